This is an optimization exercise on Yosys and OpenROAD, whose aim is small area, not a production implementation.
Where RTL was checked, it was by simulation tests only, not by an equivalence proof against the original.
Order is by start time. A run may have started before the one above it ended, and the first run may already hold edits.
Some runs may be left out. An edit can pass the tests and still lose a function that they never use.
The RTL of runs 2, 3, 7 and 8 was laid out without a check of its function.
The clock port is modelled as an ideal driver; clocking choices that lean on that would not hold on a real chip.
No activity file was given, so power comes from the tool's default toggle rates.

<file path="design.v">
module core#(
    parameter ADR_MSB = 15,
    parameter DAT_MSB = 15
)(
    input       wire            clk,
    input       wire            rst,
    input       wire            m_wait,
    input       wire[7:0]       m_idata,
    output      wire[7:0]       m_odata,
    output      wire[ADR_MSB:0] m_addr,
    output      wire            m_cs,
    output      wire            m_we
);
localparam CS_HOLD      = 3'b000;
localparam CS_PRE_FETCH = 3'b001;
localparam CS_FETCH     = 3'b010;
localparam CS_DECODE    = 3'b011;
localparam CS_LD_BYTE_L = 3'b100;
localparam CS_LD_BYTE_H = 3'b101;
localparam CS_ST_BYTE_L = 3'b110;
localparam CS_ST_BYTE_H = 3'b111;
localparam OP_LDI = 3'b000;  
localparam OP_LDM = 3'b001;  
localparam OP_STM = 3'b010;  
localparam OP_STL = 3'b011;  
localparam OP_ALU = 3'b100;  
localparam OP_MVX = 3'b101;  
localparam OP_JMP = 3'b110;  
localparam OP_JPC = 3'b111;  
reg [DAT_MSB:0] dr;          
reg [DAT_MSB:0] ac;          
reg [ADR_MSB:0] ix;          
reg [ADR_MSB:0] lr;          
reg [ADR_MSB:0] pc;          
reg [5:0]       ir;          
reg [7:0]       db;          
reg             ac_isz;      
reg             ac_carry;    
reg [2:0]       status;      
reg             ar_sel;      
reg             ar_set_bit;  
reg             mem_req;     
reg             mem_wr;      
assign m_addr = ar_sel ? pc[ADR_MSB:0] : { ix[ADR_MSB:1], ix[0] | ar_set_bit };
assign m_odata = db;
assign m_cs = mem_req;
assign m_we = mem_wr;
reg is_fetch;
reg is_decode;
reg is_ld_byte;
reg is_ld_byte_l;
wire is_ldi = ~ir[5] & ~ir[4] & ~ir[3];
wire is_ldm = ~ir[5] & ~ir[4] & ir[3];
wire is_stm = ~ir[5] & ir[4] & ~ir[3];
wire is_stl = ~ir[5] & ir[4] & ir[3];
wire is_alu = ir[5] & ~ir[4] & ~ir[3];
wire is_mvx = ir[5] & ~ir[4] & ir[3];
wire is_jmp = ir[5] & ir[4] & ~ir[3];
wire is_jpc = ir[5] & ir[4] & ir[3];
wire is_mem_op = ~ir[5];
wire is_full_word = ir[2];
wire[2:0] next_mem_status  = { 1'b1, ir[4], 1'b0 };     
always @(posedge clk) begin
    if (is_ld_byte_l) begin      
        dr[7:0] <= m_idata;
    end
    if (is_ld_byte) begin        
        dr[DAT_MSB:8] <= m_idata & { status[0], status[0], status[0], status[0], status[0], status[0], status[0], status[0] };
    end
end
wire use_alu_sel = is_decode & is_alu;
wire[2:0] alu_sel = ir[2:0] & { use_alu_sel, use_alu_sel, use_alu_sel };
reg[DAT_MSB:0] alu_rs;
reg carry;
always @(*) begin
    case(alu_sel)
        3'b000: { carry, alu_rs } = { ac_carry, ac };
        3'b001: { carry, alu_rs } = { 1'b0, dr };
        3'b010: { carry, alu_rs } = ac + dr;
        3'b011: { carry, alu_rs } = ac + ~dr + 1'b1;
        3'b100: { carry, alu_rs } = { 1'b0, ac & dr };
        3'b101: { carry, alu_rs } = { 1'b0, ac | dr };
        3'b110: { carry, alu_rs } = { 1'b0, ac ^ dr };
        3'b111: { carry, alu_rs } = { ac[0], ac_carry, ac[DAT_MSB:1] };
    endcase
end
always @(posedge clk) begin
    if (is_fetch) begin          
        ir <= m_idata[7:2];
    end
end
reg[2:0] next_status;
wire hold_status = rst | mem_req & m_wait;
wire[2:0] masked_status = status & { ~hold_status, ~hold_status, ~hold_status };
always @(*) begin
    case (masked_status)
        CS_HOLD      : next_status = rst ? CS_PRE_FETCH : status;
        CS_PRE_FETCH : next_status = CS_FETCH;
        CS_FETCH     : next_status = CS_DECODE;
        CS_DECODE    : next_status = is_mem_op ? next_mem_status : CS_PRE_FETCH;
        CS_LD_BYTE_L : next_status = is_full_word ? CS_LD_BYTE_H : CS_PRE_FETCH;
        CS_LD_BYTE_H : next_status = CS_PRE_FETCH;
        CS_ST_BYTE_L : next_status = is_full_word ? CS_ST_BYTE_H : CS_PRE_FETCH;
        CS_ST_BYTE_H : next_status = CS_PRE_FETCH;
        default      : next_status = CS_PRE_FETCH;
    endcase
end
wire will_write_mem = (next_status[2] & next_status[1]);
always @(posedge clk) begin
    mem_wr <= will_write_mem;
    mem_req <= next_status[2] | (next_status == CS_FETCH);
    ar_set_bit <= next_status[2] & next_status[0];    
    ar_sel <= ( ~next_status[2] & ( ~next_status[1] ^ ~next_status[2] ) ) | (next_status[2] & is_ldi) | rst;
    case({ir[3], next_status[0]})
    2'b00: db <= ac[7:0];
    2'b01: db <= ac[DAT_MSB:8];
    2'b10: db <= lr[7:0];
    2'b11: db <= lr[ADR_MSB:8];
    endcase
    status <= next_status;
    is_fetch <= next_status == CS_FETCH;
    is_decode <= next_status == CS_DECODE;
    is_ld_byte <= next_status[2] & ~next_status[1];
    is_ld_byte_l <= next_status == CS_LD_BYTE_L;
end
always @(posedge clk) begin
    if (is_decode & is_mvx) begin
        ix <= dr;
    end
end
always @(posedge clk) begin
    if (is_decode & is_jmp & ir[0]) begin
        lr <= pc;
    end
end
always @(posedge clk) begin
    ac <= alu_rs;
    ac_isz <= (ac == 16'b0);
	ac_carry <= carry;
end
wire do_jpc = ac_isz & ~ir[2] | ac_carry & ir[2];
wire ld_pc = (is_decode & (is_jmp | is_jpc & do_jpc)) | rst;
wire inc_pc = (is_fetch | is_ld_byte) & ar_sel & ~m_wait;
always @(posedge clk) begin
	if (ld_pc) begin
        pc <= rst ? 16'b0 : dr;
    end else begin
        pc <= pc + inc_pc;
    end
end
endmodule
</file>
<file path="run.sh">
#!/bin/bash
# synth_recipe.tcl (not shown) runs the flow's synth.tcl, then flattens the netlist and writes it again
# the make line also repeats each setting of config.mk as NAME=value (left out here)
make -C /OpenROAD-flow-scripts/flow DESIGN_CONFIG=/design/flow/config.mk WORK_HOME=/design/flow/orfs CLKGATE_MAP_FILE= SYNTH_SCRIPT=/design/flow/synth_recipe.tcl finish
</file>
<file path="config.mk">
export PLATFORM = sky130hd
export DESIGN_NAME = core
export DESIGN_NICKNAME = core
export VERILOG_FILES = /design/flow/design.v
export SDC_FILE = /design/flow/constraint.sdc
export NUM_CORES = 4
export LEC_CHECK = 0
export CAP_MARGIN = 20
export CORE_MARGIN = 2
export CORE_UTILIZATION = 40
export SLEW_MARGIN = 20
</file>
<file path="constraint.sdc">
create_clock -name core_clock -period 5.0 [get_ports {clk}]
set_input_delay 1.0000 -clock core_clock [delete_from_list [all_inputs] [get_ports {clk}]]
set_output_delay 1.0000 -clock core_clock [all_outputs]
set_load 0.01 [all_outputs]
</file>
==> results of run 1 <==
## through the flow
stage,cell area (um^2),instances,worst slack [ps]
after global placement,7243,900,1555
after CTS,7542,916,1785
final,7542,916,1761
after detailed placement,7243,900,1440
after global routing,7542,916,1609
after floorplan,6753,673,2339
## cell families (layout without fill, tap and decap cells)
family | count (synthesis) | in the layout | share of synthesized area (%)
AOI/OAI and AO/OA | 183 | 183 | 19.01
DFF | 107 | 107 | 42.25
xor gates and xnor gates | 18 | 18 | 2.335
buffers and inverters | 83 | 106 | 5.373
adders and majority gates | 52 | 52 | 9.857
muxes | 27 | 27 | 5.892
and+or+nand+nor | 203 | 203 | 15.29
## cell usage in the layout (no fill, tap or decap), types with 4 or more instances in the layout
cell	netlist	final
and3_1	5	5
xnor2_1	9	9
a211o_1	7	7
mux2_2	16	16
o21ai_1	9	9
xor2_1	9	9
dfxtp_1	36	36
o31ai_1	4	4
o211ai_1	8	8
buf_4	3	4
or3_1	6	6
o21ai_0	28	28
clkbuf_16	0	9
a21oi_1	45	45
inv_1	48	48
and2_1	11	11
clkdlybuf4s50_1	0	36
nand3_1	15	15
nor2_1	63	63
nand2_1	40	40
ha_1	50	50
a221oi_1	4	4
a311oi_1	4	4
mux4_2	6	6
edfxtp_1	71	71
nor2b_1	4	4
o221ai_1	4	4
a22oi_1	7	7
a211oi_1	20	20
nor3_1	14	14
nor4_1	8	8
nand2b_1	13	13
## critical path: stages
cell and delay (ps):
clkdlybuf4s50_1 470, nor3b_1 340, ha_1 240, ha_1 180, nand3_1 110, nor2_1 200
nand3_1 180, nor2b_1 220, nand4_1 140, xor2_1 170, a211oi_1 240
## routing by layer
layer  track usage [%]  share of wire [%]
met1             32.05                 44
met2             36.21                 46
met3             3.855                6.1
met4             9.043                3.1
met5                 0                  0
## area by class of cell
type | instances | area [um^2]
Clock buffer | 10 | 239.0
Clock inverter | 6 | 60.06
Fill cell | 1575 | 8982
Inverter | 50 | 187.7
Multi-Input combinational cell | 483 | 3537
Sequential cell | 107 | 2853
Tap cell | 220 | 275.3
Timing Repair Buffer | 40 | 390.4
## path summary, 6_finish.rpt
kind | to | slack (ps) | depth (start not counted)
setup reg to reg | ac[12]$_DFFE_PP_ | 1890 | 6
hold / removal | lr[0]$_DFFE_PP_ | 530 | 0
setup / recovery | pc[14]$_DFF_P_ | 1760 | 11
hold reg to reg | lr[0]$_DFFE_PP_ | 530 | 0
## power by group through the flow
stage	sequential (mW)	combinational (mW)	clock, mW
global placement	1.28	0.784	0
finish	1.27	0.808	0.721
CTS	1.27	0.801	0.730
floorplan	1.18	0.586	0
global route	1.28	0.889	0.758
detailed placement	1.29	0.795	0
## sequential cells by signal (all words and copies together) (netlist names), 3 cells and up
name    cells
db          8
lr         16
ac         16
ix         16
ir          6
pc         16
status      3
dr         16
==> results.sh, run 1 <==
export IMPL_setup_viol=0
export IMPL_synth_edf_count=71
export IMPL_synthCells=673
export IMPL_syn_avg_cell_area_um2=10.03
export IMPL_ys_flop_type="edfxtp_1"
export IMPL_gp_congestion=0.9394
export IMPL_final_nets=754
export IMPL_antenna_found_initial=0
export IMPL_cts_root_buf="clkbuf_16"
export IMPL_grt_max_degree=33
export IMPL_cts_tree="done"
export IMPL_total_power_mw=2.795
export IMPL_vias_per_cell=5.922
export IMPL_slew_violations=0
export IMPL_synth_top_cell_area_share_pct=31.57
export IMPL_internal_power_mw=1.821
export IMPL_drv_cap=0
export IMPL_cp_max_fo=4
export IMPL_synthToLayoutAreaGrowth_pct=11.69
export IMPL_swShare_pct=34.83
export IMPL_routed_wl_mm=20.01
export IMPL_synth_fp_nets=736
export IMPL_grt_pass1_vias=5266
export IMPL_cp_start_kind="input pin"
export IMPL_hpwlAfterDp_mm=14.49
export IMPL_post_cts_resized=0
export IMPL_core_area_mm2=0.01652
export IMPL_htree_levels=3
export IMPL_drc_errors=0
export IMPL_slew_headroom_pct=30.96
export IMPL_cts_made_buffers=9
export IMPL_yosysWarnings=1
export IMPL_p_comb_share_pct=28.9
export IMPL_powerDensity_mw_per_mm2=370.5
export IMPL_r2r_start="ir[3]$_DFFE_PP_"
export IMPL_die_h_um=133.9
export IMPL_fmax_ghz=0.3087
export IMPL_diodes=0
export IMPL_status="finished clean"
export IMPL_clk_pin_slew_ps=70
export IMPL_peakVddDrop_v=0.0002475
export IMPL_min_period_ps=3239
export IMPL_hp_start="pc[0]$_DFF_P_"
export IMPL_die_area_mm2=0.01794
export IMPL_cp_arrival_ps=3490
export IMPL_yosys_register_bits=107
export IMPL_grtUsageTotal_pct=23.10
export IMPL_synth_common_cells="edfxtp_1, nor2_1, ha_1, inv_1, a21oi_1"
export IMPL_grt_overflow=0
export IMPL_hold_worst_slack_ps=530.3
export IMPL_fin_crit_sh_pct=64.79
export IMPL_pin_count=37
export IMPL_die_w_um=133.9
export IMPL_p_sw_mw=0.9734
export IMPL_power_share_clock_pct=25.8
export IMPL_hold_violations=0
export IMPL_start_util_pct=40.86
export IMPL_setup_tns_ps=0
export IMPL_pwr_share_seq_pct=45.3
export IMPL_cts_max_path_buffers=2
export IMPL_critPathKind="input pin to flip-flop"
export IMPL_dr_total_vias=5425
export IMPL_cts_hold_buffers_added=0
export IMPL_synth_top_area_cell="edfxtp_1"
export IMPL_wl_per_cell_um=21.84
export IMPL_grt_pass1_wl_mm=31.33
export IMPL_row_count=47
export IMPL_synth_most_common_cell="edfxtp_1"
export IMPL_synth_seq_area_share_pct=42.25
export IMPL_drive_gt1_share_pct=9.052
export IMPL_drtAntennaViolNets=0
export IMPL_syn_area_mm2=0.006753
export IMPL_startpoint="m_wait"
export IMPL_async_flop_share_pct=0
export IMPL_p_leak_nw=2.816
export IMPL_clock_skew_ps=13.86
export IMPL_crit_required_ps=5250
export IMPL_cts_setup_buffers=0
export IMPL_clock_sink_count=107
export IMPL_crit_path_end_kind="flip-flop"
export IMPL_drtIter0Drc=612
export IMPL_synth_area_top_cells="edfxtp_1, dfxtp_1, ha_1"
export IMPL_rsz0062_at_grt="false"
export IMPL_insertion_delay_ps=360
export IMPL_io_buffers=36
export IMPL_post_route_util_pct=45.64
export IMPL_tightestPinTransition_ps=1033
export IMPL_hold_class="flip-flop to flip-flop"
export IMPL_synth_cell_types=86
export IMPL_firstDrtPassIters=5
==> run 2: changes to the inputs <==
==> design.v (replaced) <==
module core#(
    parameter ADR_MSB = 15,
    parameter DAT_MSB = 15
)(
    input       wire            clk,
    input       wire            rst,
    input       wire            m_wait,
    input       wire[7:0]       m_idata,
    output      wire[7:0]       m_odata,
    output      wire[ADR_MSB:0] m_addr,
    output      wire            m_cs,
    output      wire            m_we
);
reg [15:0] dr;       
reg [15:0] ac;       
reg [15:0] ix;       
reg [15:0] lr;       
reg [15:0] pc;       
reg [5:0]  ir;       
reg        cf;       
reg st_m;            
reg st_a;            
reg st_b;            
wire s_fetch  = st_b;
wire s_decode = ~st_m & st_a;
wire s_mem    = st_m;
wire s_hi     = st_a;
wire is_ldi  = ~ir[4] & ~ir[3];      
wire is_st   = ir[4];                
wire w       = ir[2];
wire sel_pc  = st_b | is_ldi;
assign m_cs   = st_m | st_b;
assign m_we   = st_m & is_st;
assign m_addr = sel_pc ? pc : { ix[15:1], ix[0] | s_hi };
wire [15:0] st_src = ir[3] ? lr : ac;
assign m_odata = s_hi ? st_src[15:8] : st_src[7:0];
always @(posedge clk) begin
    st_b <= ~rst & ~st_m & ~st_a & (~st_b | m_wait);
    st_a <= ~rst & ((st_b & ~m_wait) | (st_m & (st_a ? m_wait : (~m_wait & w))));
    st_m <= ~rst & ((s_decode & ~ir[5]) | (st_m & (m_wait | (~st_a & w))));
end
always @(posedge clk) begin
    if (s_fetch)
        ir <= m_idata[7:2];
end
wire ld_mem = s_mem & ~is_st;
always @(posedge clk) begin
    if (ld_mem & ~s_hi)
        dr[7:0] <= m_idata;
    if (ld_mem)
        dr[15:8] <= s_hi ? m_idata : 8'h00;
end
wire op_alu = ir[5] & ~ir[4] & ~ir[3];
wire op_mvx = ir[5] & ~ir[4] &  ir[3];
wire op_jmp = ir[5] &  ir[4] & ~ir[3];
wire op_jpc = ir[5] &  ir[4] &  ir[3];
always @(posedge clk) begin
    if (s_decode & op_mvx)
        ix <= dr;
    if (s_decode & op_jmp & ir[0])
        lr <= pc;
end
wire zf = ~|ac;
wire take = op_jmp | (op_jpc & (ir[2] ? cf : zf));
wire ld_pc = s_decode & take;
wire inc = m_cs & sel_pc & ~m_wait;
wire [16:0] pcc;
wire [15:0] pci;
assign pcc[0] = inc;
genvar i;
generate
    for (i = 0; i < 16; i = i + 1) begin : g_pc
        assign pci[i] = pc[i] ^ pcc[i];
        assign pcc[i+1] = pc[i] & pcc[i];
    end
endgenerate
always @(posedge clk) begin
    if (rst)
        pc <= 16'h0000;
    else if (ld_pc)
        pc <= dr;
    else
        pc <= pci;
end
wire [2:0] s = ir[2:0];
wire sub = s[0];                     
wire [15:0] bo = dr ^ {16{sub}};
wire [16:0] c;
wire [15:0] sum;
assign c[0] = sub;
generate
    for (i = 0; i < 16; i = i + 1) begin : g_add
        assign sum[i] = ac[i] ^ bo[i] ^ c[i];
        assign c[i+1] = (ac[i] & bo[i]) | (c[i] & (ac[i] ^ bo[i]));
    end
endgenerate
reg [15:0] res;
reg        cres;
always @(*) begin
    case (s)
        3'd0: begin res = ac;            cres = cf;           end
        3'd1: begin res = dr;            cres = 1'b0;         end
        3'd2: begin res = sum;           cres = c[16];        end
        3'd3: begin res = sum;           cres = ~c[16];       end
        3'd4: begin res = ac & dr;       cres = 1'b0;         end
        3'd5: begin res = ac | dr;       cres = 1'b0;         end
        3'd6: begin res = ac ^ dr;       cres = 1'b0;         end
        3'd7: begin res = {cf, ac[15:1]}; cres = ac[0];       end
    endcase
end
always @(posedge clk) begin
    if (s_decode & op_alu) begin
        ac <= res;
        cf <= cres;
    end
end
endmodule
--- a/config.mk
+++ b/config.mk
@@ -6,6 +6,8 @@
 export NUM_CORES = 4
 export LEC_CHECK = 0
+export ABC_AREA = 1
 export CAP_MARGIN = 20
 export CORE_MARGIN = 2
-export CORE_UTILIZATION = 40
+export CORE_UTILIZATION = 70
+export CTS_BUF_LIST = sky130_fd_sc_hd__clkbuf_4 sky130_fd_sc_hd__clkbuf_8
 export SLEW_MARGIN = 20
==> results.sh, run 2 <==
export IMPL_layout_cells_non_filler=713
export IMPL_total_power_mw=1.532
export IMPL_clock_sink_count=90
export IMPL_crit_required_ps=5200
export IMPL_r2r_setup_slack_ps=-980
export IMPL_cts_max_path_buffers=2
export IMPL_clock_skew_ps=10.27
export IMPL_syn_area_mm2=0.005444
export IMPL_row_count=32
export IMPL_fmax_ghz=0.1672
export IMPL_ys_flop_type="edfxtp_1"
export IMPL_cp_max_fo=2
export IMPL_routed_wl_mm=14.22
export IMPL_synth_area_top_cells="edfxtp_1, ha_1, dfxtp_1"
export IMPL_antenna_found_initial=0
export IMPL_p_leak_nw=2.576
export IMPL_setup_viol=4
export IMPL_htree_levels=3
export IMPL_synth_compound_area_share_pct=11.68
export IMPL_slew_headroom_pct=44.06
export IMPL_hold_class="flip-flop to flip-flop"
export IMPL_drv_cap=0
export IMPL_insertion_delay_ps=360
export IMPL_critPathKind="flip-flop to flip-flop"
export IMPL_rsz0062_at_grt="true"
export IMPL_synth_top_family_by_area="adder cells"
export IMPL_dr_total_vias=4343
export IMPL_drive_gt1_share_pct=13.91
export IMPL_gp_congestion=0.9592
export IMPL_critPathMaxStageDelay_ps=440
export IMPL_r2r_start="dr[1]$_DFFE_PP_"
export IMPL_post_route_util_pct=80.87
export IMPL_grt_pass1_wl_mm=22.85
export IMPL_layout_common_cells="nand2_1, inv_1, edfxtp_1"
export IMPL_wl_per_cell_um=19.95
export IMPL_drtAntennaViolNets=0
export IMPL_cts_tree="done"
export IMPL_synth_common_cells="nand2_1, inv_1, edfxtp_1, nor2_1, ha_1"
export IMPL_hold_depth=0
export IMPL_holdPathEnd="lr[11]$_DFFE_PP_"
export IMPL_setup_tns_ps=-2912
export IMPL_final_nets=679
export IMPL_min_period_ps=5980
export IMPL_syn_avg_cell_area_um2=9.670
export IMPL_synth_edf_count=71
export IMPL_n_fill_cell=510
export IMPL_placedInstanceArea_mm2=0.005978
export IMPL_cts_setup_buffers=0
export IMPL_diodes=0
export IMPL_synth_xor_area_share_pct=2.574
export IMPL_crit_path_end_kind="flip-flop"
export IMPL_grt_max_degree=32
export IMPL_grtUsageTotal_pct=35.51
export IMPL_async_flop_share_pct=0
export IMPL_path_common_cell="fa_2"
export IMPL_fin_area_mm2=0.006185
export IMPL_dp_cells=697
export IMPL_die_h_um=92.19
export IMPL_clk_pin_slew_ps=100
export IMPL_drtIter0Drc=447
export IMPL_synth_top_cell_area_share_pct=39.16
export IMPL_synth_top_area_cell="edfxtp_1"
export IMPL_checkFailReasons="negative setup slack"
export IMPL_grt_overflow=0
export IMPL_r2r_end="ac[15]$_DFFE_PP_"
export IMPL_synth_fp_nets=636
export IMPL_synth_seq_area_share_pct=46.15
export IMPL_setup_ws_ps=-979.7
export IMPL_peakVddDrop_v=0.0002114
export IMPL_hpwlAfterDp_mm=10.35
export IMPL_hp_start="pc[11]$_SDFF_PP0_"
export IMPL_core_area_mm2=0.007647
export IMPL_crit_chain="xor2_2 -> fa_2 -> fa_2 -> fa_2 -> fa_2 -> fa_2 -> inv_2 -> fa_2 -> fa_2 -> inv_2 -> fa_2 -> inv_2 -> fa_2 -> fa_2 -> inv_2 -> fa_2 -> inv_2 -> fa_2 -> inv_2 -> fa_2 -> fa_2 -> inv_2 -> fa_1 -> o221ai_1"
export IMPL_yosysWarnings=1
export IMPL_grt_pass1_vias=4482
export IMPL_cp_arrival_ps=6180
export IMPL_die_w_um=92.19
export IMPL_cts_root_buf="clkbuf_8"
export IMPL_status="finished with violations"
export IMPL_synth_fa_ha_area_share_pct=16.32
export IMPL_pin_count=37
export IMPL_worst_path_max_delay_cell="edfxtp_1"
export IMPL_hold_worst_slack_ps=476.7
export IMPL_slew_violations=0
export IMPL_yosys_register_bits=90
export IMPL_start_util_pct=71.19
export IMPL_io_buffers=36
export IMPL_synth_most_common_cell="nand2_1"
export IMPL_drc_errors=0
export IMPL_fin_crit_sh_pct=119.6
export IMPL_synthCells=563
export IMPL_synth_cell_types=35
export IMPL_synth_simple_area_share_pct=14.59
export IMPL_powerDensity_mw_per_mm2=247.7
export IMPL_vias_per_cell=6.091
export IMPL_hold_violations=0
export IMPL_dp_slack_ps=-925.4
export IMPL_cp_start_kind="flip-flop"
export IMPL_final_common_cell="nand2_1"
export IMPL_synthToLayoutAreaGrowth_pct=13.61
export IMPL_cts_made_buffers=9
export IMPL_tightestPinTransition_ps=836.0
export IMPL_die_area_mm2=0.008498
export IMPL_firstDrtPassIters=5
export IMPL_synth_mux_area_share_pct=0
export IMPL_reg2regPathDepth=24
## run 2: cell count changes after synthesis, sizes merged, moves of 14 or more
cell / change
a211oi: -22
inv: +33
nor3: -14
dfxtp: -17
nand2: +51
nand2b: -14
mux2: -16
## run 2: worst max-delay path by stage
| stage | from | to | slack (ps) |
|---|---|---|---|
| after CTS | dr[1]$_DFFE_PP_ | ac[15]$_DFFE_PP_ | -970 |
| final | dr[1]$_DFFE_PP_ | ac[15]$_DFFE_PP_ | -980 |
| after global placement | dr[1]$_DFFE_PP_ | ac[15]$_DFFE_PP_ | -870 |
| after global routing | ac[0]$_DFFE_PP_ | cf$_DFFE_PP_ | -1250 |
| after detailed placement | ac[0]$_DFFE_PP_ | ac[15]$_DFFE_PP_ | -930 |
| after floorplan | ir[0]$_DFFE_PP_ | ac[15]$_DFFE_PP_ | -950 |
## run 2: kinds of logic after synthesis
group | after synthesis
AO/OA/AOI/OAI | 104
flip-flops | 90
adder cells (fa/ha/maj) | 62
XOR/XNOR | 16
buffers and inverters | 107
AND/OR/NAND/NOR | 184
## run 2: area by class of cell
| type | count | area, um^2 | area share (%) |
|---|---|---|---|
| tap | 102 | 127.6 | 2.064 |
| clock buffer | 10 | 131.4 | 2.124 |
| clock inverter | 6 | 47.55 | 0.7688 |
| sequential | 90 | 2512 | 40.62 |
| timing repair buffer | 55 | 503.0 | 8.133 |
| multi-input combinational | 366 | 2547 | 41.19 |
| inverter | 84 | 315.3 | 5.098 |
## run 2: power by group
group / switching, mW / internal, mW / total [mW] / leakage, nW
sequential: 0.0156 / 0.819 / 0.835 / 0.786
combinational: 0.137 / 0.0936 / 0.231 / 1.69
clock: 0.274 / 0.192 / 0.467 / 0.0955
## run 2: repair_timing
| item | CTS | global route |
|---|---|---|
| setup endpoints to repair | 4 | 5 |
| resized for setup | 2 | 5 |
| pin swaps | 1 | 1 |
| hold buffers | 0 | 0 |
| cloned | 0 | 0 |
## run 2: critical path: cells and delay by family, from the launching register on
family                     cells  cell delay [ps]
adders and majority gates     15             4610
DFF                            1              440
xor gates and xnor gates       1              210
AOI/OAI and AO/OA              1              150
buffers and inverters          7              390
## run 2: layer usage
layer / vias up / track usage [%] / share of wire [%]
met5: - / 0 / 0
met4: 0 / 16.42 / 5.0
met3: 58 / 5.588 / 7.8
met2: 245 / 61.46 / 49
met1: 2062 / 43.82 / 38
li1: 1978 / - / -
==> run 3: changes to the inputs <==
==> config.mk (replaced) <==
export PLATFORM = sky130hd
export DESIGN_NAME = core
export DESIGN_NICKNAME = core
export VERILOG_FILES = /design/flow/design.v
export SDC_FILE = /design/flow/constraint.sdc
export NUM_CORES = 4
export LEC_CHECK = 0
export CAP_MARGIN = 20
export CORE_MARGIN = 2
export CORE_UTILIZATION = 40
export SLEW_MARGIN = 20
==> results.sh, run 3 <==
export IMPL_hold_class="flip-flop to flip-flop"
export IMPL_insertion_delay_ps=340
export IMPL_grt_pass1_vias=3460
export IMPL_fin_area_mm2=0.006536
export IMPL_reg2regPathDepth=26
export IMPL_die_w_um=121.5
export IMPL_peakVddDrop_v=0.0001644
export IMPL_row_count=42
export IMPL_clock_skew_ps=8.948
export IMPL_drtIter0Drc=271
export IMPL_synth_common_cells="edfxtp_1, inv_1, ha_1, nand2b_1, mux2_2"
export IMPL_synth_cell_types=36
export IMPL_cts_made_buffers=9
export IMPL_placedInstanceArea_mm2=0.006223
export IMPL_post_cts_resized=0
export IMPL_core_area_mm2=0.01335
export IMPL_cts_tree="done"
export IMPL_cp_start_kind="flip-flop"
export IMPL_status="finished with violations"
export IMPL_slew_violations=0
export IMPL_cts_root_buf="clkbuf_16"
export IMPL_grt_overflow=0
export IMPL_synth_mux_area_share_pct=17.87
export IMPL_synth_edf_count=71
export IMPL_gp_congestion=0.8304
export IMPL_setup_viol=5
export IMPL_drv_cap=0
export IMPL_r2r_setup_slack_ps=-920
export IMPL_cts_hold_buffers_added=0
export IMPL_p_leak_nw=2.619
export IMPL_setup_ws_ps=-920.0
export IMPL_grt_pass1_wl_mm=20.22
export IMPL_async_flop_share_pct=0
export IMPL_fin_crit_sh_pct=118.4
export IMPL_htree_levels=3
export IMPL_synth_area_top_cells="edfxtp_1, ha_1, mux4_2"
export IMPL_synth_most_common_cell="edfxtp_1"
export IMPL_syn_area_mm2=0.005525
export IMPL_diodes=0
export IMPL_path_common_cell="fa_2"
export IMPL_drc_errors=0
export IMPL_clk_pin_slew_ps=70
export IMPL_synth_top_area_cell="edfxtp_1"
export IMPL_min_period_ps=5920
export IMPL_cp_max_fo=3
export IMPL_synth_compound_area_share_pct=3.306
export IMPL_hp_start="pc[0]$_SDFF_PP0_"
export IMPL_worst_path_max_delay_cell="edfxtp_1"
export IMPL_synth_xor_area_share_pct=2.695
export IMPL_final_nets=555
export IMPL_setup_tns_ps=-3084
export IMPL_critPathTopFamily="adder cells"
export IMPL_rsz0062_at_grt="true"
export IMPL_synthCells=430
export IMPL_pin_count=37
export IMPL_synth_fa_ha_area_share_pct=16.08
export IMPL_holdPathEnd="lr[0]$_DFFE_PP_"
export IMPL_crit_required_ps=5200
export IMPL_synth_seq_area_share_pct=45.47
export IMPL_vias_per_cell=5.166
export IMPL_synth_simple_area_share_pct=8.945
export IMPL_hpwlAfterDp_mm=9.518
export IMPL_final_common_cell="edfxtp_1"
export IMPL_grtUsageTotal_pct=18.57
export IMPL_dr_total_vias=3425
export IMPL_cp_arrival_ps=6120
export IMPL_cts_max_path_buffers=2
export IMPL_tightestPinTransition_ps=808.4
export IMPL_io_buffers=36
export IMPL_r2r_end="ac[15]$_DFFE_PP_"
export IMPL_critPathKind="flip-flop to flip-flop"
export IMPL_synth_top_family_by_area="multiplexers"
export IMPL_layout_common_cells="edfxtp_1, ha_1, inv_1"
export IMPL_yosysWarnings=1
export IMPL_hold_violations=0
export IMPL_grt_max_degree=36
export IMPL_start_util_pct=41.39
export IMPL_routed_wl_mm=12.86
export IMPL_synth_top_cell_area_share_pct=38.59
export IMPL_critPathMaxStageDelay_ps=430
export IMPL_syn_avg_cell_area_um2=12.85
export IMPL_antenna_found_initial=0
export IMPL_wl_per_cell_um=19.39
export IMPL_powerDensity_mw_per_mm2=269.8
export IMPL_r2r_start="ir[0]$_DFFE_PP_"
export IMPL_drive_gt1_share_pct=23.41
export IMPL_crit_path_end_kind="flip-flop"
export IMPL_die_area_mm2=0.01477
export IMPL_yosys_register_bits=90
export IMPL_firstDrtPassIters=4
export IMPL_ys_flop_type="edfxtp_1"
export IMPL_path_buf_inv=7
export IMPL_drtAntennaViolNets=0
export IMPL_checkFailReasons="negative setup slack"
export IMPL_fmax_ghz=0.1689
export IMPL_slew_headroom_pct=45.90
export IMPL_synthToLayoutAreaGrowth_pct=18.30
export IMPL_die_h_um=121.5
export IMPL_clock_sink_count=90
export IMPL_hold_depth=0
export IMPL_synth_fp_nets=503
## run 3: changes by cell type after synthesis, moves of 16 or more
cell / previous run / this run
nand3_1: 21 / 3
nor2_1: 57 / 11
a21oi_1: 33 / 9
nand2_1: 88 / 20
o22ai_1: 16 / 0
mux2_2: 0 / 23
nand2b_1: 0 / 31
inv_1: 79 / 51
mux4_2: 0 / 22
mux2i_1: 0 / 18
## run 3: final cells by class
class / instances / area [um^2]
clock buffer: 11 / 242.7
inverter: 51 / 191.4
sequential: 90 / 2512
clock inverter: 5 / 60.06
tap: 176 / 220.2
timing repair buffer: 63 / 558.0
fill: 1222 / 6812
multi-input combinational: 267 / 2751
## run 3: worst reg2reg max path, delay by kind of cell (launching register included)
| family | cells | cell delay, ps |
|---|---|---|
| compound gates | 2 | 190 |
| fa+ha+maj | 15 | 4410 |
| flops | 1 | 430 |
| mux | 1 | 300 |
| simple gates | 1 | 60 |
| buf+inv | 7 | 390 |
## run 3: worst max path at each step
stage                                from               end  cells past startpoint
final                     ir[0]$_DFFE_PP_  ac[15]$_DFFE_PP_                     26
after CTS                 ir[0]$_DFFE_PP_  ac[15]$_DFFE_PP_                     26
after global routing      ir[0]$_DFFE_PP_  ac[15]$_DFFE_PP_                     26
after floorplan           ir[0]$_DFFE_PP_  ac[15]$_DFFE_PP_                     29
after detailed placement  ir[0]$_DFFE_PP_  ac[15]$_DFFE_PP_                     26
after global placement    ir[0]$_DFFE_PP_  ac[15]$_DFFE_PP_                     26
## run 3: stage by stage
step	instances	utilization [%]	total power [mW]	hold slack (ps)	setup slack [ps]
2_1_floorplan	430	-	1.002	431.1	-1198
6_report	663	48.97	1.764	465.8	-920.0
3_3_place_gp	645	46.63	1.073	444.0	-911.6
4_1_cts	663	49.01	1.776	466.8	-947.1
5_1_grt	663	48.97	1.826	479.2	-1175
3_5_place_dp	645	46.63	1.080	452.2	-976.6
## run 3: per-layer routing
layer	global-route usage [%]	vias to the layer above	wire length [um]
li1	-	1612	-
met1	25.62	1736	5864
met2	30.55	62	6315
met3	3.137	15	464
met4	4.957	0	213
met5	0	-	0
## run 3: repair_timing
| action | 4_1_cts | 5_1_grt |
|---|---|---|
| hold endpoints to repair | 0 | 0 |
| gates cloned | 0 | 0 |
| setup buffers | 2 | 0 |
| pin swaps | 3 | 0 |
| setup endpoints to repair | 6 | 6 |
## run 3: cell families after synthesis
| logic type | after synthesis |
|---|---|
| muxes | 65 |
| xor gates and xnor gates | 17 |
| buffers and inverters | 73 |
| and+or+nand+nor | 91 |
| AOI/OAI and AO/OA | 32 |
| DFF | 90 |
| adders and majority gates | 62 |
## run 3: power by group
group / leakage, nW / switching (mW) / internal, mW
registers: 0.823 / 0.0148 / 0.819
clock network: 0.147 / 0.297 / 0.404
logic: 1.65 / 0.109 / 0.120
total: 2.62 / 0.420 / 1.34
==> run 4: changes to the inputs <==
==> design.v (replaced) <==
module core#(
    parameter ADR_MSB = 15,
    parameter DAT_MSB = 15
)(
    input       wire            clk,
    input       wire            rst,
    input       wire            m_wait,
    input       wire[7:0]       m_idata,
    output      wire[7:0]       m_odata,
    output      wire[ADR_MSB:0] m_addr,
    output      wire            m_cs,
    output      wire            m_we
);
reg [15:0] dr;       
reg [15:0] ac;       
reg [15:0] ix;       
reg [15:0] lr;       
reg [15:0] pc;       
reg [5:0]  ir;       
reg        cf;       
reg        t;        
reg st_m, st_a, st_b;
wire s_fetch  = st_b & ~st_m;
wire s_decode = st_a & ~st_b;
wire s_post   = st_m & ~st_b;
wire s_mem    = st_m & st_b;
wire s_hi     = st_a;
wire is_ldi  = ~ir[4] & ~ir[3];      
wire is_st   = ir[4];                
wire w       = ir[2];
wire sel_pc  = ~st_m | is_ldi;
assign m_cs   = st_b;
assign m_we   = st_m & is_st;
assign m_addr = sel_pc ? pc : { ix[15:1], ix[0] | s_hi };
wire [15:0] st_src = ir[3] ? lr : ac;
assign m_odata = s_hi ? st_src[15:8] : st_src[7:0];
wire mem_op = ~ir[5];
always @(posedge clk) begin
    if (rst) begin
        st_m <= s_decode;
        st_a <= 1'b0;
        st_b <= 1'b0;
    end else if (s_mem) begin
        st_m <= m_wait | (~st_a & w);
        st_a <= st_a ? m_wait : (~m_wait & w);
        st_b <= m_wait | (~st_a & w);
    end else if (s_fetch) begin
        st_m <= 1'b0;
        st_a <= ~m_wait;
        st_b <= m_wait;
    end else if (s_decode) begin
        st_m <= 1'b1;
        st_a <= 1'b0;
        st_b <= mem_op;
    end else begin                   
        st_m <= 1'b0;
        st_a <= 1'b0;
        st_b <= 1'b1;
    end
end
always @(posedge clk) begin
    if (s_fetch)
        ir <= m_idata[7:2];
end
wire ld_mem = s_mem & ~is_st;
always @(posedge clk) begin
    if (ld_mem & ~s_hi)
        dr[7:0] <= m_idata;
    if (ld_mem)
        dr[15:8] <= s_hi ? m_idata : 8'h00;
end
wire op_alu = ir[5] & ~ir[4] & ~ir[3];
wire op_mvx = ir[5] & ~ir[4] &  ir[3];
wire op_jmp = ir[5] &  ir[4] & ~ir[3];
wire op_jpc = ir[5] &  ir[4] &  ir[3];
always @(posedge clk) begin
    if (s_decode & op_mvx)
        ix <= dr;
    if (s_decode & op_jmp & ir[0])
        lr <= pc;
end
wire zf = ~|ac;
wire take = op_jmp | (op_jpc & (ir[2] ? cf : zf));
wire ld_pc = s_decode & take;
wire inc = st_b & sel_pc & ~m_wait;
wire [16:0] pcc;
wire [15:0] pci;
assign pcc[0] = inc;
genvar i;
generate
    for (i = 0; i < 16; i = i + 1) begin : g_pc
        assign pci[i] = pc[i] ^ pcc[i];
        assign pcc[i+1] = pc[i] & pcc[i];
    end
endgenerate
always @(posedge clk) begin
    if (rst)
        pc <= 16'h0000;
    else if (ld_pc)
        pc <= dr;
    else
        pc <= pci;
end
wire [2:0] s = ir[2:0];
reg  [3:0] k;
always @(*) begin
    case (s)
        3'd0: k = 4'b1100;           
        3'd1: k = 4'b1010;           
        3'd2: k = 4'b0110;           
        3'd3: k = 4'b1001;           
        3'd4: k = 4'b1000;           
        3'd5: k = 4'b1110;           
        3'd6: k = 4'b0110;           
        3'd7: k = 4'b0000;           
    endcase
end
wire arith = ~s[2] & s[1];
wire sub   = arith & s[0];
wire ror   = &s;
wire ph1 = s_decode & op_alu;
wire ph2 = s_post & op_alu;
wire [7:0] a = ac[7:0];
wire [7:0] d = ph2 ? dr[15:8] : dr[7:0];
wire [8:0] nb = { 1'b0, ph2 ? cf : ac[8], a[7:1] };
wire [8:0] c;
wire [7:0] f, res;
assign c[0] = ph2 ? (arith & t) : sub;
generate
    for (i = 0; i < 8; i = i + 1) begin : g_alu
        assign f[i] = k[{a[i], d[i]}];
        assign c[i+1] = f[i] ? c[i] : (a[i] & arith);
        assign res[i] = f[i] ^ (c[i] | (ror & nb[i]));
    end
endgenerate
always @(posedge clk) begin
    t <= ror ? a[0] : c[8];
    if (ph1 | ph2) begin
        ac[7:0]  <= ac[15:8];
        ac[15:8] <= res;
    end
    if (ph2) begin
        case (s)
            3'd0:    cf <= cf;
            3'd2:    cf <= c[8];
            3'd3:    cf <= ~c[8];
            3'd7:    cf <= t;
            default: cf <= 1'b0;
        endcase
    end
end
endmodule
--- a/config.mk
+++ b/config.mk
@@ -6,6 +6,8 @@
 export NUM_CORES = 4
 export LEC_CHECK = 0
+export ABC_AREA = 1
 export CAP_MARGIN = 20
 export CORE_MARGIN = 2
-export CORE_UTILIZATION = 40
+export CORE_UTILIZATION = 70
+export CTS_BUF_LIST = sky130_fd_sc_hd__clkbuf_4 sky130_fd_sc_hd__clkbuf_8
 export SLEW_MARGIN = 20
==> results.sh, run 4 <==
export IMPL_status="finished clean"
export IMPL_grtUsageTotal_pct=31.14
export IMPL_hold_class="flip-flop to flip-flop"
export IMPL_r2r_setup_slack_ps=620
export IMPL_row_count=29
export IMPL_tightestPinTransition_ps=985.4
export IMPL_cp_max_fo=4
export IMPL_yosysWarnings=1
export IMPL_synthCells=485
export IMPL_cp_arrival_ps=4690
export IMPL_layout_cells_non_filler=601
export IMPL_synth_area_top_cells="edfxtp_1, dfxtp_1, nand2_1"
export IMPL_wl_per_cell_um=17.61
export IMPL_grt_max_degree=27
export IMPL_synth_top_family_by_area="simple AND/OR/NAND/NOR gates"
export IMPL_die_w_um=85.14
export IMPL_holdPathEnd="ix[11]$_DFFE_PP_"
export IMPL_synth_mux_area_share_pct=0
export IMPL_die_area_mm2=0.007248
export IMPL_clock_sink_count=95
export IMPL_grt_pass1_vias=3478
export IMPL_final_common_cell="nand2_1"
export IMPL_critPathKind="input pin to flip-flop"
export IMPL_cts_max_path_buffers=2
export IMPL_io_buffers=36
export IMPL_path_common_cell="ha_1"
export IMPL_cts_root_buf="clkbuf_8"
export IMPL_pin_count=37
export IMPL_synth_xor_area_share_pct=1.711
export IMPL_synth_fp_nets=512
export IMPL_hold_depth=0
export IMPL_synth_fa_ha_area_share_pct=4.344
export IMPL_synth_edf_count=71
export IMPL_firstDrtPassIters=5
export IMPL_drive_gt1_share_pct=7.634
export IMPL_async_flop_share_pct=0
export IMPL_fin_crit_sh_pct=88.87
export IMPL_worst_path_max_delay_cell="clkdlybuf4s50_1"
export IMPL_fmax_ghz=0.2251
export IMPL_critPathMaxStageDelay_ps=520
export IMPL_core_area_mm2=0.006350
export IMPL_p_leak_nw=2.247
export IMPL_drv_cap=0
export IMPL_drtAntennaViolNets=0
export IMPL_hold_violations=0
export IMPL_gp_congestion=0.9050
export IMPL_syn_avg_cell_area_um2=9.501
export IMPL_layout_common_cells="nand2_1, edfxtp_1, inv_1"
export IMPL_crit_path_end_kind="flip-flop"
export IMPL_setup_tns_ps=0
export IMPL_grt_overflow=0
export IMPL_clock_skew_ps=11.66
export IMPL_synth_simple_area_share_pct=18.57
export IMPL_r2r_end="pc[15]$_SDFF_PP0_"
export IMPL_cts_tree="done"
export IMPL_start_util_pct=72.57
export IMPL_slew_headroom_pct=33.80
export IMPL_setup_viol=0
export IMPL_clk_pin_slew_ps=100
export IMPL_die_h_um=85.14
export IMPL_dr_total_vias=3619
export IMPL_slew_violations=0
export IMPL_cts_made_buffers=9
export IMPL_syn_area_mm2=0.004608
export IMPL_cp_start_kind="input pin"
export IMPL_drtIter0Drc=351
export IMPL_n_fill_cell=377
export IMPL_vias_per_cell=6.022
export IMPL_synth_top_area_cell="edfxtp_1"
export IMPL_crit_chain="clkdlybuf4s50_1 -> nor3_1 -> ha_1 -> ha_1 -> ha_1 -> ha_1 -> ha_1 -> ha_1 -> ha_1 -> ha_1 -> ha_1 -> ha_1 -> ha_1 -> ha_1 -> ha_1 -> ha_1 -> ha_1 -> xor2_1 -> o21ai_0 -> a21oi_1"
export IMPL_cts_hold_buffers_added=0
export IMPL_rsz0062_at_grt="false"
export IMPL_synth_top_cell_area_share_pct=46.27
export IMPL_diodes=0
export IMPL_dp_cells=585
export IMPL_hp_start="dr[11]$_SDFFCE_PN0P_"
export IMPL_insertion_delay_ps=370
export IMPL_peakVddDrop_v=0.0003502
export IMPL_reg2regPathDepth=21
export IMPL_antenna_found_initial=0
export IMPL_synthToLayoutAreaGrowth_pct=13.03
export IMPL_hpwlAfterDp_mm=7.947
export IMPL_synth_compound_area_share_pct=11.87
export IMPL_synth_cell_types=31
export IMPL_ys_flop_type="edfxtp_1"
export IMPL_total_power_mw=1.557
export IMPL_crit_required_ps=5250
export IMPL_final_nets=546
export IMPL_r2r_start="ir[3]$_DFFE_PP_"
export IMPL_synth_most_common_cell="nand2_1"
export IMPL_routed_wl_mm=10.58
export IMPL_min_period_ps=4443
export IMPL_post_cts_resized=0
export IMPL_yosys_register_bits=95
export IMPL_htree_levels=3
export IMPL_drc_errors=0
export IMPL_grt_pass1_wl_mm=17.06
export IMPL_cts_setup_buffers=0
export IMPL_powerDensity_mw_per_mm2=299.0
export IMPL_synth_common_cells="nand2_1, edfxtp_1, inv_1, o21ai_0, nor2_1"
export IMPL_synth_seq_area_share_pct=56.69
==> run 4: cell count changes after synthesis, moves of 15 or more <==
| cell | before | now |
|---|---|---|
| mux2_2 | 23 | 0 |
| nand2b_1 | 31 | 0 |
| nand2_1 | 20 | 103 |
| fa_1 | 15 | 0 |
| nor2_1 | 11 | 36 |
| o211ai_1 | 0 | 15 |
| ha_1 | 47 | 16 |
| mux2i_1 | 18 | 0 |
| nand3_1 | 3 | 22 |
| o21ai_0 | 19 | 49 |
| mux4_2 | 22 | 0 |
==> run 4: worst max path at each step <==
| stage | startpoint | end | slack [ps] | depth (start not counted) |
|---|---|---|---|---|
| 6_report | m_wait | pc[15]$_SDFF_PP0_ | 560 | 20 |
| 5_1_grt | m_wait | pc[15]$_SDFF_PP0_ | 410 | 20 |
| 4_1_cts | m_wait | pc[15]$_SDFF_PP0_ | 550 | 20 |
| 3_5_place_dp | m_wait | pc[15]$_SDFF_PP0_ | 160 | 20 |
| 3_3_place_gp | m_wait | pc[15]$_SDFF_PP0_ | 260 | 20 |
| 2_1_floorplan | ir[4]$_DFFE_PP_ | pc[15]$_SDFF_PP0_ | 750 | 22 |
==> run 4: metal layers <==
metal | routed length (um) | vias up | share of wire [%] | GRT usage [%]
li1 | - | 1729 | - | -
met1 | 4341 | 1687 | 41 | 43.16
met2 | 5120 | 169 | 48 | 50.78
met3 | 852 | 34 | 8.0 | 6.128
met4 | 269 | 0 | 2.5 | 8.514
met5 | 0 | - | 0 | 0
==> run 4: layout make-up <==
type,instances,area [um^2],share of cell area [%]
flip-flops and latches,95,2613,50.16
multi-input cells,313,1699,32.62
repair buffers,38,375.4,7.206
inverters,62,232.7,4.468
clock buffers,10,137.6,2.642
well taps,77,96.34,1.850
clock inverters,6,55.05,1.057
==> run 4: logic make-up after synthesis <==
group	count (synthesis)
xor+xnor	9
simple gates	192
compound gates	96
flops	95
fa+ha+maj	16
buf+inv	77
==> run 4: stage by stage <==
stage,instance area [um^2],hold WS (ps),setup slack [ps],util [%]
after floorplan,4608,426.4,747.7,-
after global placement,5010,434.9,264.7,78.90
after detailed placement,5016,441.4,156.5,79.00
after CTS,5209,465.0,550.1,82.03
after global routing,5209,473.2,411.7,82.03
final,5209,464.4,556.6,82.03
==> run 4: where the power goes <==
part           leakage (nW)  switching, mW  internal (mW)  total (mW)
Combinational          1.27          0.100         0.0679       0.168
Clock                 0.102          0.293          0.207       0.500
Sequential            0.875         0.0271          0.862       0.889
==> run 4: worst max-delay path, delay by kind of cell <==
kind / cells / cell delay, ps
compound gates: 2 / 210
xor+xnor: 1 / 170
fa+ha+maj: 15 / 2720
buf+inv: 1 / 520
simple gates: 1 / 80
==> run 5: changes to the inputs <==
==> flow/run.sh (new file) <==
#!/bin/bash
# Own layout flow: the standard ORFS flow, with
#  - an area-oriented ABC script for the combinational logic (registers are
#    mapped exactly as in the standard synthesis; abc does not touch them),
#  - minimum-size buffers on the ports.
set -euo pipefail
HERE=$(pwd)
cat > "$HERE/flow/own_synth.tcl" <<EOT
proc abc {args} {
  set i [lsearch \$args -script]
  set args [lreplace \$args [expr {\$i+1}] [expr {\$i+1}] $HERE/flow/area.abc]
  yosys abc {*}\$args
}
source $HERE/synth_recipe.tcl
EOT
bash standard.sh SYNTH_SCRIPT="$HERE/flow/own_synth.tcl" \
  BUFFER_PORTS_ARGS="-buffer_cell sky130_fd_sc_hd__buf_1" finish > "$HERE/flow_make.log" 2>&1
==> flow/area.abc (new file) <==
strash
dch
amap
topo
==> flow/own_synth.tcl (new file) <==
proc abc {args} {
  set i [lsearch $args -script]
  set args [lreplace $args [expr {$i+1}] [expr {$i+1}] /design/flow/flow/area.abc]
  yosys abc {*}$args
}
source /design/flow/synth_recipe.tcl
==> standard.sh (new file) <==
#!/bin/bash
# synth_recipe.tcl (not shown) runs the flow's synth.tcl, then flattens the netlist and writes it again
# the make line also repeats each setting of config.mk as NAME=value (left out here)
make -C /OpenROAD-flow-scripts/flow DESIGN_CONFIG=/design/flow/config.mk WORK_HOME=/design/flow/orfs CLKGATE_MAP_FILE= SYNTH_SCRIPT=/design/flow/synth_recipe.tcl "${@:-finish}"
removed: run.sh
==> results.sh, run 5 <==
export IMPL_status="finished clean"
export IMPL_cts_setup_buffers=0
export IMPL_synth_top_area_cell="edfxtp_1"
export IMPL_path_buf_inv=5
export IMPL_fmax_ghz=0.2230
export IMPL_crit_path_end_kind="flip-flop"
export IMPL_setup_tns_ps=0
export IMPL_start_util_pct=71.60
export IMPL_fin_crit_sh_pct=89.68
export IMPL_synth_top_cell_area_share_pct=50.90
export IMPL_layout_cells_non_filler=472
export IMPL_yosysWarnings=1
export IMPL_cts_hold_buffers_added=0
export IMPL_antenna_found_initial=0
export IMPL_drive_gt1_share_pct=7.305
export IMPL_drc_errors=0
export IMPL_hold_violations=0
export IMPL_setup_ws_ps=515.9
export IMPL_layout_common_cells="edfxtp_1, clkinv_1, buf_1"
export IMPL_syn_avg_cell_area_um2=12.47
export IMPL_clock_sink_count=95
export IMPL_grt_overflow=0
export IMPL_cp_start_kind="flip-flop"
export IMPL_total_power_mw=1.492
export IMPL_dp_cells=456
export IMPL_routed_wl_mm=10.23
export IMPL_cts_made_buffers=9
export IMPL_syn_area_mm2=0.004189
export IMPL_drtAntennaViolNets=0
export IMPL_htree_levels=3
export IMPL_grt_max_degree=22
export IMPL_crit_chain="buf_4 -> clkinv_1 -> nand3_1 -> nor3_1 -> buf_4 -> clkinv_1 -> o22ai_1 -> clkinv_1 -> a22oi_1 -> o22ai_1 -> nor2_1 -> a31oi_1 -> o22a_1 -> nor2_1 -> a21oi_1 -> nor2_1 -> a31oi_1 -> a21oi_1 -> a32oi_1 -> o32ai_1 -> a22oi_1 -> a22oi_1 -> o41ai_1"
export IMPL_diodes=0
export IMPL_hold_class="flip-flop to flip-flop"
export IMPL_dr_total_vias=3219
export IMPL_holdPathEnd="lr[15]$_DFFE_PP_"
export IMPL_cp_depth=23
export IMPL_cp_max_fo=20
export IMPL_row_count=28
export IMPL_crit_required_ps=5120
export IMPL_setup_viol=0
export IMPL_cts_root_buf="clkbuf_8"
export IMPL_synth_area_top_cells="edfxtp_1, dfxtp_1, ha_1"
export IMPL_slew_violations=0
export IMPL_ys_flop_type="edfxtp_1"
export IMPL_synth_edf_count=71
export IMPL_r2r_end="cf$_DFFE_PP_"
export IMPL_core_area_mm2=0.005851
export IMPL_r2r_start="ir[3]$_DFFE_PP_"
export IMPL_pin_count=37
export IMPL_async_flop_share_pct=0
export IMPL_final_nets=419
export IMPL_worst_path_max_delay_cell="edfxtp_1"
export IMPL_synthCells=336
export IMPL_rsz0062_at_grt="false"
export IMPL_synth_most_common_cell="edfxtp_1"
export IMPL_vias_per_cell=6.820
export IMPL_synth_fp_nets=363
export IMPL_die_h_um=81.36
export IMPL_post_cts_resized=0
export IMPL_hpwlAfterDp_mm=7.497
export IMPL_critPathMaxStageDelay_ps=380
export IMPL_powerDensity_mw_per_mm2=317.8
export IMPL_cts_max_path_buffers=2
export IMPL_cts_tree="done"
export IMPL_io_buffers=36
export IMPL_min_period_ps=4484
export IMPL_firstDrtPassIters=5
export IMPL_synthToLayoutAreaGrowth_pct=12.04
export IMPL_yosys_register_bits=95
export IMPL_dp_slack_ps=531.4
export IMPL_peakVddDrop_v=0.0002858
export IMPL_critPathKind="flip-flop to flip-flop"
export IMPL_clock_skew_ps=10.59
export IMPL_gp_congestion=0.9485
export IMPL_post_route_util_pct=80.22
export IMPL_die_w_um=81.36
export IMPL_grtUsageTotal_pct=33.82
export IMPL_drv_cap=0
export IMPL_clk_pin_slew_ps=90
export IMPL_hold_depth=0
export IMPL_slew_headroom_pct=49.56
export IMPL_n_fill_cell=347
export IMPL_reg2regPathDepth=23
export IMPL_hp_start="pc[15]$_SDFF_PP0_"
export IMPL_p_leak_nw=1.578
export IMPL_grt_pass1_vias=3013
export IMPL_critPathTopFamily="compound AO/OA/AOI/OAI gates"
export IMPL_insertion_delay_ps=370
export IMPL_grt_pass1_wl_mm=15.95
export IMPL_synth_seq_area_share_pct=62.37
export IMPL_wl_per_cell_um=21.68
export IMPL_final_common_cell="edfxtp_1"
export IMPL_synth_cell_types=32
export IMPL_die_area_mm2=0.006619
export IMPL_cp_arrival_ps=4600
export IMPL_drtIter0Drc=474
export IMPL_r2r_setup_slack_ps=520
export IMPL_tightestPinTransition_ps=753.8
export IMPL_synth_common_cells="edfxtp_1, clkinv_1, dfxtp_1, nor2_1, o22ai_1"
## run 5: worst max path at each step
stage                               start           endpoint  slack, ps
after floorplan           ir[3]$_DFFE_PP_  pc[14]$_SDFF_PP0_        100
after global placement             m_wait  pc[15]$_SDFF_PP0_        740
after detailed placement           m_wait  pc[15]$_SDFF_PP0_        530
after CTS                 ir[3]$_DFFE_PP_       cf$_DFFE_PP_        630
after global routing      ir[3]$_DFFE_PP_       cf$_DFFE_PP_        240
final                     ir[3]$_DFFE_PP_       cf$_DFFE_PP_        520
## run 5: layout make-up
class	instances	area, um^2	area share (%)
Clock buffer	10	137.6	2.933
Clock inverter	6	43.79	0.9331
Inverter	41	153.9	3.279
Multi-Input combinational cell	200	1449	30.87
Sequential cell	95	2613	55.67
Tap cell	75	93.84	1.999
Timing Repair Buffer	45	202.7	4.319
## run 5: cells by family (layout without fill, tap and decap cells)
| kind of cell | Yosys count | count (layout) | share of synthesized area [%] |
|---|---|---|---|
| buffers and inverters | 41 | 102 | 3.674 |
| AOI/OAI and AO/OA | 130 | 130 | 23.24 |
| DFF | 95 | 95 | 62.37 |
| adders and majority gates | 16 | 16 | 4.779 |
| and+or+nand+nor | 54 | 54 | 5.944 |
## run 5: worst reg2reg max path, stage by stage (launching register included)
cell and delay (ps):
edfxtp_1 380, buf_4 230, clkinv_1 90, nand3_1 120, nor3_1 160, buf_4 230, clkinv_1 200, o22ai_1 350
clkinv_1 160, a22oi_1 210, o22ai_1 150, nor2_1 130, a31oi_1 70, o22a_1 250, nor2_1 90, a21oi_1 60
nor2_1 130, a31oi_1 70, a21oi_1 230, a32oi_1 100, o32ai_1 260, a22oi_1 230, a22oi_1 240, o41ai_1 110
## run 5: metrics by stage
step | cell area (um^2) | hold slack (ps)
after floorplan | 4189 | 416.1
after global placement | 4501 | 422.4
after detailed placement | 4501 | 426.2
after CTS | 4682 | 448.8
after global routing | 4693 | 482.1
final | 4693 | 452.0
## run 5: metal layers
layer | vias up | GRT usage (%) | share of wire (%)
li1 | 1464 | - | -
met1 | 1532 | 47.05 | 41
met2 | 193 | 53.28 | 48
met3 | 30 | 5.000 | 7.9
met4 | 0 | 14.75 | 2.8
met5 | - | 0 | 0
## run 5: power by group
group | internal, mW | leakage (nW) | switching [mW]
registers | 0.861 | 0.818 | 0.0273
logic | 0.0510 | 0.667 | 0.0868
clock network | 0.196 | 0.0926 | 0.270
total | 1.11 | 1.58 | 0.384
==> run 6: changes to the inputs <==
--- a/config.mk
+++ b/config.mk
@@ -9,5 +9,6 @@
 export CAP_MARGIN = 20
 export CORE_MARGIN = 2
-export CORE_UTILIZATION = 70
-export CTS_BUF_LIST = sky130_fd_sc_hd__clkbuf_4 sky130_fd_sc_hd__clkbuf_8
+export CORE_UTILIZATION = 85
+export CTS_BUF_LIST = sky130_fd_sc_hd__clkbuf_1 sky130_fd_sc_hd__clkbuf_2
+export CTS_CLUSTER_SIZE = 25
 export SLEW_MARGIN = 20
==> results.sh, run 6 <==
export IMPL_clock_sink_count=95
export IMPL_dp_slack_ps=62.01
export IMPL_async_flop_share_pct=0
export IMPL_cts_max_path_buffers=2
export IMPL_synth_most_common_cell="edfxtp_1"
export IMPL_synth_top_area_cell="edfxtp_1"
export IMPL_synth_seq_area_share_pct=62.37
export IMPL_synth_common_cells="edfxtp_1, clkinv_1, dfxtp_1, nor2_1, o22ai_1"
export IMPL_die_w_um=74.20
export IMPL_syn_area_mm2=0.004189
export IMPL_cts_setup_buffers=0
export IMPL_gp_congestion=1.002
export IMPL_row_count=25
export IMPL_synth_top_cell_area_share_pct=50.90
export IMPL_yosysWarnings=1
export IMPL_syn_avg_cell_area_um2=12.47
export IMPL_synth_fp_nets=363
export IMPL_htree_levels=3
export IMPL_cts_hold_buffers_added=0
export IMPL_ys_flop_type="edfxtp_1"
export IMPL_io_buffers=36
export IMPL_firstError="[ERROR DPL-0033] detailed placement checks failed during check placement."
export IMPL_synth_area_top_cells="edfxtp_1, dfxtp_1, ha_1"
export IMPL_die_h_um=74.20
export IMPL_hpwlAfterDp_mm=9.164
export IMPL_haltStage="clock tree synthesis"
export IMPL_pin_count=37
export IMPL_yosys_register_bits=95
export IMPL_status="stopped before the end"
export IMPL_post_cts_resized=2
export IMPL_synthCells=336
export IMPL_cts_made_buffers=9
export IMPL_cts_root_buf="clkbuf_2"
export IMPL_start_util_pct=88.69
export IMPL_synth_edf_count=71
export IMPL_synth_cell_types=32
[run 6: stage by stage]
| step | hold WS (ps) | area (um^2) | power, mW | std cells |
|---|---|---|---|---|
| floorplan | 416.1 | 4189 | 0.9899 | 336 |
| global placement | 418.2 | 4483 | 1.027 | 447 |
| detailed placement | 436.4 | 4483 | 1.053 | 447 |
[run 6: kinds of logic after synthesis]
logic type      Yosys count  share of synthesized area (%)
buf+inv                  41                          3.674
simple gates             54                          5.944
compound gates          130                          23.24
fa+ha+maj                16                          4.779
flops                    95                          62.37
[run 6: power by group through the flow]
stage               combinational, mW  sequential [mW]  clock [mW]
floorplan                      0.0925            0.897           0
global placement                0.124            0.903           0
detailed placement              0.147            0.906           0
[run 6: worst min-delay path by stage]
stage          cells past startpoint               from  slack, ps               end
3_5_place_dp                       0  pc[15]$_SDFF_PP0_        440  lr[15]$_DFFE_PP_
3_3_place_gp                       0  pc[15]$_SDFF_PP0_        420  lr[15]$_DFFE_PP_
2_1_floorplan                      0  pc[15]$_SDFF_PP0_        420  lr[15]$_DFFE_PP_
==> run 7: changes to the inputs <==
==> design.v (replaced) <==
module core#(
    parameter ADR_MSB = 15,
    parameter DAT_MSB = 15
)(
    input       wire            clk,
    input       wire            rst,
    input       wire            m_wait,
    input       wire[7:0]       m_idata,
    output      wire[7:0]       m_odata,
    output      wire[ADR_MSB:0] m_addr,
    output      wire            m_cs,
    output      wire            m_we
);
reg [15:0] dr;       
reg [15:0] ac;       
reg [15:0] ix;       
reg [15:0] lr;       
reg [15:0] pc;       
reg [5:0]  ir;       
reg        cf;       
reg st_m, st_a, st_b;
wire s_fetch  = st_b & ~st_m;
wire s_decode = st_a & ~st_b & ~st_m;
wire s_post   = st_m & ~st_b;
wire s_mem    = st_m & st_b;
wire s_hi     = st_a;
wire t        = st_a;                
wire is_ldi  = ~ir[4] & ~ir[3];      
wire is_st   = ir[4];                
wire w       = ir[2];
wire op_ld   = ~ir[5] & ~ir[4];      
wire op_alu  = ir[5] & ~ir[4] & ~ir[3];
wire op_mvx  = ir[5] & ~ir[4] &  ir[3];
wire op_jmp  = ir[5] &  ir[4] & ~ir[3];
wire op_jpc  = ir[5] &  ir[4] &  ir[3];
wire mem_op  = ~ir[5];
wire sel_pc  = ~st_m | is_ldi;
assign m_cs   = st_b;
assign m_we   = st_m & is_st;
assign m_addr = sel_pc ? pc : { ix[15:1], ix[0] | s_hi };
wire [15:0] st_src = ir[3] ? lr : ac;
assign m_odata = s_hi ? st_src[15:8] : st_src[7:0];
wire [2:0] s = ir[2:0];
reg  [3:0] k;
always @(*) begin
    case (s)
        3'd0: k = 4'b1100;           
        3'd1: k = 4'b1010;           
        3'd2: k = 4'b0110;           
        3'd3: k = 4'b1001;           
        3'd4: k = 4'b1000;           
        3'd5: k = 4'b1110;           
        3'd6: k = 4'b0110;           
        3'd7: k = 4'b0000;           
    endcase
end
wire arith = ~s[2] & s[1];
wire sub   = arith & s[0];
wire ror   = &s;
wire ph1 = s_decode & op_alu;
wire ph2 = s_post & op_alu;
wire [7:0] a = ac[7:0];
wire [7:0] d = dr[7:0];
wire [8:0] nb = { 1'b0, ph2 ? cf : ac[8], a[7:1] };
wire [8:0] c;
wire [7:0] f, res;
assign c[0] = ph2 ? (arith & t) : sub;
genvar i;
generate
    for (i = 0; i < 8; i = i + 1) begin : g_alu
        assign f[i] = k[{a[i], d[i]}];
        assign c[i+1] = f[i] ? c[i] : (a[i] & arith);
        assign res[i] = f[i] ^ (c[i] | (ror & nb[i]));
    end
endgenerate
wire t_next = ror ? a[0] : c[8];
always @(posedge clk) begin
    if (rst) begin
        st_m <= (s_decode & ~mem_op) | (s_mem & ~st_a);
        st_a <= 1'b0;
        st_b <= 1'b0;
    end else if (s_mem) begin
        st_m <= m_wait | ~st_a;
        st_a <= st_a ? m_wait : (~m_wait & w);
        st_b <= m_wait | (~st_a & w);
    end else if (s_fetch) begin
        st_m <= 1'b0;
        st_a <= ~m_wait;
        st_b <= m_wait;
    end else if (s_decode) begin
        st_m <= 1'b1;
        st_a <= ~mem_op & t_next;
        st_b <= mem_op;
    end else begin                   
        st_m <= 1'b0;
        st_a <= 1'b0;
        st_b <= 1'b1;
    end
end
always @(posedge clk) begin
    if (s_fetch)
        ir <= m_idata[7:2];
end
wire ld_step = s_mem & op_ld & ~m_wait;
wire ld_last = s_post & op_ld;
wire alu_ph  = ph1 | ph2;
always @(posedge clk) begin
    if (ld_step | ld_last | alu_ph) begin
        dr[7:0]  <= dr[15:8];
        dr[15:8] <= alu_ph ? dr[7:0] : (ld_step ? m_idata : 8'h00);
    end
end
always @(posedge clk) begin
    if (s_decode & op_mvx)
        ix <= dr;
    if (s_decode & op_jmp & ir[0])
        lr <= pc;
end
wire zf = ~|ac;
wire take = op_jmp | (op_jpc & (ir[2] ? cf : zf));
wire ld_pc = s_decode & take;
wire inc = st_b & sel_pc & ~m_wait;
wire [16:0] pcc;
wire [15:0] pci;
assign pcc[0] = inc;
generate
    for (i = 0; i < 16; i = i + 1) begin : g_pc
        assign pci[i] = pc[i] ^ pcc[i];
        assign pcc[i+1] = pc[i] & pcc[i];
    end
endgenerate
always @(posedge clk) begin
    if (rst)
        pc <= 16'h0000;
    else if (ld_pc)
        pc <= dr;
    else
        pc <= pci;
end
always @(posedge clk) begin
    if (alu_ph) begin
        ac[7:0]  <= ac[15:8];
        ac[15:8] <= res;
    end
    if (ph2) begin
        case (s)
            3'd0:    cf <= cf;
            3'd2:    cf <= c[8];
            3'd3:    cf <= ~c[8];
            3'd7:    cf <= t;
            default: cf <= 1'b0;
        endcase
    end
end
endmodule
--- a/config.mk
+++ b/config.mk
@@ -9,6 +9,5 @@
 export CAP_MARGIN = 20
 export CORE_MARGIN = 2
-export CORE_UTILIZATION = 85
-export CTS_BUF_LIST = sky130_fd_sc_hd__clkbuf_1 sky130_fd_sc_hd__clkbuf_2
-export CTS_CLUSTER_SIZE = 25
+export CORE_UTILIZATION = 70
+export CTS_BUF_LIST = sky130_fd_sc_hd__clkbuf_4 sky130_fd_sc_hd__clkbuf_8
 export SLEW_MARGIN = 20
==> results.sh, run 7 <==
export IMPL_status="finished clean"
export IMPL_swShare_pct=30.18
export IMPL_die_w_um=81.05
export IMPL_drtIter0Drc=571
export IMPL_wl_per_cell_um=23.46
export IMPL_htree_levels=3
export IMPL_rsz0062_at_grt="false"
export IMPL_antenna_found_initial=0
export IMPL_cp_arrival_ps=4340
export IMPL_synth_area_top_cells="edfxtp_1, dfxtp_1, o21ai_0"
export IMPL_cp_start_kind="flip-flop"
export IMPL_start_util_pct=71.45
export IMPL_slew_violations=0
export IMPL_power_share_clock_pct=30.8
export IMPL_row_count=28
export IMPL_dp_slack_ps=502.6
export IMPL_r2r_setup_slack_ps=780
export IMPL_post_cts_resized=0
export IMPL_clk_pin_slew_ps=90
export IMPL_synth_fp_nets=383
export IMPL_cts_made_buffers=9
export IMPL_final_common_cell="edfxtp_1"
export IMPL_synth_common_cells="edfxtp_1, clkinv_1, o21ai_0, a21oi_1, nand2_1"
export IMPL_syn_area_mm2=0.004155
export IMPL_clock_sink_count=94
export IMPL_internal_power_mw=1.273
export IMPL_fin_crit_sh_pct=84.46
export IMPL_hold_class="flip-flop to flip-flop"
export IMPL_synth_top_area_cell="edfxtp_1"
export IMPL_io_buffers=36
export IMPL_die_h_um=81.05
export IMPL_cp_max_fo=19
export IMPL_grtUsageTotal_pct=38.41
export IMPL_synth_seq_area_share_pct=62.39
export IMPL_grt_pass1_vias=3314
export IMPL_yosys_register_bits=94
export IMPL_ys_flop_type="edfxtp_1"
export IMPL_yosysWarnings=1
export IMPL_dr_total_vias=3491
export IMPL_routed_wl_mm=11.54
export IMPL_hpwlAfterDp_mm=7.610
export IMPL_p_sw_mw=0.5503
export IMPL_critPathKind="flip-flop to flip-flop"
export IMPL_die_area_mm2=0.006568
export IMPL_setup_viol=0
export IMPL_insertion_delay_ps=370
export IMPL_pin_count=37
export IMPL_async_flop_share_pct=0
export IMPL_diodes=0
export IMPL_layout_common_cells="edfxtp_1, clkinv_1, o21ai_0"
export IMPL_fmax_ghz=0.2368
export IMPL_slew_headroom_pct=46.76
export IMPL_peakVddDrop_v=0.0002539
export IMPL_grt_max_degree=26
export IMPL_grt_pass1_wl_mm=18.04
export IMPL_firstDrtPassIters=6
export IMPL_pwr_share_seq_pct=52.5
export IMPL_core_area_mm2=0.005816
export IMPL_drtAntennaViolNets=0
export IMPL_synthCells=356
export IMPL_hold_worst_slack_ps=482.8
export IMPL_fin_area_mm2=0.004696
export IMPL_setup_ws_ps=777.0
export IMPL_post_route_util_pct=80.74
export IMPL_synth_top_cell_area_share_pct=51.31
export IMPL_grt_overflow=0
export IMPL_gp_congestion=0.9742
export IMPL_syn_avg_cell_area_um2=11.67
export IMPL_synth_cell_types=26
export IMPL_min_period_ps=4223
export IMPL_cts_hold_buffers_added=0
export IMPL_cts_setup_buffers=0
export IMPL_setup_tns_ps=0
export IMPL_crit_required_ps=5120
export IMPL_p_comb_share_pct=16.7
export IMPL_clock_skew_ps=13.71
export IMPL_drv_cap=0
export IMPL_drive_gt1_share_pct=6.954
export IMPL_hold_violations=0
export IMPL_tightestPinTransition_ps=797.5
export IMPL_crit_path_end_kind="flip-flop"
export IMPL_placedInstanceArea_mm2=0.004476
export IMPL_p_leak_nw=1.601
export IMPL_regArea_mm2=0.002592
export IMPL_multi_input_area_mm2=0.001429
export IMPL_drc_errors=0
export IMPL_vias_per_cell=7.096
export IMPL_final_nets=439
export IMPL_cts_tree="done"
export IMPL_synthToLayoutAreaGrowth_pct=13.01
export IMPL_cts_max_path_buffers=2
export IMPL_n_fill_cell=364
export IMPL_cts_root_buf="clkbuf_8"
export IMPL_synth_most_common_cell="edfxtp_1"
export IMPL_synth_edf_count=71
export IMPL_powerDensity_mw_per_mm2=388.3
==> run 7: cell types whose count changed after synthesis, moves of 7 or more <==
| cell | previous run | this run |
|---|---|---|
| o21ai_0 | 18 | 42 |
| o221a_1 | 15 | 8 |
| nand2_1 | 9 | 25 |
| a21oi_1 | 13 | 25 |
| nor2b_1 | 7 | 0 |
==> run 7: cell families (layout without fill, tap and decap cells) <==
kind of cell	count (synthesis)	after routing	synth area share, %
DFF	94	94	62.39
and+or+nand+nor	62	62	6.173
adders and majority gates	16	16	4.818
AOI/OAI and AO/OA	142	142	22.82
buffers and inverters	42	103	3.794
==> run 7: per-layer routing <==
metal / track usage, % / vias to the layer above / wire, um
met5: 0 / - / 0
met4: 19.32 / 0 / 581
met3: 11.22 / 76 / 1342
met2: 60.50 / 318 / 5486
met1: 48.78 / 1589 / 4131
li1: - / 1508 / -
==> run 7: worst paths after layout <==
check	start	end	cells after the start
setup / recovery	ir[3]$_DFFE_PP_	cf$_DFFE_PP_	24
hold / removal	pc[10]$_SDFF_PP0_	lr[10]$_DFFE_PP_	0
setup reg to reg	ir[3]$_DFFE_PP_	cf$_DFFE_PP_	24
hold reg to reg	pc[10]$_SDFF_PP0_	lr[10]$_DFFE_PP_	0
==> run 7: cell type report <==
| cell class | instances | area share, % |
|---|---|---|
| sequential | 94 | 55.21 |
| multi-input combinational | 220 | 30.43 |
| timing repair buffer | 45 | 4.317 |
| inverter | 42 | 3.357 |
| clock buffer | 9 | 2.638 |
| clock inverter | 7 | 2.052 |
| tap | 75 | 1.998 |
==> run 7: power groups by stage <==
stage	combinational, mW	sequential, mW	clock, mW
floorplan	0.197	0.943	0
global placement	0.271	0.958	0
detailed placement	0.285	0.965	0
CTS	0.295	0.950	0.558
global route	0.334	0.959	0.588
finish	0.305	0.958	0.561
==> run 7: stage by stage <==
stage | power [mW] | std cells
2_1_floorplan | 1.140 | 356
3_3_place_gp | 1.229 | 476
3_5_place_dp | 1.250 | 476
4_1_cts | 1.802 | 492
5_1_grt | 1.880 | 492
6_report | 1.823 | 492
==> run 7: worst max-delay path, stage by stage, from the launching register on <==
cell	delay, ps
edfxtp_1	390
buf_4	230
clkinv_1	90
nand3_1	90
nor3_1	280
clkinv_1	230
a21oi_1	190
o21ai_0	120
nand2_1	110
o21ai_0	90
nand2_1	80
o21ai_0	90
nand2_1	100
o21ai_0	100
nand2_1	90
o21ai_0	100
nand2_1	150
o21ai_0	180
nand2_1	140
o21ai_0	150
nand2_1	90
o21ai_0	100
o32ai_1	380
nor3_1	130
a221o_1	280
==> run 8: changes to the inputs <==
--- a/design.v
+++ b/design.v
@@ -42,17 +42,9 @@
 assign m_odata = s_hi ? st_src[15:8] : st_src[7:0];
 wire [2:0] s = ir[2:0];
-reg  [3:0] k;
-always @(*) begin
-    case (s)
-        3'd0: k = 4'b1100;           
-        3'd1: k = 4'b1010;           
-        3'd2: k = 4'b0110;           
-        3'd3: k = 4'b1001;           
-        3'd4: k = 4'b1000;           
-        3'd5: k = 4'b1110;           
-        3'd6: k = 4'b0110;           
-        3'd7: k = 4'b0000;           
-    endcase
-end
+wire [3:0] k;                        
+assign k[0] = (s == 3'd3);                                   
+assign k[1] = (s == 3'd1) | (s[1:0] == 2'd2) | (s == 3'd5);  
+assign k[2] = (s == 3'd0) | (s[1:0] == 2'd2) | (s == 3'd5);  
+assign k[3] = ~s[2] & ~(s[1] & ~s[0]) | (s[2] & ~s[1]);      
 wire arith = ~s[2] & s[1];
 wire sub   = arith & s[0];
@@ -105,9 +97,9 @@
 wire ld_last = s_post & op_ld;
 wire alu_ph  = ph1 | ph2;
+wire dr_hold = ~(ld_step | ld_last | alu_ph);
 always @(posedge clk) begin
-    if (ld_step | ld_last | alu_ph) begin
-        dr[7:0]  <= dr[15:8];
-        dr[15:8] <= alu_ph ? dr[7:0] : (ld_step ? m_idata : 8'h00);
-    end
+    if (~dr_hold)
+        dr[7:0] <= dr[15:8];
+    dr[15:8] <= ({8{alu_ph}} & dr[7:0]) | ({8{ld_step}} & m_idata) | ({8{dr_hold}} & dr[15:8]);
 end
 always @(posedge clk) begin
--- a/config.mk
+++ b/config.mk
@@ -10,4 +10,6 @@
 export CORE_MARGIN = 2
 export CORE_UTILIZATION = 70
-export CTS_BUF_LIST = sky130_fd_sc_hd__clkbuf_4 sky130_fd_sc_hd__clkbuf_8
+export CTS_BUF_LIST = sky130_fd_sc_hd__clkbuf_16
+export CTS_CLUSTER_DIAMETER = 500
+export CTS_CLUSTER_SIZE = 100
 export SLEW_MARGIN = 20
==> results.sh, run 8 <==
export IMPL_cts_tree="done"
export IMPL_row_count=27
export IMPL_cts_hold_buffers_added=0
export IMPL_cp_arrival_ps=4790
export IMPL_powerDensity_mw_per_mm2=391.2
export IMPL_r2r_start="ir[2]$_DFFE_PP_"
export IMPL_clk_pin_slew_ps=60
export IMPL_crit_path_end_kind="flip-flop"
export IMPL_clock_skew_ps=8.132
export IMPL_grt_pass1_vias=3243
export IMPL_critPathTopFamily="compound AO/OA/AOI/OAI gates"
export IMPL_slew_headroom_pct=43.28
export IMPL_drc_errors=0
export IMPL_grtUsageTotal_pct=36.97
export IMPL_yosysWarnings=1
export IMPL_grt_pass1_wl_mm=17.26
export IMPL_io_buffers=36
export IMPL_fin_crit_sh_pct=94.15
export IMPL_dp_cells=469
export IMPL_die_area_mm2=0.006327
export IMPL_synthToLayoutAreaGrowth_pct=19.29
export IMPL_r2r_setup_slack_ps=290
export IMPL_p_leak_nw=1.698
export IMPL_holdPathEnd="dr[1]$_DFFE_PP_"
export IMPL_hold_depth=0
export IMPL_cp_max_fo=5
export IMPL_path_common_cell="nand2_1"
export IMPL_firstDrtPassIters=8
export IMPL_tightestPinTransition_ps=844.2
export IMPL_wl_per_cell_um=23.18
export IMPL_drv_cap=0
export IMPL_drtIter0Drc=591
export IMPL_clock_sink_count=90
export IMPL_insertion_delay_ps=340
export IMPL_synth_seq_area_share_pct=60.88
export IMPL_synth_top_area_cell="edfxtp_1"
export IMPL_synth_most_common_cell="edfxtp_1"
export IMPL_slew_violations=0
export IMPL_die_h_um=79.55
export IMPL_synth_top_cell_area_share_pct=47.35
export IMPL_vias_per_cell=7.120
export IMPL_synth_edf_count=63
export IMPL_cts_root_buf="clkbuf_16"
export IMPL_critPathMaxStageDelay_ps=480
export IMPL_final_common_cell="edfxtp_1"
export IMPL_status="finished clean"
export IMPL_synth_cell_types=27
export IMPL_fmax_ghz=0.2124
export IMPL_peakVddDrop_v=0.0003905
export IMPL_hp_start="dr[9]$_DFF_P_"
export IMPL_final_nets=440
export IMPL_syn_avg_cell_area_um2=11.55
export IMPL_htree_levels=3
export IMPL_routed_wl_mm=11.38
export IMPL_synth_fp_nets=372
export IMPL_drtAntennaViolNets=0
export IMPL_dr_total_vias=3496
export IMPL_layout_common_cells="edfxtp_1, clkinv_1, o21ai_0"
export IMPL_yosys_register_bits=90
export IMPL_ys_flop_type="edfxtp_1"
export IMPL_synth_common_cells="edfxtp_1, clkinv_1, o21ai_0, a22oi_1, dfxtp_1"
export IMPL_drive_gt1_share_pct=11.22
export IMPL_path_buf_inv=4
export IMPL_antenna_found_initial=0
export IMPL_total_power_mw=1.864
export IMPL_cts_max_path_buffers=2
export IMPL_layout_cells_non_filler=491
export IMPL_r2r_end="cf$_DFFE_PP_"
export IMPL_worst_path_max_delay_cell="edfxtp_1"
export IMPL_hpwlAfterDp_mm=7.042
export IMPL_cp_start_kind="flip-flop"
export IMPL_reg2regPathDepth=28
export IMPL_start_util_pct=72.55
export IMPL_async_flop_share_pct=0
export IMPL_gp_congestion=0.9150
export IMPL_diodes=0
export IMPL_crit_required_ps=5080
export IMPL_hold_class="flip-flop to flip-flop"
export IMPL_synthCells=346
export IMPL_synth_area_top_cells="edfxtp_1, dfxtp_1, a22oi_1"
export IMPL_syn_area_mm2=0.003995
export IMPL_critPathKind="flip-flop to flip-flop"
export IMPL_pin_count=37
export IMPL_grt_max_degree=28
export IMPL_die_w_um=79.55
export IMPL_grt_overflow=0
export IMPL_hold_violations=0
export IMPL_core_area_mm2=0.005507
export IMPL_n_fill_cell=280
export IMPL_setup_viol=0
export IMPL_cts_made_buffers=9
export IMPL_setup_tns_ps=0
export IMPL_hold_worst_slack_ps=469.1
export IMPL_min_period_ps=4707
[run 8: cell count changes after synthesis, moves of 5 or more]
cell and change:
a22oi_1 +19, o22ai_1 -13, nand2_1 -11, edfxtp_1 -8, o221a_1 -8, o221ai_1 +6
nor2_1 -5, o21a_1 +5
[run 8: worst max-delay path by stage]
stage,startpoint,to,cells past startpoint
floorplan,ir[3]$_DFFE_PP_,pc[15]$_SDFF_PP0_,21
global placement,m_wait,pc[15]$_SDFF_PP0_,20
detailed placement,m_wait,pc[15]$_SDFF_PP0_,20
CTS,ir[0]$_DFFE_PP_,cf$_DFFE_PP_,27
global route,ir[0]$_DFFE_PP_,cf$_DFFE_PP_,27
finish,ir[2]$_DFFE_PP_,cf$_DFFE_PP_,28
[run 8: through the flow]
step | util, % | worst slack, ps | instance area (um^2)
after floorplan | - | 1.847 | 3995
after global placement | 79.05 | 571.3 | 4353
after detailed placement | 79.05 | 445.2 | 4353
after CTS | 84.96 | 329.6 | 4678
after global routing | 86.55 | -86.58 | 4766
final | 86.55 | 292.7 | 4766
[run 8: power breakdown]
part,switching [mW],internal (mW)
Combinational,0.143,0.0815
Clock,0.288,0.442
Sequential,0.0454,0.863
Total,0.477,1.39
[run 8: per-layer routing]
layer	up-vias	GRT usage, %	wire (um)
met4	0	15.69	450
met5	-	0	0
met2	305	60.08	5465
met3	56	6.335	1353
li1	1506	-	-
met1	1629	49.45	4113
[run 8: layout make-up]
type                            instances  area, um^2  share of cell area (%)
Inverter                               42       161.4                   3.387
Clock buffer                            9       225.2                   4.726
Tap cell                               72       90.09                   1.890
Sequential cell                        90        2432                   51.04
Timing Repair Buffer                   57       292.8                   6.143
Clock inverter                          7       100.1                   2.100
Multi-Input combinational cell        214        1464                   30.72
[run 8: repair_timing]
| item | in CTS | in global routing |
|---|---|---|
| setup endpoints to repair | 0 | 2 |
| endpoints found under the hold margin | 0 | 0 |
| resized for setup | 0 | 8 |
| buffers inserted | 0 | 6 |
[run 8: logic make-up after synthesis]
family,share of synthesized area [%]
AOI/OAI and AO/OA,24.71
adders and majority gates,4.698
buffers and inverters,3.946
DFF,60.88
and+or+nand+nor,5.763
==> run 9: changes to the inputs <==
--- a/design.v
+++ b/design.v
@@ -54,8 +54,8 @@
 wire [7:0] a = ac[7:0];
 wire [7:0] d = dr[7:0];
-wire [8:0] nb = { 1'b0, ph2 ? cf : ac[8], a[7:1] };
+wire [8:0] nb = { 1'b0, st_m ? cf : ac[8], a[7:1] };    
 wire [8:0] c;
 wire [7:0] f, res;
-assign c[0] = ph2 ? (arith & t) : sub;
+assign c[0] = arith & (st_m ? t : s[0]);
 genvar i;
 generate
@@ -135,13 +135,7 @@
         ac[15:8] <= res;
     end
-    if (ph2) begin
-        case (s)
-            3'd0:    cf <= cf;
-            3'd2:    cf <= c[8];
-            3'd3:    cf <= ~c[8];
-            3'd7:    cf <= t;
-            default: cf <= 1'b0;
-        endcase
-    end
 end
+wire cf_keep = ~ph2 | (s == 3'd0);
+always @(posedge clk)
+    cf <= (cf_keep & cf) | (ph2 & arith & (c[8] ^ s[0])) | (ph2 & ror & t);
 endmodule
==> flow/run.sh (replaced) <==
#!/bin/bash
# Own layout flow: the standard ORFS flow (standard.sh), with
#  - an area-oriented ABC script for the combinational logic (the registers
#    are mapped exactly as in the standard synthesis; abc does not touch them),
#  - minimum-size buffers on the ports,
#  - a clock tree without dummy loads.
set -euo pipefail
HERE=$(pwd)
cat > "$HERE/flow/own_synth.tcl" <<EOT
proc abc {args} {
  set i [lsearch \$args -script]
  set args [lreplace \$args [expr {\$i+1}] [expr {\$i+1}] $HERE/flow/area.abc]
  yosys abc {*}\$args
}
source $HERE/synth_recipe.tcl
EOT
bash standard.sh SYNTH_SCRIPT="$HERE/flow/own_synth.tcl" \
  BUFFER_PORTS_ARGS="-buffer_cell sky130_fd_sc_hd__buf_1" \
  CTS_ARGS="-sink_clustering_enable -repair_clock_nets -buf_list sky130_fd_sc_hd__clkbuf_8 -dont_use_dummy_load" \
  finish > "$HERE/flow_make.log" 2>&1
--- a/config.mk
+++ b/config.mk
@@ -10,6 +10,4 @@
 export CORE_MARGIN = 2
 export CORE_UTILIZATION = 70
-export CTS_BUF_LIST = sky130_fd_sc_hd__clkbuf_16
-export CTS_CLUSTER_DIAMETER = 500
-export CTS_CLUSTER_SIZE = 100
+export GPL_TIMING_DRIVEN = 0
 export SLEW_MARGIN = 20
==> results.sh, run 9 <==
export IMPL_vias_per_cell=7.255
export IMPL_synth_seq_area_share_pct=60.69
export IMPL_hpwlAfterDp_mm=6.996
export IMPL_fin_area_mm2=0.004604
export IMPL_path_buf_inv=2
export IMPL_cts_max_path_buffers=2
export IMPL_synthCells=338
export IMPL_multi_input_area_mm2=0.001521
export IMPL_grt_pass1_vias=3049
export IMPL_firstDrtPassIters=5
export IMPL_slew_headroom_pct=43.56
export IMPL_syn_area_mm2=0.003991
export IMPL_ys_flop_type="edfxtp_1"
export IMPL_drv_cap=0
export IMPL_pin_count=37
export IMPL_synth_area_top_cells="edfxtp_1, dfxtp_1, a22oi_1"
export IMPL_crit_path_end_kind="flip-flop"
export IMPL_grt_max_degree=21
export IMPL_checkFailReasons="negative setup slack"
export IMPL_cp_start_kind="flip-flop"
export IMPL_regArea_mm2=0.002424
export IMPL_total_power_mw=1.663
export IMPL_drtIter0Drc=533
export IMPL_cts_root_buf="clkbuf_8"
export IMPL_cp_depth=29
export IMPL_synth_fp_nets=364
export IMPL_p_leak_nw=1.579
export IMPL_final_common_cell="edfxtp_1"
export IMPL_die_area_mm2=0.006322
export IMPL_die_h_um=79.51
export IMPL_post_route_util_pct=83.62
export IMPL_slew_violations=0
export IMPL_powerDensity_mw_per_mm2=361.2
export IMPL_die_w_um=79.51
export IMPL_critPathTopFamily="compound AO/OA/AOI/OAI gates"
export IMPL_hold_depth=0
export IMPL_yosys_register_bits=90
export IMPL_placedInstanceArea_mm2=0.004267
export IMPL_dp_slack_ps=-672.6
export IMPL_path_common_cell="o21ai_0"
export IMPL_start_util_pct=72.48
export IMPL_cts_tree="done"
export IMPL_antenna_found_initial=0
export IMPL_worst_path_max_delay_cell="edfxtp_1"
export IMPL_hold_worst_slack_ps=462.5
export IMPL_clock_sink_count=90
export IMPL_gp_congestion=0.9455
export IMPL_cts_hold_buffers_added=0
export IMPL_reg2regPathDepth=29
export IMPL_synthToLayoutAreaGrowth_pct=15.36
export IMPL_peakVddDrop_v=0.0002434
export IMPL_routed_wl_mm=11.12
export IMPL_grt_busiest_layer="met2"
export IMPL_met2_usage_pct=55.13
export IMPL_status="finished with violations"
export IMPL_insertion_delay_ps=350
export IMPL_n_fill_cell=299
export IMPL_min_period_ps=5264
export IMPL_yosysWarnings=1
export IMPL_cts_made_buffers=9
export IMPL_dr_total_vias=3446
export IMPL_crit_required_ps=5290
export IMPL_setup_ws_ps=-264.3
export IMPL_hold_class="flip-flop to flip-flop"
export IMPL_use_met3_pct=7.466
export IMPL_fin_crit_sh_pct=105.3
export IMPL_htree_levels=3
export IMPL_wl_per_cell_um=23.40
export IMPL_syn_avg_cell_area_um2=11.81
export IMPL_synth_common_cells="edfxtp_1, clkinv_1, o21ai_0, a22oi_1, dfxtp_1"
export IMPL_setup_viol=2
export IMPL_clk_pin_slew_ps=80
export IMPL_grtUsageTotal_pct=34.43
export IMPL_synth_edf_count=62
export IMPL_row_count=27
export IMPL_synth_top_area_cell="edfxtp_1"
export IMPL_drtAntennaViolNets=0
export IMPL_rsz0062_at_grt="true"
export IMPL_synth_top_cell_area_share_pct=46.65
export IMPL_io_buffers=36
export IMPL_drive_gt1_share_pct=12.41
export IMPL_dp_cells=449
export IMPL_diodes=0
export IMPL_cp_arrival_ps=5560
export IMPL_clock_skew_ps=20.28
export IMPL_drc_errors=0
export IMPL_synth_most_common_cell="edfxtp_1"
export IMPL_layout_cells_non_filler=475
export IMPL_setup_tns_ps=-367.4
export IMPL_cp_max_fo=8
export IMPL_grt_pass1_wl_mm=15.90
export IMPL_fmax_ghz=0.1900
export IMPL_hold_violations=0
export IMPL_grt_met1_usage_pct=45.88
export IMPL_layout_common_cells="edfxtp_1, clkinv_1, buf_1"
export IMPL_final_nets=431
export IMPL_tightestPinTransition_ps=842.0
export IMPL_async_flop_share_pct=0
export IMPL_synth_cell_types=27
export IMPL_core_area_mm2=0.005507
export IMPL_critPathMaxStageDelay_ps=490
export IMPL_grt_overflow=0
export IMPL_critPathKind="flip-flop to flip-flop"
-- run 9: cell types whose count changed after synthesis, moves of 3 or more --
cell,before,now
nor3_1,12,9
a21oi_1,23,12
a31oi_1,2,6
nor2_1,18,14
o22a_1,3,6
o31a_1,1,5
o221a_1,0,5
o21ai_0,41,36
nand2_1,14,20
-- run 9: kinds of logic (layout without fill, tap and decap cells) --
| logic type | Yosys count | count (layout) | share of synthesized area (%) |
|---|---|---|---|
| adder cells (fa/ha/maj) | 15 | 15 | 4.702 |
| AND/OR/NAND/NOR | 49 | 49 | 5.204 |
| flip-flops | 90 | 90 | 60.69 |
| buffers and inverters | 40 | 105 | 3.762 |
| AO/OA/AOI/OAI | 144 | 144 | 25.64 |
-- run 9: timing repair --
item | CTS | global route
setup buffers | 1 | 16
gates cloned | 0 | 0
endpoints found under the setup margin | 19 | 8
pin swaps | 0 | 5
gates resized for setup | 10 | 14
-- run 9: power breakdown --
group	internal, mW	switching (mW)	leakage, nW	total, mW
clock	0.161	0.221	0.0647	0.382
combinational	0.134	0.199	0.744	0.334
sequential	0.875	0.0718	0.770	0.947
-- run 9: worst register-to-register path, delay by kind of cell (launching register included) --
kind                   cells  cell delay, ps
flip-flops                 1             490
AO/OA/AOI/OAI             19            3280
AND/OR/NAND/NOR            8            1150
buffers and inverters      2             330
-- run 9: final cells by class --
cell class,count,share of cell area [%]
inverter,40,3.315
clock buffer,9,2.690
multi-input combinational,208,33.04
timing repair buffer,56,6.359
sequential,90,52.64
tap,72,1.957
-- run 9: path summary, 6_finish.rpt --
| kind | slack, ps | from | end |
|---|---|---|---|
| max | -260 | ir[1]$_DFFE_PP_ | cf$_DFF_P_ |
| max reg2reg | -260 | ir[1]$_DFFE_PP_ | cf$_DFF_P_ |
| min reg2reg | 460 | ac[9]$_DFFE_PN_ | ac[1]$_DFFE_PN_ |
| min | 460 | ac[9]$_DFFE_PN_ | ac[1]$_DFFE_PN_ |
-- run 9: per-layer routing --
metal / part of all wire (%) / routed length [um]
met2: 47 / 5241
met3: 12 / 1300
met4: 4.3 / 478
met5: 0 / 0
met1: 37 / 4096
==> run 10: changes to the inputs <==
==> flow/area.abc (replaced) <==
strash
dc2
dch -f
amap
strash
dc2
dch
amap
strash
dch
amap
topo
--- a/config.mk
+++ b/config.mk
@@ -10,4 +10,4 @@
 export CORE_MARGIN = 2
 export CORE_UTILIZATION = 70
-export GPL_TIMING_DRIVEN = 0
+export SETUP_SLACK_MARGIN = 0.2
 export SLEW_MARGIN = 20
==> results.sh, run 10 <==
export IMPL_cp_max_fo=8
export IMPL_insertion_delay_ps=360
export IMPL_grt_pass1_vias=3132
export IMPL_p_comb_share_pct=20.4
export IMPL_drc_errors=0
export IMPL_slew_violations=0
export IMPL_critPathKind="flip-flop to flip-flop"
export IMPL_cts_tree="done"
export IMPL_yosysWarnings=1
export IMPL_die_area_mm2=0.006235
export IMPL_drv_cap=0
export IMPL_hpwlAfterDp_mm=7.030
export IMPL_path_common_cell="nor2_1"
export IMPL_cp_arrival_ps=4900
export IMPL_grt_max_degree=29
export IMPL_grt_overflow=0
export IMPL_drive_gt1_share_pct=13.46
export IMPL_syn_avg_cell_area_um2=11.34
export IMPL_async_flop_share_pct=0
export IMPL_grt_pass1_wl_mm=15.85
export IMPL_fin_crit_sh_pct=92.72
export IMPL_hold_class="flip-flop to flip-flop"
export IMPL_start_util_pct=71.88
export IMPL_die_w_um=78.97
export IMPL_powerDensity_mw_per_mm2=356.6
export IMPL_syn_area_mm2=0.003934
export IMPL_final_common_cell="edfxtp_1"
export IMPL_synth_seq_area_share_pct=61.58
export IMPL_gp_congestion=1.026
export IMPL_synth_most_common_cell="edfxtp_1"
export IMPL_critPathMaxStageDelay_ps=520
export IMPL_vias_per_cell=6.885
export IMPL_wl_per_cell_um=21.25
export IMPL_synthToLayoutAreaGrowth_pct=16.41
export IMPL_io_buffers=36
export IMPL_cts_root_buf="clkbuf_8"
export IMPL_clk_pin_slew_ps=70
export IMPL_critPathTopFamily="compound AO/OA/AOI/OAI gates"
export IMPL_dp_slack_ps=160.9
export IMPL_peakVddDrop_v=0.0003559
export IMPL_r2r_start="ir[2]$_DFFE_PP_"
export IMPL_cts_max_path_buffers=2
export IMPL_hold_violations=0
export IMPL_min_period_ps=4636
export IMPL_worst_path_max_delay_cell="edfxtp_1"
export IMPL_ys_flop_type="edfxtp_1"
export IMPL_htree_levels=3
export IMPL_setup_tns_ps=0
export IMPL_holdPathEnd="ix[13]$_DFFE_PP_"
export IMPL_power_share_clock_pct=23.0
export IMPL_swShare_pct=29.06
export IMPL_synth_edf_count=62
export IMPL_cts_made_buffers=9
export IMPL_path_buf_inv=4
export IMPL_reg2regPathDepth=24
export IMPL_routed_wl_mm=10.37
export IMPL_final_nets=444
export IMPL_setup_viol=0
export IMPL_tightestPinTransition_ps=736.5
export IMPL_diodes=0
export IMPL_total_power_mw=1.633
export IMPL_fmax_ghz=0.2157
export IMPL_synth_top_cell_area_share_pct=47.33
export IMPL_synthCells=347
export IMPL_p_sw_mw=0.4746
export IMPL_synth_common_cells="edfxtp_1, clkinv_1, nor2_1, o22ai_1"
export IMPL_firstDrtPassIters=5
export IMPL_layout_common_cells="edfxtp_1, buf_1, clkinv_1"
export IMPL_r2r_end="cf$_DFF_P_"
export IMPL_dr_total_vias=3360
export IMPL_clock_sink_count=90
export IMPL_hp_start="dr[13]$_DFF_P_"
export IMPL_crit_chain="buf_4 -> buf_4 -> nor2_1 -> clkinv_1 -> o31ai_2 -> a222oi_1 -> nor2_1 -> a211oi_2 -> nor2_2 -> clkinv_1 -> o221ai_2 -> nand2_1 -> o221ai_2 -> a222oi_1 -> nor2_1 -> a211oi_2 -> nor2_2 -> a311oi_2 -> nor2_1 -> a31o_1 -> nor2_2 -> a211oi_2 -> a21oi_1 -> o22ai_1"
export IMPL_grtUsageTotal_pct=34.25
export IMPL_core_area_mm2=0.005473
export IMPL_pwr_share_seq_pct=56.6
export IMPL_slew_headroom_pct=50.63
export IMPL_yosys_register_bits=90
export IMPL_hold_depth=0
export IMPL_cp_start_kind="flip-flop"
export IMPL_synth_cell_types=29
export IMPL_r2r_setup_slack_ps=360
export IMPL_crit_path_end_kind="flip-flop"
export IMPL_drtIter0Drc=360
export IMPL_internal_power_mw=1.158
export IMPL_synth_area_top_cells="edfxtp_1, dfxtp_1, o22ai_1"
export IMPL_rsz0062_at_grt="false"
export IMPL_setup_ws_ps=363.8
export IMPL_synth_fp_nets=373
export IMPL_clock_skew_ps=22.61
export IMPL_die_h_um=78.97
export IMPL_drtAntennaViolNets=0
export IMPL_row_count=27
export IMPL_p_leak_nw=1.567
export IMPL_n_fill_cell=315
export IMPL_antenna_found_initial=0
export IMPL_crit_required_ps=5270
export IMPL_synth_top_area_cell="edfxtp_1"
export IMPL_status="finished clean"
export IMPL_pin_count=37
-- run 10: changes by cell type after synthesis, moves of 8 or more --
cell,before,now
o21ai_0,36,28
o22a_1,6,15
a22oi_1,31,10
o22ai_1,3,32
nor2_1,14,34
a22o_1,14,0
a21oi_1,12,24
-- run 10: cell families after synthesis --
group                    count (synthesis)  share of synthesized area [%]
AO/OA/AOI/OAI                          138                          22.87
adder cells (fa/ha/maj)                 15                          4.771
flip-flops                              90                          61.58
AND/OR/NAND/NOR                         68                          7.347
buffers and inverters                   36                          3.435
-- run 10: final cells by class --
class	count	area [um^2]	share of cell area [%]
Multi-Input combinational cell	221	1493	32.60
Tap cell	72	90.09	1.967
Inverter	36	135.1	2.951
Clock buffer	9	123.9	2.705
Timing Repair Buffer	60	315.3	6.885
Sequential cell	90	2422	52.90
-- run 10: how the worst max path moves through the flow --
stage | startpoint | to | slack [ps] | cells after the start
floorplan | ir[3]$_DFFE_PP_ | pc[15]$_SDFF_PP0_ | 450 | 21
finish | ir[2]$_DFFE_PP_ | cf$_DFF_P_ | 360 | 24
global placement | ir[0]$_DFFE_PP_ | cf$_DFF_P_ | 250 | 26
global route | ir[2]$_DFFE_PP_ | cf$_DFF_P_ | 70 | 24
detailed placement | ir[0]$_DFFE_PP_ | cf$_DFF_P_ | 160 | 26
CTS | ir[0]$_DFFE_PP_ | cf$_DFF_P_ | 220 | 26
-- run 10: metal layers --
| layer | global-route usage [%] | wire length (um) |
|---|---|---|
| met5 | 0 | 0 |
| met3 | 4.545 | 876 |
| met2 | 55.68 | 5054 |
| met4 | 15.17 | 393 |
| met1 | 46.61 | 4044 |
-- run 10: repair_timing --
action	in CTS	in global routing
hold buffers	0	0
setup buffers	1	11
pin swaps	1	15
endpoints found under the setup margin	2	3
resized for setup	2	22
-- run 10: power groups by stage --
stage,Clock [mW],Combinational (mW),Sequential (mW)
4_1_cts,0.373,0.288,0.922
3_3_place_gp,0,0.274,0.936
2_1_floorplan,0,0.185,0.927
3_5_place_dp,0,0.281,0.938
6_report,0.376,0.332,0.925
5_1_grt,0.398,0.364,0.933
-- run 10: through the flow --
step	cell area [um^2]	utilization, %	hold slack, ps	instances
after detailed placement	4265	77.94	442.1	467
after global placement	4265	77.94	443.8	467
after global routing	4579	83.68	475.8	488
final	4579	83.68	459.3	488
after CTS	4405	80.50	459.8	477
after floorplan	3934	-	416.1	347
==> run 11: changes to the inputs <==
--- a/config.mk
+++ b/config.mk
@@ -10,4 +10,4 @@
 export CORE_MARGIN = 2
 export CORE_UTILIZATION = 70
-export SETUP_SLACK_MARGIN = 0.2
+export SETUP_SLACK_MARGIN = 0.1
 export SLEW_MARGIN = 20
==> results.sh, run 11 <==
export IMPL_final_nets=439
export IMPL_clk_pin_slew_ps=70
export IMPL_clock_sink_count=90
export IMPL_wl_per_cell_um=20.55
export IMPL_synth_seq_area_share_pct=61.58
export IMPL_crit_path_end_kind="flip-flop"
export IMPL_grt_max_degree=29
export IMPL_synth_cell_types=29
export IMPL_antenna_found_initial=0
export IMPL_dp_cells=467
export IMPL_htree_levels=3
export IMPL_diodes=0
export IMPL_reg2regPathDepth=25
export IMPL_crit_end="cf$_DFF_P_"
export IMPL_grt_pass1_wl_mm=15.81
export IMPL_synth_top_area_cell="edfxtp_1"
export IMPL_grt_overflow=0
export IMPL_dr_total_vias=3249
export IMPL_cp_max_fo=8
export IMPL_drtIter0Drc=405
export IMPL_hold_violations=0
export IMPL_layout_common_cells="edfxtp_1, buf_1, clkinv_1"
export IMPL_gp_congestion=1.026
export IMPL_final_common_cell="edfxtp_1"
export IMPL_row_count=27
export IMPL_p_leak_nw=1.530
export IMPL_async_flop_share_pct=0
export IMPL_synth_edf_count=62
export IMPL_crit_required_ps=5270
export IMPL_routed_wl_mm=9.924
export IMPL_syn_area_mm2=0.003934
export IMPL_cts_hold_buffers_added=0
export IMPL_setup_tns_ps=0
export IMPL_rsz0062_at_grt="false"
export IMPL_yosysWarnings=1
export IMPL_die_w_um=78.97
export IMPL_grt_pass1_vias=3133
export IMPL_cts_made_buffers=9
export IMPL_status="finished clean"
export IMPL_drtAntennaViolNets=0
export IMPL_r2r_setup_slack_ps=420
export IMPL_post_route_util_pct=81.78
export IMPL_io_buffers=36
export IMPL_grtUsageTotal_pct=34.15
export IMPL_layout_cells_non_filler=483
export IMPL_tightestPinTransition_ps=725.4
export IMPL_min_period_ps=4582
export IMPL_slew_violations=0
export IMPL_r2r_end="cf$_DFF_P_"
export IMPL_powerDensity_mw_per_mm2=358.7
export IMPL_synth_fp_nets=373
export IMPL_clock_skew_ps=20.62
export IMPL_slew_headroom_pct=51.38
export IMPL_hold_class="flip-flop to flip-flop"
export IMPL_die_area_mm2=0.006235
export IMPL_synth_top_cell_area_share_pct=47.33
export IMPL_hpwlAfterDp_mm=7.030
export IMPL_fin_crit_sh_pct=91.63
export IMPL_cts_root_buf="clkbuf_8"
export IMPL_cts_tree="done"
export IMPL_ys_flop_type="edfxtp_1"
export IMPL_r2r_start="ir[2]$_DFFE_PP_"
export IMPL_synthToLayoutAreaGrowth_pct=13.77
export IMPL_core_area_mm2=0.005473
export IMPL_insertion_delay_ps=360
export IMPL_synth_most_common_cell="edfxtp_1"
export IMPL_startpoint="ir[2]$_DFFE_PP_"
export IMPL_setup_viol=0
export IMPL_syn_avg_cell_area_um2=11.34
export IMPL_die_h_um=78.97
export IMPL_peakVddDrop_v=0.0003532
export IMPL_drv_cap=0
export IMPL_critPathKind="flip-flop to flip-flop"
export IMPL_cts_max_path_buffers=2
export IMPL_synth_common_cells="edfxtp_1, clkinv_1, nor2_1, o22ai_1"
export IMPL_hold_worst_slack_ps=460.7
export IMPL_vias_per_cell=6.727
export IMPL_firstDrtPassIters=6
export IMPL_start_util_pct=71.88
export IMPL_cp_start_kind="flip-flop"
export IMPL_drive_gt1_share_pct=9.732
export IMPL_pin_count=37
export IMPL_synthCells=347
export IMPL_synth_area_top_cells="edfxtp_1, dfxtp_1, o22ai_1"
export IMPL_fmax_ghz=0.2183
export IMPL_cp_arrival_ps=4850
export IMPL_drc_errors=0
export IMPL_yosys_register_bits=90
==> run 11: worst min path at each step <==
stage,start,to,cells after the start
after detailed placement,pc[15]$_SDFF_PP0_,lr[15]$_DFFE_PP_,0
after global placement,dr[11]$_DFF_P_,ix[11]$_DFFE_PP_,0
final,dr[13]$_DFF_P_,ix[13]$_DFFE_PP_,0
after global routing,dr[13]$_DFF_P_,ix[13]$_DFFE_PP_,0
after floorplan,pc[15]$_SDFF_PP0_,lr[15]$_DFFE_PP_,0
after CTS,pc[15]$_SDFF_PP0_,lr[15]$_DFFE_PP_,0
==> run 11: critical path, cell delays in order, from the launching register on <==
cell and delay [ps]:
edfxtp_1 530, nor2_2 150, nor2_1 60, buf_4 160, o22ai_1 150, nor2_1 70
a31oi_2 190, nor2_1 70, a222oi_1 310, nor2_1 120, a211oi_2 240, nor2_1 110
clkinv_1 60, o221ai_1 120, nand2_1 110, o221ai_1 160, a222oi_1 430, nor2_1 130
a211oi_2 190, nor2_1 110, a311oi_2 280, nor2_1 100, a31o_1 220, a211oi_1 240
a21oi_1 60, o22ai_1 130
==> run 11: timing repair <==
action                                  4_1_cts  5_1_grt
endpoints found under the setup margin        0        3
buffers inserted                              0        7
resized for setup                             0       10
==> run 11: kinds of logic (layout without fill, tap and decap cells) <==
| logic type | Yosys count | after routing | share of synthesized area (%) |
|---|---|---|---|
| AO/OA/AOI/OAI | 138 | 138 | 22.87 |
| flip-flops | 90 | 90 | 61.58 |
| AND/OR/NAND/NOR | 68 | 68 | 7.347 |
| buffers and inverters | 36 | 100 | 3.435 |
| adder cells (fa/ha/maj) | 15 | 15 | 4.771 |
==> run 11: metrics by stage <==
stage | setup slack (ps) | total power, mW | area [um^2]
6_report | 418.5 | 1.605 | 4476
3_3_place_gp | 247.3 | 1.210 | 4265
5_1_grt | 19.91 | 1.669 | 4476
4_1_cts | 102.3 | 1.581 | 4389
3_5_place_dp | 160.9 | 1.220 | 4265
2_1_floorplan | 454.2 | 1.112 | 3934
==> run 11: cell type report <==
type | instances | area (um^2)
inverter | 36 | 135.1
multi-input combinational | 221 | 1426
fill | 336 | 997.2
tap | 72 | 90.09
clock buffer | 9 | 123.9
timing repair buffer | 55 | 277.8
sequential | 90 | 2422
==> run 11: where the power goes <==
| part | internal (mW) | switching [mW] | total [mW] | leakage [nW] |
|---|---|---|---|---|
| registers | 0.872 | 0.0518 | 0.924 | 0.772 |
| logic | 0.114 | 0.194 | 0.308 | 0.693 |
| clock network | 0.161 | 0.213 | 0.374 | 0.0647 |
| total | 1.15 | 0.458 | 1.61 | 1.53 |
==> run 11: per-layer routing <==
| metal | global-route usage [%] | up-vias | share of wire (%) |
|---|---|---|---|
| met5 | 0 | - | 0 |
| met3 | 4.545 | 37 | 8.5 |
| li1 | - | 1488 | - |
| met4 | 15.52 | 0 | 3.3 |
| met1 | 46.53 | 1506 | 40 |
| met2 | 55.25 | 218 | 48 |
==> run 12: changes to the inputs <==
--- a/config.mk
+++ b/config.mk
@@ -10,4 +10,4 @@
 export CORE_MARGIN = 2
 export CORE_UTILIZATION = 70
-export SETUP_SLACK_MARGIN = 0.1
+export SETUP_SLACK_MARGIN = 0.2
 export SLEW_MARGIN = 20
removed: flow/own_synth.tcl
==> results.sh, run 12 <==
export IMPL_pin_count=37
export IMPL_grt_pass1_wl_mm=15.85
export IMPL_use_met3_pct=4.545
export IMPL_fin_crit_sh_pct=92.72
export IMPL_min_period_ps=4636
export IMPL_slew_headroom_pct=50.63
export IMPL_io_buffers=36
export IMPL_synth_cell_types=29
export IMPL_start_util_pct=71.88
export IMPL_insertion_delay_ps=360
export IMPL_cts_max_path_buffers=2
export IMPL_cp_max_fo=8
export IMPL_clk_pin_slew_ps=70
export IMPL_syn_area_mm2=0.003934
export IMPL_grt_busiest_layer="met2"
export IMPL_grt_max_degree=29
export IMPL_layout_common_cells="edfxtp_1, buf_1, clkinv_1"
export IMPL_die_h_um=78.97
export IMPL_firstDrtPassIters=5
export IMPL_async_flop_share_pct=0
export IMPL_cp_arrival_ps=4900
export IMPL_synth_top_area_cell="edfxtp_1"
export IMPL_core_area_mm2=0.005473
export IMPL_regArea_mm2=0.002422
export IMPL_final_common_cell="edfxtp_1"
export IMPL_hold_class="flip-flop to flip-flop"
export IMPL_total_power_mw=1.633
export IMPL_die_w_um=78.97
export IMPL_drtIter0Drc=360
export IMPL_crit_path_end_kind="flip-flop"
export IMPL_synthCells=347
export IMPL_cp_start_kind="flip-flop"
export IMPL_cts_tree="done"
export IMPL_met2_usage_pct=55.68
export IMPL_row_count=27
export IMPL_synth_top_cell_area_share_pct=47.33
export IMPL_synth_fp_nets=373
export IMPL_r2r_end="cf$_DFF_P_"
export IMPL_r2r_setup_slack_ps=360
export IMPL_yosys_register_bits=90
export IMPL_drc_errors=0
export IMPL_rsz0062_at_grt="false"
export IMPL_drive_gt1_share_pct=13.46
export IMPL_n_fill_cell=315
export IMPL_multi_input_area_mm2=0.001493
export IMPL_cts_root_buf="clkbuf_8"
export IMPL_r2r_start="ir[2]$_DFFE_PP_"
export IMPL_cts_made_buffers=9
export IMPL_die_area_mm2=0.006235
export IMPL_hp_start="dr[13]$_DFF_P_"
export IMPL_antenna_found_initial=0
export IMPL_p_leak_nw=1.567
export IMPL_tightestPinTransition_ps=736.5
export IMPL_drv_cap=0
export IMPL_powerDensity_mw_per_mm2=356.6
export IMPL_gp_congestion=1.026
export IMPL_diodes=0
export IMPL_reg2regPathDepth=24
export IMPL_setup_tns_ps=0
export IMPL_drtAntennaViolNets=0
export IMPL_final_nets=444
export IMPL_cts_hold_buffers_added=0
export IMPL_hold_violations=0
export IMPL_syn_avg_cell_area_um2=11.34
export IMPL_synth_area_top_cells="edfxtp_1, dfxtp_1, o22ai_1"
export IMPL_synth_edf_count=62
export IMPL_ys_flop_type="edfxtp_1"
export IMPL_synthToLayoutAreaGrowth_pct=16.41
export IMPL_clock_skew_ps=22.61
export IMPL_routed_wl_mm=10.37
export IMPL_grtUsageTotal_pct=34.25
export IMPL_peakVddDrop_v=0.0003559
export IMPL_grt_met1_usage_pct=46.61
export IMPL_dr_total_vias=3360
export IMPL_synth_common_cells="edfxtp_1, clkinv_1, nor2_1, o22ai_1"
export IMPL_holdPathEnd="ix[13]$_DFFE_PP_"
export IMPL_slew_violations=0
export IMPL_hold_depth=0
export IMPL_yosysWarnings=1
export IMPL_fmax_ghz=0.2157
export IMPL_synth_seq_area_share_pct=61.58
export IMPL_wl_per_cell_um=21.25
export IMPL_setup_viol=0
export IMPL_status="finished clean"
export IMPL_critPathKind="flip-flop to flip-flop"
export IMPL_vias_per_cell=6.885
export IMPL_clock_sink_count=90
export IMPL_htree_levels=3
export IMPL_hpwlAfterDp_mm=7.030
export IMPL_crit_required_ps=5270
export IMPL_synth_most_common_cell="edfxtp_1"
export IMPL_grt_overflow=0
export IMPL_grt_pass1_vias=3132
==> run 12: critical path, stage by stage (launching register included) <==
cell and delay, ps:
edfxtp_1 520, buf_4 200, buf_4 140, nor2_1 240, clkinv_1 360, o31ai_2 430
a222oi_1 190, nor2_1 210, a211oi_2 80, nor2_2 200, clkinv_1 100, o221ai_2 80
nand2_1 140, o221ai_2 90, a222oi_1 160, nor2_1 230, a211oi_2 80, nor2_2 180
a311oi_2 60, nor2_1 190, a31o_1 210, nor2_2 60, a211oi_2 200, a21oi_1 60
o22ai_1 140
==> run 12: how the worst max path moves through the flow <==
stage,startpoint,to,slack [ps],cells after the start
global placement,ir[0]$_DFFE_PP_,cf$_DFF_P_,250,26
finish,ir[2]$_DFFE_PP_,cf$_DFF_P_,360,24
global route,ir[2]$_DFFE_PP_,cf$_DFF_P_,70,24
floorplan,ir[3]$_DFFE_PP_,pc[15]$_SDFF_PP0_,450,21
CTS,ir[0]$_DFFE_PP_,cf$_DFF_P_,220,26
detailed placement,ir[0]$_DFFE_PP_,cf$_DFF_P_,160,26
==> run 12: area by class of cell <==
type	instances	share of cell area [%]
multi-input cells	221	32.60
flip-flops and latches	90	52.90
repair buffers	60	6.885
clock buffers	9	2.705
well taps	72	1.967
inverters	36	2.951
==> run 12: timing repair <==
action,in CTS,in global routing
setup endpoints to repair,2,3
setup buffers,1,11
resized for setup,2,22
pin swaps,1,15
cloned,0,0
==> run 12: cells by family after synthesis <==
family / share of synthesized area (%)
AOI/OAI and AO/OA: 22.87
adders and majority gates: 4.771
buffers and inverters: 3.435
DFF: 61.58
and+or+nand+nor: 7.347
==> run 12: per-stage QoR <==
step,util (%),instances,hold WS [ps],setup slack (ps),cell area (um^2)
finish,83.68,488,459.3,363.8,4579
global route,83.68,488,475.8,70.55,4579
CTS,80.50,477,459.8,223.8,4405
detailed placement,77.94,467,442.1,160.9,4265
global placement,77.94,467,443.8,247.3,4265
floorplan,-,347,416.1,454.2,3934
==> run 12: report_power, final <==
group	switching, mW	internal [mW]
sequential	0.0531	0.872
combinational	0.207	0.125
clock	0.214	0.161
==> run 12: layer usage <==
layer | vias to the layer above | wire (um)
li1 | 1499 | -
met1 | 1575 | 4044
met2 | 240 | 5054
met3 | 46 | 876
met4 | 0 | 393
met5 | - | 0
==> run 13: changes to the inputs <==
--- a/config.mk
+++ b/config.mk
@@ -10,4 +10,4 @@
 export CORE_MARGIN = 2
 export CORE_UTILIZATION = 70
-export SETUP_SLACK_MARGIN = 0.2
+export SETUP_SLACK_MARGIN = 0.1
 export SLEW_MARGIN = 20
==> results.sh, run 13 <==
export IMPL_syn_avg_cell_area_um2=11.34
export IMPL_drv_cap=0
export IMPL_path_common_cell="nor2_1"
export IMPL_drc_errors=0
export IMPL_drtIter0Drc=405
export IMPL_slew_headroom_pct=51.38
export IMPL_cp_start_kind="flip-flop"
export IMPL_multi_input_area_mm2=0.001426
export IMPL_dr_total_vias=3249
export IMPL_async_flop_share_pct=0
export IMPL_grt_overflow=0
export IMPL_firstDrtPassIters=6
export IMPL_insertion_delay_ps=360
export IMPL_htree_levels=3
export IMPL_drive_gt1_share_pct=9.732
export IMPL_grt_pass1_vias=3133
export IMPL_cp_max_fo=8
export IMPL_crit_required_ps=5270
export IMPL_drtAntennaViolNets=0
export IMPL_critPathMaxStageDelay_ps=530
export IMPL_synth_cell_types=29
export IMPL_setup_tns_ps=0
export IMPL_start_util_pct=71.88
export IMPL_clock_sink_count=90
export IMPL_cp_arrival_ps=4850
export IMPL_grt_busiest_layer="met2"
export IMPL_min_period_ps=4582
export IMPL_vias_per_cell=6.727
export IMPL_n_fill_cell=336
export IMPL_post_route_util_pct=81.78
export IMPL_synth_fp_nets=373
export IMPL_die_area_mm2=0.006235
export IMPL_peakVddDrop_v=0.0003532
export IMPL_row_count=27
export IMPL_met2_usage_pct=55.25
export IMPL_pin_count=37
export IMPL_grt_met1_usage_pct=46.53
export IMPL_synth_seq_area_share_pct=61.58
export IMPL_synth_most_common_cell="edfxtp_1"
export IMPL_final_nets=439
export IMPL_die_w_um=78.97
export IMPL_worst_path_max_delay_cell="edfxtp_1"
export IMPL_critPathKind="flip-flop to flip-flop"
export IMPL_synth_top_area_cell="edfxtp_1"
export IMPL_grtUsageTotal_pct=34.15
export IMPL_use_met3_pct=4.545
export IMPL_cts_root_buf="clkbuf_8"
export IMPL_cts_made_buffers=9
export IMPL_gp_congestion=1.026
export IMPL_hold_violations=0
export IMPL_wl_per_cell_um=20.55
export IMPL_crit_path_end_kind="flip-flop"
export IMPL_synthToLayoutAreaGrowth_pct=13.77
export IMPL_routed_wl_mm=9.924
export IMPL_core_area_mm2=0.005473
export IMPL_synth_top_cell_area_share_pct=47.33
export IMPL_antenna_found_initial=0
export IMPL_layout_common_cells="edfxtp_1, buf_1, clkinv_1"
export IMPL_cts_max_path_buffers=2
export IMPL_powerDensity_mw_per_mm2=358.7
export IMPL_yosysWarnings=1
export IMPL_clk_pin_slew_ps=70
export IMPL_fin_crit_sh_pct=91.63
export IMPL_regArea_mm2=0.002422
export IMPL_syn_area_mm2=0.003934
export IMPL_yosys_register_bits=90
export IMPL_setup_viol=0
export IMPL_io_buffers=36
export IMPL_fmax_ghz=0.2183
export IMPL_synth_edf_count=62
export IMPL_hold_class="flip-flop to flip-flop"
export IMPL_clock_skew_ps=20.62
export IMPL_slew_violations=0
export IMPL_tightestPinTransition_ps=725.4
export IMPL_grt_max_degree=29
export IMPL_hpwlAfterDp_mm=7.030
export IMPL_status="finished clean"
export IMPL_synth_common_cells="edfxtp_1, clkinv_1, nor2_1, o22ai_1"
export IMPL_grt_pass1_wl_mm=15.81
export IMPL_ys_flop_type="edfxtp_1"
export IMPL_synth_area_top_cells="edfxtp_1, dfxtp_1, o22ai_1"
export IMPL_p_leak_nw=1.530
export IMPL_synthCells=347
export IMPL_cts_tree="done"
export IMPL_die_h_um=78.97
export IMPL_final_common_cell="edfxtp_1"
export IMPL_rsz0062_at_grt="false"
export IMPL_diodes=0
## run 13: cell counts after synthesis
No cell type changed its count.
## run 13: layer usage
metal  share of wire (%)  wire length (um)  vias to the layer above
li1                    -                 -                     1488
met1                  40              4017                     1506
met2                  48              4739                      218
met3                 8.5               842                       37
met4                 3.3               325                        0
met5                   0                 0                        -
## run 13: per-stage QoR
stage                     instances  worst slack (ps)  power (mW)  hold WS (ps)  cell area, um^2
final                           483             418.5       1.605         460.7             4476
after global routing            483             19.91       1.669         475.8             4476
after CTS                       476             102.3       1.581         459.8             4389
after detailed placement        467             160.9       1.220         442.1             4265
after global placement          467             247.3       1.210         443.8             4265
after floorplan                 347             454.2       1.112         416.1             3934
## run 13: cell families after synthesis
logic type      share of synthesized area (%)
compound gates                          22.87
flops                                   61.58
simple gates                            7.347
fa+ha+maj                               4.771
buf+inv                                 3.435
## run 13: what timing repair did
item	in CTS	in global routing
hold buffers	0	0
gates resized for setup	0	10
endpoints found under the setup margin	0	3
endpoints found under the hold margin	0	0
setup buffers	0	7
## run 13: final timing paths
| path | cells past startpoint | slack, ps | startpoint | endpoint |
|---|---|---|---|---|
| worst max-delay path | 25 | 420 | ir[2]$_DFFE_PP_ | cf$_DFF_P_ |
| worst min-delay path | 0 | 460 | dr[13]$_DFF_P_ | ix[13]$_DFFE_PP_ |
| worst max register to register | 25 | 420 | ir[2]$_DFFE_PP_ | cf$_DFF_P_ |
| worst min register to register | 0 | 460 | dr[13]$_DFF_P_ | ix[13]$_DFFE_PP_ |
## run 13: power by group
group | switching [mW] | internal (mW) | leakage (nW)
sequential | 0.0518 | 0.872 | 0.772
clock | 0.213 | 0.161 | 0.0647
combinational | 0.194 | 0.114 | 0.693
total | 0.458 | 1.15 | 1.53
## run 13: cell type report
type,instances,area share [%]
sequential,90,54.12
multi-input combinational,221,31.87
timing repair buffer,55,6.206
inverter,36,3.019
clock buffer,9,2.768
tap,72,2.013
## run 13: critical path: cells and delay by family, from the launching register on
kind	cells	cell delay (ps)
AOI/OAI and AO/OA	13	2720
and+or+nand+nor	10	1030
DFF	1	530
buffers and inverters	2	220
==> run 14: changes to the inputs <==
--- a/flow/run.sh
+++ b/flow/run.sh
@@ -17,4 +17,4 @@
 bash standard.sh SYNTH_SCRIPT="$HERE/flow/own_synth.tcl" \
   BUFFER_PORTS_ARGS="-buffer_cell sky130_fd_sc_hd__buf_1" \
-  CTS_ARGS="-sink_clustering_enable -repair_clock_nets -buf_list sky130_fd_sc_hd__clkbuf_8 -dont_use_dummy_load" \
+  CTS_ARGS="-buf_list sky130_fd_sc_hd__clkbuf_16 -root_buf sky130_fd_sc_hd__clkbuf_16 -sink_clustering_enable -sink_clustering_size 90 -sink_clustering_max_diameter 1000 -dont_use_dummy_load -repair_clock_nets" \
   finish > "$HERE/flow_make.log" 2>&1
==> flow/own_synth.tcl (new file) <==
proc abc {args} {
  set i [lsearch $args -script]
  set args [lreplace $args [expr {$i+1}] [expr {$i+1}] /design/flow/flow/area.abc]
  yosys abc {*}$args
}
source /design/flow/synth_recipe.tcl
==> results.sh, run 14 <==
export IMPL_status="finished clean"
export IMPL_internal_power_mw=1.307
export IMPL_p_sw_mw=0.4889
export IMPL_grt_pass1_vias=3169
export IMPL_firstDrtPassIters=5
export IMPL_dr_total_vias=3301
export IMPL_vias_per_cell=6.820
export IMPL_drive_gt1_share_pct=11.17
export IMPL_crit_required_ps=5200
export IMPL_pin_count=37
export IMPL_grtUsageTotal_pct=34.61
export IMPL_synth_edf_count=62
export IMPL_io_buffers=36
export IMPL_yosysWarnings=1
export IMPL_setup_viol=0
export IMPL_slew_headroom_pct=51.30
export IMPL_hpwlAfterDp_mm=7.030
export IMPL_fmax_ghz=0.2139
export IMPL_clk_pin_slew_ps=60
export IMPL_synthToLayoutAreaGrowth_pct=17.08
export IMPL_synth_compound_area_share_pct=22.87
export IMPL_drc_errors=0
export IMPL_core_area_mm2=0.005473
export IMPL_synth_seq_area_share_pct=61.58
export IMPL_grt_max_degree=29
export IMPL_die_area_mm2=0.006235
export IMPL_slew_violations=0
export IMPL_final_common_cell="edfxtp_1"
export IMPL_p_leak_nw=1.585
export IMPL_cts_root_buf="clkbuf_16"
export IMPL_min_period_ps=4676
export IMPL_multi_input_area_mm2=0.001448
export IMPL_critPathMaxStageDelay_ps=500
export IMPL_swShare_pct=27.23
export IMPL_peakVddDrop_v=0.0003301
export IMPL_ys_flop_type="edfxtp_1"
export IMPL_diodes=0
export IMPL_post_route_util_pct=84.16
export IMPL_synth_top_family_by_area="compound AO/OA/AOI/OAI gates"
export IMPL_synth_fa_ha_area_share_pct=4.771
export IMPL_cp_start_kind="flip-flop"
export IMPL_layout_common_cells="edfxtp_1, buf_1, clkinv_1"
export IMPL_hold_class="flip-flop to flip-flop"
export IMPL_wl_per_cell_um=21.30
export IMPL_start_util_pct=71.88
export IMPL_synth_fp_nets=373
export IMPL_gp_congestion=1.026
export IMPL_cp_arrival_ps=4870
export IMPL_synth_area_top_cells="edfxtp_1, dfxtp_1, o22ai_1"
export IMPL_synth_cell_types=29
export IMPL_clock_sink_count=90
export IMPL_n_fill_cell=305
export IMPL_async_flop_share_pct=0
export IMPL_synth_xor_area_share_pct=0
export IMPL_cts_tree="done"
export IMPL_final_nets=440
export IMPL_drtAntennaViolNets=0
export IMPL_cp_max_fo=8
export IMPL_rsz0062_at_grt="false"
export IMPL_critPathKind="flip-flop to flip-flop"
export IMPL_crit_path_end_kind="flip-flop"
export IMPL_row_count=27
export IMPL_synth_most_common_cell="edfxtp_1"
export IMPL_synth_top_area_cell="edfxtp_1"
export IMPL_regArea_mm2=0.002422
export IMPL_die_w_um=78.97
export IMPL_tightestPinTransition_ps=727.8
export IMPL_fin_crit_sh_pct=93.52
export IMPL_power_share_clock_pct=30.8
export IMPL_worst_path_max_delay_cell="edfxtp_1"
export IMPL_powerDensity_mw_per_mm2=389.9
export IMPL_synth_common_cells="edfxtp_1, clkinv_1, nor2_1, o22ai_1"
export IMPL_p_comb_share_pct=17.7
export IMPL_path_common_cell="nor2_1"
export IMPL_synth_top_cell_area_share_pct=47.33
export IMPL_routed_wl_mm=10.31
export IMPL_insertion_delay_ps=330
export IMPL_syn_avg_cell_area_um2=11.34
export IMPL_hold_violations=0
export IMPL_drtIter0Drc=378
export IMPL_yosys_register_bits=90
export IMPL_pwr_share_seq_pct=51.5
export IMPL_synth_mux_area_share_pct=0
export IMPL_hold_worst_slack_ps=460.5
export IMPL_grt_pass1_wl_mm=16.19
export IMPL_clock_skew_ps=14.42
export IMPL_synth_simple_area_share_pct=7.347
export IMPL_grt_overflow=0
export IMPL_die_h_um=78.97
export IMPL_antenna_found_initial=0
export IMPL_cts_max_path_buffers=2
export IMPL_cts_made_buffers=9
export IMPL_setup_tns_ps=0
export IMPL_drv_cap=0
export IMPL_htree_levels=3
export IMPL_syn_area_mm2=0.003934
export IMPL_synthCells=347
==> run 14: cells by family (layout without fill, tap and decap cells) <==
kind of cell,after synthesis,in the layout
AOI/OAI and AO/OA,138,138
adders and majority gates,15,15
buffers and inverters,36,101
DFF,90,90
and+or+nand+nor,68,68
==> run 14: path summary, 6_finish.rpt <==
kind / from / end / slack [ps] / cells past startpoint
setup / recovery: ir[2]$_DFFE_PP_ / cf$_DFF_P_ / 320 / 26
setup reg to reg: ir[2]$_DFFE_PP_ / cf$_DFF_P_ / 320 / 26
hold reg to reg: dr[14]$_DFF_P_ / dr[6]$_DFFE_PP_ / 460 / 0
hold / removal: dr[14]$_DFF_P_ / dr[6]$_DFFE_PP_ / 460 / 0
==> run 14: stage by stage <==
stage               cell area, um^2  std cells  total power, mW  setup slack, ps
floorplan                      3934        347            1.112            454.2
global placement               4265        467            1.210            247.3
detailed placement             4265        467            1.220            160.9
CTS                            4504        477            1.761            134.6
global route                   4606        484            1.859           0.5786
finish                         4606        484            1.796            323.9
==> run 14: what timing repair did <==
| action | 4_1_cts | 5_1_grt |
|---|---|---|
| hold buffers | 0 | 0 |
| buffers inserted | 1 | 7 |
| pin swaps | 1 | 14 |
| gates resized for setup | 1 | 14 |
| endpoints found under the setup margin | 1 | 3 |
==> run 14: per-layer routing <==
metal	vias to the layer above	wire, um	GRT usage, %
met5	-	0	0
met4	0	336	13.45
met3	38	813	4.545
li1	1485	-	-
met2	225	4953	56.53
met1	1553	4205	47.75
==> run 14: area by class of cell <==
class / count / area share [%]
Clock buffer: 9 / 4.890
Inverter: 36 / 2.934
Multi-Input combinational cell: 221 / 31.43
Sequential cell: 90 / 52.59
Tap cell: 72 / 1.956
Timing Repair Buffer: 56 / 6.194
==> run 14: critical path: cells and delay by family, from the launching register on <==
family,cells,cell delay (ps)
compound gates,13,2650
buf+inv,2,220
flops,1,500
simple gates,11,1170
==> run 14: power by group through the flow <==
| stage | Sequential (mW) | Clock (mW) | Combinational [mW] |
|---|---|---|---|
| finish | 0.926 | 0.552 | 0.318 |
| global route | 0.933 | 0.577 | 0.349 |
| CTS | 0.924 | 0.548 | 0.289 |
| detailed placement | 0.938 | 0 | 0.281 |
| global placement | 0.936 | 0 | 0.274 |
| floorplan | 0.927 | 0 | 0.185 |
==> run 15: changes to the inputs <==
--- a/flow/run.sh
+++ b/flow/run.sh
@@ -4,5 +4,7 @@
 #    are mapped exactly as in the standard synthesis; abc does not touch them),
 #  - minimum-size buffers on the ports,
-#  - a clock tree without dummy loads.
+#  - a one-level clock tree: the clock port drives a few clock buffers, each
+#    driving the clock pins of one group of nearby registers (own_cts.tcl,
+#    run just before TritonCTS, which then leaves the clock net alone).
 set -euo pipefail
 HERE=$(pwd)
@@ -15,6 +17,9 @@
 source $HERE/synth_recipe.tcl
 EOT
+export OWN_NCLK=3
+export OWN_CLKBUF=sky130_fd_sc_hd__clkbuf_16
 bash standard.sh SYNTH_SCRIPT="$HERE/flow/own_synth.tcl" \
   BUFFER_PORTS_ARGS="-buffer_cell sky130_fd_sc_hd__buf_1" \
-  CTS_ARGS="-buf_list sky130_fd_sc_hd__clkbuf_16 -root_buf sky130_fd_sc_hd__clkbuf_16 -sink_clustering_enable -sink_clustering_size 90 -sink_clustering_max_diameter 1000 -dont_use_dummy_load -repair_clock_nets" \
+  PRE_CTS_TCL="$HERE/flow/own_cts.tcl" \
+  CTS_ARGS="-sink_clustering_enable -repair_clock_nets -buf_list sky130_fd_sc_hd__clkbuf_16 -dont_use_dummy_load" \
   finish > "$HERE/flow_make.log" 2>&1
==> flow/own_cts.tcl (new file) <==
# Clock tree: the clock port drives NCLK clock buffers, each driving the
# clock pins of one group of registers (grouped by placement, k-means).
set nclk [expr {[info exists ::env(OWN_NCLK)] ? $::env(OWN_NCLK) : 3}]
set bufcell [expr {[info exists ::env(OWN_CLKBUF)] ? $::env(OWN_CLKBUF) : "sky130_fd_sc_hd__clkbuf_16"}]
set block [ord::get_db_block]
set net [$block findNet clk]
set sinks {}
foreach it [$net getITerms] {
  set inst [$it getInst]
  set bb [$inst getBBox]
  set x [expr {([$bb xMin] + [$bb xMax]) / 2.0}]
  set y [expr {([$bb yMin] + [$bb yMax]) / 2.0}]
  lappend sinks [list [$inst getName] [[$it getMTerm] getName] $x $y]
}
# k-means, seeded along x
set sorted [lsort -real -index 2 $sinks]
set n [llength $sorted]
set cent {}
for {set k 0} {$k < $nclk} {incr k} {
  set s [lindex $sorted [expr {int(($k + 0.5) * $n / $nclk)}]]
  lappend cent [list [lindex $s 2] [lindex $s 3]]
}
for {set iter 0} {$iter < 50} {incr iter} {
  set groups {}
  for {set k 0} {$k < $nclk} {incr k} { lappend groups {} }
  foreach s $sinks {
    set best 0; set bd 1e30
    for {set k 0} {$k < $nclk} {incr k} {
      set c [lindex $cent $k]
      set d [expr {abs([lindex $s 2] - [lindex $c 0]) + abs([lindex $s 3] - [lindex $c 1])}]
      if {$d < $bd} { set bd $d; set best $k }
    }
    lset groups $best [concat [lindex $groups $best] [list $s]]
  }
  set cent {}
  foreach g $groups {
    set sx 0; set sy 0
    foreach s $g { set sx [expr {$sx + [lindex $s 2]}]; set sy [expr {$sy + [lindex $s 3]}] }
    set m [llength $g]
    if {$m == 0} { set m 1 }
    lappend cent [list [expr {$sx / $m}] [expr {$sy / $m}]]
  }
}
set dbu [$block getDbUnitsPerMicron]
for {set k 0} {$k < $nclk} {incr k} {
  set g [lindex $groups $k]
  if {[llength $g] == 0} continue
  set pins {}
  foreach s $g { lappend pins [get_pins "[lindex $s 0]/[lindex $s 1]"] }
  set c [lindex $cent $k]
  set lx [expr {[lindex $c 0] / $dbu}]
  set ly [expr {[lindex $c 1] / $dbu}]
  puts "clock group $k: [llength $g] sinks, buffer at $lx $ly"
  insert_buffer -buffer_cell $bufcell -net clk -load_pins $pins -location [list $lx $ly] -buffer_name clkbuf_g$k -net_name clknet_g$k
}
==> results.sh, run 15 <==
export IMPL_dp_slack_ps=160.9
export IMPL_gp_congestion=1.026
export IMPL_rsz0062_at_grt="false"
export IMPL_synth_seq_area_share_pct=61.58
export IMPL_yosys_register_bits=90
export IMPL_hold_class="flip-flop to flip-flop"
export IMPL_pwr_share_seq_pct=61.3
export IMPL_drtAntennaViolNets=0
export IMPL_synth_common_cells="edfxtp_1, clkinv_1, nor2_1, o22ai_1"
export IMPL_drive_gt1_share_pct=8.642
export IMPL_layout_common_cells="edfxtp_1, buf_1, clkinv_1"
export IMPL_wl_per_cell_um=20.55
export IMPL_synth_fp_nets=373
export IMPL_fin_area_mm2=0.004433
export IMPL_setup_tns_ps=0
export IMPL_drc_errors=0
export IMPL_fin_crit_sh_pct=91.24
export IMPL_die_h_um=78.97
export IMPL_path_common_cell="nor2_1"
export IMPL_hold_violations=0
export IMPL_grtUsageTotal_pct=32.01
export IMPL_insertion_delay_ps=180
export IMPL_tightestPinTransition_ps=715.2
export IMPL_syn_avg_cell_area_um2=11.34
export IMPL_crit_required_ps=5090
export IMPL_syn_area_mm2=0.003934
export IMPL_cp_depth=25
export IMPL_layout_cells_non_filler=477
export IMPL_hold_depth=0
export IMPL_critPathMaxStageDelay_ps=550
export IMPL_start_util_pct=71.88
export IMPL_die_w_um=78.97
export IMPL_grt_pass1_wl_mm=15.55
export IMPL_async_flop_share_pct=0
export IMPL_final_nets=433
export IMPL_reg2regPathDepth=25
export IMPL_routed_wl_mm=9.800
export IMPL_synthToLayoutAreaGrowth_pct=12.69
export IMPL_clock_skew_ps=28.90
export IMPL_cp_arrival_ps=4650
export IMPL_ys_flop_type="edfxtp_1"
export IMPL_status="finished clean"
export IMPL_path_buf_inv=2
export IMPL_p_comb_share_pct=20.3
export IMPL_p_sw_mw=0.4114
export IMPL_p_leak_nw=1.503
export IMPL_slew_violations=0
export IMPL_grt_max_degree=38
export IMPL_yosysWarnings=1
export IMPL_vias_per_cell=6.746
export IMPL_clk_pin_slew_ps=100
export IMPL_worst_path_max_delay_cell="edfxtp_1"
export IMPL_setup_ws_ps=437.8
export IMPL_internal_power_mw=1.097
export IMPL_powerDensity_mw_per_mm2=340.3
export IMPL_pin_count=37
export IMPL_slew_headroom_pct=52.14
export IMPL_drtIter0Drc=289
export IMPL_drv_cap=0
export IMPL_synth_cell_types=29
export IMPL_critPathKind="flip-flop to flip-flop"
export IMPL_power_share_clock_pct=18.4
export IMPL_peakVddDrop_v=0.0004257
export IMPL_synth_area_top_cells="edfxtp_1, dfxtp_1, o22ai_1"
export IMPL_diodes=0
export IMPL_r2r_end="cf$_DFF_P_"
export IMPL_swShare_pct=27.27
export IMPL_fmax_ghz=0.2192
export IMPL_grt_pass1_vias=3044
export IMPL_setup_viol=0
export IMPL_row_count=27
export IMPL_hpwlAfterDp_mm=7.030
export IMPL_cp_start_kind="flip-flop"
export IMPL_synth_top_area_cell="edfxtp_1"
export IMPL_core_area_mm2=0.005473
export IMPL_min_period_ps=4562
export IMPL_die_area_mm2=0.006235
export IMPL_placedInstanceArea_mm2=0.004265
export IMPL_io_buffers=36
export IMPL_crit_end="cf$_DFF_P_"
export IMPL_final_common_cell="edfxtp_1"
export IMPL_dp_cells=467
export IMPL_dr_total_vias=3218
export IMPL_firstDrtPassIters=5
export IMPL_synth_top_cell_area_share_pct=47.33
export IMPL_synth_most_common_cell="edfxtp_1"
export IMPL_crit_path_end_kind="flip-flop"
export IMPL_startpoint="ir[2]$_DFFE_PP_"
export IMPL_r2r_setup_slack_ps=440
export IMPL_antenna_found_initial=0
export IMPL_critPathTopFamily="compound AO/OA/AOI/OAI gates"
export IMPL_grt_overflow=0
export IMPL_synth_edf_count=62
export IMPL_cp_max_fo=8
export IMPL_r2r_start="ir[2]$_DFFE_PP_"
export IMPL_synthCells=347
run 15: routing by layer:
| metal | part of all wire [%] | up-vias | GRT usage, % |
|---|---|---|---|
| met5 | 0 | - | 0 |
| met4 | 2.9 | 0 | 7.069 |
| met3 | 6.8 | 32 | 2.273 |
| met2 | 49 | 180 | 54.32 |
| met1 | 41 | 1536 | 46.06 |
| li1 | - | 1470 | - |
run 15: cells by family (layout without fill, tap and decap cells):
logic type,count (synthesis),after routing,synth area share (%)
buffers and inverters,36,94,3.435
adder cells (fa/ha/maj),15,15,4.771
AO/OA/AOI/OAI,138,138,22.87
flip-flops,90,90,61.58
AND/OR/NAND/NOR,68,68,7.347
run 15: worst reg2reg max path: stages (launching register included):
cell and delay (ps):
edfxtp_1 550, nor2_2 200, nor2_1 60, buf_4 160
o22ai_1 160, nor2_1 70, a31oi_2 200, nor2_1 70
a222oi_1 320, nor2_1 120, a211oi_2 240, nor2_1 110
clkinv_1 60, o221ai_1 120, nand2_1 140, o221ai_2 120
a222oi_1 420, nor2_1 130, a211oi_2 190, nor2_1 100
a311oi_2 220, nor2_1 100, a31o_1 230, a211oi_1 240
a21oi_1 60, o22ai_1 120
run 15: how the worst min path moves through the flow:
stage / to / start / slack, ps
2_1_floorplan: lr[15]$_DFFE_PP_ / pc[15]$_SDFF_PP0_ / 420
3_3_place_gp: ix[11]$_DFFE_PP_ / dr[11]$_DFF_P_ / 440
3_5_place_dp: lr[15]$_DFFE_PP_ / pc[15]$_SDFF_PP0_ / 440
4_1_cts: lr[15]$_DFFE_PP_ / pc[15]$_SDFF_PP0_ / 440
5_1_grt: lr[15]$_DFFE_PP_ / pc[15]$_SDFF_PP0_ / 480
6_report: lr[15]$_DFFE_PP_ / pc[15]$_SDFF_PP0_ / 460
run 15: final cells by class, without the clock buffers:
type                            count  area [um^2]
Fill cell                         354         1040
Inverter                           36        135.1
Multi-Input combinational cell    221         1433
Sequential cell                    90         2422
Tap cell                           72        90.09
Timing Repair Buffer               55        277.8
run 15: metrics by stage:
stage / util (%) / total power [mW] / hold slack (ps)
floorplan: - / 1.112 / 416.1
global placement: 77.94 / 1.210 / 443.8
detailed placement: 77.94 / 1.220 / 442.1
CTS: 79.31 / 1.440 / 443.7
global route: 81.00 / 1.570 / 479.6
finish: 81.00 / 1.508 / 458.4
run 15: timing repair:
action	in CTS	in global routing
buffers inserted	0	7
setup endpoints to repair	0	3
resized for setup	0	11
hold buffers	0	0
run 15: power groups by stage:
stage	registers, mW	clock network [mW]	logic, mW
finish	0.924	0.277	0.307
global route	0.932	0.297	0.340
CTS	0.939	0.217	0.284
detailed placement	0.938	0	0.281
global placement	0.936	0	0.274
floorplan	0.927	0	0.185
==> run 16: changes to the inputs <==
--- a/flow/run.sh
+++ b/flow/run.sh
@@ -6,6 +6,9 @@
 #  - a one-level clock tree: the clock port drives a few clock buffers, each
 #    driving the clock pins of one group of nearby registers (own_cts.tcl,
-#    run just before TritonCTS, which then leaves the clock net alone).
+#    run just before TritonCTS, which then leaves the clock net alone),
+#  - no large buffers for the resizer's repairs (the platform's dont-use
+#    list plus buf_4 and up).
 set -euo pipefail
+DONT_USE="sky130_fd_sc_hd__probe_p_8 sky130_fd_sc_hd__probec_p_8 sky130_fd_sc_hd__lpflow_bleeder_1 sky130_fd_sc_hd__lpflow_clkbufkapwr_1 sky130_fd_sc_hd__lpflow_clkbufkapwr_16 sky130_fd_sc_hd__lpflow_clkbufkapwr_2 sky130_fd_sc_hd__lpflow_clkbufkapwr_4 sky130_fd_sc_hd__lpflow_clkbufkapwr_8 sky130_fd_sc_hd__lpflow_clkinvkapwr_1 sky130_fd_sc_hd__lpflow_clkinvkapwr_16 sky130_fd_sc_hd__lpflow_clkinvkapwr_2 sky130_fd_sc_hd__lpflow_clkinvkapwr_4 sky130_fd_sc_hd__lpflow_clkinvkapwr_8 sky130_fd_sc_hd__lpflow_decapkapwr_12 sky130_fd_sc_hd__lpflow_decapkapwr_3 sky130_fd_sc_hd__lpflow_decapkapwr_4 sky130_fd_sc_hd__lpflow_decapkapwr_6 sky130_fd_sc_hd__lpflow_decapkapwr_8 sky130_fd_sc_hd__lpflow_inputiso0n_1 sky130_fd_sc_hd__lpflow_inputiso0p_1 sky130_fd_sc_hd__lpflow_inputiso1n_1 sky130_fd_sc_hd__lpflow_inputiso1p_1 sky130_fd_sc_hd__lpflow_inputisolatch_1 sky130_fd_sc_hd__lpflow_isobufsrc_1 sky130_fd_sc_hd__lpflow_isobufsrc_16 sky130_fd_sc_hd__lpflow_isobufsrc_2 sky130_fd_sc_hd__lpflow_isobufsrc_4 sky130_fd_sc_hd__lpflow_isobufsrc_8 sky130_fd_sc_hd__lpflow_isobufsrckapwr_16 sky130_fd_sc_hd__lpflow_lsbuf_lh_hl_isowell_tap_1 sky130_fd_sc_hd__lpflow_lsbuf_lh_hl_isowell_tap_2 sky130_fd_sc_hd__lpflow_lsbuf_lh_hl_isowell_tap_4 sky130_fd_sc_hd__lpflow_lsbuf_lh_isowell_4 sky130_fd_sc_hd__lpflow_lsbuf_lh_isowell_tap_1 sky130_fd_sc_hd__lpflow_lsbuf_lh_isowell_tap_2 sky130_fd_sc_hd__lpflow_lsbuf_lh_isowell_tap_4 sky130_fd_sc_hd__buf_4 sky130_fd_sc_hd__buf_6 sky130_fd_sc_hd__buf_8 sky130_fd_sc_hd__buf_12 sky130_fd_sc_hd__buf_16 sky130_fd_sc_hd__bufinv_16 sky130_fd_sc_hd__bufbuf_16 sky130_fd_sc_hd__bufbuf_8"
 HERE=$(pwd)
 cat > "$HERE/flow/own_synth.tcl" <<EOT
@@ -17,8 +20,9 @@
 source $HERE/synth_recipe.tcl
 EOT
-export OWN_NCLK=3
+export OWN_NCLK=4
 export OWN_CLKBUF=sky130_fd_sc_hd__clkbuf_16
 bash standard.sh SYNTH_SCRIPT="$HERE/flow/own_synth.tcl" \
   BUFFER_PORTS_ARGS="-buffer_cell sky130_fd_sc_hd__buf_1" \
+  DONT_USE_CELLS="$DONT_USE" \
   PRE_CTS_TCL="$HERE/flow/own_cts.tcl" \
   CTS_ARGS="-sink_clustering_enable -repair_clock_nets -buf_list sky130_fd_sc_hd__clkbuf_16 -dont_use_dummy_load" \
==> results.sh, run 16 <==
export IMPL_status="finished clean"
export IMPL_synth_top_cell_area_share_pct=47.33
export IMPL_grtUsageTotal_pct=32.81
export IMPL_slew_headroom_pct=31.42
export IMPL_critPathKind="flip-flop to flip-flop"
export IMPL_final_common_cell="edfxtp_1"
export IMPL_grt_max_degree=28
export IMPL_yosysWarnings=1
export IMPL_ys_flop_type="edfxtp_1"
export IMPL_synth_fp_nets=373
export IMPL_synth_most_common_cell="edfxtp_1"
export IMPL_syn_avg_cell_area_um2=11.34
export IMPL_clk_pin_slew_ps=80
export IMPL_die_area_mm2=0.006235
export IMPL_crit_path_end_kind="flip-flop"
export IMPL_diodes=0
export IMPL_start_util_pct=71.88
export IMPL_die_w_um=78.97
export IMPL_min_period_ps=4527
export IMPL_final_nets=435
export IMPL_synth_area_top_cells="edfxtp_1, dfxtp_1, o22ai_1"
export IMPL_dp_slack_ps=221.0
export IMPL_hpwlAfterDp_mm=7.300
export IMPL_yosys_register_bits=90
export IMPL_row_count=27
export IMPL_drive_gt1_share_pct=6.143
export IMPL_firstDrtPassIters=5
export IMPL_powerDensity_mw_per_mm2=350.7
export IMPL_synthToLayoutAreaGrowth_pct=12.34
export IMPL_drtAntennaViolNets=0
export IMPL_rsz0062_at_grt="false"
export IMPL_synth_cell_types=29
export IMPL_fin_crit_sh_pct=90.54
export IMPL_drv_cap=0
export IMPL_grt_busiest_layer="met2"
export IMPL_slew_violations=0
export IMPL_async_flop_share_pct=0
export IMPL_cp_start_kind="flip-flop"
export IMPL_wl_per_cell_um=21.37
export IMPL_core_area_mm2=0.005473
export IMPL_setup_ws_ps=472.9
export IMPL_cp_arrival_ps=4560
export IMPL_setup_viol=0
export IMPL_met2_usage_pct=56.53
export IMPL_synth_common_cells="edfxtp_1, clkinv_1, nor2_1, o22ai_1"
export IMPL_gp_congestion=1.007
export IMPL_grt_pass1_vias=3092
export IMPL_crit_required_ps=5030
export IMPL_layout_common_cells="edfxtp_1, buf_1, clkinv_1"
export IMPL_routed_wl_mm=10.24
export IMPL_cts_hold_buffers_added=0
export IMPL_syn_area_mm2=0.003934
export IMPL_synth_seq_area_share_pct=61.58
export IMPL_synth_edf_count=62
export IMPL_cp_max_fo=7
export IMPL_drtIter0Drc=389
export IMPL_io_buffers=36
export IMPL_synthCells=347
export IMPL_drc_errors=0
export IMPL_n_fill_cell=345
export IMPL_peakVddDrop_v=0.0004059
export IMPL_tightestPinTransition_ps=1029
export IMPL_grt_overflow=0
export IMPL_post_route_util_pct=80.75
export IMPL_insertion_delay_ps=160
export IMPL_vias_per_cell=6.944
export IMPL_fmax_ghz=0.2209
export IMPL_die_h_um=78.97
export IMPL_pin_count=37
export IMPL_p_leak_nw=1.458
export IMPL_hold_class="flip-flop to flip-flop"
export IMPL_antenna_found_initial=0
export IMPL_synth_top_area_cell="edfxtp_1"
export IMPL_setup_tns_ps=0
export IMPL_clock_skew_ps=14.84
export IMPL_dr_total_vias=3326
export IMPL_grt_pass1_wl_mm=15.93
export IMPL_grt_met1_usage_pct=45.38
export IMPL_use_met3_pct=2.614
export IMPL_hold_violations=0
-- run 16: cell counts after synthesis --
Identical to the previous run, type by type.
-- run 16: final timing paths --
path / start / endpoint / slack [ps] / cells past startpoint
worst max-delay path: ir[2]$_DFFE_PP_ / cf$_DFF_P_ / 470 / 25
worst min-delay path: dr[14]$_DFF_P_ / dr[6]$_DFFE_PP_ / 470 / 0
worst max register to register: ir[2]$_DFFE_PP_ / cf$_DFF_P_ / 470 / 25
worst min register to register: dr[14]$_DFF_P_ / dr[6]$_DFFE_PP_ / 470 / 0
-- run 16: cell families (layout without fill, tap and decap cells) --
family / after synthesis / count (layout) / share of synthesized area [%]
AOI/OAI and AO/OA: 138 / 138 / 22.87
DFF: 90 / 90 / 61.58
adders and majority gates: 15 / 15 / 4.771
buffers and inverters: 36 / 96 / 3.435
and+or+nand+nor: 68 / 68 / 7.347
-- run 16: routing by layer --
layer,up-vias,share of wire (%)
met5,-,0
met3,34,7.8
met2,219,50
met4,0,3.3
li1,1480,-
met1,1593,39
-- run 16: cell type report, without the clock buffers --
cell class,instances,area [um^2],area share (%)
Sequential cell,90,2422,54.81
Multi-Input combinational cell,221,1458,32.98
Timing Repair Buffer,56,214.0,4.841
Inverter,36,135.1,3.058
Tap cell,72,90.09,2.039
-- run 16: stage by stage --
step	total power, mW	cell area (um^2)	instances	hold WS [ps]
floorplan	1.112	3934	347	416.1
global placement	1.204	4224	468	441.6
detailed placement	1.215	4224	468	448.9
CTS	1.469	4324	472	448.9
global route	1.600	4419	479	487.0
finish	1.550	4419	479	467.3
-- run 16: power breakdown --
group          switching, mW  internal [mW]  leakage, nW
Sequential            0.0555          0.872        0.772
Clock                  0.174          0.146       0.0493
Combinational          0.198          0.105        0.636
Total                  0.428           1.12         1.46
-- run 16: critical path, stage by stage, from the launching register on --
cell and delay [ps]:
edfxtp_1 540, nor2_2 210, nor2_1 80, o22ai_1 160, nor2_1 90, a31oi_4 180
nor2_1 70, a222oi_1 270, nor2_1 140, a211oi_2 290, nor2_2 80, clkinv_1 50
o221ai_1 120, nand2_1 130, o221ai_2 110, a222oi_1 380, nor2_1 130, a211oi_2 200
nor2_1 120, a311oi_2 290, nor2_1 100, a31o_1 240, nor2_1 120, a211oi_2 60
a21oi_1 140, o22ai_1 80
-- run 16: what timing repair did --
| item | 4_1_cts | 5_1_grt |
|---|---|---|
| buffers inserted | 0 | 7 |
| resized for setup | 0 | 17 |
| setup endpoints to repair | 0 | 3 |
| endpoints found under the hold margin | 0 | 0 |
==> run 17: changes to the inputs <==
--- a/flow/run.sh
+++ b/flow/run.sh
@@ -21,5 +21,5 @@
 EOT
 export OWN_NCLK=4
-export OWN_CLKBUF=sky130_fd_sc_hd__clkbuf_16
+export OWN_CLKBUF=sky130_fd_sc_hd__clkbuf_8
 bash standard.sh SYNTH_SCRIPT="$HERE/flow/own_synth.tcl" \
   BUFFER_PORTS_ARGS="-buffer_cell sky130_fd_sc_hd__buf_1" \
==> results.sh, run 17 <==
export IMPL_min_period_ps=4630
export IMPL_total_power_mw=2.137
export IMPL_grt_pass1_wl_mm=17.72
export IMPL_grtUsageTotal_pct=38.59
export IMPL_cp_arrival_ps=5170
export IMPL_critPathKind="flip-flop to flip-flop"
export IMPL_wl_per_cell_um=23.43
export IMPL_synth_common_cells="edfxtp_1, clkinv_1, nor2_1, o22ai_1"
export IMPL_r2r_start="ir[2]$_DFFE_PP_"
export IMPL_cp_max_fo=7
export IMPL_power_share_clock_pct=42.0
export IMPL_cp_start_kind="flip-flop"
export IMPL_grt_pass1_vias=3419
export IMPL_yosysWarnings=1
export IMPL_synth_cell_types=29
export IMPL_cts_hold_buffers_added=0
export IMPL_yosys_register_bits=90
export IMPL_grt_max_degree=20
export IMPL_final_nets=449
export IMPL_slew_headroom_pct=31.28
export IMPL_syn_area_mm2=0.003934
export IMPL_drtIter0Drc=560
export IMPL_diodes=0
export IMPL_gp_congestion=1.007
export IMPL_synth_seq_area_share_pct=61.58
export IMPL_row_count=27
export IMPL_crit_path_end_kind="flip-flop"
export IMPL_startpoint="ir[2]$_DFFE_PP_"
export IMPL_synth_top_cell_area_share_pct=47.33
export IMPL_layout_common_cells="edfxtp_1, buf_1, clkinv_1"
export IMPL_routed_wl_mm=11.55
export IMPL_io_buffers=36
export IMPL_async_flop_share_pct=0
export IMPL_start_util_pct=71.88
export IMPL_drv_cap=0
export IMPL_die_h_um=78.97
export IMPL_setup_viol=0
export IMPL_hp_start="dr[14]$_DFF_P_"
export IMPL_fmax_ghz=0.2160
export IMPL_p_leak_nw=1.613
export IMPL_tightestPinTransition_ps=1031
export IMPL_hold_violations=0
export IMPL_synth_most_common_cell="edfxtp_1"
export IMPL_fin_crit_sh_pct=92.59
export IMPL_peakVddDrop_v=0.0004035
export IMPL_status="finished clean"
export IMPL_synth_edf_count=62
export IMPL_slew_violations=0
export IMPL_drtAntennaViolNets=0
export IMPL_pwr_share_seq_pct=43.6
export IMPL_synthToLayoutAreaGrowth_pct=20.07
export IMPL_insertion_delay_ps=630
export IMPL_pin_count=37
export IMPL_drc_errors=0
export IMPL_final_common_cell="edfxtp_1"
export IMPL_crit_required_ps=5540
export IMPL_hpwlAfterDp_mm=7.300
export IMPL_vias_per_cell=7.227
export IMPL_p_comb_share_pct=14.4
export IMPL_synthCells=347
export IMPL_ys_flop_type="edfxtp_1"
export IMPL_grt_overflow=0
export IMPL_antenna_found_initial=0
export IMPL_hold_class="flip-flop to flip-flop"
export IMPL_swShare_pct=26.55
export IMPL_p_sw_mw=0.5673
export IMPL_internal_power_mw=1.569
export IMPL_die_w_um=78.97
export IMPL_drive_gt1_share_pct=8.076
export IMPL_setup_tns_ps=0
export IMPL_core_area_mm2=0.005473
export IMPL_die_area_mm2=0.006235
export IMPL_synth_top_area_cell="edfxtp_1"
export IMPL_synth_area_top_cells="edfxtp_1, dfxtp_1, o22ai_1"
export IMPL_cts_tree="done"
export IMPL_clk_pin_slew_ps=50
export IMPL_clock_skew_ps=12.33
export IMPL_synth_fp_nets=373
export IMPL_dr_total_vias=3563
export IMPL_powerDensity_mw_per_mm2=452.3
export IMPL_syn_avg_cell_area_um2=11.34
export IMPL_firstDrtPassIters=6
## run 17: cell counts after synthesis
No cell type changed its count.
## run 17: repair_timing
action,in CTS,in global routing
endpoints found under the setup margin,1,3
gates resized for setup,2,9
setup buffers,0,6
pin swaps,0,5
## run 17: final timing paths
kind | endpoint | slack (ps) | cells past startpoint
max | cf$_DFF_P_ | 370 | 24
min | dr[6]$_DFFE_PP_ | 460 | 0
max reg2reg | cf$_DFF_P_ | 370 | 24
min reg2reg | dr[6]$_DFFE_PP_ | 460 | 0
## run 17: layout make-up, without the clock buffers
cell class                 count  area, um^2
fill                         280       749.5
sequential                    90        2422
tap                           72       90.09
multi-input combinational    221        1435
timing repair buffer          55       210.2
inverter                      36       135.1
## run 17: routing by layer
layer	vias up	routed length, um	GRT usage [%]
met3	93	1231	9.318
met5	-	0	0
li1	1510	-	-
met2	319	5474	63.64
met4	0	692	18.45
met1	1641	4153	48.15
## run 17: per-stage QoR
| stage | instance area (um^2) | hold WS [ps] | util [%] | worst slack [ps] | instances |
|---|---|---|---|---|---|
| global placement | 4224 | 441.6 | 77.18 | 336.4 | 468 |
| CTS | 4666 | 460.7 | 85.25 | 198.6 | 487 |
| floorplan | 3934 | 416.1 | - | 454.2 | 347 |
| finish | 4723 | 460.1 | 86.31 | 370.4 | 493 |
| detailed placement | 4224 | 448.9 | 77.18 | 221.0 | 468 |
| global route | 4723 | 475.1 | 86.31 | -11.46 | 493 |
## run 17: kinds of logic after synthesis
kind of cell | share of synthesized area (%)
AO/OA/AOI/OAI | 22.87
flip-flops | 61.58
buffers and inverters | 3.435
AND/OR/NAND/NOR | 7.347
adder cells (fa/ha/maj) | 4.771
## run 17: power by group through the flow
stage	combinational, mW	clock, mW	sequential (mW)
5_1_grt	0.329	0.924	0.935
2_1_floorplan	0.185	0	0.927
3_5_place_dp	0.275	0	0.940
6_report	0.308	0.897	0.932
4_1_cts	0.285	0.899	0.928
3_3_place_gp	0.268	0	0.936
## run 17: critical path: stages, from the launching register on
cell,delay (ps)
edfxtp_1,540
nor2_2,220
nor2_1,100
o22ai_1,210
nor2_2,80
a31oi_4,180
nor2_1,70
a222oi_1,310
nor2_1,130
a211oi_2,200
nor2_1,100
clkinv_1,50
o221ai_1,120
nand2_1,110
o221ai_1,170
a222oi_1,400
nor2_1,120
a211oi_2,240
nor2_1,120
a311oi_2,280
nor2_1,90
a31o_1,230
a211oi_1,230
a21oi_1,60
o22ai_1,160
==> run 18: changes to the inputs <==
--- a/flow/run.sh
+++ b/flow/run.sh
@@ -21,9 +21,9 @@
 EOT
 export OWN_NCLK=4
-export OWN_CLKBUF=sky130_fd_sc_hd__clkbuf_8
+export OWN_CLKBUF=sky130_fd_sc_hd__buf_12
 bash standard.sh SYNTH_SCRIPT="$HERE/flow/own_synth.tcl" \
   BUFFER_PORTS_ARGS="-buffer_cell sky130_fd_sc_hd__buf_1" \
   DONT_USE_CELLS="$DONT_USE" \
   PRE_CTS_TCL="$HERE/flow/own_cts.tcl" \
-  CTS_ARGS="-sink_clustering_enable -repair_clock_nets -buf_list sky130_fd_sc_hd__clkbuf_16 -dont_use_dummy_load" \
+  CTS_ARGS="-sink_clustering_enable -repair_clock_nets -buf_list $OWN_CLKBUF -dont_use_dummy_load" \
   finish > "$HERE/flow_make.log" 2>&1
==> results.sh, run 18 <==
export IMPL_status="finished clean"
export IMPL_synth_common_cells="edfxtp_1, clkinv_1, nor2_1, o22ai_1"
export IMPL_crit_chain="clkinv_1 -> nor2_1 -> o31ai_1 -> a222oi_1 -> nor2_1 -> a211oi_2 -> nor2_1 -> clkinv_1 -> o221ai_1 -> nand2_1 -> o221ai_1 -> a222oi_1 -> nor2_1 -> a211oi_2 -> nor2_1 -> a311oi_2 -> nor2_1 -> a31o_1 -> a211oi_1 -> a21oi_1 -> o22ai_1"
export IMPL_holdPathEnd="ix[14]$_DFFE_PP_"
export IMPL_routed_wl_mm=10.06
export IMPL_r2r_setup_slack_ps=430
export IMPL_grtUsageTotal_pct=32.59
export IMPL_r2r_start="st_m$_DFF_P_"
export IMPL_fmax_ghz=0.2190
export IMPL_cp_max_fo=8
export IMPL_wl_per_cell_um=21.14
export IMPL_syn_avg_cell_area_um2=11.34
export IMPL_hold_class="flip-flop to flip-flop"
export IMPL_firstDrtPassIters=5
export IMPL_syn_area_mm2=0.003934
export IMPL_gp_congestion=1.007
export IMPL_synthCells=347
export IMPL_setup_tns_ps=0
export IMPL_drc_errors=0
export IMPL_peakVddDrop_v=0.0004100
export IMPL_min_period_ps=4567
export IMPL_synth_cell_types=29
export IMPL_ys_flop_type="edfxtp_1"
export IMPL_yosys_register_bits=90
export IMPL_hold_worst_slack_ps=469.3
export IMPL_slew_violations=0
export IMPL_die_h_um=78.97
export IMPL_drtAntennaViolNets=0
export IMPL_path_common_cell="nor2_1"
export IMPL_critPathMaxStageDelay_ps=510
export IMPL_synth_most_common_cell="edfxtp_1"
export IMPL_core_area_mm2=0.005473
export IMPL_cp_start_kind="flip-flop"
export IMPL_start_util_pct=71.88
export IMPL_layout_common_cells="edfxtp_1, buf_1, clkinv_1"
export IMPL_fin_crit_sh_pct=91.34
export IMPL_synthToLayoutAreaGrowth_pct=10.66
export IMPL_synth_edf_count=62
export IMPL_grt_overflow=0
export IMPL_hpwlAfterDp_mm=7.300
export IMPL_synth_area_top_cells="edfxtp_1, dfxtp_1, o22ai_1"
export IMPL_crit_path_end_kind="flip-flop"
export IMPL_powerDensity_mw_per_mm2=349.9
export IMPL_synth_fp_nets=373
export IMPL_hold_violations=0
export IMPL_row_count=27
export IMPL_p_leak_nw=1.431
export IMPL_setup_viol=0
export IMPL_clk_pin_slew_ps=80
export IMPL_diodes=0
export IMPL_vias_per_cell=6.857
export IMPL_die_area_mm2=0.006235
export IMPL_drive_gt1_share_pct=3.218
export IMPL_crit_required_ps=5050
export IMPL_setup_ws_ps=433.2
export IMPL_layout_cells_non_filler=476
export IMPL_antenna_found_initial=0
export IMPL_rsz0062_at_grt="false"
export IMPL_insertion_delay_ps=130
export IMPL_synth_seq_area_share_pct=61.58
export IMPL_critPathKind="flip-flop to flip-flop"
export IMPL_pin_count=37
export IMPL_synth_top_cell_area_share_pct=47.33
export IMPL_drtIter0Drc=344
export IMPL_tightestPinTransition_ps=1035
export IMPL_grt_pass1_vias=3089
export IMPL_hp_start="dr[14]$_DFF_P_"
export IMPL_slew_headroom_pct=31.03
export IMPL_io_buffers=36
export IMPL_synth_top_area_cell="edfxtp_1"
export IMPL_total_power_mw=1.523
export IMPL_worst_path_max_delay_cell="dfxtp_1"
export IMPL_startpoint="st_m$_DFF_P_"
export IMPL_drv_cap=0
export IMPL_r2r_end="cf$_DFF_P_"
export IMPL_dp_cells=468
export IMPL_clock_skew_ps=17.38
export IMPL_hold_depth=0
export IMPL_cp_arrival_ps=4610
export IMPL_dr_total_vias=3264
export IMPL_async_flop_share_pct=0
export IMPL_die_w_um=78.97
export IMPL_yosysWarnings=1
export IMPL_final_nets=432
export IMPL_dp_slack_ps=221.0
export IMPL_grt_max_degree=28
export IMPL_grt_pass1_wl_mm=15.84
export IMPL_reg2regPathDepth=21
export IMPL_final_common_cell="edfxtp_1"
-- run 18: changes by cell type in the layout (fill, tap and decap cells not counted), moves of 3 or more --
| cell | previous run | this run |
|---|---|---|
| buf_12 | 0 | 4 |
| clkbuf_16 | 15 | 0 |
| nor2_1 | 31 | 34 |
| nor2_2 | 3 | 0 |
| clkbuf_8 | 4 | 0 |
-- run 18: timing repair --
action,in CTS,in global routing
setup endpoints to repair,0,3
resized for setup,0,5
endpoints found under the hold margin,0,0
setup buffers,0,4
hold buffers,0,0
-- run 18: cell families after synthesis --
logic type      after synthesis  share of synthesized area [%]
compound gates              138                          22.87
flops                        90                          61.58
fa+ha+maj                    15                          4.771
simple gates                 68                          7.347
buf+inv                      36                          3.435
-- run 18: area by class of cell, without the clock buffers --
| cell class | count | area [um^2] |
|---|---|---|
| Sequential cell | 90 | 2422 |
| Timing Repair Buffer | 53 | 201.4 |
| Tap cell | 72 | 90.09 |
| Multi-Input combinational cell | 221 | 1424 |
| Inverter | 36 | 135.1 |
| Fill cell | 351 | 1120 |
-- run 18: metal layers --
metal  global-route usage, %  share of wire, %  wire length, um  up-vias
met3                   2.614               7.6              764       29
met2                   55.93                50             4983      185
met4                   9.138               3.0              299        0
li1                        -                 -                -     1473
met5                       0                 0                0        -
met1                   45.22                40             4015     1577
-- run 18: stage by stage --
stage               utilization [%]  instance area (um^2)
finish                        79.54                  4353
global route                  79.54                  4353
CTS                           78.65                  4304
detailed placement            77.18                  4224
global placement              77.18                  4224
floorplan                         -                  3934
-- run 18: how the worst max path moves through the flow --
stage / end / slack (ps) / cells past startpoint
after detailed placement: cf$_DFF_P_ / 220 / 24
after global placement: cf$_DFF_P_ / 340 / 24
after global routing: cf$_DFF_P_ / 10 / 24
final: cf$_DFF_P_ / 430 / 21
after floorplan: pc[15]$_SDFF_PP0_ / 450 / 21
after CTS: cf$_DFF_P_ / 210 / 24
-- run 18: critical path, delay by kind of cell, from the launching register on --
kind	cells	cell delay, ps
AO/OA/AOI/OAI	12	2690
AND/OR/NAND/NOR	7	990
flip-flops	1	510
buffers and inverters	2	310
-- run 18: report_power, final --
part           total (mW)  switching, mW  internal, mW  leakage [nW]
registers           0.926         0.0541         0.872         0.772
logic               0.291          0.191         0.100         0.621
clock network       0.305          0.175         0.130        0.0376
total                1.52          0.420          1.10          1.43
==> run 19: changes to the inputs <==
removed: flow/own_synth.tcl
==> results.sh, run 19 <==
export IMPL_powerDensity_mw_per_mm2=349.9
export IMPL_n_fill_cell=351
export IMPL_synth_seq_area_share_pct=61.58
export IMPL_syn_avg_cell_area_um2=11.34
export IMPL_syn_area_mm2=0.003934
export IMPL_synthToLayoutAreaGrowth_pct=10.66
export IMPL_p_sw_mw=0.4202
export IMPL_layout_cells_non_filler=476
export IMPL_slew_violations=0
export IMPL_wl_met3_um=764
export IMPL_power_share_clock_pct=20.0
export IMPL_crit_chain="clkinv_1 -> nor2_1 -> o31ai_1 -> a222oi_1 -> nor2_1 -> a211oi_2 -> nor2_1 -> clkinv_1 -> o221ai_1 -> nand2_1 -> o221ai_1 -> a222oi_1 -> nor2_1 -> a211oi_2 -> nor2_1 -> a311oi_2 -> nor2_1 -> a31o_1 -> a211oi_1 -> a21oi_1 -> o22ai_1"
export IMPL_min_period_ps=4567
export IMPL_drv_cap=0
export IMPL_critPathTopFamily="compound AO/OA/AOI/OAI gates"
export IMPL_wl_met1_mm=4.015
export IMPL_grt_pass1_vias=3089
export IMPL_grt_overflow=0
export IMPL_hold_class="flip-flop to flip-flop"
export IMPL_hold_violations=0
export IMPL_grtUsageTotal_pct=32.59
export IMPL_insertion_delay_ps=130
export IMPL_firstDrtPassIters=5
export IMPL_wl_per_cell_um=21.14
export IMPL_drtIter0Drc=344
export IMPL_async_flop_share_pct=0
export IMPL_core_area_mm2=0.005473
export IMPL_synth_top_area_cell="edfxtp_1"
export IMPL_wl_met2_mm=4.983
export IMPL_synth_edf_count=62
export IMPL_p_comb_share_pct=19.1
export IMPL_dp_cells=468
export IMPL_synth_fp_nets=373
export IMPL_worst_path_max_delay_cell="dfxtp_1"
export IMPL_pwr_share_seq_pct=60.8
export IMPL_gp_congestion=1.007
export IMPL_critPathKind="flip-flop to flip-flop"
export IMPL_synth_cell_types=29
export IMPL_routed_wl_mm=10.06
export IMPL_die_area_mm2=0.006235
export IMPL_start_util_pct=71.88
export IMPL_drtAntennaViolNets=0
export IMPL_r2r_start="st_m$_DFF_P_"
export IMPL_clock_skew_ps=17.38
export IMPL_synth_area_top_cells="edfxtp_1, dfxtp_1, o22ai_1"
export IMPL_ys_flop_type="edfxtp_1"
export IMPL_cp_max_fo=8
export IMPL_startpoint="st_m$_DFF_P_"
export IMPL_setup_tns_ps=0
export IMPL_holdPathEnd="ix[14]$_DFFE_PP_"
export IMPL_dr_total_vias=3264
export IMPL_final_nets=432
export IMPL_yosys_register_bits=90
export IMPL_cp_arrival_ps=4610
export IMPL_diodes=0
export IMPL_pin_count=37
export IMPL_p_leak_nw=1.431
export IMPL_critPathMaxStageDelay_ps=510
export IMPL_io_buffers=36
export IMPL_rsz0062_at_grt="false"
export IMPL_top_layer_used="met4"
export IMPL_swShare_pct=27.59
export IMPL_drc_errors=0
export IMPL_hp_start="dr[14]$_DFF_P_"
export IMPL_cp_start_kind="flip-flop"
export IMPL_die_w_um=78.97
export IMPL_hpwlAfterDp_mm=7.300
export IMPL_yosysWarnings=1
export IMPL_tightestPinTransition_ps=1035
export IMPL_setup_ws_ps=433.2
export IMPL_vias_per_cell=6.857
export IMPL_final_common_cell="edfxtp_1"
export IMPL_total_power_mw=1.523
export IMPL_fin_crit_sh_pct=91.34
export IMPL_grt_pass1_wl_mm=15.84
export IMPL_internal_power_mw=1.103
export IMPL_synth_common_cells="edfxtp_1, clkinv_1, nor2_1, o22ai_1"
export IMPL_r2r_setup_slack_ps=430
export IMPL_die_h_um=78.97
export IMPL_drive_gt1_share_pct=3.218
export IMPL_peakVddDrop_v=0.0004100
export IMPL_grt_max_degree=28
export IMPL_synthCells=347
export IMPL_path_buf_inv=2
export IMPL_clk_pin_slew_ps=80
export IMPL_path_common_cell="nor2_1"
export IMPL_hold_depth=0
export IMPL_setup_viol=0
export IMPL_layout_common_cells="edfxtp_1, buf_1, clkinv_1"
export IMPL_crit_required_ps=5050
export IMPL_reg2regPathDepth=21
export IMPL_slew_headroom_pct=31.03
export IMPL_synth_top_cell_area_share_pct=47.33
export IMPL_crit_path_end_kind="flip-flop"
export IMPL_status="finished clean"
export IMPL_r2r_end="cf$_DFF_P_"
export IMPL_synth_most_common_cell="edfxtp_1"
export IMPL_antenna_found_initial=0
export IMPL_fmax_ghz=0.2190
export IMPL_dp_slack_ps=221.0
export IMPL_row_count=27
-- run 19: cell counts after synthesis --
No cell type changed its count.
-- run 19: cells by family (layout without fill, tap and decap cells) --
family / Yosys count / in the layout / share of synthesized area [%]
AO/OA/AOI/OAI: 138 / 138 / 22.87
adder cells (fa/ha/maj): 15 / 15 / 4.771
buffers and inverters: 36 / 93 / 3.435
flip-flops: 90 / 90 / 61.58
AND/OR/NAND/NOR: 68 / 68 / 7.347
-- run 19: worst max path at each step --
stage	endpoint	slack, ps	depth (start not counted)
2_1_floorplan	pc[15]$_SDFF_PP0_	450	21
3_3_place_gp	cf$_DFF_P_	340	24
3_5_place_dp	cf$_DFF_P_	220	24
4_1_cts	cf$_DFF_P_	210	24
5_1_grt	cf$_DFF_P_	10	24
6_report	cf$_DFF_P_	430	21
-- run 19: per-stage QoR --
stage | area [um^2] | hold WS [ps] | util (%)
floorplan | 3934 | 416.1 | -
global placement | 4224 | 441.6 | 77.18
detailed placement | 4224 | 448.9 | 77.18
finish | 4353 | 469.3 | 79.54
CTS | 4304 | 448.9 | 78.65
global route | 4353 | 487.6 | 79.54
-- run 19: routing by layer --
layer | GRT usage [%] | vias to the layer above
met5 | 0 | -
li1 | - | 1473
met4 | 9.138 | 0
met1 | 45.22 | 1577
met3 | 2.614 | 29
met2 | 55.93 | 185
-- run 19: timing repair --
action,CTS,global route
buffers inserted,0,4
endpoints found under the hold margin,0,0
setup endpoints to repair,0,3
hold buffers,0,0
resized for setup,0,5
-- run 19: power by group through the flow --
| stage | clock [mW] | combinational (mW) | sequential [mW] |
|---|---|---|---|
| 5_1_grt | 0.325 | 0.317 | 0.931 |
| 2_1_floorplan | 0 | 0.185 | 0.927 |
| 6_report | 0.305 | 0.291 | 0.926 |
| 3_3_place_gp | 0 | 0.268 | 0.936 |
| 4_1_cts | 0.236 | 0.277 | 0.941 |
| 3_5_place_dp | 0 | 0.275 | 0.940 |
-- run 19: area by class of cell, without the clock buffers --
cell class	count	area, um^2	area share [%]
timing repair buffer	53	201.4	4.628
multi-input combinational	221	1424	32.71
tap	72	90.09	2.070
inverter	36	135.1	3.104
sequential	90	2422	55.65
==> run 20: changes to the inputs <==
==> flow/own_synth.tcl (new file) <==
proc abc {args} {
  set i [lsearch $args -script]
  set args [lreplace $args [expr {$i+1}] [expr {$i+1}] /design/flow/flow/area.abc]
  yosys abc {*}$args
}
source /design/flow/synth_recipe.tcl
--- a/config.mk
+++ b/config.mk
@@ -9,5 +9,5 @@
 export CAP_MARGIN = 20
 export CORE_MARGIN = 2
-export CORE_UTILIZATION = 70
+export CORE_UTILIZATION = 75
 export SETUP_SLACK_MARGIN = 0.1
 export SLEW_MARGIN = 20
==> results.sh, run 20 <==
export IMPL_row_count=26
export IMPL_die_w_um=76.42
export IMPL_regArea_mm2=0.002422
export IMPL_powerDensity_mw_per_mm2=351.7
export IMPL_synth_fp_nets=373
export IMPL_cts_hold_buffers_added=0
export IMPL_rsz0062_at_grt="false"
export IMPL_synthToLayoutAreaGrowth_pct=10.27
export IMPL_insertion_delay_ps=150
export IMPL_vias_per_cell=7.062
export IMPL_drtIter0Drc=318
export IMPL_grt_pass1_wl_mm=16.55
export IMPL_dp_cells=464
export IMPL_layout_cells_non_filler=471
export IMPL_min_period_ps=4701
export IMPL_final_nets=429
export IMPL_tightestPinTransition_ps=991.8
export IMPL_hold_violations=0
export IMPL_fmax_ghz=0.2127
export IMPL_p_comb_share_pct=19.3
export IMPL_final_common_cell="edfxtp_1"
export IMPL_peakVddDrop_v=0.0003852
export IMPL_synth_area_top_cells="edfxtp_1, dfxtp_1, o22ai_1"
export IMPL_core_area_mm2=0.005075
export IMPL_p_leak_nw=1.431
export IMPL_syn_area_mm2=0.003934
export IMPL_yosys_register_bits=90
export IMPL_grtUsageTotal_pct=35.88
export IMPL_io_buffers=36
export IMPL_cp_max_fo=8
export IMPL_start_util_pct=77.51
export IMPL_die_area_mm2=0.005840
export IMPL_cp_start_kind="flip-flop"
export IMPL_layout_common_cells="edfxtp_1, buf_1, clkinv_1"
export IMPL_yosysWarnings=1
export IMPL_cp_arrival_ps=4780
export IMPL_grt_overflow=0
export IMPL_grt_pass1_vias=3164
export IMPL_hold_worst_slack_ps=463.0
export IMPL_pin_count=37
export IMPL_ys_flop_type="edfxtp_1"
export IMPL_synth_top_cell_area_share_pct=47.33
export IMPL_grt_max_degree=35
export IMPL_diodes=0
export IMPL_antenna_found_initial=0
export IMPL_setup_viol=0
export IMPL_n_fill_cell=290
export IMPL_critPathKind="flip-flop to flip-flop"
export IMPL_drtAntennaViolNets=0
export IMPL_synth_most_common_cell="edfxtp_1"
export IMPL_drive_gt1_share_pct=3.491
export IMPL_swShare_pct=27.77
export IMPL_hold_class="flip-flop to flip-flop"
export IMPL_drc_errors=0
export IMPL_synth_top_area_cell="edfxtp_1"
export IMPL_synth_seq_area_share_pct=61.58
export IMPL_hpwlAfterDp_mm=7.494
export IMPL_drv_cap=0
export IMPL_synthCells=347
export IMPL_power_share_clock_pct=19.7
export IMPL_status="finished clean"
export IMPL_syn_avg_cell_area_um2=11.34
export IMPL_synth_edf_count=62
export IMPL_synth_common_cells="edfxtp_1, clkinv_1, nor2_1, o22ai_1"
export IMPL_total_power_mw=1.526
export IMPL_dr_total_vias=3326
export IMPL_synth_cell_types=29
export IMPL_pwr_share_seq_pct=61.0
export IMPL_fin_crit_sh_pct=94.03
export IMPL_gp_congestion=0.9613
export IMPL_wl_per_cell_um=22.27
export IMPL_crit_path_end_kind="flip-flop"
export IMPL_setup_tns_ps=0
export IMPL_multi_input_area_mm2=0.001423
export IMPL_p_sw_mw=0.4238
export IMPL_die_h_um=76.42
export IMPL_async_flop_share_pct=0
export IMPL_internal_power_mw=1.102
export IMPL_slew_headroom_pct=33.88
export IMPL_slew_violations=0
export IMPL_clk_pin_slew_ps=120
export IMPL_firstDrtPassIters=5
export IMPL_routed_wl_mm=10.49
export IMPL_clock_skew_ps=47.89
export IMPL_crit_required_ps=5070
export IMPL_post_route_util_pct=85.48
[run 20: cell type report, without the clock buffers]
class                      instances  share of cell area, %
inverter                          36                  3.115
tap                               70                  2.019
multi-input combinational        221                  32.79
timing repair buffer              50                  4.384
sequential                        90                  55.84
[run 20: path summary, 6_finish.rpt]
path	start	cells after the start	slack [ps]	to
worst max-delay path	st_m$_DFF_P_	21	300	cf$_DFF_P_
worst min-delay path	dr[12]$_DFF_P_	0	460	dr[4]$_DFFE_PP_
worst max register to register	st_m$_DFF_P_	21	300	cf$_DFF_P_
worst min register to register	dr[12]$_DFF_P_	0	460	dr[4]$_DFFE_PP_
[run 20: layer usage]
layer,up-vias,track usage [%],part of all wire (%)
li1,1469,-,-
met1,1556,48.10,36
met2,260,63.63,50
met3,41,3.318,10
met4,0,9.091,3.3
met5,-,0,0
[run 20: cell families after synthesis]
group                      count (synthesis)  share of synthesized area [%]
adders and majority gates                 15                          4.771
DFF                                       90                          61.58
buffers and inverters                     36                          3.435
AOI/OAI and AO/OA                        138                          22.87
and+or+nand+nor                           68                          7.347
[run 20: worst max-delay path, stage by stage, from the launching register on]
cell,delay (ps)
dfxtp_1,490
clkinv_1,270
nor2_1,330
o31ai_1,180
a222oi_1,480
nor2_1,120
a211oi_2,220
nor2_1,100
clkinv_1,60
o221ai_1,110
nand2_1,110
o221ai_1,160
a222oi_1,450
nor2_1,130
a211oi_2,240
nor2_1,90
a311oi_1,320
nor2_1,110
a31o_1,220
a211oi_1,240
a21oi_1,60
o22ai_1,160
[run 20: power groups by stage]
stage	Sequential, mW	Clock [mW]	Combinational, mW
2_1_floorplan	0.927	0	0.185
3_3_place_gp	0.939	0	0.263
3_5_place_dp	0.944	0	0.274
4_1_cts	0.944	0.235	0.279
5_1_grt	0.937	0.320	0.321
6_report	0.931	0.300	0.294
[run 20: repair_timing]
action	4_1_cts	5_1_grt
buffers inserted	1	2
pin swaps	1	2
endpoints found under the hold margin	0	0
resized for setup	1	5
endpoints found under the setup margin	1	2
[run 20: per-stage QoR]
stage | area, um^2 | setup slack, ps
floorplan | 3934 | 454.2
global placement | 4214 | 238.4
detailed placement | 4214 | 84.57
CTS | 4299 | 180.2
global route | 4338 | 78.60
finish | 4338 | 298.5
==> run 21: changes to the inputs <==
--- a/config.mk
+++ b/config.mk
@@ -9,5 +9,4 @@
 export CAP_MARGIN = 20
 export CORE_MARGIN = 2
-export CORE_UTILIZATION = 75
-export SETUP_SLACK_MARGIN = 0.1
+export CORE_UTILIZATION = 70
 export SLEW_MARGIN = 20
==> results.sh, run 21 <==
export IMPL_critPathMaxStageDelay_ps=510
export IMPL_internal_power_mw=1.102
export IMPL_vias_per_cell=6.876
export IMPL_cp_arrival_ps=4640
export IMPL_synth_cell_types=29
export IMPL_pwr_share_seq_pct=60.9
export IMPL_drc_errors=0
export IMPL_critPathTopFamily="compound AO/OA/AOI/OAI gates"
export IMPL_worst_path_max_delay_cell="dfxtp_1"
export IMPL_final_common_cell="edfxtp_1"
export IMPL_drv_cap=0
export IMPL_async_flop_share_pct=0
export IMPL_hold_class="flip-flop to flip-flop"
export IMPL_reg2regPathDepth=21
export IMPL_powerDensity_mw_per_mm2=349.6
export IMPL_cp_start_kind="flip-flop"
export IMPL_peakVddDrop_v=0.0004099
export IMPL_setup_ws_ps=403.8
export IMPL_r2r_setup_slack_ps=400
export IMPL_synth_simple_area_share_pct=7.347
export IMPL_synth_compound_area_share_pct=22.87
export IMPL_ys_flop_type="edfxtp_1"
export IMPL_insertion_delay_ps=130
export IMPL_syn_area_mm2=0.003934
export IMPL_synthToLayoutAreaGrowth_pct=10.53
export IMPL_drtIter0Drc=376
export IMPL_drive_gt1_share_pct=2.978
export IMPL_synth_fp_nets=373
export IMPL_diodes=0
export IMPL_antenna_found_initial=0
export IMPL_fmax_ghz=0.2176
export IMPL_clk_pin_slew_ps=80
export IMPL_dr_total_vias=3266
export IMPL_fin_area_mm2=0.004348
export IMPL_cp_depth=21
export IMPL_die_h_um=78.97
export IMPL_total_power_mw=1.520
export IMPL_synthCells=347
export IMPL_slew_headroom_pct=31.11
export IMPL_startpoint="st_m$_DFF_P_"
export IMPL_final_nets=431
export IMPL_n_fill_cell=353
export IMPL_gp_congestion=1.007
export IMPL_grt_pass1_vias=3089
export IMPL_layout_cells_non_filler=475
export IMPL_wl_per_cell_um=21.14
export IMPL_tightestPinTransition_ps=1033
export IMPL_grtUsageTotal_pct=32.59
export IMPL_critPathKind="flip-flop to flip-flop"
export IMPL_power_share_clock_pct=19.9
export IMPL_synth_seq_area_share_pct=61.58
export IMPL_synth_most_common_cell="edfxtp_1"
export IMPL_cp_max_fo=8
export IMPL_slew_violations=0
export IMPL_multi_input_area_mm2=0.001424
export IMPL_crit_chain="clkinv_1 -> nor2_1 -> o31ai_1 -> a222oi_1 -> nor2_1 -> a211oi_2 -> nor2_1 -> clkinv_1 -> o221ai_1 -> nand2_1 -> o221ai_1 -> a222oi_1 -> nor2_1 -> a211oi_2 -> nor2_1 -> a311oi_2 -> nor2_1 -> a31o_1 -> a211oi_1 -> a21oi_1 -> o22ai_1"
export IMPL_dp_cells=468
export IMPL_p_sw_mw=0.4177
export IMPL_hpwlAfterDp_mm=7.300
export IMPL_hold_violations=0
export IMPL_synth_mux_area_share_pct=0
export IMPL_path_common_cell="nor2_1"
export IMPL_crit_required_ps=5050
export IMPL_crit_path_end_kind="flip-flop"
export IMPL_grt_overflow=0
export IMPL_start_util_pct=71.88
export IMPL_dp_slack_ps=221.0
export IMPL_p_comb_share_pct=19.1
export IMPL_min_period_ps=4596
export IMPL_setup_viol=0
export IMPL_die_w_um=78.97
export IMPL_r2r_end="cf$_DFF_P_"
export IMPL_synth_top_cell_area_share_pct=47.33
export IMPL_clock_skew_ps=16.80
export IMPL_status="finished clean"
export IMPL_synth_xor_area_share_pct=0
export IMPL_cts_hold_buffers_added=0
export IMPL_core_area_mm2=0.005473
export IMPL_p_leak_nw=1.427
export IMPL_fin_crit_sh_pct=91.92
export IMPL_pin_count=37
export IMPL_setup_tns_ps=0
export IMPL_path_buf_inv=2
export IMPL_firstDrtPassIters=5
export IMPL_regArea_mm2=0.002422
export IMPL_die_area_mm2=0.006235
export IMPL_row_count=27
export IMPL_yosys_register_bits=90
export IMPL_grt_pass1_wl_mm=15.84
export IMPL_synth_common_cells="edfxtp_1, clkinv_1, nor2_1, o22ai_1"
export IMPL_grt_max_degree=28
export IMPL_swShare_pct=27.48
export IMPL_synth_area_top_cells="edfxtp_1, dfxtp_1, o22ai_1"
export IMPL_routed_wl_mm=10.04
export IMPL_crit_end="cf$_DFF_P_"
export IMPL_synth_top_area_cell="edfxtp_1"
export IMPL_yosysWarnings=1
export IMPL_synth_top_family_by_area="compound AO/OA/AOI/OAI gates"
export IMPL_layout_common_cells="edfxtp_1, buf_1, clkinv_1"
export IMPL_placedInstanceArea_mm2=0.004224
export IMPL_io_buffers=36
export IMPL_synth_fa_ha_area_share_pct=4.771
export IMPL_synth_edf_count=62
export IMPL_r2r_start="st_m$_DFF_P_"
export IMPL_syn_avg_cell_area_um2=11.34
export IMPL_drtAntennaViolNets=0
## run 21: timing repair
action	in CTS	in global routing
setup endpoints to repair	0	3
setup buffers	0	3
gates resized for setup	0	5
## run 21: metrics by stage
step | hold slack [ps] | util [%]
6_report | 467.8 | 79.45
3_3_place_gp | 441.6 | 77.18
4_1_cts | 448.9 | 78.65
2_1_floorplan | 416.1 | -
3_5_place_dp | 448.9 | 77.18
5_1_grt | 487.6 | 79.45
## run 21: worst min-delay path by stage
stage	endpoint	from	slack (ps)	depth (start not counted)
finish	ix[14]$_DFFE_PP_	dr[14]$_DFF_P_	470	0
floorplan	lr[15]$_DFFE_PP_	pc[15]$_SDFF_PP0_	420	0
global route	lr[15]$_DFFE_PP_	pc[15]$_SDFF_PP0_	490	0
detailed placement	ix[14]$_DFFE_PP_	dr[14]$_DFF_P_	450	0
global placement	lr[15]$_DFFE_PP_	pc[15]$_SDFF_PP0_	440	0
CTS	ix[14]$_DFFE_PP_	dr[14]$_DFF_P_	450	0
## run 21: power groups by stage
stage | combinational (mW) | sequential (mW) | clock, mW
after global placement | 0.268 | 0.936 | 0
after global routing | 0.316 | 0.931 | 0.325
after detailed placement | 0.275 | 0.940 | 0
after floorplan | 0.185 | 0.927 | 0
after CTS | 0.277 | 0.941 | 0.236
final | 0.291 | 0.926 | 0.303
## run 21: cell type report, without the clock buffers
type | count | area share (%)
inverter | 36 | 3.108
timing repair buffer | 52 | 4.518
multi-input combinational | 221 | 32.75
sequential | 90 | 55.71
tap | 72 | 2.072
## run 21: cells by family after synthesis
kind of cell,count (synthesis)
buffers and inverters,36
AND/OR/NAND/NOR,68
AO/OA/AOI/OAI,138
adder cells (fa/ha/maj),15
flip-flops,90
## run 21: worst reg2reg max path, cell delays in order (launching register included)
cell      delay [ps]
dfxtp_1          510
clkinv_1         260
nor2_1           320
o31ai_1          190
a222oi_1         450
nor2_1           130
a211oi_2         200
nor2_1           100
clkinv_1          50
o221ai_1         120
nand2_1          110
o221ai_1         170
a222oi_1         400
nor2_1           120
a211oi_2         250
nor2_1           120
a311oi_2         290
nor2_1           100
a31o_1           230
a211oi_1         230
a21oi_1           60
o22ai_1          130
## run 21: per-layer routing
metal  global-route usage (%)  share of wire, %
met5                        0                 0
met4                    9.138               3.0
met3                    2.614               8.1
met2                    55.93                49
met1                    45.22                40
==> run 22: changes to the inputs <==
--- a/flow/own_cts.tcl
+++ b/flow/own_cts.tcl
@@ -1,4 +1,5 @@
 # Clock tree: the clock port drives NCLK clock buffers, each driving the
-# clock pins of one group of registers (grouped by placement, k-means).
+# clock pins of one group of registers (grouped by placement with a k-means
+# whose groups hold at most ceil(registers / NCLK) registers each).
 set nclk [expr {[info exists ::env(OWN_NCLK)] ? $::env(OWN_NCLK) : 3}]
 set bufcell [expr {[info exists ::env(OWN_CLKBUF)] ? $::env(OWN_CLKBUF) : "sky130_fd_sc_hd__clkbuf_16"}]
@@ -21,15 +22,28 @@
   lappend cent [list [lindex $s 2] [lindex $s 3]]
 }
-for {set iter 0} {$iter < 50} {incr iter} {
-  set groups {}
-  for {set k 0} {$k < $nclk} {incr k} { lappend groups {} }
+# balanced k-means: each group takes at most ceil(n / nclk) sinks
+set cap [expr {($n + $nclk - 1) / $nclk}]
+for {set iter 0} {$iter < 30} {incr iter} {
+  set pairs {}
+  set si 0
   foreach s $sinks {
-    set best 0; set bd 1e30
     for {set k 0} {$k < $nclk} {incr k} {
       set c [lindex $cent $k]
-      set d [expr {abs([lindex $s 2] - [lindex $c 0]) + abs([lindex $s 3] - [lindex $c 1])}]
-      if {$d < $bd} { set bd $d; set best $k }
+      lappend pairs [list [expr {abs([lindex $s 2] - [lindex $c 0]) + abs([lindex $s 3] - [lindex $c 1])}] $si $k]
     }
-    lset groups $best [concat [lindex $groups $best] [list $s]]
+    incr si
+  }
+  set pairs [lsort -real -index 0 $pairs]
+  set done {}
+  set groups {}
+  set cnt {}
+  for {set k 0} {$k < $nclk} {incr k} { lappend groups {}; lappend cnt 0 }
+  foreach p $pairs {
+    set si [lindex $p 1]; set k [lindex $p 2]
+    if {[dict exists $done $si]} continue
+    if {[lindex $cnt $k] >= $cap} continue
+    dict set done $si 1
+    lset cnt $k [expr {[lindex $cnt $k] + 1}]
+    lset groups $k [concat [lindex $groups $k] [list [lindex $sinks $si]]]
   }
   set cent {}
--- a/config.mk
+++ b/config.mk
@@ -10,3 +10,4 @@
 export CORE_MARGIN = 2
 export CORE_UTILIZATION = 70
+export SETUP_SLACK_MARGIN = 0.1
 export SLEW_MARGIN = 20
==> results.sh, run 22 <==
export IMPL_worst_path_max_delay_cell="dfxtp_1"
export IMPL_crit_path_end_kind="flip-flop"
export IMPL_synth_area_top_cells="edfxtp_1, dfxtp_1, o22ai_1"
export IMPL_cp_max_fo=8
export IMPL_synth_edf_count=62
export IMPL_synth_top_cell_area_share_pct=47.33
export IMPL_firstDrtPassIters=6
export IMPL_min_period_ps=4570
export IMPL_r2r_end="cf$_DFF_P_"
export IMPL_synth_seq_area_share_pct=61.58
export IMPL_post_route_util_pct=79.45
export IMPL_clk_pin_slew_ps=90
export IMPL_p_leak_nw=1.427
export IMPL_synthCells=347
export IMPL_placedInstanceArea_mm2=0.004224
export IMPL_crit_required_ps=5060
export IMPL_row_count=27
export IMPL_fmax_ghz=0.2188
export IMPL_final_common_cell="edfxtp_1"
export IMPL_slew_headroom_pct=27.95
export IMPL_start_util_pct=71.88
export IMPL_hold_class="flip-flop to flip-flop"
export IMPL_tightestPinTransition_ps=1081
export IMPL_synth_fp_nets=373
export IMPL_setup_viol=0
export IMPL_dr_total_vias=3300
export IMPL_drtIter0Drc=326
export IMPL_status="finished clean"
export IMPL_wl_per_cell_um=21.27
export IMPL_die_h_um=78.97
export IMPL_grt_overflow=0
export IMPL_async_flop_share_pct=0
export IMPL_startpoint="st_m$_DFF_P_"
export IMPL_grt_pass1_vias=3134
export IMPL_gp_congestion=1.007
export IMPL_cp_start_kind="flip-flop"
export IMPL_synth_common_cells="edfxtp_1, clkinv_1, nor2_1, o22ai_1"
export IMPL_peakVddDrop_v=0.0003282
export IMPL_pin_count=37
export IMPL_critPathKind="flip-flop to flip-flop"
export IMPL_vias_per_cell=6.947
export IMPL_grt_max_degree=24
export IMPL_final_nets=431
export IMPL_grt_pass1_wl_mm=15.95
export IMPL_layout_common_cells="edfxtp_1, buf_1, clkinv_1"
export IMPL_drc_errors=0
export IMPL_synth_most_common_cell="edfxtp_1"
export IMPL_antenna_found_initial=0
export IMPL_fin_area_mm2=0.004348
export IMPL_core_area_mm2=0.005473
export IMPL_synth_top_area_cell="edfxtp_1"
export IMPL_critPathMaxStageDelay_ps=510
export IMPL_die_area_mm2=0.006235
export IMPL_diodes=0
export IMPL_slew_violations=0
export IMPL_ys_flop_type="edfxtp_1"
export IMPL_synth_cell_types=29
export IMPL_total_power_mw=1.530
export IMPL_syn_area_mm2=0.003934
export IMPL_setup_tns_ps=0
export IMPL_grtUsageTotal_pct=33.06
export IMPL_dp_cells=468
export IMPL_powerDensity_mw_per_mm2=351.8
export IMPL_crit_end="cf$_DFF_P_"
export IMPL_insertion_delay_ps=130
export IMPL_drtAntennaViolNets=0
export IMPL_clock_skew_ps=11.05
export IMPL_die_w_um=78.97
export IMPL_cts_hold_buffers_added=0
export IMPL_fin_crit_sh_pct=91.41
export IMPL_r2r_start="st_m$_DFF_P_"
export IMPL_drive_gt1_share_pct=2.978
export IMPL_drv_cap=0
export IMPL_yosysWarnings=1
export IMPL_hold_violations=0
export IMPL_layout_cells_non_filler=475
export IMPL_reg2regPathDepth=21
export IMPL_io_buffers=36
export IMPL_hpwlAfterDp_mm=7.300
export IMPL_synthToLayoutAreaGrowth_pct=10.53
export IMPL_r2r_setup_slack_ps=430
export IMPL_cp_arrival_ps=4630
export IMPL_path_common_cell="nor2_1"
export IMPL_yosys_register_bits=90
export IMPL_routed_wl_mm=10.11
export IMPL_crit_chain="clkinv_1 -> nor2_1 -> o31ai_1 -> a222oi_1 -> nor2_1 -> a211oi_2 -> nor2_1 -> clkinv_1 -> o221ai_1 -> nand2_1 -> o221ai_1 -> a222oi_1 -> nor2_1 -> a211oi_2 -> nor2_1 -> a311oi_2 -> nor2_1 -> a31o_1 -> a211oi_1 -> a21oi_1 -> o22ai_1"
export IMPL_syn_avg_cell_area_um2=11.34
run 22: cell counts after synthesis:
No cell type changed its count.
run 22: critical path: cells and delay by family (launching register included):
| kind | cells | cell delay (ps) |
|---|---|---|
| AND/OR/NAND/NOR | 7 | 980 |
| AO/OA/AOI/OAI | 12 | 2690 |
| buffers and inverters | 2 | 320 |
| flip-flops | 1 | 510 |
run 22: through the flow:
stage / hold slack [ps] / worst slack (ps)
floorplan: 416.1 / 454.2
global placement: 441.6 / 336.4
detailed placement: 448.9 / 221.0
CTS: 448.9 / 206.4
global route: 487.6 / -11.81
finish: 467.7 / 429.6
run 22: per-layer routing:
metal  global-route usage [%]  share of wire [%]  vias up
met4                    11.21                3.7        0
met5                        0                  0        -
met3                    3.182                8.6       51
met1                    44.59                 38     1566
met2                    56.78                 49      209
li1                         -                  -     1474
run 22: what timing repair did:
item | 4_1_cts | 5_1_grt
buffers inserted | 0 | 3
resized for setup | 0 | 5
setup endpoints to repair | 0 | 3
run 22: area by class of cell, without the clock buffers:
class                      instances  area, um^2
tap                               72       90.09
fill                             345        1125
multi-input combinational        221        1424
sequential                        90        2422
timing repair buffer              52       196.4
inverter                          36       135.1
run 22: kinds of logic (layout without fill, tap and decap cells):
family | count (synthesis) | in the layout | synth area share (%)
adder cells (fa/ha/maj) | 15 | 15 | 4.771
AO/OA/AOI/OAI | 138 | 138 | 22.87
buffers and inverters | 36 | 92 | 3.435
AND/OR/NAND/NOR | 68 | 68 | 7.347
flip-flops | 90 | 90 | 61.58
run 22: worst min path at each step:
stage                            startpoint                to  slack [ps]  depth (start not counted)
after global placement    pc[15]$_SDFF_PP0_  lr[15]$_DFFE_PP_         440                          0
after global routing         dr[10]$_DFF_P_  ix[10]$_DFFE_PP_         490                          0
after detailed placement     dr[14]$_DFF_P_  ix[14]$_DFFE_PP_         450                          0
after floorplan           pc[15]$_SDFF_PP0_  lr[15]$_DFFE_PP_         420                          0
after CTS                    dr[14]$_DFF_P_  ix[14]$_DFFE_PP_         450                          0
final                        dr[14]$_DFF_P_   dr[6]$_DFFE_PP_         470                          0
run 22: power breakdown:
part	switching (mW)	internal, mW
logic	0.192	0.0997
registers	0.0531	0.872
clock network	0.182	0.130
==> run 23: changes to the inputs <==
--- a/config.mk
+++ b/config.mk
@@ -9,5 +9,4 @@
 export CAP_MARGIN = 20
 export CORE_MARGIN = 2
-export CORE_UTILIZATION = 70
-export SETUP_SLACK_MARGIN = 0.1
+export CORE_UTILIZATION = 72
 export SLEW_MARGIN = 20
==> results.sh, run 23 <==
export IMPL_r2r_end="cf$_DFF_P_"
export IMPL_synth_fp_nets=373
export IMPL_yosysWarnings=1
export IMPL_drtAntennaViolNets=0
export IMPL_synth_area_top_cells="edfxtp_1, dfxtp_1, o22ai_1"
export IMPL_hold_depth=0
export IMPL_syn_area_mm2=0.003934
export IMPL_grt_max_degree=24
export IMPL_drive_gt1_share_pct=3.465
export IMPL_firstDrtPassIters=5
export IMPL_hp_start="dr[14]$_DFF_P_"
export IMPL_synth_cell_types=29
export IMPL_antenna_found_initial=0
export IMPL_p_leak_nw=1.432
export IMPL_synthCells=347
export IMPL_synth_top_cell_area_share_pct=47.33
export IMPL_drtIter0Drc=529
export IMPL_peakVddDrop_v=0.0003358
export IMPL_r2r_start="ir[0]$_DFFE_PP_"
export IMPL_cts_hold_buffers_added=0
export IMPL_hpwlAfterDp_mm=7.287
export IMPL_grtUsageTotal_pct=34.58
export IMPL_cp_arrival_ps=4720
export IMPL_tightestPinTransition_ps=1139
export IMPL_hold_worst_slack_ps=470.2
export IMPL_worst_path_max_delay_cell="edfxtp_1"
export IMPL_crit_path_end_kind="flip-flop"
export IMPL_row_count=26
export IMPL_hold_violations=0
export IMPL_layout_common_cells="edfxtp_1, buf_1, clkinv_1"
export IMPL_die_w_um=77.92
export IMPL_fin_crit_sh_pct=94.03
export IMPL_critPathKind="flip-flop to flip-flop"
export IMPL_path_common_cell="nor2_1"
export IMPL_async_flop_share_pct=0
export IMPL_r2r_setup_slack_ps=300
export IMPL_synth_edf_count=62
export IMPL_die_area_mm2=0.006071
export IMPL_insertion_delay_ps=130
export IMPL_holdPathEnd="ix[14]$_DFFE_PP_"
export IMPL_syn_avg_cell_area_um2=11.34
export IMPL_cp_start_kind="flip-flop"
export IMPL_hold_class="flip-flop to flip-flop"
export IMPL_yosys_register_bits=90
export IMPL_die_h_um=77.92
export IMPL_setup_tns_ps=0
export IMPL_crit_required_ps=5010
export IMPL_slew_violations=0
export IMPL_final_common_cell="edfxtp_1"
export IMPL_wl_per_cell_um=22.08
export IMPL_drc_errors=0
export IMPL_synthToLayoutAreaGrowth_pct=10.40
export IMPL_grt_pass1_vias=3208
export IMPL_critPathMaxStageDelay_ps=510
export IMPL_diodes=0
export IMPL_ys_flop_type="edfxtp_1"
export IMPL_dr_total_vias=3370
export IMPL_startpoint="ir[0]$_DFFE_PP_"
export IMPL_pin_count=37
export IMPL_synth_common_cells="edfxtp_1, clkinv_1, nor2_1, o22ai_1"
export IMPL_core_area_mm2=0.005205
export IMPL_io_buffers=36
export IMPL_cp_max_fo=6
export IMPL_synth_most_common_cell="edfxtp_1"
export IMPL_reg2regPathDepth=25
export IMPL_grt_pass1_wl_mm=16.45
export IMPL_gp_congestion=1.026
export IMPL_synth_seq_area_share_pct=61.58
export IMPL_start_util_pct=75.58
export IMPL_status="finished clean"
export IMPL_fmax_ghz=0.2127
export IMPL_total_power_mw=1.524
export IMPL_final_nets=432
export IMPL_setup_viol=0
export IMPL_min_period_ps=4701
export IMPL_clk_pin_slew_ps=80
export IMPL_clock_skew_ps=10.84
export IMPL_slew_headroom_pct=24.06
export IMPL_grt_overflow=0
export IMPL_routed_wl_mm=10.47
export IMPL_synth_top_area_cell="edfxtp_1"
export IMPL_drv_cap=0
export IMPL_powerDensity_mw_per_mm2=351.0
export IMPL_vias_per_cell=7.110
==> run 23: cell counts after synthesis <==
No cell type changed its count.
==> run 23: power by group <==
group | switching, mW | total [mW] | leakage, nW | internal [mW]
Sequential | 0.0547 | 0.927 | 0.772 | 0.873
Combinational | 0.195 | 0.295 | 0.622 | 0.100
Clock | 0.172 | 0.302 | 0.0376 | 0.130
==> run 23: cell families after synthesis <==
logic type / synth area share [%]
AO/OA/AOI/OAI: 22.87
flip-flops: 61.58
AND/OR/NAND/NOR: 7.347
buffers and inverters: 3.435
adder cells (fa/ha/maj): 4.771
==> run 23: worst max path at each step <==
stage          cells past startpoint                 to
2_1_floorplan                     21  pc[15]$_SDFF_PP0_
3_3_place_gp                      24         cf$_DFF_P_
3_5_place_dp                      24         cf$_DFF_P_
4_1_cts                           25         cf$_DFF_P_
5_1_grt                           25         cf$_DFF_P_
6_report                          25         cf$_DFF_P_
==> run 23: timing repair <==
| action | in CTS | in global routing |
|---|---|---|
| setup endpoints to repair | 0 | 2 |
| gates resized for setup | 0 | 5 |
| buffers inserted | 0 | 4 |
==> run 23: routing by layer <==
layer  share of wire, %  global-route usage (%)
met4                3.5                   10.18
met1                 36                   47.13
met2                 50                   59.31
met5                  0                       0
met3                 11                   3.721
==> run 23: final cells by class, without the clock buffers <==
class                           instances  area (um^2)
Tap cell                               70        87.58
Inverter                               36        135.1
Timing Repair Buffer                   53        202.7
Multi-Input combinational cell        221         1415
Fill cell                             301        862.1
Sequential cell                        90         2422
==> run 23: critical path: cells and delay by family (launching register included) <==
family,cells,cell delay [ps]
buffers and inverters,1,60
AND/OR/NAND/NOR,10,1110
AO/OA/AOI/OAI,14,2920
flip-flops,1,510
==> run 23: per-stage QoR <==
stage	util, %	instance area (um^2)	setup slack (ps)	instances
after CTS	82.64	4302	40.60	470
after global routing	83.44	4343	-24.12	474
final	83.44	4343	298.6	474
after global placement	81.11	4222	221.6	466
after floorplan	-	3934	454.2	347
after detailed placement	81.11	4222	128.2	466
==> run 24: changes to the inputs <==
--- a/config.mk
+++ b/config.mk
@@ -7,6 +7,6 @@
 export LEC_CHECK = 0
 export ABC_AREA = 1
-export CAP_MARGIN = 20
+export CAP_MARGIN = 0
 export CORE_MARGIN = 2
-export CORE_UTILIZATION = 72
-export SLEW_MARGIN = 20
+export CORE_UTILIZATION = 75
+export SLEW_MARGIN = 0
==> results.sh, run 24 <==
export IMPL_async_flop_share_pct=0
export IMPL_clk_pin_slew_ps=90
export IMPL_fmax_ghz=0.2074
export IMPL_antenna_found_initial=0
export IMPL_grt_max_degree=24
export IMPL_drv_cap=0
export IMPL_grtUsageTotal_pct=35.11
export IMPL_status="finished clean"
export IMPL_synth_fp_nets=373
export IMPL_drtIter0Drc=291
export IMPL_grt_pass1_wl_mm=16.28
export IMPL_diodes=0
export IMPL_hp_start="pc[15]$_SDFF_PP0_"
export IMPL_r2r_start="st_m$_DFF_P_"
export IMPL_cp_start_kind="flip-flop"
export IMPL_cp_max_fo=8
export IMPL_rsz0062_at_grt="false"
export IMPL_swShare_pct=27.88
export IMPL_syn_area_mm2=0.003934
export IMPL_synth_fa_ha_area_share_pct=4.771
export IMPL_synth_most_common_cell="edfxtp_1"
export IMPL_grt_overflow=0
export IMPL_critPathMaxStageDelay_ps=540
export IMPL_synth_top_area_cell="edfxtp_1"
export IMPL_synthCells=347
export IMPL_peakVddDrop_v=0.0003399
export IMPL_setup_tns_ps=0
export IMPL_crit_path_end_kind="flip-flop"
export IMPL_total_power_mw=1.526
export IMPL_clock_skew_ps=10.14
export IMPL_layout_cells_non_filler=469
export IMPL_slew_headroom_pct=19.68
export IMPL_vias_per_cell=7.164
export IMPL_powerDensity_mw_per_mm2=353.3
export IMPL_fin_crit_sh_pct=96.41
export IMPL_critPathKind="flip-flop to flip-flop"
export IMPL_yosys_register_bits=90
export IMPL_synth_xor_area_share_pct=0
export IMPL_synth_area_top_cells="edfxtp_1, dfxtp_1, o22ai_1"
export IMPL_r2r_end="cf$_DFF_P_"
export IMPL_hold_worst_slack_ps=471.0
export IMPL_hpwlAfterDp_mm=7.494
export IMPL_synth_seq_area_share_pct=61.58
export IMPL_hold_violations=0
export IMPL_layout_common_cells="edfxtp_1, buf_1, clkinv_1"
export IMPL_synth_top_cell_area_share_pct=47.33
export IMPL_min_period_ps=4821
export IMPL_yosysWarnings=1
export IMPL_r2r_setup_slack_ps=180
export IMPL_routed_wl_mm=10.43
export IMPL_final_common_cell="edfxtp_1"
export IMPL_synth_simple_area_share_pct=7.347
export IMPL_synth_compound_area_share_pct=22.87
export IMPL_die_h_um=76.42
export IMPL_synth_cell_types=29
export IMPL_critPathTopFamily="compound AO/OA/AOI/OAI gates"
export IMPL_slew_violations=0
export IMPL_reg2regPathDepth=21
export IMPL_synthToLayoutAreaGrowth_pct=9.796
export IMPL_synth_common_cells="edfxtp_1, clkinv_1, nor2_1, o22ai_1"
export IMPL_p_comb_share_pct=19.1
export IMPL_firstDrtPassIters=4
export IMPL_grt_pass1_vias=3205
export IMPL_final_nets=427
export IMPL_power_share_clock_pct=19.8
export IMPL_core_area_mm2=0.005075
export IMPL_insertion_delay_ps=130
export IMPL_ys_flop_type="edfxtp_1"
export IMPL_drive_gt1_share_pct=3.008
export IMPL_dp_cells=464
export IMPL_p_sw_mw=0.4254
export IMPL_synth_mux_area_share_pct=0
export IMPL_drc_errors=0
export IMPL_syn_avg_cell_area_um2=11.34
export IMPL_synth_top_family_by_area="compound AO/OA/AOI/OAI gates"
export IMPL_die_area_mm2=0.005840
export IMPL_path_common_cell="nor2_1"
export IMPL_die_w_um=76.42
export IMPL_tightestPinTransition_ps=1198
export IMPL_crit_chain="clkinv_1 -> nor2_1 -> o31ai_1 -> a222oi_1 -> nor2_1 -> a211oi_2 -> nor2_1 -> clkinv_1 -> o221ai_1 -> nand2_1 -> o221ai_1 -> a222oi_1 -> nor2_1 -> a211oi_2 -> nor2_1 -> a311oi_1 -> nor2_1 -> a31o_1 -> a211oi_1 -> a21oi_1 -> o22ai_1"
export IMPL_hold_class="flip-flop to flip-flop"
export IMPL_setup_viol=0
export IMPL_row_count=26
export IMPL_drtAntennaViolNets=0
export IMPL_hold_depth=0
export IMPL_crit_required_ps=5050
export IMPL_worst_path_max_delay_cell="dfxtp_1"
export IMPL_path_buf_inv=2
export IMPL_holdPathEnd="lr[15]$_DFFE_PP_"
export IMPL_cp_arrival_ps=4870
export IMPL_io_buffers=36
export IMPL_synth_edf_count=62
export IMPL_p_leak_nw=1.421
export IMPL_gp_congestion=0.9613
export IMPL_internal_power_mw=1.101
export IMPL_post_route_util_pct=85.11
export IMPL_start_util_pct=77.51
export IMPL_dr_total_vias=3360
export IMPL_wl_per_cell_um=22.23
export IMPL_pin_count=37
export IMPL_pwr_share_seq_pct=61.1
## run 24: cells by family (layout without fill, tap and decap cells)
family                     after synthesis  in the layout
AOI/OAI and AO/OA                      138            138
adders and majority gates               15             15
buffers and inverters                   36             88
DFF                                     90             90
and+or+nand+nor                         68             68
## run 24: cell type report, without the clock buffers
class / instances / area (um^2)
Sequential cell: 90 / 2422
Multi-Input combinational cell: 221 / 1413
Fill cell: 284 / 755.7
Timing Repair Buffer: 48 / 181.4
Inverter: 36 / 135.1
Tap cell: 70 / 87.58
## run 24: worst max path at each step
stage,slack (ps),start,end,cells after the start
global placement,240,ir[0]$_DFFE_PP_,cf$_DFF_P_,24
floorplan,450,ir[3]$_DFFE_PP_,pc[15]$_SDFF_PP0_,21
finish,180,st_m$_DFF_P_,cf$_DFF_P_,21
CTS,80,ir[0]$_DFFE_PP_,cf$_DFF_P_,24
global route,4,ir[0]$_DFFE_PP_,cf$_DFF_P_,24
detailed placement,80,ir[0]$_DFFE_PP_,cf$_DFF_P_,24
## run 24: timing repair
item / CTS / global route
buffers inserted: 0 / 1
gates resized for setup: 0 / 5
endpoints found under the hold margin: 0 / 0
endpoints found under the setup margin: 0 / 2
hold buffers: 0 / 0
## run 24: layer usage
layer  share of wire (%)  wire [um]  up-vias  track usage, %
met2                  49       5142      237           59.47
met3                 8.9        927       54           3.673
li1                    -          -     1472               -
met5                   0          0        -               0
met1                  37       3894     1597           46.82
met4                 4.4        462        0           14.55
## run 24: worst reg2reg max path: cells and delay by family (launching register included)
family / cells / cell delay, ps
AO/OA/AOI/OAI: 12 / 2840
buffers and inverters: 2 / 360
flip-flops: 1 / 540
AND/OR/NAND/NOR: 7 / 1000
## run 24: stage by stage
stage	cell area (um^2)	setup WS, ps
6_report	4319	179.3
3_5_place_dp	4214	84.57
2_1_floorplan	3934	454.2
4_1_cts	4294	81.04
5_1_grt	4319	4.205
3_3_place_gp	4214	238.4
## run 24: power by group through the flow
stage,Clock (mW),Combinational [mW],Sequential (mW)
finish,0.302,0.291,0.932
global route,0.323,0.316,0.936
CTS,0.236,0.278,0.945
detailed placement,0,0.274,0.944
global placement,0,0.263,0.939
floorplan,0,0.185,0.927
==> run 25: changes to the inputs <==
--- a/config.mk
+++ b/config.mk
@@ -10,3 +10,4 @@
 export CORE_MARGIN = 2
 export CORE_UTILIZATION = 75
+export SETUP_SLACK_MARGIN = 0.1
 export SLEW_MARGIN = 0
==> results.sh, run 25 <==
export IMPL_synth_common_cells="edfxtp_1, clkinv_1, nor2_1, o22ai_1"
export IMPL_syn_area_mm2=0.003934
export IMPL_drtIter0Drc=324
export IMPL_cp_max_fo=8
export IMPL_pwr_share_seq_pct=61.1
export IMPL_antenna_found_initial=0
export IMPL_routed_wl_mm=10.33
export IMPL_synth_top_cell_area_share_pct=47.33
export IMPL_wl_per_cell_um=21.98
export IMPL_synth_top_area_cell="edfxtp_1"
export IMPL_peakVddDrop_v=0.0003377
export IMPL_drive_gt1_share_pct=3.750
export IMPL_die_area_mm2=0.005840
export IMPL_synth_cell_types=29
export IMPL_synth_area_top_cells="edfxtp_1, dfxtp_1, o22ai_1"
export IMPL_hold_violations=0
export IMPL_path_buf_inv=2
export IMPL_p_comb_share_pct=19.2
export IMPL_clock_skew_ps=11.09
export IMPL_powerDensity_mw_per_mm2=351.8
export IMPL_grt_max_degree=24
export IMPL_crit_required_ps=5050
export IMPL_syn_avg_cell_area_um2=11.34
export IMPL_grtUsageTotal_pct=35.14
export IMPL_swShare_pct=27.66
export IMPL_n_fill_cell=280
export IMPL_io_buffers=36
export IMPL_min_period_ps=4638
export IMPL_setup_tns_ps=0
export IMPL_synthToLayoutAreaGrowth_pct=10.08
export IMPL_synthCells=347
export IMPL_ys_flop_type="edfxtp_1"
export IMPL_drv_cap=0
export IMPL_regArea_mm2=0.002422
export IMPL_slew_violations=0
export IMPL_grt_pass1_wl_mm=16.29
export IMPL_worst_path_max_delay_cell="dfxtp_1"
export IMPL_grt_overflow=0
export IMPL_die_h_um=76.42
export IMPL_crit_chain="clkinv_1 -> nor2_2 -> o31ai_1 -> a222oi_1 -> nor2_1 -> a211oi_2 -> nor2_1 -> clkinv_1 -> o221ai_1 -> nand2_1 -> o221ai_1 -> a222oi_1 -> nor2_1 -> a211oi_2 -> nor2_1 -> a311oi_1 -> nor2_1 -> a31o_1 -> a211oi_1 -> a21oi_1 -> o22ai_1"
export IMPL_dp_cells=464
export IMPL_cp_start_kind="flip-flop"
export IMPL_yosys_register_bits=90
export IMPL_hpwlAfterDp_mm=7.494
export IMPL_hold_worst_slack_ps=471.9
export IMPL_start_util_pct=77.51
export IMPL_row_count=26
export IMPL_yosysWarnings=1
export IMPL_pin_count=37
export IMPL_p_sw_mw=0.4215
export IMPL_clk_pin_slew_ps=90
export IMPL_fmax_ghz=0.2156
export IMPL_synth_fp_nets=373
export IMPL_critPathKind="flip-flop to flip-flop"
export IMPL_p_leak_nw=1.425
export IMPL_layout_cells_non_filler=470
export IMPL_drc_errors=0
export IMPL_status="finished clean"
export IMPL_async_flop_share_pct=0
export IMPL_path_common_cell="nor2_1"
export IMPL_internal_power_mw=1.102
export IMPL_synth_seq_area_share_pct=61.58
export IMPL_drtAntennaViolNets=0
export IMPL_final_common_cell="edfxtp_1"
export IMPL_multi_input_area_mm2=0.001419
export IMPL_power_share_clock_pct=19.7
export IMPL_firstDrtPassIters=5
export IMPL_synth_most_common_cell="edfxtp_1"
export IMPL_hold_class="flip-flop to flip-flop"
export IMPL_layout_common_cells="edfxtp_1, buf_1, clkinv_1"
export IMPL_crit_path_end_kind="flip-flop"
export IMPL_critPathMaxStageDelay_ps=520
export IMPL_critPathTopFamily="compound AO/OA/AOI/OAI gates"
export IMPL_gp_congestion=0.9613
export IMPL_synth_edf_count=62
export IMPL_insertion_delay_ps=130
export IMPL_final_nets=428
export IMPL_fin_crit_sh_pct=92.75
export IMPL_setup_viol=0
export IMPL_core_area_mm2=0.005075
export IMPL_dp_slack_ps=84.57
export IMPL_die_w_um=76.42
export IMPL_diodes=0
export IMPL_cp_arrival_ps=4690
export IMPL_vias_per_cell=7.191
export IMPL_dr_total_vias=3380
export IMPL_setup_ws_ps=362.4
export IMPL_post_route_util_pct=85.33
export IMPL_grt_pass1_vias=3208
export IMPL_slew_headroom_pct=19.24
export IMPL_tightestPinTransition_ps=1205
export IMPL_rsz0062_at_grt="false"
-- run 25: cell counts after synthesis --
Identical to the previous run, type by type.
-- run 25: path summary, 6_finish.rpt --
path	start	to	slack [ps]	cells past startpoint
worst min register to register	pc[15]$_SDFF_PP0_	lr[15]$_DFFE_PP_	470	0
worst max register to register	st_m$_DFF_P_	cf$_DFF_P_	360	21
worst max-delay path	st_m$_DFF_P_	cf$_DFF_P_	360	21
worst min-delay path	pc[15]$_SDFF_PP0_	lr[15]$_DFFE_PP_	470	0
-- run 25: cells by family after synthesis --
| kind of cell | after synthesis | share of synthesized area [%] |
|---|---|---|
| compound gates | 138 | 22.87 |
| flops | 90 | 61.58 |
| simple gates | 68 | 7.347 |
| buf+inv | 36 | 3.435 |
| fa+ha+maj | 15 | 4.771 |
-- run 25: layout make-up, without the clock buffers --
class | instances | share of cell area [%]
sequential | 90 | 55.94
multi-input combinational | 221 | 32.77
tap | 70 | 2.023
timing repair buffer | 49 | 4.305
inverter | 36 | 3.120
-- run 25: stage by stage --
| stage | instance area [um^2] | power [mW] |
|---|---|---|
| finish | 4330 | 1.524 |
| global route | 4330 | 1.578 |
| CTS | 4299 | 1.460 |
| detailed placement | 4214 | 1.217 |
| global placement | 4214 | 1.202 |
| floorplan | 3934 | 1.112 |
-- run 25: power by group through the flow --
| stage | combinational, mW | sequential (mW) | clock (mW) |
|---|---|---|---|
| 6_report | 0.292 | 0.932 | 0.300 |
| 5_1_grt | 0.319 | 0.937 | 0.323 |
| 4_1_cts | 0.279 | 0.945 | 0.236 |
| 3_5_place_dp | 0.274 | 0.944 | 0 |
| 3_3_place_gp | 0.263 | 0.939 | 0 |
| 2_1_floorplan | 0.185 | 0.927 | 0 |
-- run 25: timing repair --
action,4_1_cts,5_1_grt
hold buffers,0,0
buffers inserted,1,1
pin swaps,1,2
resized for setup,0,7
endpoints found under the setup margin,1,3
-- run 25: metal layers --
metal	global-route usage, %	routed length (um)
met5	0	0
met1	46.90	3695
met2	59.47	5053
met4	14.55	529
met3	3.673	1053
==> run 26: changes to the inputs <==
--- a/config.mk
+++ b/config.mk
@@ -7,7 +7,7 @@
 export LEC_CHECK = 0
 export ABC_AREA = 1
-export CAP_MARGIN = 0
+export CAP_MARGIN = 20
 export CORE_MARGIN = 2
 export CORE_UTILIZATION = 75
 export SETUP_SLACK_MARGIN = 0.1
-export SLEW_MARGIN = 0
+export SLEW_MARGIN = 20
==> results.sh, run 26 <==
export IMPL_crit_required_ps=5050
export IMPL_powerDensity_mw_per_mm2=351.6
export IMPL_final_common_cell="edfxtp_1"
export IMPL_r2r_start="st_m$_DFF_P_"
export IMPL_dp_cells=464
export IMPL_hold_class="flip-flop to flip-flop"
export IMPL_hpwlAfterDp_mm=7.494
export IMPL_io_buffers=36
export IMPL_multi_input_area_mm2=0.001428
export IMPL_synth_edf_count=62
export IMPL_layout_common_cells="edfxtp_1, buf_1, clkinv_1"
export IMPL_synth_fp_nets=373
export IMPL_hold_depth=0
export IMPL_drtIter0Drc=348
export IMPL_tightestPinTransition_ps=976.2
export IMPL_synth_most_common_cell="edfxtp_1"
export IMPL_pin_count=37
export IMPL_hp_start="pc[15]$_SDFF_PP0_"
export IMPL_routed_wl_mm=10.37
export IMPL_ys_flop_type="edfxtp_1"
export IMPL_syn_avg_cell_area_um2=11.34
export IMPL_vias_per_cell=7.179
export IMPL_wl_per_cell_um=22.06
export IMPL_n_fill_cell=276
export IMPL_grtUsageTotal_pct=35.14
export IMPL_start_util_pct=77.51
export IMPL_fmax_ghz=0.2131
export IMPL_reg2regPathDepth=21
export IMPL_critPathKind="flip-flop to flip-flop"
export IMPL_core_area_mm2=0.005075
export IMPL_drv_cap=0
export IMPL_synth_cell_types=29
export IMPL_layout_cells_non_filler=470
export IMPL_cts_hold_buffers_added=0
export IMPL_fin_area_mm2=0.004339
export IMPL_die_area_mm2=0.005840
export IMPL_slew_violations=0
export IMPL_setup_viol=0
export IMPL_peakVddDrop_v=0.0003385
export IMPL_p_leak_nw=1.430
export IMPL_cp_max_fo=8
export IMPL_clk_pin_slew_ps=90
export IMPL_dr_total_vias=3374
export IMPL_cp_arrival_ps=4740
export IMPL_slew_headroom_pct=34.92
export IMPL_synthToLayoutAreaGrowth_pct=10.31
export IMPL_hold_violations=0
export IMPL_post_route_util_pct=85.50
export IMPL_r2r_end="cf$_DFF_P_"
export IMPL_async_flop_share_pct=0
export IMPL_crit_path_end_kind="flip-flop"
export IMPL_clock_skew_ps=9.857
export IMPL_final_nets=428
export IMPL_yosysWarnings=1
export IMPL_cp_start_kind="flip-flop"
export IMPL_setup_tns_ps=0
export IMPL_status="finished clean"
export IMPL_synth_top_cell_area_share_pct=47.33
export IMPL_r2r_setup_slack_ps=310
export IMPL_placedInstanceArea_mm2=0.004214
export IMPL_grt_pass1_wl_mm=16.29
export IMPL_antenna_found_initial=0
export IMPL_synthCells=347
export IMPL_synth_common_cells="edfxtp_1, clkinv_1, nor2_1, o22ai_1"
export IMPL_syn_area_mm2=0.003934
export IMPL_yosys_register_bits=90
export IMPL_grt_pass1_vias=3208
export IMPL_die_w_um=76.42
export IMPL_drc_errors=0
export IMPL_grt_overflow=0
export IMPL_synth_top_area_cell="edfxtp_1"
export IMPL_rsz0062_at_grt="false"
export IMPL_synth_area_top_cells="edfxtp_1, dfxtp_1, o22ai_1"
export IMPL_fin_crit_sh_pct=93.84
export IMPL_diodes=0
export IMPL_row_count=26
export IMPL_gp_congestion=0.9613
export IMPL_drive_gt1_share_pct=4.000
export IMPL_die_h_um=76.42
export IMPL_synth_seq_area_share_pct=61.58
export IMPL_holdPathEnd="lr[15]$_DFFE_PP_"
export IMPL_drtAntennaViolNets=0
export IMPL_insertion_delay_ps=130
export IMPL_firstDrtPassIters=7
export IMPL_grt_max_degree=24
export IMPL_regArea_mm2=0.002422
export IMPL_min_period_ps=4692
-- run 26: kinds of logic (layout without fill, tap and decap cells) --
family	count (synthesis)	count (layout)	share of synthesized area, %
simple gates	68	68	7.347
flops	90	90	61.58
fa+ha+maj	15	15	4.771
buf+inv	36	89	3.435
compound gates	138	138	22.87
-- run 26: stage by stage --
step                      power, mW  hold WS, ps  setup slack (ps)
after floorplan               1.112        416.1             454.2
after global placement        1.202        422.0             238.4
after detailed placement      1.217        449.7             84.57
after CTS                     1.460        451.2             114.7
after global routing          1.580        492.8             82.88
final                         1.526        470.3             307.9
-- run 26: final cells by class, without the clock buffers --
type,count,area share (%)
Multi-Input combinational cell,221,32.90
Timing Repair Buffer,49,4.296
Sequential cell,90,55.82
Inverter,36,3.114
Tap cell,70,2.018
-- run 26: timing repair --
| item | in CTS | in global routing |
|---|---|---|
| setup endpoints to repair | 1 | 3 |
| buffers inserted | 1 | 1 |
| pin swaps | 1 | 2 |
| gates resized for setup | 0 | 8 |
-- run 26: worst max-delay path by stage --
stage	startpoint	slack, ps	to
after global placement	ir[0]$_DFFE_PP_	240	cf$_DFF_P_
after detailed placement	ir[0]$_DFFE_PP_	80	cf$_DFF_P_
after floorplan	ir[3]$_DFFE_PP_	450	pc[15]$_SDFF_PP0_
after CTS	ir[0]$_DFFE_PP_	110	cf$_DFF_P_
after global routing	ir[0]$_DFFE_PP_	80	cf$_DFF_P_
final	st_m$_DFF_P_	310	cf$_DFF_P_
-- run 26: critical path, stage by stage, from the launching register on --
cell and delay [ps]:
dfxtp_1 540, clkinv_1 320, nor2_2 270, o31ai_1 160
a222oi_1 440, nor2_1 110, a211oi_2 220, nor2_1 90
clkinv_1 60, o221ai_1 110, nand2_1 110, o221ai_1 160
a222oi_1 460, nor2_1 130, a211oi_2 240, nor2_1 90
a311oi_1 320, nor2_1 110, a31o_1 220, a211oi_1 240
a21oi_1 60, o22ai_1 150
-- run 26: report_power, final --
part | internal, mW | switching, mW | total (mW) | leakage [nW]
combinational | 0.0999 | 0.194 | 0.294 | 0.620
clock | 0.130 | 0.170 | 0.300 | 0.0376
sequential | 0.873 | 0.0592 | 0.932 | 0.772
-- run 26: layer usage --
layer / routed length (um) / share of wire (%) / GRT usage (%) / vias up
li1: - / - / - / 1472
met1: 3774 / 36 / 46.90 / 1575
met2: 5103 / 49 / 59.47 / 271
met3: 975 / 9.4 / 3.673 / 56
met4: 516 / 5.0 / 14.55 / 0
met5: 0 / 0 / 0 / -
==> run 27: changes to the inputs <==
--- a/config.mk
+++ b/config.mk
@@ -7,7 +7,7 @@
 export LEC_CHECK = 0
 export ABC_AREA = 1
-export CAP_MARGIN = 20
+export CAP_MARGIN = 0
 export CORE_MARGIN = 2
 export CORE_UTILIZATION = 75
 export SETUP_SLACK_MARGIN = 0.1
-export SLEW_MARGIN = 20
+export SLEW_MARGIN = 0
removed: flow/own_synth.tcl
==> results.sh, run 27 <==
export IMPL_status="finished clean"
export IMPL_drc_errors=0
export IMPL_final_common_cell="edfxtp_1"
export IMPL_async_flop_share_pct=0
export IMPL_p_leak_nw=1.425
export IMPL_gp_congestion=0.9613
export IMPL_die_h_um=76.42
export IMPL_critPathKind="flip-flop to flip-flop"
export IMPL_layout_common_cells="edfxtp_1, buf_1, clkinv_1"
export IMPL_io_buffers=36
export IMPL_critPathMaxStageDelay_ps=520
export IMPL_cp_max_fo=8
export IMPL_diodes=0
export IMPL_crit_path_end_kind="flip-flop"
export IMPL_dr_total_vias=3380
export IMPL_crit_chain="clkinv_1 -> nor2_2 -> o31ai_1 -> a222oi_1 -> nor2_1 -> a211oi_2 -> nor2_1 -> clkinv_1 -> o221ai_1 -> nand2_1 -> o221ai_1 -> a222oi_1 -> nor2_1 -> a211oi_2 -> nor2_1 -> a311oi_1 -> nor2_1 -> a31o_1 -> a211oi_1 -> a21oi_1 -> o22ai_1"
export IMPL_syn_area_mm2=0.003934
export IMPL_tightestPinTransition_ps=1205
export IMPL_pin_count=37
export IMPL_synth_fp_nets=373
export IMPL_hpwlAfterDp_mm=7.494
export IMPL_fin_crit_sh_pct=92.75
export IMPL_firstDrtPassIters=5
export IMPL_synth_area_top_cells="edfxtp_1, dfxtp_1, o22ai_1"
export IMPL_synthCells=347
export IMPL_drtAntennaViolNets=0
export IMPL_final_nets=428
export IMPL_worst_path_max_delay_cell="dfxtp_1"
export IMPL_hold_violations=0
export IMPL_path_common_cell="nor2_1"
export IMPL_synth_top_cell_area_share_pct=47.33
export IMPL_grt_pass1_wl_mm=16.29
export IMPL_start_util_pct=77.51
export IMPL_clk_pin_slew_ps=90
export IMPL_min_period_ps=4638
export IMPL_row_count=26
export IMPL_slew_headroom_pct=19.24
export IMPL_synthToLayoutAreaGrowth_pct=10.08
export IMPL_slew_violations=0
export IMPL_synth_common_cells="edfxtp_1, clkinv_1, nor2_1, o22ai_1"
export IMPL_fmax_ghz=0.2156
export IMPL_fin_area_mm2=0.004330
export IMPL_synth_edf_count=62
export IMPL_crit_required_ps=5050
export IMPL_ys_flop_type="edfxtp_1"
export IMPL_n_fill_cell=280
export IMPL_die_w_um=76.42
export IMPL_grt_overflow=0
export IMPL_cp_arrival_ps=4690
export IMPL_peakVddDrop_v=0.0003377
export IMPL_wl_per_cell_um=21.98
export IMPL_setup_tns_ps=0
export IMPL_grt_max_degree=24
export IMPL_setup_viol=0
export IMPL_syn_avg_cell_area_um2=11.34
export IMPL_clock_skew_ps=11.09
export IMPL_grtUsageTotal_pct=35.14
export IMPL_routed_wl_mm=10.33
export IMPL_cts_hold_buffers_added=0
export IMPL_die_area_mm2=0.005840
export IMPL_total_power_mw=1.524
export IMPL_drtIter0Drc=324
export IMPL_synth_top_area_cell="edfxtp_1"
export IMPL_synth_seq_area_share_pct=61.58
export IMPL_yosysWarnings=1
export IMPL_synth_cell_types=29
export IMPL_critPathTopFamily="compound AO/OA/AOI/OAI gates"
export IMPL_core_area_mm2=0.005075
export IMPL_placedInstanceArea_mm2=0.004214
export IMPL_synth_most_common_cell="edfxtp_1"
export IMPL_drive_gt1_share_pct=3.750
export IMPL_hold_class="flip-flop to flip-flop"
export IMPL_cp_start_kind="flip-flop"
export IMPL_antenna_found_initial=0
export IMPL_grt_pass1_vias=3208
export IMPL_yosys_register_bits=90
export IMPL_drv_cap=0
export IMPL_rsz0062_at_grt="false"
export IMPL_insertion_delay_ps=130
export IMPL_powerDensity_mw_per_mm2=351.8
export IMPL_vias_per_cell=7.191
export IMPL_path_buf_inv=2
-- run 27: cell counts after synthesis --
No cell type changed its count.
-- run 27: cell families after synthesis --
logic type	synth area share (%)
flip-flops	61.58
adder cells (fa/ha/maj)	4.771
AND/OR/NAND/NOR	7.347
buffers and inverters	3.435
AO/OA/AOI/OAI	22.87
-- run 27: path summary, 6_finish.rpt --
path | start | endpoint | slack [ps] | depth (start not counted)
setup / recovery | st_m$_DFF_P_ | cf$_DFF_P_ | 360 | 21
hold / removal | pc[15]$_SDFF_PP0_ | lr[15]$_DFFE_PP_ | 470 | 0
setup reg to reg | st_m$_DFF_P_ | cf$_DFF_P_ | 360 | 21
hold reg to reg | pc[15]$_SDFF_PP0_ | lr[15]$_DFFE_PP_ | 470 | 0
-- run 27: timing repair --
action,CTS,global route
pin swaps,1,2
setup endpoints to repair,1,3
resized for setup,0,7
setup buffers,1,1
-- run 27: per-stage QoR --
step	std cells	setup WS [ps]	hold slack [ps]	utilization [%]
2_1_floorplan	347	454.2	416.1	-
3_3_place_gp	464	238.4	422.0	83.04
3_5_place_dp	464	84.57	449.7	83.04
4_1_cts	469	114.7	451.2	84.71
5_1_grt	470	73.13	492.8	85.33
6_report	470	362.4	471.9	85.33
-- run 27: routing by layer --
| metal | vias up | track usage, % | share of wire (%) |
|---|---|---|---|
| li1 | 1475 | - | - |
| met1 | 1572 | 46.90 | 36 |
| met2 | 270 | 59.47 | 49 |
| met3 | 63 | 3.673 | 10 |
| met4 | 0 | 14.55 | 5.1 |
| met5 | - | 0 | 0 |
-- run 27: cell type report, without the clock buffers --
class	count	area, um^2	share of cell area, %
Inverter	36	135.1	3.120
Multi-Input combinational cell	221	1419	32.77
Sequential cell	90	2422	55.94
Tap cell	70	87.58	2.023
Timing Repair Buffer	49	186.4	4.305
-- run 27: power breakdown --
group          internal, mW  switching [mW]
registers             0.873          0.0590
clock network         0.130           0.170
logic                0.0996           0.193
total                  1.10           0.421
==> run 28: changes to the inputs <==
==> flow/own_synth.tcl (new file) <==
proc abc {args} {
  set i [lsearch $args -script]
  set args [lreplace $args [expr {$i+1}] [expr {$i+1}] /design/flow/flow/area.abc]
  yosys abc {*}$args
}
source /design/flow/synth_recipe.tcl
--- a/config.mk
+++ b/config.mk
@@ -8,4 +8,5 @@
 export ABC_AREA = 1
 export CAP_MARGIN = 0
+export CORE_ASPECT_RATIO = 2.0
 export CORE_MARGIN = 2
 export CORE_UTILIZATION = 75
==> results.sh, run 28 <==
export IMPL_setup_viol=0
export IMPL_dr_total_vias=3304
export IMPL_io_buffers=36
export IMPL_grt_pass1_wl_mm=16.42
export IMPL_p_leak_nw=1.434
export IMPL_row_count=37
export IMPL_placedInstanceArea_mm2=0.004192
export IMPL_synth_common_cells="edfxtp_1, clkinv_1, nor2_1, o22ai_1"
export IMPL_critPathMaxStageDelay_ps=470
export IMPL_crit_required_ps=5070
export IMPL_core_area_mm2=0.005092
export IMPL_synth_most_common_cell="edfxtp_1"
export IMPL_synth_area_top_cells="edfxtp_1, dfxtp_1, o22ai_1"
export IMPL_critPathKind="flip-flop to flip-flop"
export IMPL_synth_cell_types=29
export IMPL_start_util_pct=77.25
export IMPL_die_w_um=55.21
export IMPL_drtIter0Drc=406
export IMPL_crit_path_end_kind="flip-flop"
export IMPL_synthToLayoutAreaGrowth_pct=10.81
export IMPL_synth_edf_count=62
export IMPL_syn_area_mm2=0.003934
export IMPL_clk_pin_slew_ps=100
export IMPL_hp_start="pc[15]$_SDFF_PP0_"
export IMPL_min_period_ps=4569
export IMPL_insertion_delay_ps=130
export IMPL_cp_max_fo=5
export IMPL_slew_headroom_pct=20.91
export IMPL_firstDrtPassIters=5
export IMPL_tightestPinTransition_ps=1180
export IMPL_ys_flop_type="edfxtp_1"
export IMPL_powerDensity_mw_per_mm2=352.7
export IMPL_r2r_setup_slack_ps=430
export IMPL_yosysWarnings=1
export IMPL_cp_start_kind="flip-flop"
export IMPL_worst_path_max_delay_cell="edfxtp_1"
export IMPL_synth_fp_nets=373
export IMPL_pin_count=37
export IMPL_diodes=0
export IMPL_r2r_start="ir[0]$_DFFE_PP_"
export IMPL_critPathTopFamily="compound AO/OA/AOI/OAI gates"
export IMPL_clock_skew_ps=14.95
export IMPL_syn_avg_cell_area_um2=11.34
export IMPL_drc_errors=0
export IMPL_final_common_cell="edfxtp_1"
export IMPL_fin_crit_sh_pct=91.39
export IMPL_routed_wl_mm=10.51
export IMPL_setup_ws_ps=430.7
export IMPL_synth_seq_area_share_pct=61.58
export IMPL_startpoint="ir[0]$_DFFE_PP_"
export IMPL_path_buf_inv=4
export IMPL_synthCells=347
export IMPL_dp_slack_ps=1.904
export IMPL_hold_class="flip-flop to flip-flop"
export IMPL_grtUsageTotal_pct=35.61
export IMPL_peakVddDrop_v=0.0004385
export IMPL_grt_overflow=0
export IMPL_drv_cap=0
export IMPL_grt_max_degree=24
export IMPL_hpwlAfterDp_mm=7.755
export IMPL_grt_pass1_vias=3313
export IMPL_die_h_um=106.4
export IMPL_yosys_register_bits=90
export IMPL_die_area_mm2=0.005875
export IMPL_layout_common_cells="edfxtp_1, buf_1, clkinv_1"
export IMPL_slew_violations=0
export IMPL_drtAntennaViolNets=0
export IMPL_cp_arrival_ps=4640
export IMPL_hold_violations=0
export IMPL_antenna_found_initial=0
export IMPL_fin_area_mm2=0.004359
export IMPL_synth_top_area_cell="edfxtp_1"
export IMPL_fmax_ghz=0.2189
export IMPL_vias_per_cell=7.152
export IMPL_drive_gt1_share_pct=4.455
export IMPL_gp_congestion=0.9926
export IMPL_synth_top_cell_area_share_pct=47.33
export IMPL_async_flop_share_pct=0
export IMPL_path_common_cell="nor2_1"
export IMPL_final_nets=432
export IMPL_status="finished clean"
export IMPL_wl_per_cell_um=22.75
==> run 28: cell counts after synthesis <==
Identical to the previous run, type by type.
==> run 28: stage by stage <==
step                      instances  setup TNS (ps)  power [mW]  hold WS [ps]  utilization, %
after floorplan                 347               0       1.112         416.1               -
after global placement          450               0       1.205         426.8           82.31
after detailed placement        450               0       1.220         440.4           82.31
after CTS                       454               0       1.460         442.0           84.05
after global routing            462          -6.532       1.592         453.7           85.60
final                           462               0       1.537         451.5           85.60
==> run 28: metal layers <==
| metal | global-route usage (%) | share of wire (%) |
|---|---|---|
| met5 | 0 | 0 |
| met4 | 17.60 | 6.3 |
| met3 | 2.920 | 6.8 |
| met2 | 65.99 | 55 |
| met1 | 40.07 | 32 |
==> run 28: logic make-up after synthesis <==
| family | after synthesis | share of synthesized area, % |
|---|---|---|
| compound gates | 138 | 22.87 |
| fa+ha+maj | 15 | 4.771 |
| buf+inv | 36 | 3.435 |
| flops | 90 | 61.58 |
| simple gates | 68 | 7.347 |
==> run 28: path summary, 6_finish.rpt <==
check | end | cells past startpoint
max | cf$_DFF_P_ | 26
min | lr[15]$_DFFE_PP_ | 0
max reg2reg | cf$_DFF_P_ | 26
min reg2reg | lr[15]$_DFFE_PP_ | 0
==> run 28: area by class of cell, without the clock buffers <==
| type | count | area [um^2] |
|---|---|---|
| flip-flops and latches | 90 | 2422 |
| multi-input cells | 221 | 1448 |
| fillers | 285 | 733.2 |
| repair buffers | 53 | 201.4 |
| inverters | 36 | 135.1 |
| well taps | 58 | 72.57 |
==> run 28: timing repair <==
item | CTS | global route
setup endpoints to repair | 2 | 3
pin swaps | 0 | 7
resized for setup | 3 | 9
hold buffers | 0 | 0
setup buffers | 0 | 8
==> run 28: power by group <==
| part | switching, mW | total (mW) | internal (mW) |
|---|---|---|---|
| clock network | 0.176 | 0.306 | 0.130 |
| logic | 0.200 | 0.303 | 0.104 |
| registers | 0.0551 | 0.928 | 0.873 |
==> run 29: changes to the inputs <==
--- a/config.mk
+++ b/config.mk
@@ -8,5 +8,5 @@
 export ABC_AREA = 1
 export CAP_MARGIN = 0
-export CORE_ASPECT_RATIO = 2.0
+export CORE_ASPECT_RATIO = 0.5
 export CORE_MARGIN = 2
 export CORE_UTILIZATION = 75
==> results.sh, run 29 <==
export IMPL_crit_required_ps=5040
export IMPL_core_area_mm2=0.005000
export IMPL_final_nets=434
export IMPL_firstDrtPassIters=7
export IMPL_dp_slack_ps=234.2
export IMPL_final_common_cell="edfxtp_1"
export IMPL_vias_per_cell=7.405
export IMPL_layout_common_cells="edfxtp_1, buf_1, clkinv_1"
export IMPL_r2r_end="cf$_DFF_P_"
export IMPL_antenna_found_initial=0
export IMPL_wl_per_cell_um=24.21
export IMPL_drv_cap=0
export IMPL_cts_hold_buffers_added=0
export IMPL_syn_avg_cell_area_um2=11.34
export IMPL_gp_congestion=0.9728
export IMPL_drtIter0Drc=558
export IMPL_slew_violations=0
export IMPL_grtUsageTotal_pct=38.31
export IMPL_cp_start_kind="input pin"
export IMPL_synth_common_cells="edfxtp_1, clkinv_1, nor2_1, o22ai_1"
export IMPL_r2r_setup_slack_ps=390
export IMPL_reg2regPathDepth=24
export IMPL_clk_pin_slew_ps=90
export IMPL_tightestPinTransition_ps=1286
export IMPL_synth_seq_area_share_pct=61.58
export IMPL_synth_most_common_cell="edfxtp_1"
export IMPL_clock_skew_ps=8.356
export IMPL_powerDensity_mw_per_mm2=358.2
export IMPL_drtAntennaViolNets=0
export IMPL_fin_crit_sh_pct=94.07
export IMPL_synthCells=347
export IMPL_drc_errors=0
export IMPL_io_buffers=36
export IMPL_diodes=0
export IMPL_critPathKind="input pin to flip-flop"
export IMPL_grt_max_degree=24
export IMPL_hpwlAfterDp_mm=7.941
export IMPL_syn_area_mm2=0.003934
export IMPL_grt_overflow=0
export IMPL_synth_cell_types=29
export IMPL_regArea_mm2=0.002424
export IMPL_async_flop_share_pct=0
export IMPL_setup_viol=0
export IMPL_yosys_register_bits=90
export IMPL_setup_ws_ps=296.4
export IMPL_routed_wl_mm=11.53
export IMPL_startpoint="m_wait"
export IMPL_synth_top_cell_area_share_pct=47.33
export IMPL_die_h_um=55.21
export IMPL_die_area_mm2=0.005875
export IMPL_p_leak_nw=1.445
export IMPL_total_power_mw=1.567
export IMPL_row_count=18
export IMPL_crit_path_end_kind="flip-flop"
export IMPL_grt_pass1_wl_mm=17.14
export IMPL_start_util_pct=78.68
export IMPL_min_period_ps=4704
export IMPL_synth_fp_nets=373
export IMPL_synthToLayoutAreaGrowth_pct=11.23
export IMPL_n_fill_cell=234
export IMPL_ys_flop_type="edfxtp_1"
export IMPL_multi_input_area_mm2=0.001436
export IMPL_synth_top_area_cell="edfxtp_1"
export IMPL_fmax_ghz=0.2126
export IMPL_status="finished clean"
export IMPL_synth_area_top_cells="edfxtp_1, dfxtp_1, o22ai_1"
export IMPL_dr_total_vias=3525
export IMPL_cp_arrival_ps=4750
export IMPL_insertion_delay_ps=130
export IMPL_slew_headroom_pct=13.68
export IMPL_peakVddDrop_v=0.0004583
export IMPL_pin_count=37
export IMPL_synth_edf_count=62
export IMPL_yosysWarnings=1
export IMPL_cp_max_fo=4
export IMPL_crit_end="pc[15]$_SDFF_PP0_"
export IMPL_die_w_um=106.4
export IMPL_hold_violations=0
export IMPL_r2r_start="ir[0]$_DFFE_PP_"
export IMPL_drive_gt1_share_pct=5.172
export IMPL_hold_class="flip-flop to flip-flop"
export IMPL_grt_pass1_vias=3113
-- run 29: metrics by stage --
| step | instance area (um^2) | TNS [ps] | cells | util [%] | hold WS (ps) |
|---|---|---|---|---|---|
| floorplan | 3934 | 0 | 347 | - | 416.1 |
| global placement | 4218 | 0 | 465 | 84.36 | 429.4 |
| detailed placement | 4218 | 0 | 465 | 84.36 | 426.6 |
| CTS | 4298 | 0 | 469 | 85.96 | 426.6 |
| global route | 4375 | -43.19 | 476 | 87.51 | 458.1 |
| finish | 4375 | 0 | 476 | 87.51 | 450.8 |
-- run 29: worst min-delay path by stage --
stage,startpoint,endpoint,depth (start not counted)
2_1_floorplan,pc[15]$_SDFF_PP0_,lr[15]$_DFFE_PP_,0
3_3_place_gp,pc[15]$_SDFF_PP0_,lr[15]$_DFFE_PP_,0
3_5_place_dp,pc[15]$_SDFF_PP0_,lr[15]$_DFFE_PP_,0
4_1_cts,pc[15]$_SDFF_PP0_,lr[15]$_DFFE_PP_,0
5_1_grt,pc[15]$_SDFF_PP0_,lr[15]$_DFFE_PP_,0
6_report,pc[15]$_SDFF_PP0_,lr[15]$_DFFE_PP_,0
-- run 29: power by group --
| part | total, mW | internal (mW) | switching, mW |
|---|---|---|---|
| clock | 0.320 | 0.130 | 0.190 |
| combinational | 0.312 | 0.103 | 0.209 |
| sequential | 0.935 | 0.873 | 0.0625 |
-- run 29: layer usage --
metal  vias up  global-route usage [%]  part of all wire [%]
met5         -                       0                     0
met1      1635                   57.08                    36
li1       1475                       -                     -
met4         0                   6.308                   4.2
met2       345                   58.70                    43
met3        70                   10.39                    16
-- run 29: logic make-up (layout without fill, tap and decap cells) --
family | Yosys count | in the layout | share of synthesized area (%)
and+or+nand+nor | 68 | 68 | 7.347
DFF | 90 | 90 | 61.58
AOI/OAI and AO/OA | 138 | 138 | 22.87
buffers and inverters | 36 | 95 | 3.435
adders and majority gates | 15 | 15 | 4.771
-- run 29: layout make-up, without the clock buffers --
type	count	share of cell area, %
Timing Repair Buffer	55	4.861
Inverter	36	3.088
Sequential cell	90	55.39
Tap cell	70	2.002
Multi-Input combinational cell	221	32.83
-- run 29: timing repair --
item / in CTS / in global routing
hold endpoints to repair: 0 / 0
endpoints found under the setup margin: 0 / 3
buffers inserted: 0 / 7
resized for setup: 0 / 11
-- run 29: critical path, cell delays in order --
cell,delay [ps]
buf_1,190
nor3_1,90
ha_1,200
ha_1,180
ha_1,180
ha_1,200
ha_1,200
ha_1,200
ha_1,210
ha_1,220
ha_1,210
ha_1,200
ha_1,200
ha_1,200
ha_1,210
ha_1,190
ha_1,200
nor2_1,130
a21oi_1,80
a221oi_2,250

separate check: timing with driven ports:
The flow's constraints put no driver on any port. The routed layouts listed below were extracted and timed again, unchanged, in two steps. Step 1 sets driving cells, clkbuf_16 on the clock port and buf_2 on the other inputs (assumed; they add their load-dependent delay and slew). Step 2 moves the port delays by t, midway between the first and last clock arrival at a register: inputs arrive t later, outputs are due t later. That takes back most of the time a late clock gives input paths. Three values: ideal, step 1, step 2; two values: the first two.
run	shift t [ns]	setup WS [ns]	worst register clock-pin slew, ns	worst slew at a driven data input, ns
run 1	0.395	1.761 / 1.783 / 1.388	0.09 / 0.09	0.03
run 2	0.387	-0.980 / -0.980 / -0.980	0.10 / 0.10	0.05
run 3	0.374	-0.920 / -0.920 / -0.920	0.07 / 0.07	0.03
run 4	0.394	0.557 / 0.564 / 0.170	0.10 / 0.10	0.03
run 5	0.400	0.516 / 0.516 / 0.479	0.09 / 0.09	0.03
run 7	0.389	0.777 / 0.777 / 0.464	0.10 / 0.10	0.03
run 8	0.371	0.293 / 0.293 / 0.257	0.07 / 0.07	0.03
run 9	0.372	-0.264 / -0.264 / -0.264	0.09 / 0.09	0.03
run 10	0.377	0.364 / 0.364 / 0.364	0.09 / 0.09	0.03
run 11	0.379	0.418 / 0.418 / 0.418	0.09 / 0.09	0.03
run 12	0.377	0.364 / 0.364 / 0.364	0.09 / 0.09	0.03
run 13	0.379	0.418 / 0.418 / 0.418	0.09 / 0.09	0.03
run 14	0.359	0.324 / 0.324 / 0.324	0.06 / 0.06	0.03
run 15	0.231	0.438 / 0.438 / 0.438	0.12 / 0.12	0.04
run 16	0.230	0.473 / 0.473 / 0.443	0.09 / 0.09	0.04
run 17	0.656	0.370 / 0.364 / 0.370	0.06 / 0.06	0.03
run 18	0.210	0.433 / 0.433 / 0.433	0.10 / 0.10	0.04
run 19	0.210	0.433 / 0.433 / 0.433	0.10 / 0.10	0.04
run 20	0.207	0.299 / 0.299 / 0.299	0.12 / 0.12	0.03
run 21	0.210	0.404 / 0.404 / 0.404	0.10 / 0.10	0.04
run 22	0.212	0.430 / 0.430 / 0.426	0.10 / 0.10	0.03
run 23	0.210	0.299 / 0.298 / 0.298	0.09 / 0.09	0.03
run 24	0.206	0.179 / 0.179 / 0.179	0.09 / 0.09	0.03
run 25	0.206	0.362 / 0.363 / 0.363	0.09 / 0.09	0.03
run 26	0.205	0.308 / 0.308 / 0.308	0.09 / 0.09	0.03
run 27	0.206	0.362 / 0.363 / 0.363	0.09 / 0.09	0.03
run 28	0.212	0.431 / 0.431 / 0.347	0.10 / 0.10	0.03
run 29	0.208	0.296 / 0.357 / 0.148	0.10 / 0.10	0.03
For run 4, which loses most, drivers alone change the setup slack by +0.007 ns; drivers and shift together by -0.387 ns.
